Background: an optimization exercise with open tools, aiming at small area, a short achievable clock period and few clock cycles per item. Do not read the settings as production practice.
At most, simulation tests tie the RTL to the original design; equivalence was not proved.
The runs stand in the order in which they began. Some may have run side by side, so a run need not build on the results above it, and the first need not be the original design.
Not every run is shown, and edits may drop behaviour that the tests do not exercise.
Only the layout flow was run in runs 2 to 7, 9, 12 to 14, 21 and 22; the RTL was not checked for function there.

==> flow/design.v <==
module DCSformer(
	clk,
	rst_n,
	i_valid,
	w_valid,
	i_data,
	w_data,
	w_ready,
	o_valid,
	o_data
);
input               clk, rst_n, i_valid, w_valid;
input         [7:0] i_data, w_data;
output logic        w_ready, o_valid;
output logic [31:0] o_data;
parameter IDLE = 3'b000,
		  INPUT = 3'b001,
		  MM = 3'b010,
		  RAT = 3'b011,
		  WEIGHT_IN = 3'b100,
		  OUTPUT = 3'b101;
logic [2:0] current_state, next_state;
logic [6:0] counter;
always_ff @( posedge clk or negedge rst_n ) begin 
	if(!rst_n)begin
		current_state <= IDLE;
	end
	else begin
		current_state <= next_state;
	end
end
always_ff @( posedge clk or negedge rst_n ) begin 
	if(!rst_n)begin
		counter <= 7'b0;
	end
	else begin
		if((current_state==IDLE&&!i_valid) || (current_state==INPUT&& counter==127) || (current_state==MM && counter==63) || (current_state==RAT&& counter==7) || (current_state==WEIGHT_IN && (counter==7 || !w_valid)) || (current_state==OUTPUT && counter==7))begin
			counter <= 7'b0;
		end
		else begin
			counter <= counter + 1;
		end
	end
end
always_comb begin : fsm
	case (current_state)
		IDLE:begin
			if(i_valid)begin
				next_state = INPUT;
			end
			else begin
				next_state = IDLE;
			end
		end 
		INPUT:begin
			if(counter==127)begin
				next_state = MM;
			end
			else begin
				next_state = INPUT;
			end
		end
		MM:begin
			if(counter==63)begin
				next_state = RAT;
			end
			else begin
				next_state = MM;
			end
		end
		RAT:begin
			if(counter==7)begin
				next_state = WEIGHT_IN;
			end
			else begin
				next_state = RAT;
			end
		end
		WEIGHT_IN:begin
			if(counter==7)begin
				next_state = OUTPUT;
			end
			else begin
				next_state = WEIGHT_IN;
			end
		end
		OUTPUT:begin
			if(counter==7)begin
				next_state = IDLE;
			end
			else begin
				next_state = OUTPUT;
			end
		end
		default:
			next_state = IDLE; 
	endcase
end
logic  [7:0][15:0][7:0] i_data_reg;
logic  [7:0][7:0][19:0] mm_out_reg;
logic [22:0] RAT_value;
logic [7:0][19:0] sel_row;
assign sel_row = mm_out_reg[counter[2:0]];
logic [19:0] mm_dot;
logic [15:0][15:0] mm_prod;
logic [15:0][7:0] mm_row_a, mm_row_b;
assign mm_row_a = i_data_reg[counter[5:3]];
assign mm_row_b = i_data_reg[counter[2:0]];
always_comb begin
	mm_dot = 20'b0;
	for(int k=0;k<16;k=k+1)begin
		mm_prod[k] = mm_row_a[k]*mm_row_b[k];
		mm_dot = mm_dot + {4'b0,mm_prod[k]};
	end
end
genvar i,j;
generate
	for(i=0;i<8;i=i+1)begin
		for(j=0;j<16;j=j+1)begin
			always_ff @(posedge clk or negedge rst_n)begin
				if(~rst_n)begin
					i_data_reg[i][j] <= 8'b0;
				end
				else begin
					if(i_valid)begin
						if(i==counter[6:4] && j==counter[3:0])begin
							i_data_reg[i][j] <= i_data;
						end
					end
				end
			end
		end
	end
endgenerate
generate
	for(i=0;i<8;i=i+1)begin
		for(j=0;j<8;j=j+1)begin
			always_ff @(posedge clk or negedge rst_n)begin
				if(~rst_n)begin
					mm_out_reg[i][j] <= 8'b0;
				end
				else begin
					if(current_state==MM)begin
						if(i==counter[5:3] && j==counter[2:0])begin
							mm_out_reg[i][j] <= mm_dot;
						end
					end
					if(current_state==RAT)begin
						if(i==counter[2:0])begin
							if(mm_out_reg[i][j]<RAT_value[22:3])begin
								mm_out_reg[i][j] <= 0;
							end
						end
					end
				end
			end
		end
	end
endgenerate
always_comb  begin
	begin
		if(current_state==RAT)begin
			RAT_value = sel_row[0] + sel_row[1] + sel_row[2] + sel_row[3] + sel_row[4] + sel_row[5] + sel_row[6] + sel_row[7];
		end
		else
			RAT_value = 0;
	end
end
logic [7:0][7:0] weight_in_reg;
always_comb  begin
	if(current_state==RAT && counter==7)begin
		w_ready = 1'b1;
	end
	else
		w_ready = 1'b0;
end
generate
	for(i=0;i<8;i=i+1)begin
		always_ff @(posedge clk or negedge rst_n)begin
			if(~rst_n)begin
				weight_in_reg[i] <= 4'b0;
			end
			else begin
				if(current_state==WEIGHT_IN)begin
					if(i==counter[2:0])begin
						weight_in_reg[i] <= w_data;
					end
				end
			end
		end
	end
endgenerate
always_ff @(posedge clk or negedge rst_n)begin
	if(!rst_n)begin
		o_data <= 31'b0;
	end
	else
	begin
		if(current_state==OUTPUT)begin
			o_data <= sel_row[0]*weight_in_reg[0] + sel_row[1]*weight_in_reg[1] + sel_row[2]*weight_in_reg[2] + sel_row[3]*weight_in_reg[3] + sel_row[4]*weight_in_reg[4] + sel_row[5]*weight_in_reg[5] + sel_row[6]*weight_in_reg[6] + sel_row[7]*weight_in_reg[7];
		end
		else
			o_data <= 0;
	end
end
always_ff @(posedge clk or negedge rst_n)begin
	if(!rst_n)begin
		o_valid <= 1'b0;
	end
	else
	if(current_state==OUTPUT)begin
		o_valid <= 1'b1;
	end
	else
		o_valid <= 1'b0;
end
endmodule
==> flow/run.sh <==
#!/bin/bash
# synth_recipe.tcl (not shown) runs the flow's synth.tcl, then flattens the netlist and writes it again
# the make line also repeats each setting of config.mk as NAME=value (left out here)
make -C /OpenROAD-flow-scripts/flow DESIGN_CONFIG=/design/flow/config.mk WORK_HOME=/design/flow/orfs CLKGATE_MAP_FILE= SYNTH_SCRIPT=/design/flow/synth_recipe.tcl finish
==> flow/config.mk <==
export PLATFORM = sky130hd
export DESIGN_NAME = DCSformer
export DESIGN_NICKNAME = DCSformer
export VERILOG_FILES = /design/flow/design.v
export SDC_FILE = /design/flow/constraint.sdc
export NUM_CORES = 4
export LEC_CHECK = 0
export CAP_MARGIN = 20
export CORE_MARGIN = 2
export CORE_UTILIZATION = 30
export PLACE_DENSITY = 0.5
export SLEW_MARGIN = 20
==> flow/constraint.sdc <==
create_clock -name core_clock -period 12.0 [get_ports {clk}]
set_input_delay 2.4000 -clock core_clock [delete_from_list [all_inputs] [get_ports {clk}]]
set_output_delay 2.4000 -clock core_clock [all_outputs]
set_load 0.01 [all_outputs]
==> impl_metrics.tcl, run 1 <==
set metrics [dict create \
    portBuffers 53 \
    grt_max_degree 180 \
    root_buffer "clkbuf_16" \
    grt_pass1_vias 169183 \
    ys_ff_latch 2411 \
    cpMostUsedCell "fa_1" \
    routedWlPerCell_um 26.4 \
    antenna_found_initial 42 \
    slew_viol_final 0 \
    syn-instance-count 21253 \
    worst_path_largest_cell_delay_ns 0.87 \
    cts_buffers 308 \
    tns_ns 0 \
    wirelength_um 828000 \
    syn_to_final_growth_pct 11.7 \
    chipHeight_um 863 \
    final_common_cell "nand2_1" \
    clock_path_buffers 4 \
    async_reset_ff_share_pct 100 \
    min_period_over_period_pct 96.7 \
    post-place-ws_ns 0.472 \
    tightest_slew_ns 1.23 \
    gp_congestion 0.938 \
    largest_reg_flops 1280 \
    layout.nets 25552 \
    fp.dieArea_um2 745000 \
    grt_util_all_layers_pct 21.9 \
    post-route-util_pct 33.6 \
    cp_slowest_cell "dfrtp_4" \
    synth_nets 25532 \
    grt_overflow_total 0 \
    rows 315 \
    crit_fanout 34 \
    final_antenna_net_count 0 \
    min_period_ns 11.61 \
    h-tree-depth 5 \
    synth_sequential_area_ratio_pct 27.3 \
    cts_setup_buffers 0 \
    worstPathRequired_ns 12.88 \
    hold_violations 0 \
    syn_area_per_cell_um2 10.4 \
    status "complete, no violations" \
    final_cell_mix "3462 x nand2_1, 2498 x inv_1, 2405 x dfrtp_1" \
    netlist_area_um2 221000 \
    critPathArrivalTime_ns 12.49 \
    die_x_um 863 \
    wirelength_met1_um 361000 \
    grt_pass1_wl_um 1210000 \
    post_route_cells_drive_above_1_share_pct 16.4 \
    final_area_um2 247000 \
    top_layer_used "met5" \
    ys_types 88 \
    n_fill_cell 74355 \
    clk-insertion-delay-late_ns 1.05 \
    start_util_pct 30.1 \
    clock_sinks 2411 \
    rsz0062_at_grt "no" \
    core_um2 735000 \
    finClkSkew_ns 0.110 \
    met2_wirelength_um 366000 \
    path_class "reg2reg" \
    setup_violations 0 \
    max-cap-violations 0 \
    synth_edf_count 0 \
    path_clk_slew_ns 0.06 \
    max_freq_mhz 86.1 \
    worstSetupEndpointType "flip-flop" \
    vias_per_cell 5.27 \
    synth_ff_type "dfrtp_1" \
    met3WireLength_um 66500 \
    dr_total_vias 165162 \
    cp-start-kind "flip-flop" \
    drtIter0Drc 15943 \
    drc 0 \
    dr.pass1.iters 8 \
    slew_headroom_pct 17.4 \
    min_path_type "reg2reg" \
    yosys_warnings 1 \
    cts_tree "yes" \
    dp_hpwl_um 619000 \
    io_pins 54 \
    placedInstanceArea_um2 237000 \
    layout_setup_ws_ns 0.392 \
]
## per-stage QoR
step / hold slack [ns] / instances
5_1_grt: 0.533 / 31353
6_report: 0.520 / 31368
4_1_cts: 0.521 / 31344
3_3_place_gp: 0.500 / 30785
2_1_floorplan: 0.491 / 21253
3_5_place_dp: 0.508 / 30785
## cell type report
type / instances / area, µm² / area share [%]
inverters: 2499 / 9390 / 3.80
multi-input cells: 15330 / 148000 / 59.7
diodes: 19 / 47.5 / 0.0192
well taps: 9827 / 12300 / 4.97
clock buffers: 445 / 9030 / 3.65
flip-flops and latches: 2411 / 60400 / 24.4
clock inverters: 114 / 1530 / 0.617
repair buffers: 723 / 6960 / 2.81
## timing repair
action	in CTS	in global routing
setup endpoints to repair	0	1
hold buffers	0	0
gates resized for setup	0	1
## worst paths after layout
kind	startpoint	endpoint	slack, ns	cells past startpoint
max	counter[0]	mm_out_reg[1134]	0.39	28
min	i_data_reg[833]	i_data_reg[833]	0.52	1
max reg2reg	counter[0]	mm_out_reg[1134]	0.39	28
min reg2reg	i_data_reg[833]	i_data_reg[833]	0.52	1
max in group asynchronous	rst_n	i_data_reg[223]	7.91	4
min in group asynchronous	rst_n	mm_out_reg[140]	1.30	1
## synth_stat cells (38+ instances only)
library cell  instances  area [µm²]
nand3_1             102         510
inv_1              2499        9380
o21ai_0             199         996
mux4_2              832       18700
a2111oi_0            38         333
nor3_1               62         310
fa_1               2330       46600
o22ai_1             122         763
nor2_1             1440        5410
buf_2               322        1610
o211ai_1             62         465
dfrtp_1            2411       60300
a21o_1              272        2040
nand2_1            3480       13100
clkbuf_1            591        2220
buf_1                51         191
nand2b_1             94         588
and2_1              328        2050
a211oi_1            324        2430
ha_1               1929       24100
or2_2               145         907
mux2i_1             210        2100
nor2b_1             198        1240
nand4_1             181        1130
mux2_2             1118       12600
nor2_2              136         851
a21oi_1            1363        6820
## worst max-delay path: cells and delay by family, from the launching register on
| kind | cells | cell delay, ns |
|---|---|---|
| flops | 1 | 0.87 |
| buf+inv | 6 | 0.90 |
| compound gates | 5 | 1.04 |
| xor+xnor | 1 | 0.74 |
| fa+ha+maj | 12 | 6.26 |
| simple gates | 2 | 0.25 |
| mux | 2 | 1.30 |
## per-layer routing
layer	vias up	global-route usage [%]
li1	71013	-
met1	86614	30.6
met2	6233	33.7
met3	1294	4.51
met4	8	7.68
met5	-	0
## kinds of logic (layout without fill, tap and decap cells)
family	count (synthesis)	in the layout	synth area share, %
AOI/OAI and AO/OA	2602	2602	7.08
xor gates and xnor gates	43	43	0.180
adders and majority gates	4259	4259	32.0
buffers and inverters	3512	3781	6.25
DFF	2411	2411	27.3
muxes	2160	2160	15.1
other	0	19	0
and+or+nand+nor	6266	6266	12.1
Testbench counts, summed over its fixed seeds: cycles 14,083, items 64.
Power of run 1 is not shown: the default activity estimate is doubtful for this run.
==> run 2, diff against run 1 <==
==> flow/design.v (replaced) <==
module DCSformer(
	clk,
	rst_n,
	i_valid,
	w_valid,
	i_data,
	w_data,
	w_ready,
	o_valid,
	o_data
);
input               clk, rst_n, i_valid, w_valid;
input         [7:0] i_data, w_data;
output logic        w_ready, o_valid;
output logic [31:0] o_data;
localparam [2:0] S_IDLE = 3'd0, S_P1 = 3'd1, S_WAIT = 3'd2, S_P2 = 3'd3,
                 S_FIN = 3'd4, S_OUT = 3'd5;
logic       iv_r, wv_r;
logic [7:0] id_r, wd_r;
always_ff @(posedge clk or negedge rst_n) begin
	if (!rst_n) begin
		iv_r <= 1'b0;
		wv_r <= 1'b0;
	end else begin
		iv_r <= i_valid;
		wv_r <= w_valid;
	end
end
always_ff @(posedge clk) begin
	id_r <= i_data;
	wd_r <= w_data;
end
logic [6:0] cnt;
always_ff @(posedge clk or negedge rst_n) begin
	if (!rst_n) cnt <= 7'd0;
	else if (iv_r) cnt <= cnt + 7'd1;
end
logic [111:0][7:0] xd;
always_ff @(posedge clk) xd <= {xd[110:0], id_r};
logic [2:0] st;
logic [2:0] s;      
logic       h;      
logic [2:0] oc;     
logic [3:0] wcnt;   
logic s2_acc, s2_clr, s2_sh, s2_rot, s2_end;
logic       wr;       
logic [2:0] row_1, row_2, wr_row;
always_ff @(posedge clk or negedge rst_n) begin
	if (!rst_n) begin
		s2_acc <= 1'b0;
		s2_clr <= 1'b0;
		s2_sh  <= 1'b0;
		s2_rot <= 1'b0;
		s2_end <= 1'b0;
		wr     <= 1'b0;
	end else begin
		s2_acc <= iv_r | (st == S_P2);
		s2_clr <= iv_r ? (cnt[3:0] == 4'd0) : (st == S_P2 && s == 3'd0 && !h);
		s2_sh  <= (st == S_P2) & h;
		s2_rot <= (st == S_P2) & h;
		s2_end <= iv_r & (cnt[3:0] == 4'd15);
		wr     <= s2_end;
	end
end
always_ff @(posedge clk) begin
	row_2  <= cnt[6:4];
	wr_row <= row_2;
end
logic p1, p1_last, p2_adv;
assign p1      = (st == S_P1);
assign p1_last = p1 && (s == 3'd7);
assign p2_adv  = (st == S_P2) && h;
always_ff @(posedge clk or negedge rst_n) begin
	if (!rst_n) begin
		st <= S_IDLE;
		s  <= 3'd0;
		h  <= 1'b0;
		oc <= 3'd0;
	end else begin
		case (st)
			S_IDLE: begin
				s <= 3'd0;
				h <= 1'b0;
				if (wr && wr_row == 3'd7) st <= S_P1;
			end
			S_P1: begin
				s <= s + 3'd1;
				if (s == 3'd7) st <= (wcnt != 4'd0) ? S_P2 : S_WAIT;
			end
			S_WAIT: begin
				s <= 3'd0;
				h <= 1'b0;
				if (wcnt != 4'd0) st <= S_P2;
			end
			S_P2: begin
				h <= ~h;
				if (h) begin
					s <= s + 3'd1;
					if (s == 3'd7) st <= S_FIN;
				end
			end
			S_FIN: begin
				st <= S_OUT;
				oc <= 3'd0;
			end
			S_OUT: begin
				oc <= oc + 3'd1;
				if (oc == 3'd7) st <= S_IDLE;
			end
			default: st <= S_IDLE;
		endcase
	end
end
always_ff @(posedge clk or negedge rst_n) begin
	if (!rst_n) begin
		w_ready <= 1'b0;
		o_valid <= 1'b0;
	end else begin
		w_ready <= iv_r && (cnt == 7'd125);
		o_valid <= (st == S_FIN) || (st == S_OUT && oc != 3'd7);
	end
end
logic [7:0][7:0] wbuf;
logic [7:0]      wcur;
always_ff @(posedge clk or negedge rst_n) begin
	if (!rst_n) wcnt <= 4'd0;
	else if (st == S_OUT) wcnt <= 4'd0;
	else if (wv_r) wcnt <= wcnt + 4'd1;
end
always_ff @(posedge clk) begin
	if (wv_r) wbuf[wcnt[2:0]] <= wd_r;
	if ((p1_last || st == S_WAIT) && wcnt != 4'd0) wcur <= wbuf[0];
	else if (p2_adv) wcur <= wbuf[s + 3'd1];
end
logic ring_rot;
assign ring_rot = p1 | p2_adv;
logic [7:0][19:0] acc20;    
logic [7:0][19:0] C0, C1, C2, C3;
logic [3:0][19:0] C4;
logic wrA0, wrA1, wrA2, wrA3, wrA4, wrB1, wrB2, wrB3;
assign wrA0 = wr;
assign wrA1 = wr && wr_row >= 3'd1;
assign wrA2 = wr && wr_row >= 3'd2;
assign wrA3 = wr && wr_row >= 3'd3;
assign wrA4 = wr && wr_row >= 3'd4;
assign wrB3 = wr && wr_row >= 3'd5;
assign wrB2 = wr && wr_row >= 3'd6;
assign wrB1 = wr && wr_row == 3'd7;
always_ff @(posedge clk) begin
	if (ring_rot || wrA0) C0 <= {(ring_rot ? C0[0] : acc20[0]), C0[7:1]};
	if (ring_rot || wrA1) C1[6:0] <= {(ring_rot ? C1[7] : acc20[1]), C1[6:1]};
	if (ring_rot || wrB1) C1[7]   <= ring_rot ? C1[0] : acc20[7];
	if (ring_rot || wrA2) C2[5:0] <= {(ring_rot ? C2[6] : acc20[2]), C2[5:1]};
	if (ring_rot || wrB2) C2[7:6] <= {(ring_rot ? C2[0] : acc20[6]), C2[7]};
	if (ring_rot || wrA3) C3[4:0] <= {(ring_rot ? C3[5] : acc20[3]), C3[4:1]};
	if (ring_rot || wrB3) C3[7:5] <= {(ring_rot ? C3[0] : acc20[5]), C3[7:6]};
	if (ring_rot || wrA4) C4 <= {(ring_rot ? C4[0] : acc20[4]), C4[3:1]};
end
logic [7:0][19:0] tap, tapn;
assign tap[0] = C0[0]; assign tapn[0] = C0[1];
assign tap[1] = C1[7]; assign tapn[1] = C1[0];
assign tap[2] = C2[6]; assign tapn[2] = C2[7];
assign tap[3] = C3[5]; assign tapn[3] = C3[6];
assign tap[4] = C4[0]; assign tapn[4] = C4[1];
assign tap[5] = C3[0]; assign tapn[5] = C3[1];
assign tap[6] = C2[0]; assign tapn[6] = C2[1];
assign tap[7] = C1[0]; assign tapn[7] = C1[1];
logic [7:0][30:0] acc, sum;
logic [7:0][19:0] tr;       
logic [7:0]       mask;
logic [7:0][17:0] prod;
logic a_rot;
assign a_rot = s2_rot | (p1 && s != 3'd7) | (st == S_OUT);
genvar m;
generate
	for (m = 0; m < 8; m = m + 1) begin : lane
		logic [9:0]  a;
		logic [7:0]  b;
		logic [7:0]  xtap;
		logic [30:0] A, T;
		if (m == 0) begin : g0
			assign xtap = id_r;
		end else begin : gm
			assign xtap = xd[16*m-1];
		end
		assign a = (st == S_P2) ? (h ? tap[m][19:10] : tap[m][9:0]) : {2'b00, id_r};
		assign b = (st == S_P2) ? (mask[m] ? wcur : 8'd0) : xtap;
		always_ff @(posedge clk) prod[m] <= a * b;
		assign A = (s2_clr || (p1 && s == 3'd0)) ? 31'd0 : acc[m];
		assign T = p1 ? {11'd0, tap[m]} :
		           (s2_acc ? (s2_sh ? {3'd0, prod[m], 10'd0} : {13'd0, prod[m]}) : 31'd0);
		assign sum[m] = A + T;
		always_ff @(posedge clk) begin
			acc[m] <= a_rot ? sum[(m+7)%8] : sum[m];
			if (p1_last) begin
				tr[m]   <= sum[(m+7)%8][22:3];
				mask[m] <= tapn[m] >= sum[(m+7)%8][22:3];
			end else if (p2_adv) begin
				tr[m]   <= tr[(m+7)%8];
				mask[m] <= tapn[m] >= tr[(m+7)%8];
			end
		end
		assign acc20[m] = acc[m][19:0];
	end
endgenerate
assign o_data = {1'b0, acc[0]};
endmodule
==> run 2 against run 1 <==
  * Hold slack worse by 0.23 ns
  * Synthesized area is 51% lower
  * Design area fell by 50%
  * Wire length fell by 56%
  * Global-route usage fell by 2.6 points
  * Critical path depth shrank 6
  * Clock skew shrank 0.029 ns
  * Critical path type unchanged
  * Core utilization rose by 0.79 points
  * Clock-buffer cell count fell by 136
  * Largest cell class is now sequential cells
==> impl_metrics.tcl, run 2 <==
set metrics [dict create \
    setup_violations 0 \
    synth_edf_count 960 \
    die_x_um 608 \
    portBuffers 52 \
    grt_max_degree 200 \
    cts_tree "yes" \
    rows 221 \
    max_freq_mhz 123 \
    status "complete, no violations" \
    cts_resized 0 \
    fp.dieArea_um2 370000 \
    syn_area_per_cell_um2 11.0 \
    dp_hpwl_um 277000 \
    reg2reg_depth 22 \
    synth_sequential_area_ratio_pct 50.9 \
    wirelength_met1_um 167000 \
    hold_start "xd[731]" \
    ys_types 90 \
    synth_ff_type "dfxtp_1" \
    netlist_area_um2 110000 \
    rsz0062_at_grt "no" \
    start_util_pct 30.2 \
    drc 0 \
    final_common_cell "dfxtp_1" \
    multi_input_area_um2 49400 \
    finClkSkew_ns 0.0805 \
    antenna_found_initial 46 \
    post_route_cells_drive_above_1_share_pct 8.60 \
    gp_congestion 0.922 \
    n_fill_cell 36333 \
    grt_pass1_wl_um 522000 \
    hold_violations 0 \
    final_cell_mix "1307 x dfxtp_1, 1138 x nand2_1, 960 x edfxtp_1" \
    grt_overflow_total 0 \
    path_class "reg2reg" \
    synthTopCellsByCount "1310 x dfxtp_1, 1142 x nand2_1, 960 x edfxtp_1" \
    critPathArrivalTime_ns 8.83 \
    layout.nets 11371 \
    worstSetupEndpointType "flip-flop" \
    root_buffer "clkbuf_16" \
    hold_buffers 0 \
    dr.pass1.iters 9 \
    synthMostInstantiatedCell "dfxtp_1" \
    wirelength_um 364000 \
    seqCellArea_um2 55800 \
    worst_path_largest_cell_delay_ns 0.74 \
    io_pins 54 \
    cp_slowest_cell "xor2_1" \
    tightest_slew_ns 1.28 \
    worstPathRequired_ns 12.67 \
    cts_setup_buffers 0 \
    met2_wirelength_um 162000 \
    post-route-util_pct 34.4 \
    path_clk_slew_ns 0.06 \
    synth_top_area_share_pct 26.3 \
    chipHeight_um 608 \
    yosys_warnings 1 \
    worstSetupEndpoint "mask[0]" \
    drtIter0Drc 6649 \
    r2r-end "mask[0]" \
    syn-instance-count 9936 \
    dr_total_vias 73977 \
    grt_util_all_layers_pct 19.3 \
    yosysTopAreaCell "edfxtp_1" \
    yosys-top-cells-area "edfxtp_1 26%, dfxtp_1 24%, ha_1 9.8%" \
    synth_nets 11209 \
    tns_ns 0 \
    clock_sinks 2300 \
    grt_pass1_vias 73536 \
    h-tree-depth 4 \
    slew_viol_final 0 \
    cp-start-kind "flip-flop" \
    syn_to_final_growth_pct 14.0 \
    largest_reg_flops 896 \
    clock_path_buffers 4 \
    min_period_over_period_pct 68.0 \
    max-cap-violations 0 \
    clk-insertion-delay-late_ns 0.97 \
    top_layer_used "met5" \
    startpoint "st[0]" \
    core_um2 363000 \
    critical_path.cell_chain "inv_1, nor3_2, buf_12, buf_4, buf_4, o21ai_0, ha_1, o211ai_1, a21oi_1, nor4_1, o31a_1, o21ai_0, a21oi_1, xor2_1, ha_1, a21o_1, a21o_1, a21oi_1, o21ai_0, o2111ai_1, a21boi_0, o32a_1" \
    routedWlPerCell_um 24.1 \
    r2r_slack_ns 3.84 \
    min_path_type "reg2reg" \
    crit_fanout 156 \
    r2r_start "st[0]" \
    min_period_ns 8.16 \
    vias_per_cell 4.89 \
    async_reset_ff_share_pct 1.30 \
    met3WireLength_um 24100 \
    slew_headroom_pct 13.6 \
    ys_ff_latch 2300 \
    final_antenna_net_count 0 \
    cts_buffers 240 \
]
==> run 2: cell count changes after synthesis, moves of 960 or more <==
cell and delta:
dfrtp_1 -2381, nand2_1 -2338, fa_1 -1938, inv_1 -1646, dfxtp_1 +1310, ha_1 -1068, a21oi_1 -979, edfxtp_1 +960
==> run 2: per-layer routing <==
metal	up-vias	global-route usage, %
li1	34419	-
met1	36735	27.2
met2	2338	30.2
met3	477	2.91
met4	8	5.92
met5	-	0
==> run 2: worst min path at each step <==
stage	to	depth (start not counted)	slack, ns
4_1_cts	xd[379]	0	0.29
2_1_floorplan	wr_row[0]	0	0.31
3_3_place_gp	xd[668]	0	0.31
3_5_place_dp	xd[269]	0	0.31
6_report	xd[739]	0	0.29
5_1_grt	xd[730]	0	0.30
==> run 2: metrics by stage <==
step           hold WS, ns  worst slack (ns)  instance area (µm²)  cells
6_report             0.287              3.84               125000  15114
2_1_floorplan        0.310              3.28               110000   9936
3_3_place_gp         0.310              4.10               116000  14648
3_5_place_dp         0.312              4.09               116000  14648
4_1_cts              0.293              4.01               125000  15101
5_1_grt              0.299              3.61               125000  15104
==> run 2: critical path: cells and delay by family (launching register included) <==
kind / cells / cell delay, ns
AOI/OAI and AO/OA: 13 / 2.75
buffers and inverters: 4 / 1.86
and+or+nand+nor: 2 / 0.92
adders and majority gates: 2 / 0.85
xor gates and xnor gates: 1 / 0.74
DFF: 1 / 0.48
==> run 2: layout make-up <==
type | instances | share of cell area, %
Antenna cell | 11 | 0.0220
Clock buffer | 309 | 5.30
Clock inverter | 144 | 1.46
Inverter | 853 | 2.56
Multi-Input combinational cell | 6462 | 39.5
Sequential cell | 2300 | 44.7
Tap cell | 4794 | 4.80
Timing Repair Buffer | 241 | 1.61
==> run 2: cell families after synthesis <==
| kind of cell | count (synthesis) | synth area share (%) |
|---|---|---|
| DFF | 2300 | 50.9 |
| adders and majority gates | 1253 | 17.0 |
| other | 1 | 0.00342 |
| xor gates and xnor gates | 309 | 2.47 |
| muxes | 422 | 4.19 |
| buffers and inverters | 1174 | 4.14 |
| and+or+nand+nor | 2653 | 11.0 |
| AOI/OAI and AO/OA | 1824 | 10.3 |
Power of run 2 is not shown: the default activity estimate is doubtful for this run.
==> run 3, diff against run 2 <==
==> flow/design.v (replaced) <==
module DCSformer(
	clk,
	rst_n,
	i_valid,
	w_valid,
	i_data,
	w_data,
	w_ready,
	o_valid,
	o_data
);
input               clk, rst_n, i_valid, w_valid;
input         [7:0] i_data, w_data;
output logic        w_ready, o_valid;
output logic [31:0] o_data;
localparam [2:0] S_IDLE = 3'd0, S_P1 = 3'd1, S_PRE = 3'd2, S_WAIT = 3'd3,
                 S_P2 = 3'd4, S_FIN = 3'd5, S_OUT = 3'd6;
function automatic [35:0] csa;
	input [17:0] x, y, z;
	begin
		csa = {((x & y) | (x & z) | (y & z)) << 1, x ^ y ^ z};
	end
endfunction
logic       iv_r, wv_r;
logic [7:0] id_r, wd_r;
always_ff @(posedge clk or negedge rst_n) begin
	if (!rst_n) begin
		iv_r <= 1'b0;
		wv_r <= 1'b0;
	end else begin
		iv_r <= i_valid;
		wv_r <= w_valid;
	end
end
always_ff @(posedge clk) begin
	id_r <= i_data;
	wd_r <= w_data;
end
logic [6:0] cnt;
always_ff @(posedge clk or negedge rst_n) begin
	if (!rst_n) cnt <= 7'd0;
	else if (iv_r) cnt <= cnt + 7'd1;
end
logic [111:0][7:0] xd;
always_ff @(posedge clk) xd <= {xd[110:0], id_r};
logic [2:0] st, st_n;
logic [2:0] s, s_n;      
logic       h, h_n;      
logic [2:0] oc;          
logic [3:0] wcnt;        
logic       wr;          
logic       s2_end;
logic [2:0] row_2, wr_row;
always_comb begin
	st_n = st;
	s_n  = s;
	h_n  = h;
	case (st)
		S_IDLE: begin
			s_n = 3'd0;
			h_n = 1'b0;
			if (wr && wr_row == 3'd7) st_n = S_P1;
		end
		S_P1: begin
			s_n = s + 3'd1;
			if (s == 3'd7) st_n = S_PRE;
		end
		S_PRE: begin
			s_n = 3'd0;
			h_n = 1'b0;
			st_n = (wcnt != 4'd0) ? S_P2 : S_WAIT;
		end
		S_WAIT: begin
			if (wcnt != 4'd0) st_n = S_P2;
		end
		S_P2: begin
			h_n = ~h;
			if (h) begin
				s_n = s + 3'd1;
				if (s == 3'd7) st_n = S_FIN;
			end
		end
		S_FIN: st_n = S_OUT;
		S_OUT: if (oc == 3'd7) st_n = S_IDLE;
		default: st_n = S_IDLE;
	endcase
end
logic q_p2, q_rrot, q_tadv, q_p1, q_p1clr, q_tload, q_arot, q_wcur;
logic s2_acc, s2_clr, s2_sh;
logic sel_tap, sel_lo, sel_hi, clrA;
always_ff @(posedge clk or negedge rst_n) begin
	if (!rst_n) begin
		st <= S_IDLE;
		s  <= 3'd0;
		h  <= 1'b0;
		oc <= 3'd0;
		q_p2 <= 1'b0; q_rrot <= 1'b0; q_tadv <= 1'b0; q_p1 <= 1'b0;
		q_p1clr <= 1'b0; q_tload <= 1'b0; q_arot <= 1'b0; q_wcur <= 1'b0;
		s2_acc <= 1'b0; s2_clr <= 1'b0; s2_sh <= 1'b0;
		sel_tap <= 1'b0; sel_lo <= 1'b0; sel_hi <= 1'b0; clrA <= 1'b0;
		s2_end <= 1'b0;
		wr     <= 1'b0;
		w_ready <= 1'b0;
		o_valid <= 1'b0;
	end else begin
		st <= st_n;
		s  <= s_n;
		h  <= h_n;
		oc <= (st == S_OUT) ? oc + 3'd1 : 3'd0;
		q_p2    <= (st_n == S_P2);
		q_rrot  <= (st_n == S_P1 && s_n != 3'd7) || (st_n == S_PRE) || (st_n == S_P2 && h_n);
		q_tadv  <= (st_n == S_PRE) || (st_n == S_P2 && h_n);
		q_wcur  <= (st_n == S_P2 && (st != S_P2 || h));
		q_p1    <= (st_n == S_P1);
		q_p1clr <= (st_n == S_P1 && s_n == 3'd0);
		q_tload <= (st_n == S_P1 && s_n == 3'd7);
		q_arot  <= (st_n == S_P1 && s_n != 3'd7) || (st == S_P2 && h) || (st_n == S_OUT);
		s2_acc  <= iv_r | (st == S_P2);
		s2_clr  <= iv_r ? (cnt[3:0] == 4'd0) : (st == S_P2 && s == 3'd0 && !h);
		s2_sh   <= (st == S_P2) & h;
		sel_tap <= (st_n == S_P1);
		sel_lo  <= iv_r | (st == S_P2 && !h);
		sel_hi  <= (st == S_P2 && h);
		clrA    <= (iv_r && cnt[3:0] == 4'd0) || (st == S_P2 && s == 3'd0 && !h) ||
		           (st_n == S_P1 && s_n == 3'd0);
		s2_end  <= iv_r & (cnt[3:0] == 4'd15);
		wr      <= s2_end;
		w_ready <= iv_r && (cnt == 7'd125);
		o_valid <= (st_n == S_OUT);
	end
end
always_ff @(posedge clk) begin
	row_2  <= cnt[6:4];
	wr_row <= row_2;
end
logic [7:0][7:0] wbuf;
logic [7:0]      wcur;
always_ff @(posedge clk or negedge rst_n) begin
	if (!rst_n) wcnt <= 4'd0;
	else if (st == S_OUT) wcnt <= 4'd0;
	else if (wv_r) wcnt <= wcnt + 4'd1;
end
always_ff @(posedge clk) begin
	if (wv_r) wbuf[wcnt[2:0]] <= wd_r;
	if (st_n == S_P2 && (st != S_P2 || h)) wcur <= wbuf[s_n];
end
logic [7:0][19:0] acc20;    
logic [7:0][19:0] C0, C1, C2, C3;
logic [3:0][19:0] C4;
logic wrA0, wrA1, wrA2, wrA3, wrA4, wrB1, wrB2, wrB3;
assign wrA0 = wr;
assign wrA1 = wr && wr_row >= 3'd1;
assign wrA2 = wr && wr_row >= 3'd2;
assign wrA3 = wr && wr_row >= 3'd3;
assign wrA4 = wr && wr_row >= 3'd4;
assign wrB3 = wr && wr_row >= 3'd5;
assign wrB2 = wr && wr_row >= 3'd6;
assign wrB1 = wr && wr_row == 3'd7;
always_ff @(posedge clk) begin
	if (q_rrot || wrA0) C0 <= {(q_rrot ? C0[0] : acc20[0]), C0[7:1]};
	if (q_rrot || wrA1) C1[6:0] <= {(q_rrot ? C1[7] : acc20[1]), C1[6:1]};
	if (q_rrot || wrB1) C1[7]   <= q_rrot ? C1[0] : acc20[7];
	if (q_rrot || wrA2) C2[5:0] <= {(q_rrot ? C2[6] : acc20[2]), C2[5:1]};
	if (q_rrot || wrB2) C2[7:6] <= {(q_rrot ? C2[0] : acc20[6]), C2[7]};
	if (q_rrot || wrA3) C3[4:0] <= {(q_rrot ? C3[5] : acc20[3]), C3[4:1]};
	if (q_rrot || wrB3) C3[7:5] <= {(q_rrot ? C3[0] : acc20[5]), C3[7:6]};
	if (q_rrot || wrA4) C4 <= {(q_rrot ? C4[0] : acc20[4]), C4[3:1]};
end
logic [7:0][19:0] tap, tapn;
assign tap[0] = C0[0]; assign tapn[0] = C0[1];
assign tap[1] = C1[7]; assign tapn[1] = C1[0];
assign tap[2] = C2[6]; assign tapn[2] = C2[7];
assign tap[3] = C3[5]; assign tapn[3] = C3[6];
assign tap[4] = C4[0]; assign tapn[4] = C4[1];
assign tap[5] = C3[0]; assign tapn[5] = C3[1];
assign tap[6] = C2[0]; assign tapn[6] = C2[1];
assign tap[7] = C1[0]; assign tapn[7] = C1[1];
logic [7:0][30:0] acc, sum;
logic [7:0][19:0] tr;       
logic [7:0]       mask;
genvar m;
generate
	for (m = 0; m < 8; m = m + 1) begin : lane
		logic [9:0]  a;
		logic [7:0]  b;
		logic [7:0]  xtap;
		logic [35:0] l1a, l1b, l2a, l2b, l3, l4;
		logic [17:0] ps, pc;
		logic [30:0] A, T1, T2;
		if (m == 0) begin : g0
			assign xtap = id_r;
		end else begin : gm
			assign xtap = xd[16*m-1];
		end
		assign a = q_p2 ? (h ? tap[m][19:10] : tap[m][9:0]) : {2'b00, id_r};
		assign b = q_p2 ? (mask[m] ? wcur : 8'd0) : xtap;
		wire [17:0] pp0 = {8'd0, (a & {10{b[0]}})};
		wire [17:0] pp1 = {7'd0, (a & {10{b[1]}}), 1'd0};
		wire [17:0] pp2 = {6'd0, (a & {10{b[2]}}), 2'd0};
		wire [17:0] pp3 = {5'd0, (a & {10{b[3]}}), 3'd0};
		wire [17:0] pp4 = {4'd0, (a & {10{b[4]}}), 4'd0};
		wire [17:0] pp5 = {3'd0, (a & {10{b[5]}}), 5'd0};
		wire [17:0] pp6 = {2'd0, (a & {10{b[6]}}), 6'd0};
		wire [17:0] pp7 = {1'd0, (a & {10{b[7]}}), 7'd0};
		assign l1a = csa(pp0, pp1, pp2);
		assign l1b = csa(pp3, pp4, pp5);
		assign l2a = csa(l1a[17:0], l1a[35:18], l1b[17:0]);
		assign l2b = csa(l1b[35:18], pp6, pp7);
		assign l3  = csa(l2a[17:0], l2a[35:18], l2b[17:0]);
		assign l4  = csa(l3[17:0], l3[35:18], l2b[35:18]);
		always_ff @(posedge clk) begin
			ps <= l4[17:0];
			pc <= l4[35:18];
		end
		assign A  = clrA ? 31'd0 : acc[m];
		assign T1 = ({31{sel_tap}} & {11'd0, tap[m]}) |
		            ({31{sel_lo}}  & {13'd0, ps}) |
		            ({31{sel_hi}}  & {3'd0, ps, 10'd0});
		assign T2 = ({31{sel_lo}}  & {13'd0, pc}) |
		            ({31{sel_hi}}  & {3'd0, pc, 10'd0});
		assign sum[m] = A + T1 + T2;
		always_ff @(posedge clk) begin
			acc[m] <= q_arot ? sum[(m+7)%8] : sum[m];
			if (q_tload) begin
				tr[m] <= sum[m][22:3];
			end else if (q_tadv) begin
				tr[m] <= tr[(m+7)%8];
			end
			if (q_tadv) mask[m] <= tapn[m] >= tr[(m+7)%8];
		end
		assign acc20[m] = acc[m][19:0];
	end
endgenerate
assign o_data = {1'b0, acc[0]};
endmodule
==> run 3 against run 2 <==
  * Clock-buffer cell count grew 43
  * Die area is 2.2% lower
  * Critical path depth fell by 6
  * Design area fell by 2.1%
  * Flip-flop and latch count is 102 higher
  * Non-clock buffer count shrank 114
  * Register-to-register slack better by 1.6 ns
  * Still clean on timing, DRC and antenna
  * Hold slack improved by 0.012 ns
  * Clock skew is 0.031 ns lower
==> impl_metrics.tcl, run 3 <==
set metrics [dict create \
    slew_viol_final 0 \
    grt_pass1_vias 68843 \
    cts_buffers 267 \
    post_route_cells_drive_above_1_share_pct 9.30 \
    grt_util_met3_pct 2.97 \
    dr_total_vias 68091 \
    yosys-top-cells-area "edfxtp_1 27%, dfxtp_1 26%, fa_1 11%" \
    syn_to_final_growth_pct 14.1 \
    worstSetupEndpointType "flip-flop" \
    finClkSkew_ns 0.0496 \
    gp_congestion 0.933 \
    final_cells 14117 \
    grt_max_degree 138 \
    tns_ns 0 \
    grt_pass1_wl_um 491000 \
    final_common_cell "dfxtp_1" \
    dp_cells 13613 \
    ys_ff_latch 2402 \
    grt_most_used_layer "met2" \
    die_x_um 601 \
    yosysTopAreaCell "edfxtp_1" \
    fp.dieArea_um2 362000 \
    antenna_found_initial 24 \
    rows 219 \
    max-cap-violations 0 \
    io_pins 54 \
    synth_top_area_share_pct 26.9 \
    synthMostInstantiatedCell "dfxtp_1" \
    routedWlPerCell_um 24.3 \
    synth_edf_count 960 \
    max_freq_mhz 151 \
    tightest_slew_ns 1.25 \
    min_path_type "reg2reg" \
    grt_overflow_total 0 \
    met1_usage_pct 25.3 \
    crit_fanout 51 \
    cp-start-kind "flip-flop" \
    whs_ns 0.299 \
    slew_headroom_pct 16.1 \
    yosys_warnings 1 \
    dp_hpwl_um 257000 \
    clock_path_buffers 4 \
    min_period_ns 6.60 \
    netlist_area_um2 107000 \
    final_antenna_net_count 0 \
    vias_per_cell 4.82 \
    h-tree-depth 5 \
    worstPathRequired_ns 12.74 \
    setup_violations 0 \
    core_um2 356000 \
    grt_util_all_layers_pct 18.6 \
    root_buffer "clkbuf_16" \
    dr.pass1.iters 9 \
    layout.nets 10300 \
    hold_violations 0 \
    wirelength_um 343000 \
    syn-instance-count 9067 \
    status "complete, no violations" \
    path_class "reg2reg" \
    drc 0 \
    clk-insertion-delay-late_ns 0.90 \
    grt_use_met2_pct 29.6 \
    chipHeight_um 601 \
    async_reset_ff_share_pct 1.50 \
    min_period_over_period_pct 55.0 \
    largest_reg_flops 896 \
    synthTopCellsByCount "1406 x dfxtp_1, 1295 x nand2_1, 960 x edfxtp_1" \
    synth_sequential_area_ratio_pct 54.1 \
    path_clk_slew_ns 0.06 \
    hold_buffers 0 \
    clock_sinks 2402 \
    synth_ff_type "dfxtp_1" \
    cts_setup_buffers 0 \
    syn_area_per_cell_um2 11.8 \
    ys_types 95 \
    rsz0062_at_grt "no" \
    cts_resized 0 \
    portBuffers 52 \
    drtIter0Drc 6759 \
    final_cell_mix "1406 x dfxtp_1, 1292 x nand2_1, 960 x edfxtp_1" \
    cts_tree "yes" \
    synth_nets 10236 \
    critPathArrivalTime_ns 7.35 \
    start_util_pct 30.1 \
]
==> run 3: changes by cell type after synthesis, moves of 153 or more <==
cell	before	now
fa_1	392	584
ha_1	861	565
o21ai_0	686	317
nor2_1	618	349
nand2_1	1142	1295
and2_1	336	122
==> run 3: final cells by class <==
| class | count | area (µm²) |
|---|---|---|
| diodes | 21 | 52.6 |
| clock buffers | 352 | 7580 |
| clock inverters | 131 | 1580 |
| fillers | 35368 | 233000 |
| inverters | 895 | 3370 |
| multi-input cells | 5438 | 44600 |
| flip-flops and latches | 2402 | 57900 |
| well taps | 4751 | 5940 |
| repair buffers | 127 | 1150 |
==> run 3: per-layer routing <==
| layer | share of wire [%] | vias to the layer above |
|---|---|---|
| li1 | - | 30925 |
| met1 | 44 | 34246 |
| met2 | 45 | 2406 |
| met3 | 6.7 | 504 |
| met4 | 3.9 | 10 |
| met5 | 0.10 | - |
==> run 3: worst max-delay path, stage by stage, from the launching register on <==
cell and delay [ns]:
dfrtp_4 0.67, inv_6 0.36, buf_4 0.63, buf_4 0.67
nand2_1 0.16, fa_1 0.52, inv_1 0.04, ha_1 0.43
nand3_1 0.15, or3_1 0.41, a211oi_1 0.34, o22ai_1 0.27
o31ai_1 0.38, a21o_1 0.24, nand3_1 0.16, xor2_1 0.68
o21ai_0 0.16
==> run 3: cells by family after synthesis <==
family | count (synthesis) | share of synthesized area (%)
fa+ha+maj | 1149 | 17.5
simple gates | 2194 | 8.92
flops | 2402 | 54.1
other cells | 1 | 0.00350
mux | 398 | 4.07
buf+inv | 1227 | 4.42
xor+xnor | 217 | 1.78
compound gates | 1479 | 9.23
==> run 3: worst paths after layout <==
path | startpoint | endpoint | slack [ns] | cells past startpoint
min | xd[530] | xd[538] | 0.30 | 0
max in group asynchronous | rst_n | clrA | 9.93 | 2
min in group asynchronous | rst_n | w_ready | 1.58 | 2
max | clrA | acc[185] | 5.40 | 16
min reg2reg | xd[530] | xd[538] | 0.30 | 0
max reg2reg | clrA | acc[185] | 5.40 | 16
==> run 3: through the flow <==
stage,utilization (%),worst slack (ns),area [µm²]
global placement,31.7,5.57,113000
global route,34.3,5.34,122000
floorplan,-,7.44,107000
finish,34.4,5.40,122000
detailed placement,31.8,5.59,113000
CTS,34.3,5.55,122000
Power of run 3 is not shown: the default activity estimate is doubtful for this run.
==> run 4, diff against run 3 <==
--- a/flow/design.v
+++ b/flow/design.v
@@ -15,4 +15,4 @@
 output logic [31:0] o_data;
-localparam [2:0] S_IDLE = 3'd0, S_P1 = 3'd1, S_PRE = 3'd2, S_WAIT = 3'd3,
-                 S_P2 = 3'd4, S_FIN = 3'd5, S_OUT = 3'd6;
+localparam [2:0] S_IDLE = 3'd0, S_P1 = 3'd1, S_TW = 3'd2, S_PRE = 3'd3,
+                 S_WAIT = 3'd4, S_P2 = 3'd5, S_DRAIN = 3'd6;
 function automatic [35:0] csa;
@@ -48,3 +48,2 @@
 logic       h, h_n;      
-logic [2:0] oc;          
 logic [3:0] wcnt;        
@@ -65,4 +64,5 @@
 			s_n = s + 3'd1;
-			if (s == 3'd7) st_n = S_PRE;
-		end
+			if (s == 3'd7) st_n = S_TW;
+		end
+		S_TW: st_n = S_PRE;
 		S_PRE: begin
@@ -70,6 +70,6 @@
 			h_n = 1'b0;
-			st_n = (wcnt != 4'd0) ? S_P2 : S_WAIT;
+			st_n = (wcnt == 4'd8) ? S_P2 : S_WAIT;
 		end
 		S_WAIT: begin
-			if (wcnt != 4'd0) st_n = S_P2;
+			if (wcnt == 4'd8) st_n = S_P2;
 		end
@@ -79,7 +79,9 @@
 				s_n = s + 3'd1;
-				if (s == 3'd7) st_n = S_FIN;
+				if (s == 3'd7) st_n = S_DRAIN;
 			end
 		end
-		S_FIN: st_n = S_OUT;
-		S_OUT: if (oc == 3'd7) st_n = S_IDLE;
+		S_DRAIN: begin
+			s_n = s + 3'd1;
+			if (s == 3'd1) st_n = S_IDLE;
+		end
 		default: st_n = S_IDLE;
@@ -87,5 +89,5 @@
 end
-logic q_p2, q_rrot, q_tadv, q_p1, q_p1clr, q_tload, q_arot, q_wcur;
-logic s2_acc, s2_clr, s2_sh;
-logic sel_tap, sel_lo, sel_hi, clrA;
+logic q_p2, q_rrot, q_tadv, q_wrot;
+logic clrA, sel_tap, sel_lo, sel_hi;
+logic s3_t, s3_o;
 always_ff @(posedge clk or negedge rst_n) begin
@@ -95,7 +97,5 @@
 		h  <= 1'b0;
-		oc <= 3'd0;
-		q_p2 <= 1'b0; q_rrot <= 1'b0; q_tadv <= 1'b0; q_p1 <= 1'b0;
-		q_p1clr <= 1'b0; q_tload <= 1'b0; q_arot <= 1'b0; q_wcur <= 1'b0;
-		s2_acc <= 1'b0; s2_clr <= 1'b0; s2_sh <= 1'b0;
-		sel_tap <= 1'b0; sel_lo <= 1'b0; sel_hi <= 1'b0; clrA <= 1'b0;
+		q_p2 <= 1'b0; q_rrot <= 1'b0; q_tadv <= 1'b0; q_wrot <= 1'b0;
+		clrA <= 1'b0; sel_tap <= 1'b0; sel_lo <= 1'b0; sel_hi <= 1'b0;
+		s3_t <= 1'b0; s3_o <= 1'b0;
 		s2_end <= 1'b0;
@@ -108,3 +108,2 @@
 		h  <= h_n;
-		oc <= (st == S_OUT) ? oc + 3'd1 : 3'd0;
 		q_p2    <= (st_n == S_P2);
@@ -112,10 +111,4 @@
 		q_tadv  <= (st_n == S_PRE) || (st_n == S_P2 && h_n);
-		q_wcur  <= (st_n == S_P2 && (st != S_P2 || h));
-		q_p1    <= (st_n == S_P1);
-		q_p1clr <= (st_n == S_P1 && s_n == 3'd0);
-		q_tload <= (st_n == S_P1 && s_n == 3'd7);
-		q_arot  <= (st_n == S_P1 && s_n != 3'd7) || (st == S_P2 && h) || (st_n == S_OUT);
-		s2_acc  <= iv_r | (st == S_P2);
-		s2_clr  <= iv_r ? (cnt[3:0] == 4'd0) : (st == S_P2 && s == 3'd0 && !h);
-		s2_sh   <= (st == S_P2) & h;
+		q_wrot  <= (st_n == S_P2 && h_n);
+		clrA    <= (iv_r && cnt[3:0] == 4'd0) || (st == S_P2 && !h) || (st_n == S_P1);
 		sel_tap <= (st_n == S_P1);
@@ -123,4 +116,4 @@
 		sel_hi  <= (st == S_P2 && h);
-		clrA    <= (iv_r && cnt[3:0] == 4'd0) || (st == S_P2 && s == 3'd0 && !h) ||
-		           (st_n == S_P1 && s_n == 3'd0);
+		s3_t    <= sel_tap;
+		s3_o    <= sel_hi;
 		s2_end  <= iv_r & (cnt[3:0] == 4'd15);
@@ -128,3 +121,3 @@
 		w_ready <= iv_r && (cnt == 7'd125);
-		o_valid <= (st_n == S_OUT);
+		o_valid <= s3_o;
 	end
@@ -135,7 +128,6 @@
 end
-logic [7:0][7:0] wbuf;
-logic [7:0]      wcur;
+logic [7:0][7:0] wsr;
 always_ff @(posedge clk or negedge rst_n) begin
 	if (!rst_n) wcnt <= 4'd0;
-	else if (st == S_OUT) wcnt <= 4'd0;
+	else if (st == S_P2) wcnt <= 4'd0;
 	else if (wv_r) wcnt <= wcnt + 4'd1;
@@ -143,4 +135,3 @@
 always_ff @(posedge clk) begin
-	if (wv_r) wbuf[wcnt[2:0]] <= wd_r;
-	if (st_n == S_P2 && (st != S_P2 || h)) wcur <= wbuf[s_n];
+	if (wv_r || q_wrot) wsr <= {(q_wrot ? wsr[0] : wd_r), wsr[7:1]};
 end
@@ -177,5 +168,5 @@
 assign tap[7] = C1[0]; assign tapn[7] = C1[1];
-logic [7:0][30:0] acc, sum;
-logic [7:0][19:0] tr;       
+logic [7:0][27:0] acc;
 logic [7:0]       mask;
+logic [7:0][19:0] tq;       
 genvar m;
@@ -188,3 +179,3 @@
 		logic [17:0] ps, pc;
-		logic [30:0] A, T1, T2;
+		logic [27:0] A, T1, T2;
 		if (m == 0) begin : g0
@@ -195,3 +186,3 @@
 		assign a = q_p2 ? (h ? tap[m][19:10] : tap[m][9:0]) : {2'b00, id_r};
-		assign b = q_p2 ? (mask[m] ? wcur : 8'd0) : xtap;
+		assign b = q_p2 ? (mask[m] ? wsr[(8-m)%8] : 8'd0) : xtap;
 		wire [17:0] pp0 = {8'd0, (a & {10{b[0]}})};
@@ -214,17 +205,11 @@
 		end
-		assign A  = clrA ? 31'd0 : acc[m];
-		assign T1 = ({31{sel_tap}} & {11'd0, tap[m]}) |
-		            ({31{sel_lo}}  & {13'd0, ps}) |
-		            ({31{sel_hi}}  & {3'd0, ps, 10'd0});
-		assign T2 = ({31{sel_lo}}  & {13'd0, pc}) |
-		            ({31{sel_hi}}  & {3'd0, pc, 10'd0});
-		assign sum[m] = A + T1 + T2;
+		assign A  = clrA ? 28'd0 : acc[m];
+		assign T1 = ({28{sel_tap}} & {8'd0, tap[m]}) |
+		            ({28{sel_lo}}  & {10'd0, ps}) |
+		            ({28{sel_hi}}  & {ps, 10'd0});
+		assign T2 = ({28{sel_lo}}  & {10'd0, pc}) |
+		            ({28{sel_hi}}  & {pc, 10'd0});
 		always_ff @(posedge clk) begin
-			acc[m] <= q_arot ? sum[(m+7)%8] : sum[m];
-			if (q_tload) begin
-				tr[m] <= sum[m][22:3];
-			end else if (q_tadv) begin
-				tr[m] <= tr[(m+7)%8];
-			end
-			if (q_tadv) mask[m] <= tapn[m] >= tr[(m+7)%8];
+			acc[m] <= A + T1 + T2;
+			if (q_tadv) mask[m] <= tapn[m] >= tq[0];
 		end
@@ -233,3 +218,8 @@
 endgenerate
-assign o_data = {1'b0, acc[0]};
+logic [30:0] tsum;
+assign tsum = acc[0] + acc[1] + acc[2] + acc[3] + acc[4] + acc[5] + acc[6] + acc[7];
+always_ff @(posedge clk) begin
+	if (s3_t || q_tadv) tq <= {(s3_t ? tsum[22:3] : tq[0]), tq[7:1]};
+	if (s3_o) o_data <= {1'b0, tsum};
+end
 endmodule
==> run 4 against run 3 <==
  * Still clean on timing, DRC and antenna
  * Cell count decreased by 5.5%
  * Fmax grew 16%
  * Synthesized cell count shrank 8.2%
  * Via count fell by 7.9%
  * Critical path depth fell by 5
  * Worst setup slack better by 0.91 ns
  * Design area down 1.7%
  * Critical path type unchanged
==> impl_metrics.tcl, run 4 <==
set metrics [dict create \
    status "complete, no violations" \
    slew_headroom_pct 15.8 \
    dp_cells 12842 \
    syn_area_per_cell_um2 12.6 \
    final_cells 13335 \
    setup_violations 0 \
    ys_types 86 \
    gp_congestion 0.908 \
    top_layer_used "met5" \
    clk-insertion-delay-late_ns 0.91 \
    n_fill_cell 33961 \
    cts_tree "yes" \
    antenna_found_initial 43 \
    finClkSkew_ns 0.0479 \
    yosys_warnings 1 \
    synth_ff_type "dfxtp_1" \
    multi_input_area_um2 42200 \
    cts_setup_buffers 0 \
    worstPathRequired_ns 12.75 \
    chipHeight_um 595 \
    core_um2 347000 \
    netlist_area_um2 105000 \
    min_period_over_period_pct 47.5 \
    wirelength_um 314000 \
    routedWlPerCell_um 23.6 \
    clock_path_buffers 4 \
    hold_violations 0 \
    cp-start-kind "flip-flop" \
    max-cap-violations 0 \
    final_common_cell "dfxtp_1" \
    worstSetupEndpointType "flip-flop" \
    grt_overflow_total 0 \
    path_class "reg2reg" \
    met2_wirelength_um 134000 \
    yosys-top-cells-area "edfxtp_1 28%, dfxtp_1 26%, fa_1 14%" \
    synthMostInstantiatedCell "dfxtp_1" \
    drtIter0Drc 6556 \
    drc 0 \
    path_clk_slew_ns 0.06 \
    layout.nets 9874 \
    hold_buffers 0 \
    grt_pass1_vias 62873 \
    synth_top_area_share_pct 28.2 \
    die_x_um 595 \
    met3WireLength_um 24900 \
    synthTopCellsByCount "1382 x dfxtp_1, 1052 x inv_1, 983 x edfxtp_1" \
    rows 216 \
    post_route_cells_drive_above_1_share_pct 8.58 \
    cts_resized 0 \
    slew_viol_final 0 \
    max_freq_mhz 176 \
    async_reset_ff_share_pct 1.42 \
    wirelength_met1_um 146000 \
    start_util_pct 30.2 \
    yosysTopAreaCell "edfxtp_1" \
    ys_ff_latch 2399 \
    portBuffers 52 \
    largest_reg_flops 896 \
    tns_ns 0 \
    dr.pass1.iters 9 \
    syn-instance-count 8328 \
    min_path_type "reg2reg" \
    synth_sequential_area_ratio_pct 55.4 \
    clock_sinks 2399 \
    rsz0062_at_grt "no" \
    dp_hpwl_um 240000 \
    fp.dieArea_um2 354000 \
    io_pins 54 \
    min_period_ns 5.69 \
    post-route-util_pct 34.6 \
    root_buffer "clkbuf_16" \
    synth_edf_count 983 \
    grt_util_all_layers_pct 17.5 \
    final_antenna_net_count 0 \
    seqCellArea_um2 58100 \
    vias_per_cell 4.70 \
    tightest_slew_ns 1.25 \
    grt_max_degree 181 \
    syn_to_final_growth_pct 14.7 \
    grt_pass1_wl_um 448000 \
    critPathArrivalTime_ns 6.45 \
    synth_nets 9666 \
    cts_buffers 267 \
    final_cell_mix "1382 x dfxtp_1, 1052 x inv_1, 983 x edfxtp_1" \
    crit_fanout 69 \
    h-tree-depth 5 \
    dr_total_vias 62741 \
]
==> run 4: stage by stage <==
| step | worst slack [ns] | instance area [µm²] | hold WS, ns |
|---|---|---|---|
| 3_5_place_dp | 6.33 | 111000 | 0.312 |
| 2_1_floorplan | 3.42 | 105000 | 0.310 |
| 4_1_cts | 6.31 | 120000 | 0.313 |
| 6_report | 6.31 | 120000 | 0.312 |
| 3_3_place_gp | 6.43 | 111000 | 0.310 |
| 5_1_grt | 6.06 | 120000 | 0.320 |
==> run 4: final timing paths <==
| path | depth (start not counted) | start | slack (ns) | endpoint |
|---|---|---|---|---|
| min in group asynchronous | 2 | rst_n | 1.59 | w_ready |
| worst max-delay path | 11 | q_p2 | 6.31 | lane[6].ps[9] |
| worst max register to register | 11 | q_p2 | 6.31 | lane[6].ps[9] |
| worst min-delay path | 0 | xd[623] | 0.31 | xd[631] |
| worst min register to register | 0 | xd[623] | 0.31 | xd[631] |
| max in group asynchronous | 2 | rst_n | 9.93 | q_rrot |
==> run 4: logic make-up (layout without fill, tap and decap cells) <==
family	Yosys count	in the layout	synth area share, %
AO/OA/AOI/OAI	1181	1181	7.63
XOR/XNOR	234	234	1.96
buffers and inverters	1237	1654	4.44
adder cells (fa/ha/maj)	1318	1318	21.1
flip-flops	2399	2399	55.4
AND/OR/NAND/NOR	1816	1816	7.99
multiplexers	142	142	1.45
other	1	13	0.00358
==> run 4: worst max-delay path, stage by stage (launching register included) <==
cell     delay [ns]
dfrtp_4        0.88
buf_4          0.58
buf_4          0.78
nor2b_1        0.12
a21oi_1        0.86
nor2_1         0.18
fa_1           0.57
inv_1          0.06
fa_1           0.51
fa_1           0.49
inv_1          0.05
fa_1           0.43
==> run 4: final cells by class <==
class	count	share of cell area, %
Timing Repair Buffer	124	0.927
Tap cell	4578	4.77
Antenna cell	12	0.0250
Sequential cell	2399	48.4
Multi-Input combinational cell	4692	35.1
Clock inverter	120	1.27
Inverter	1052	3.29
Clock buffer	358	6.26
==> run 4: routing by layer <==
metal	up-vias	GRT usage [%]
met5	-	0
met4	6	5.25
met3	424	3.89
met2	2188	26.0
met1	31932	25.3
li1	28191	-
Power of run 4 is not shown: the default activity estimate is doubtful for this run.
==> run 5, diff against run 4 <==
--- a/flow/config.mk
+++ b/flow/config.mk
@@ -7,3 +7,4 @@
 export LEC_CHECK = 0
-export CAP_MARGIN = 20
+export ABC_CLOCK_PERIOD_IN_PS = 4000
+export CAP_MARGIN = 80
 export CORE_MARGIN = 2
@@ -11,2 +12,2 @@
 export PLACE_DENSITY = 0.5
-export SLEW_MARGIN = 20
+export SLEW_MARGIN = 80
==> run 5 against run 4 <==
  * Sequential share of layout area fell by 2.4 points
  * Critical path depth rose by 6
  * Wire length rose by 0.72%
  * Synthesized cell count did not move
  * Critical endpoint is now o_data[30]
  * Fmax rose by 2.6%
  * Global-route usage rose by 0.14 points
  * Die area did not move
  * Register-to-register slack improved by 0.15 ns
  * Design area rose by 5.3%
==> impl_metrics.tcl, run 5 <==
set metrics [dict create \
    finClkSkew_ns 0.0471 \
    chipHeight_um 595 \
    dr_total_vias 64706 \
    synth_ff_type "dfxtp_1" \
    syn_to_final_growth_pct 20.8 \
    routedWlPerCell_um 23.0 \
    path_class "reg2reg" \
    r2r_start "acc[86]" \
    root_buffer "clkbuf_16" \
    min_period_ns 5.55 \
    yosys_warnings 1 \
    dp_cells 13251 \
    critPathArrivalTime_ns 6.19 \
    synth_edf_count 983 \
    io_pins 54 \
    r2r_slack_ns 6.45 \
    ys_types 86 \
    async_reset_ff_share_pct 1.42 \
    core_um2 347000 \
    tns_ns 0 \
    vias_per_cell 4.70 \
    max_freq_mhz 180 \
    cts_tree "yes" \
    worstSetupEndpointType "flip-flop" \
    hold_buffers 0 \
    n_fill_cell 33469 \
    final_cell_mix "1316 x dfxtp_1, 1009 x inv_1, 983 x edfxtp_1" \
    start_util_pct 30.2 \
    layout.nets 10310 \
    post-route-util_pct 36.5 \
    cts_setup_buffers 0 \
    setup_violations 0 \
    syn_area_per_cell_um2 12.6 \
    max-cap-violations 0 \
    path_clk_slew_ns 0.06 \
    synth_sequential_area_ratio_pct 55.4 \
    min_path_cells 0 \
    rows 216 \
    die_x_um 595 \
    grt_util_all_layers_pct 17.6 \
    synth_top_area_share_pct 28.2 \
    crit_fanout 3 \
    status "complete, no violations" \
    post_route_cells_drive_above_1_share_pct 16.7 \
    cp-start-kind "flip-flop" \
    cts_buffers 267 \
    syn-instance-count 8328 \
    yosys-top-cells-area "edfxtp_1 28%, dfxtp_1 26%, fa_1 14%" \
    grt_pass1_wl_um 455000 \
    hold_start "xd[451]" \
    final_cells 13771 \
    multi_input_area_um2 44400 \
    h-tree-depth 5 \
    min_period_over_period_pct 46.2 \
    drtIter0Drc 6448 \
    netlist_area_um2 105000 \
    r2r-end "o_data[30]" \
    antenna_found_initial 31 \
    synthTopCellsByCount "1382 x dfxtp_1, 1052 x inv_1, 983 x edfxtp_1" \
    grt_pass1_vias 65066 \
    largest_reg_flops 896 \
    reg2reg_depth 17 \
    dp_hpwl_um 252000 \
    hold_violations 0 \
    grt_max_degree 46 \
    fp.dieArea_um2 354000 \
    dr.pass1.iters 7 \
    cts_resized 0 \
    final_common_cell "dfxtp_1" \
    clock_sinks 2399 \
    slew_viol_final 0 \
    wirelength_um 317000 \
    grt_overflow_total 0 \
    drc 0 \
    seqCellArea_um2 58200 \
    worstPathRequired_ns 12.65 \
    yosysTopAreaCell "edfxtp_1" \
    portBuffers 52 \
    holdPathEnd "xd[459]" \
    ys_ff_latch 2399 \
    clock_path_buffers 4 \
    final_antenna_net_count 0 \
    gp_congestion 0.908 \
    min_path_type "reg2reg" \
    synthMostInstantiatedCell "dfxtp_1" \
    clk-insertion-delay-late_ns 0.89 \
    rsz0062_at_grt "no" \
    synth_nets 9666 \
]
-- run 5: cell counts after synthesis --
Identical to the previous run, type by type.
-- run 5: worst max-delay path, stage by stage (launching register included) --
cell,delay (ns)
dfxtp_1,0.35
fa_1,0.56
inv_1,0.09
fa_1,0.56
fa_1,0.43
fa_1,0.49
inv_1,0.04
ha_1,0.23
fa_1,0.54
a21o_1,0.21
a21oi_2,0.24
o21a_1,0.23
o21ai_1,0.14
a21oi_2,0.24
o31ai_4,0.11
and3_2,0.29
a21o_1,0.23
a221o_1,0.31
-- run 5: final cells by class --
cell class	instances	area share [%]
diodes	6	0.0119
inverters	1052	3.14
well taps	4578	4.53
clock buffers	360	5.91
clock inverters	124	1.01
repair buffers	560	4.35
multi-input cells	4692	35.1
flip-flops and latches	2399	46.0
-- run 5: how the worst max path moves through the flow --
stage,startpoint,to,slack [ns]
detailed placement,acc[86],o_data[30],6.47
CTS,acc[86],tq[159],6.46
finish,acc[86],o_data[30],6.45
floorplan,q_rrot,C1[0],3.42
global route,acc[86],tq[159],6.28
global placement,q_p2,lane[6].ps[8],6.43
-- run 5: metal layers --
metal | vias up | global-route usage (%) | share of wire [%]
met5 | - | 0 | 0.0041
met2 | 2301 | 26.0 | 43
met1 | 32860 | 26.1 | 47
met4 | 2 | 5.78 | 3.4
met3 | 426 | 2.93 | 7.3
li1 | 29117 | - | -
-- run 5: stage by stage --
step	area, µm²	worst slack (ns)	hold WS (ns)
floorplan	105000	3.42	0.310
global placement	111000	6.43	0.310
detailed placement	117000	6.47	0.312
CTS	126000	6.46	0.305
global route	126000	6.28	0.313
finish	127000	6.45	0.308
-- run 5: cells by family (layout without fill, tap and decap cells) --
group                    after synthesis  after routing  share of synthesized area, %
other                                  1              7                       0.00358
XOR/XNOR                             234            234                          1.96
flip-flops                          2399           2399                          55.4
AND/OR/NAND/NOR                     1816           1816                          7.99
AO/OA/AOI/OAI                       1181           1181                          7.63
adder cells (fa/ha/maj)             1318           1318                          21.1
buffers and inverters               1237           2096                          4.44
multiplexers                         142            142                          1.45
Power of run 5 is not shown: the default activity estimate is doubtful for this run.
==> run 6, diff against run 5 <==
--- a/flow/config.mk
+++ b/flow/config.mk
@@ -10,4 +10,4 @@
 export CORE_MARGIN = 2
-export CORE_UTILIZATION = 30
-export PLACE_DENSITY = 0.5
+export CORE_UTILIZATION = 55
+export PLACE_DENSITY = 0.65
 export SLEW_MARGIN = 80
==> run 6 against run 5 <==
  * First-iteration DRC count rose by 3.5%
  * Synthesized cell count unchanged
  * Die area fell by 45%
  * Design area decreased by 2.9%
  * Sequential share of layout area increased by 1.3 points
  * Non-clock buffer count fell by 66
  * Clock skew up 0.057 ns
  * Wire length fell by 6.6%
  * Hold slack improved by 0.0013 ns
  * Highest routed layer unchanged
==> impl_metrics.tcl, run 6 <==
set metrics [dict create \
    synth_top_family_by_area "adder cells" \
    ys_ff_latch 2399 \
    final_common_cell "dfxtp_1" \
    min_path_cells 0 \
    crit_fanout 30 \
    async_reset_ff_share_pct 1.42 \
    vias_per_cell 5.56 \
    cts_resized 0 \
    synthAdderAreaFrac_pct 21.1 \
    synth_ff_type "dfxtp_1" \
    gp_congestion 1.00 \
    final_cell_mix "1337 x dfxtp_1, 1004 x inv_1, 983 x edfxtp_1" \
    cp-start-kind "flip-flop" \
    final_area_um2 123000 \
    grt_pass1_vias 63852 \
    worstPathRequired_ns 12.72 \
    dr.pass1.iters 7 \
    dp_cells 11120 \
    syn_to_final_growth_pct 17.3 \
    drc 0 \
    ys_types 86 \
    drtIter0Drc 6676 \
    rsz0062_at_grt "no" \
    tns_ns 0 \
    final_antenna_net_count 0 \
    critPathArrivalTime_ns 6.28 \
    finClkSkew_ns 0.104 \
    min_path_type "reg2reg" \
    start_util_pct 55.2 \
    clk-insertion-delay-late_ns 0.91 \
    synth_top_area_share_pct 28.2 \
    largest_reg_flops 896 \
    synth_nets 9666 \
    routedWlPerCell_um 25.5 \
    dr_total_vias 64500 \
    portBuffers 52 \
    cts_setup_buffers 0 \
    cts_tree "yes" \
    synth_sequential_area_ratio_pct 55.4 \
    yosys_warnings 1 \
    cts_buffers 233 \
    synthMuxAreaShare_pct 1.45 \
    syn_area_per_cell_um2 12.6 \
    layout.nets 10210 \
    hold_start "xd[333]" \
    root_buffer "clkbuf_16" \
    io_pins 54 \
    synth-compound-area-share_pct 7.63 \
    clock_path_buffers 3 \
    wirelength_um 296000 \
    max_freq_mhz 180 \
    hold_violations 0 \
    die_x_um 440 \
    synthSimpleGateAreaFrac_pct 7.99 \
    post_route_cells_drive_above_1_share_pct 15.9 \
    min_period_over_period_pct 46.3 \
    fp.dieArea_um2 194000 \
    reg2reg_depth 21 \
    worstSetupEndpointType "flip-flop" \
    clock_sinks 2399 \
    syn-instance-count 8328 \
    grt_util_all_layers_pct 30.7 \
    holdPathEnd "xd[341]" \
    placedInstanceArea_um2 114000 \
    synth_xor_area_share_pct 1.96 \
    r2r-end "acc[166]" \
    min_period_ns 5.56 \
    chipHeight_um 440 \
    status "complete, no violations" \
    rows 160 \
    dp_hpwl_um 233000 \
    netlist_area_um2 105000 \
    final_cells 11600 \
    yosysTopAreaCell "edfxtp_1" \
    h-tree-depth 4 \
    antenna_found_initial 17 \
    slew_viol_final 0 \
    grt_pass1_wl_um 428000 \
    r2r_start "sel_lo" \
    path_clk_slew_ns 0.06 \
    path_class "reg2reg" \
    grt_overflow_total 0 \
    synth_edf_count 983 \
    r2r_slack_ns 6.44 \
    synthTopCellsByCount "1382 x dfxtp_1, 1052 x inv_1, 983 x edfxtp_1" \
    post-route-util_pct 64.7 \
    core_um2 190000 \
    synthMostInstantiatedCell "dfxtp_1" \
    grt_max_degree 46 \
    yosys-top-cells-area "edfxtp_1 28%, dfxtp_1 26%, fa_1 14%" \
    max-cap-violations 0 \
    setup_violations 0 \
    hold_buffers 0 \
]
==> run 6: layout make-up <==
type,instances,area [µm²]
diodes,7,17.5
clock buffers,303,6430
clock inverters,142,1760
fillers,14175,66900
inverters,1052,3970
multi-input cells,4692,44200
flip-flops and latches,2399,58100
well taps,2511,3140
repair buffers,494,5260
==> run 6: how the worst max path moves through the flow <==
stage | start | to | slack, ns | cells after the start
2_1_floorplan | q_rrot | C1[0] | 3.42 | 4
3_3_place_gp | sel_lo | acc[166] | 6.39 | 15
3_5_place_dp | sel_lo | acc[166] | 6.61 | 21
4_1_cts | sel_lo | acc[166] | 6.52 | 21
5_1_grt | sel_lo | acc[166] | 6.23 | 21
6_report | sel_lo | acc[166] | 6.44 | 21
==> run 6: critical path, stage by stage (launching register included) <==
cell,delay (ns)
dfrtp_4,0.54
buf_8,0.19
buf_16,0.18
buf_16,0.18
buf_8,0.18
buf_16,0.16
buf_16,0.17
a222oi_1,0.33
clkdlybuf4s50_1,0.57
fa_1,0.41
inv_1,0.07
ha_1,0.29
a21o_1,0.22
a21o_1,0.17
a21oi_1,0.16
nand3_1,0.24
o31ai_4,0.24
buf_2,0.20
o31ai_4,0.08
a41o_1,0.27
o41a_1,0.32
xor2_1,0.15
==> run 6: kinds of logic after synthesis <==
logic type,after synthesis
xor gates and xnor gates,234
DFF,2399
and+or+nand+nor,1816
other,1
buffers and inverters,1237
AOI/OAI and AO/OA,1181
muxes,142
adders and majority gates,1318
==> run 6: stage by stage <==
step / setup WS, ns / hold slack [ns]
floorplan: 3.42 / 0.310
global placement: 6.39 / 0.310
detailed placement: 6.61 / 0.312
CTS: 6.52 / 0.291
global route: 6.23 / 0.307
finish: 6.44 / 0.309
==> run 6: layer usage <==
| metal | share of wire [%] | global-route usage (%) | vias to the layer above |
|---|---|---|---|
| li1 | - | - | 28891 |
| met1 | 44 | 45.4 | 32391 |
| met5 | 0.0044 | 0 | - |
| met4 | 3.9 | 11.3 | 2 |
| met3 | 9.7 | 7.72 | 504 |
| met2 | 42 | 43.6 | 2712 |
Power of run 6 is not shown: the default activity estimate is doubtful for this run.
==> run 7, diff against run 6 <==
--- a/flow/design.v
+++ b/flow/design.v
@@ -89,5 +89,4 @@
 end
-logic q_p2, q_rrot, q_tadv, q_wrot;
-logic clrA, sel_tap, sel_lo, sel_hi;
-logic s3_t, s3_o;
+logic q_rrot, q_tadv, q_wrot;
+logic s3_t, s3_o, s3_hi;
 always_ff @(posedge clk or negedge rst_n) begin
@@ -97,5 +96,5 @@
 		h  <= 1'b0;
-		q_p2 <= 1'b0; q_rrot <= 1'b0; q_tadv <= 1'b0; q_wrot <= 1'b0;
-		clrA <= 1'b0; sel_tap <= 1'b0; sel_lo <= 1'b0; sel_hi <= 1'b0;
-		s3_t <= 1'b0; s3_o <= 1'b0;
+		q_rrot <= 1'b0; q_tadv <= 1'b0; q_wrot <= 1'b0;
+		stap <= 1'b0;
+		s3_t <= 1'b0; s3_o <= 1'b0; s3_hi <= 1'b0;
 		s2_end <= 1'b0;
@@ -108,3 +107,2 @@
 		h  <= h_n;
-		q_p2    <= (st_n == S_P2);
 		q_rrot  <= (st_n == S_P1 && s_n != 3'd7) || (st_n == S_PRE) || (st_n == S_P2 && h_n);
@@ -112,8 +110,6 @@
 		q_wrot  <= (st_n == S_P2 && h_n);
-		clrA    <= (iv_r && cnt[3:0] == 4'd0) || (st == S_P2 && !h) || (st_n == S_P1);
-		sel_tap <= (st_n == S_P1);
-		sel_lo  <= iv_r | (st == S_P2 && !h);
-		sel_hi  <= (st == S_P2 && h);
-		s3_t    <= sel_tap;
-		s3_o    <= sel_hi;
+		stap    <= (st_n == S_P1);
+		s3_hi   <= (st == S_P2 && h);
+		s3_t    <= stap;
+		s3_o    <= s3_hi;
 		s2_end  <= iv_r & (cnt[3:0] == 4'd15);
@@ -171,2 +167,10 @@
 logic [7:0][19:0] tq;       
+logic [6:0] nidx;           
+assign nidx = iv_r ? cnt + 7'd1 : cnt;
+logic [7:0] mask_n;         
+logic [7:0] sin, slo, shi, sw, clr, tlo, thi;
+logic       stap;
+logic       p2h0_n, p2h1_n;
+assign p2h0_n = (st_n == S_P2) && !h_n;
+assign p2h1_n = (st_n == S_P2) && h_n;
 genvar m;
@@ -185,4 +189,20 @@
 		end
-		assign a = q_p2 ? (h ? tap[m][19:10] : tap[m][9:0]) : {2'b00, id_r};
-		assign b = q_p2 ? (mask[m] ? wsr[(8-m)%8] : 8'd0) : xtap;
+		always_ff @(posedge clk or negedge rst_n) begin
+			if (!rst_n) begin
+				sin[m] <= 1'b0; slo[m] <= 1'b0; shi[m] <= 1'b0; sw[m] <= 1'b0;
+				clr[m] <= 1'b0; tlo[m] <= 1'b0; thi[m] <= 1'b0;
+			end else begin
+				sin[m] <= i_valid && (nidx[6:4] >= m);
+				slo[m] <= p2h0_n && mask_n[m];
+				shi[m] <= p2h1_n && mask_n[m];
+				sw[m]  <= (st_n == S_P2) && mask_n[m];
+				clr[m] <= (sin[m] && cnt[3:0] == 4'd0) || (st == S_P2 && !h) || (st_n == S_P1);
+				tlo[m] <= sin[m] || slo[m];
+				thi[m] <= shi[m];
+			end
+		end
+		assign mask_n[m] = q_tadv ? (tapn[m] >= tq[0]) : mask[m];
+		assign a = ({10{shi[m]}} & tap[m][19:10]) | ({10{slo[m]}} & tap[m][9:0]) |
+		           ({10{sin[m]}} & {2'b00, id_r});
+		assign b = ({8{sw[m]}} & wsr[(8-m)%8]) | ({8{sin[m]}} & xtap);
 		wire [17:0] pp0 = {8'd0, (a & {10{b[0]}})};
@@ -205,11 +225,11 @@
 		end
-		assign A  = clrA ? 28'd0 : acc[m];
-		assign T1 = ({28{sel_tap}} & {8'd0, tap[m]}) |
-		            ({28{sel_lo}}  & {10'd0, ps}) |
-		            ({28{sel_hi}}  & {ps, 10'd0});
-		assign T2 = ({28{sel_lo}}  & {10'd0, pc}) |
-		            ({28{sel_hi}}  & {pc, 10'd0});
+		assign A  = clr[m] ? 28'd0 : acc[m];
+		assign T1 = ({28{stap}}   & {8'd0, tap[m]}) |
+		            ({28{tlo[m]}} & {10'd0, ps}) |
+		            ({28{thi[m]}} & {ps, 10'd0});
+		assign T2 = ({28{tlo[m]}} & {10'd0, pc}) |
+		            ({28{thi[m]}} & {pc, 10'd0});
 		always_ff @(posedge clk) begin
 			acc[m] <= A + T1 + T2;
-			if (q_tadv) mask[m] <= tapn[m] >= tq[0];
+			mask[m] <= mask_n[m];
 		end
==> flow/config.mk (replaced) <==
export PLATFORM = sky130hd
export DESIGN_NAME = DCSformer
export DESIGN_NICKNAME = DCSformer
export VERILOG_FILES = /design/flow/design.v
export SDC_FILE = /design/flow/constraint.sdc
export NUM_CORES = 4
export LEC_CHECK = 0
export CAP_MARGIN = 20
export CORE_MARGIN = 2
export CORE_UTILIZATION = 30
export PLACE_DENSITY = 0.5
export SLEW_MARGIN = 20
==> run 7 against run 6 <==
  * Critical path depth decreased by 1
  * Cell count increased by 16%
  * Non-clock buffer count decreased by 266
  * Critical endpoint is now tq[159]
  * Synthesized area increased by 0.72%
  * First-iteration DRC count increased by 8.8%
  * Die area increased by 84%
  * Via count increased by 0.24%
  * Clock-buffer cell count increased by 54
  * Core utilization decreased by 30 points
  * Sequential share of layout area increased by 1.5 points
  * Fmax decreased by 3.1%
==> impl_metrics.tcl, run 7 <==
set metrics [dict create \
    h-tree-depth 5 \
    setup_violations 0 \
    holdPathEnd "xd[166]" \
    worst_path_largest_cell_delay_ns 0.72 \
    wirelength_um 335000 \
    final_cells 13495 \
    synth_top_area_share_pct 27.8 \
    slew_viol_final 0 \
    drtIter0Drc 7265 \
    dp_hpwl_um 256000 \
    core_um2 350000 \
    rows 217 \
    clock_sinks 2451 \
    hold_violations 0 \
    grt_overflow_total 0 \
    max-cap-violations 0 \
    cp_slowest_cell "o31ai_1" \
    rsz0062_at_grt "no" \
    die_x_um 597 \
    grt_pass1_vias 65110 \
    min_path_cells 0 \
    grt_util_all_layers_pct 18.6 \
    critical_path.cell_chain "inv_1, fa_1, inv_1, fa_1, fa_1, inv_1, fa_1, inv_1, ha_1, inv_1, fa_1, nor2b_1, o31a_1, nor3_1, o31ai_1, a31o_2, a211o_1, a21oi_1, xnor2_1, mux2_2" \
    synth_sequential_area_ratio_pct 56.2 \
    synth_ff_type "dfxtp_1" \
    r2r_slack_ns 6.26 \
    syn_area_per_cell_um2 12.6 \
    crit_fanout 5 \
    slew_headroom_pct 18.3 \
    dp_cells 12973 \
    synth_nets 9706 \
    gp_congestion 0.940 \
    max_freq_mhz 174 \
    hold_buffers 0 \
    drc 0 \
    wirelength_met1_um 148000 \
    dr_total_vias 64652 \
    finClkSkew_ns 0.0646 \
    async_reset_ff_share_pct 3.51 \
    worstPathRequired_ns 12.62 \
    path_clk_slew_ns 0.06 \
    layout.nets 9997 \
    vias_per_cell 4.79 \
    ys_ff_latch 2451 \
    post_route_cells_drive_above_1_share_pct 9.00 \
    top_layer_used "met5" \
    yosys_warnings 1 \
    clock_path_buffers 4 \
    hold_start "xd[158]" \
    antenna_found_initial 40 \
    final_antenna_net_count 0 \
    reg2reg_depth 20 \
    r2r_start "acc[86]" \
    grt_pass1_wl_um 476000 \
    worstSetupEndpointType "flip-flop" \
    cp-start-kind "flip-flop" \
    cts_resized 0 \
    root_buffer "clkbuf_16" \
    portBuffers 52 \
    clk-insertion-delay-late_ns 0.91 \
    synthTopCellsByCount "1390 x dfxtp_1, 1080 x inv_1, 975 x edfxtp_1" \
    cts_tree "yes" \
    final_cell_mix "1385 x dfxtp_1, 1079 x inv_1, 975 x edfxtp_1" \
    grt_max_degree 92 \
    tns_ns 0 \
    fp.dieArea_um2 356000 \
    ys_types 76 \
    r2r-end "tq[159]" \
    status "complete, no violations" \
    yosys-top-cells-area "edfxtp_1 28%, dfxtp_1 26%, fa_1 14%" \
    largest_reg_flops 896 \
    chipHeight_um 597 \
    met3WireLength_um 22300 \
    synthMostInstantiatedCell "dfxtp_1" \
    path_class "reg2reg" \
    post-route-util_pct 34.8 \
    synth_edf_count 975 \
    routedWlPerCell_um 24.8 \
    cts_setup_buffers 0 \
    whs_ns 0.304 \
    dr.pass1.iters 13 \
    start_util_pct 30.2 \
    netlist_area_um2 105000 \
    min_period_ns 5.74 \
    io_pins 54 \
    yosysTopAreaCell "edfxtp_1" \
    cts_buffers 270 \
    critPathArrivalTime_ns 6.35 \
    final_common_cell "dfxtp_1" \
    met2_wirelength_um 153000 \
    min_path_type "reg2reg" \
    syn-instance-count 8368 \
    min_period_over_period_pct 47.8 \
    tightest_slew_ns 1.22 \
    syn_to_final_growth_pct 15.2 \
]
## run 7: changes by cell type after synthesis, sizes merged, moves of 13 or more
| cell | delta |
|---|---|
| a211oi | +13 |
| a21o | -46 |
| a21oi | -24 |
| a222oi | +64 |
| a22oi | +83 |
| clkbuf | +36 |
| dfrtp | +52 |
| inv | +28 |
| mux2 | -28 |
| mux2i | -65 |
| nor2 | +19 |
| nor2b | -88 |
| o21ai | +21 |
## run 7: cells by family after synthesis
logic type      synth area share (%)
compound gates                  8.39
xor+xnor                        1.94
flops                           56.2
other cells                  0.00355
buf+inv                         4.59
simple gates                    7.40
mux                            0.521
fa+ha+maj                       21.0
## run 7: final cells by class
type,instances,area [µm²]
flip-flops and latches,2451,59300
multi-input cells,4627,41400
clock inverters,134,1520
repair buffers,228,1820
clock buffers,357,7610
well taps,4599,5750
diodes,18,45.0
fillers,34198,228000
inverters,1081,4060
## run 7: worst max path at each step
stage | start | endpoint
after global placement | acc[86] | tq[157]
after CTS | acc[86] | tq[159]
after floorplan | wr | C1[0]
after detailed placement | acc[86] | tq[159]
final | acc[86] | tq[159]
after global routing | acc[87] | tq[156]
## run 7: per-layer routing
metal	GRT usage, %	vias up
li1	-	28753
met1	25.9	33014
met2	29.5	2410
met3	2.80	469
met4	6.50	6
met5	0	-
## run 7: critical path: cells and delay by family (launching register included)
kind,cells,cell delay [ns]
AOI/OAI and AO/OA,5,1.47
xor gates and xnor gates,1,0.17
adders and majority gates,6,2.63
buffers and inverters,5,0.38
DFF,1,0.30
muxes,1,0.28
and+or+nand+nor,2,0.23
## run 7: stage by stage
step           setup slack [ns]  instance area, µm²
6_report                   6.26              122000
5_1_grt                    5.92              121000
4_1_cts                    6.28              121000
3_5_place_dp               6.30              112000
3_3_place_gp               6.29              112000
2_1_floorplan              3.37              106000
Power of run 7 is not shown: the default activity estimate is doubtful for this run.
==> run 8, diff against run 7 <==
--- a/flow/design.v
+++ b/flow/design.v
@@ -16,3 +16,3 @@
 localparam [2:0] S_IDLE = 3'd0, S_P1 = 3'd1, S_TW = 3'd2, S_PRE = 3'd3,
-                 S_WAIT = 3'd4, S_P2 = 3'd5, S_DRAIN = 3'd6;
+                 S_WAIT = 3'd4, S_P2 = 3'd5;
 function automatic [35:0] csa;
@@ -21,2 +21,8 @@
 		csa = {((x & y) | (x & z) | (y & z)) << 1, x ^ y ^ z};
+	end
+endfunction
+function automatic [61:0] csa31;
+	input [30:0] x, y, z;
+	begin
+		csa31 = {((x & y) | (x & z) | (y & z)) << 1, x ^ y ^ z};
 	end
@@ -66,3 +72,6 @@
 		end
-		S_TW: st_n = S_PRE;
+		S_TW: begin
+			s_n = s + 3'd1;
+			if (s == 3'd1) st_n = S_PRE;
+		end
 		S_PRE: begin
@@ -79,8 +88,4 @@
 				s_n = s + 3'd1;
-				if (s == 3'd7) st_n = S_DRAIN;
+				if (s == 3'd7) st_n = S_IDLE;
 			end
-		end
-		S_DRAIN: begin
-			s_n = s + 3'd1;
-			if (s == 3'd1) st_n = S_IDLE;
 		end
@@ -90,3 +95,3 @@
 logic q_rrot, q_tadv, q_wrot;
-logic s3_t, s3_o, s3_hi;
+logic s3_t, s3_o, s3_hi, s4_t, s4_o;
 always_ff @(posedge clk or negedge rst_n) begin
@@ -98,3 +103,3 @@
 		stap <= 1'b0;
-		s3_t <= 1'b0; s3_o <= 1'b0; s3_hi <= 1'b0;
+		s3_t <= 1'b0; s3_o <= 1'b0; s3_hi <= 1'b0; s4_t <= 1'b0; s4_o <= 1'b0;
 		s2_end <= 1'b0;
@@ -114,2 +119,4 @@
 		s3_o    <= s3_hi;
+		s4_t    <= s3_t;
+		s4_o    <= s3_o;
 		s2_end  <= iv_r & (cnt[3:0] == 4'd15);
@@ -117,3 +124,3 @@
 		w_ready <= iv_r && (cnt == 7'd125);
-		o_valid <= s3_o;
+		o_valid <= s4_o;
 	end
@@ -238,7 +245,18 @@
 endgenerate
-logic [30:0] tsum;
-assign tsum = acc[0] + acc[1] + acc[2] + acc[3] + acc[4] + acc[5] + acc[6] + acc[7];
-always_ff @(posedge clk) begin
-	if (s3_t || q_tadv) tq <= {(s3_t ? tsum[22:3] : tq[0]), tq[7:1]};
-	if (s3_o) o_data <= {1'b0, tsum};
+logic [61:0] t1a, t1b, t2a, t2b, t3, t4;
+logic [30:0] ts, tc, tsum;
+assign t1a = csa31({3'd0, acc[0]}, {3'd0, acc[1]}, {3'd0, acc[2]});
+assign t1b = csa31({3'd0, acc[3]}, {3'd0, acc[4]}, {3'd0, acc[5]});
+assign t2a = csa31(t1a[30:0], t1a[61:31], t1b[30:0]);
+assign t2b = csa31(t1b[61:31], {3'd0, acc[6]}, {3'd0, acc[7]});
+assign t3  = csa31(t2a[30:0], t2a[61:31], t2b[30:0]);
+assign t4  = csa31(t3[30:0], t3[61:31], t2b[61:31]);
+always_ff @(posedge clk) begin
+	ts <= t4[30:0];
+	tc <= t4[61:31];
+end
+assign tsum = ts + tc;
+always_ff @(posedge clk) begin
+	if (s4_t || q_tadv) tq <= {(s4_t ? tsum[22:3] : tq[0]), tq[7:1]};
+	if (s4_o) o_data <= {1'b0, tsum};
 end
==> flow/flow/run.sh (new file) <==
#!/bin/bash
set -uo pipefail
cd "$(dirname "$0")/.."
bash standard.sh SETUP_SLACK_MARGIN=8 SKIP_GATE_CLONING=1 \
  "BUFFER_PORTS_ARGS=-buffer_cell sky130_fd_sc_hd__buf_4" finish > flow_standard.log 2>&1
==> flow/standard.sh (new file) <==
#!/bin/bash
# synth_recipe.tcl (not shown) runs the flow's synth.tcl, then flattens the netlist and writes it again
# the make line also repeats each setting of config.mk as NAME=value (left out here)
make -C /OpenROAD-flow-scripts/flow DESIGN_CONFIG=/design/flow/config.mk WORK_HOME=/design/flow/orfs CLKGATE_MAP_FILE= SYNTH_SCRIPT=/design/flow/synth_recipe.tcl "${@:-finish}"
removed: flow/run.sh
==> run 8 against run 7 <==
  * Still clean on timing, DRC and antenna
  * Non-clock buffer count is 24 lower
  * First-iteration DRC count is 15% lower
  * Via count is 0.39% lower
  * Design area is 2.6% higher
  * Die area is 1.2% higher
  * Register-to-register slack better by 1.6 ns
==> impl_metrics.tcl, run 8 <==
set metrics [dict create \
    status "complete, no violations" \
    synthTopCellsByCount "1448 x dfxtp_1, 975 x edfxtp_1, 930 x inv_1" \
    synth_sequential_area_ratio_pct 56.6 \
    min_period_ns 4.13 \
    slew_headroom_pct 30.4 \
    critical_path.cell_chain "buf_16, buf_12, buf_16, a22o_1, fa_1, ha_4, a21oi_2, o211ai_1, o31ai_2, o21ai_2, a311oi_2, o21ai_1, a21o_1, a21o_1, a21oi_2, xnor2_1" \
    syn-instance-count 8308 \
    critPathArrivalTime_ns 4.97 \
    rows 219 \
    yosys-top-cells-area "edfxtp_1 27%, dfxtp_1 27%, fa_1 14%" \
    grt_pass1_wl_um 472000 \
    cts_tree "yes" \
    dr_total_vias 64399 \
    final_cell_mix "1442 x dfxtp_1, 975 x edfxtp_1, 917 x inv_1, 917 x nand2_1, 744 x fa_1" \
    grt_overflow_total 0 \
    clock_path_buffers 4 \
    max-cap-violations 0 \
    worst_path_largest_cell_delay_ns 0.60 \
    finClkSkew_ns 0.101 \
    dp_hpwl_um 249000 \
    portBuffers 52 \
    largest_reg_flops 896 \
    cts_buffers 281 \
    hold_start "xd[146]" \
    grt_util_all_layers_pct 18.1 \
    fp.dieArea_um2 361000 \
    path_class "reg2reg" \
    final_antenna_net_count 0 \
    hold_violations 0 \
    min_path_type "reg2reg" \
    vias_per_cell 4.73 \
    gp_congestion 0.944 \
    setup_violations 0 \
    post_route_cells_drive_above_1_share_pct 11.7 \
    worstPathRequired_ns 12.84 \
    routedWlPerCell_um 24.5 \
    start_util_pct 30.1 \
    clock_sinks 2511 \
    hold_buffers 0 \
    layout.nets 9944 \
    drc 0 \
    tightest_slew_ns 1.04 \
    synth_top_area_share_pct 27.4 \
    min_period_over_period_pct 34.4 \
    die_x_um 601 \
    slew_viol_final 0 \
    worstSetupEndpointType "flip-flop" \
    drtIter0Drc 6146 \
    grt_max_degree 141 \
    rsz0062_at_grt "yes" \
    netlist_area_um2 107000 \
    max_freq_mhz 242 \
    syn_to_final_growth_pct 16.8 \
    core_um2 355000 \
    clk-insertion-delay-late_ns 0.93 \
    dr.pass1.iters 6 \
    io_pins 54 \
    cp_num_buf_inv 3 \
    r2r_start "stap" \
    ys_types 77 \
    synth_ff_type "dfxtp_1" \
    ys_ff_latch 2511 \
    h-tree-depth 5 \
    chipHeight_um 601 \
    yosys_warnings 1 \
    synth_edf_count 975 \
    synth_nets 9646 \
    syn_area_per_cell_um2 12.9 \
    synthMostInstantiatedCell "dfxtp_1" \
    cp_slowest_cell "fa_1" \
    r2r_slack_ns 7.87 \
    startpoint "stap" \
    cp-start-kind "flip-flop" \
    crit_fanout 17 \
    tns_ns 0 \
    wirelength_um 334000 \
    yosysTopAreaCell "edfxtp_1" \
    root_buffer "clkbuf_16" \
    final_common_cell "dfxtp_1" \
    cpLargestDelayFamily "compound AO/OA/AOI/OAI gates" \
    path_clk_slew_ns 0.06 \
    grt_pass1_vias 65603 \
    async_reset_ff_share_pct 3.50 \
    antenna_found_initial 40 \
]
run 8: cell count changes after synthesis, sizes merged, moves of 58 or more:
cell / previous run / this run
nand2: 470 / 924
nor2: 730 / 306
inv: 1080 / 930
or2: 129 / 18
o21ai: 274 / 185
mux2: 47 / 133
a22oi: 141 / 200
dfxtp: 1390 / 1448
run 8: final timing paths:
check,depth (start not counted),endpoint
setup reg to reg,16,acc[136]
max in group asynchronous,3,q_rrot
setup / recovery,16,acc[136]
hold / removal,0,xd[154]
hold reg to reg,0,xd[154]
min in group asynchronous,1,w_ready
run 8: per-stage QoR:
stage                     std cells  hold slack, ns  area [µm²]  setup WS (ns)  util [%]
after floorplan                8308           0.310      107000           8.01         -
after global placement        12989           0.310      113000           6.16      31.8
after detailed placement      12989           0.312      113000           6.08      31.8
after CTS                     13543           0.241      123000           7.83      34.7
after global routing          13607           0.261      125000           7.73      35.1
final                         13623           0.253      125000           7.87      35.1
run 8: metal layers:
layer	GRT usage, %	vias to the layer above	share of wire [%]
met1	24.2	32883	43
met3	3.19	522	6.9
li1	-	28743	-
met5	0	-	0.017
met2	28.8	2243	46
met4	7.89	8	4.8
run 8: cell families after synthesis:
family	share of synthesized area, %
muxes	1.42
xor gates and xnor gates	1.94
other	0.00351
AOI/OAI and AO/OA	7.95
buffers and inverters	3.94
and+or+nand+nor	7.40
adders and majority gates	20.7
DFF	56.6
run 8: final cells by class:
cell class / instances / area, µm²
Tap cell: 4751 / 5940
Inverter: 930 / 3490
Clock inverter: 130 / 1390
Fill cell: 34804 / 230000
Antenna cell: 33 / 82.6
Multi-Input combinational cell: 4678 / 43500
Clock buffer: 386 / 7880
Sequential cell: 2511 / 60500
Timing Repair Buffer: 204 / 1860
run 8: repair_timing:
| action | 4_1_cts | 5_1_grt |
|---|---|---|
| pin swaps | 59 | 157 |
| gates resized for setup | 144 | 183 |
| endpoints found under the setup margin | 171 | 90 |
| endpoints found under the hold margin | 0 | 0 |
| buffers inserted | 38 | 46 |
Testbench counts for the RTL of run 8, summed over its fixed seeds: cycles 10,384, items 64.
Power of run 8 is not shown: the default activity estimate is doubtful for this run.
==> run 9, diff against run 8 <==
--- a/flow/design.v
+++ b/flow/design.v
@@ -72,6 +72,3 @@
 		end
-		S_TW: begin
-			s_n = s + 3'd1;
-			if (s == 3'd1) st_n = S_PRE;
-		end
+		S_TW: st_n = S_PRE;
 		S_PRE: begin
@@ -95,3 +92,3 @@
 logic q_rrot, q_tadv, q_wrot;
-logic s3_t, s3_o, s3_hi, s4_t, s4_o;
+logic s3_o, s3_hi, s4_t, s4_o;
 always_ff @(posedge clk or negedge rst_n) begin
@@ -102,4 +99,4 @@
 		q_rrot <= 1'b0; q_tadv <= 1'b0; q_wrot <= 1'b0;
-		stap <= 1'b0;
-		s3_t <= 1'b0; s3_o <= 1'b0; s3_hi <= 1'b0; s4_t <= 1'b0; s4_o <= 1'b0;
+		p1t <= 1'b0;
+		s3_o <= 1'b0; s3_hi <= 1'b0; s4_t <= 1'b0; s4_o <= 1'b0;
 		s2_end <= 1'b0;
@@ -115,7 +112,6 @@
 		q_wrot  <= (st_n == S_P2 && h_n);
-		stap    <= (st_n == S_P1);
+		p1t     <= (st_n == S_P1);
 		s3_hi   <= (st == S_P2 && h);
-		s3_t    <= stap;
 		s3_o    <= s3_hi;
-		s4_t    <= s3_t;
+		s4_t    <= p1t;
 		s4_o    <= s3_o;
@@ -177,4 +173,4 @@
 logic [7:0] mask_n;         
-logic [7:0] sin, slo, shi, sw, clr, tlo, thi;
-logic       stap;
+logic [7:0] sin, slo, shi, sw, clr, thi;
+logic       p1t;            
 logic       p2h0_n, p2h1_n;
@@ -199,3 +195,3 @@
 				sin[m] <= 1'b0; slo[m] <= 1'b0; shi[m] <= 1'b0; sw[m] <= 1'b0;
-				clr[m] <= 1'b0; tlo[m] <= 1'b0; thi[m] <= 1'b0;
+				clr[m] <= 1'b0; thi[m] <= 1'b0;
 			end else begin
@@ -205,4 +201,4 @@
 				sw[m]  <= (st_n == S_P2) && mask_n[m];
-				clr[m] <= (sin[m] && cnt[3:0] == 4'd0) || (st == S_P2 && !h) || (st_n == S_P1);
-				tlo[m] <= sin[m] || slo[m];
+				clr[m] <= (sin[m] && cnt[3:0] == 4'd0) || (s2_end && row_2 == 3'd7) ||
+				          (st == S_P2 && !h);
 				thi[m] <= shi[m];
@@ -233,7 +229,4 @@
 		assign A  = clr[m] ? 28'd0 : acc[m];
-		assign T1 = ({28{stap}}   & {8'd0, tap[m]}) |
-		            ({28{tlo[m]}} & {10'd0, ps}) |
-		            ({28{thi[m]}} & {ps, 10'd0});
-		assign T2 = ({28{tlo[m]}} & {10'd0, pc}) |
-		            ({28{thi[m]}} & {pc, 10'd0});
+		assign T1 = thi[m] ? {ps, 10'd0} : {10'd0, ps};
+		assign T2 = thi[m] ? {pc, 10'd0} : {10'd0, pc};
 		always_ff @(posedge clk) begin
@@ -247,6 +240,10 @@
 logic [30:0] ts, tc, tsum;
-assign t1a = csa31({3'd0, acc[0]}, {3'd0, acc[1]}, {3'd0, acc[2]});
-assign t1b = csa31({3'd0, acc[3]}, {3'd0, acc[4]}, {3'd0, acc[5]});
+logic [7:0][27:0] tin;
+for (genvar k = 0; k < 8; k = k + 1) begin : g_tin
+	assign tin[k] = acc[k] | ({8'd0, tap[k]} & {28{p1t}});
+end
+assign t1a = csa31({3'd0, tin[0]}, {3'd0, tin[1]}, {3'd0, tin[2]});
+assign t1b = csa31({3'd0, tin[3]}, {3'd0, tin[4]}, {3'd0, tin[5]});
 assign t2a = csa31(t1a[30:0], t1a[61:31], t1b[30:0]);
-assign t2b = csa31(t1b[61:31], {3'd0, acc[6]}, {3'd0, acc[7]});
+assign t2b = csa31(t1b[61:31], {3'd0, tin[6]}, {3'd0, tin[7]});
 assign t3  = csa31(t2a[30:0], t2a[61:31], t2b[30:0]);
@@ -260,3 +257,3 @@
 	if (s4_t || q_tadv) tq <= {(s4_t ? tsum[22:3] : tq[0]), tq[7:1]};
-	if (s4_o) o_data <= {1'b0, tsum};
+	o_data <= {1'b0, tsum};
 end
==> flow/flow/run.sh (replaced) <==
#!/bin/bash
set -uo pipefail
cd "$(dirname "$0")/.."
bash standard.sh SETUP_SLACK_MARGIN=8.5 SKIP_GATE_CLONING=1 \
  "BUFFER_PORTS_ARGS=-buffer_cell sky130_fd_sc_hd__buf_4" finish > flow_standard.log 2>&1
==> run 9 against run 8 <==
  * Still clean on timing, DRC and antenna
  * Cell count increased by 0.76%
  * Synthesized cell count grew 0.43%
  * First-iteration DRC count down 2.3%
  * Core utilization up 0.85 points
  * Global-route usage is 0.45 points lower
  * Critical path depth down 15
  * Worst setup slack improved by 0.22 ns
  * Hold slack improved by 0.047 ns
  * Via count is 0.22% lower
  * Non-clock buffer count rose by 100
  * Critical path type is now reg2out
  * Critical endpoint is now o_valid
==> impl_metrics.tcl, run 9 <==
set metrics [dict create \
    r2r-end "acc[111]" \
    worstSetupEndpointType "output port" \
    r2r_slack_ns 8.42 \
    min_path_cells 0 \
    crit_fanout 1 \
    die_x_um 602 \
    worstPathRequired_ns 9.60 \
    status "complete, no violations" \
    io_pins 54 \
    slew_headroom_pct 29.1 \
    yosys-top-cells-area "dfxtp_1 28%, edfxtp_1 26%, fa_1 14%" \
    drtIter0Drc 6004 \
    cts_buffers 281 \
    synthTopCellsByCount "1479 x dfxtp_1, 944 x edfxtp_1, 877 x nand2_1" \
    setup_violations 0 \
    critical_path.cell_chain "buf_6" \
    grt_overflow_total 0 \
    layout.nets 10069 \
    post_route_cells_drive_above_1_share_pct 16.2 \
    ys_ff_latch 2502 \
    final_cells 13726 \
    path_class "reg2out" \
    clock_sinks 2502 \
    synth_sequential_area_ratio_pct 55.9 \
    rows 219 \
    max-cap-violations 0 \
    yosys_warnings 1 \
    ys_types 84 \
    netlist_area_um2 107000 \
    reg2reg_depth 15 \
    hold_start "xd[331]" \
    dp_cells 12998 \
    hold_violations 0 \
    drc 0 \
    met1_usage_pct 24.9 \
    synth_top_area_share_pct 27.6 \
    critPathArrivalTime_ns 1.51 \
    synth_ff_type "dfxtp_1" \
    cpLargestDelayFamily "flip-flops" \
    synth_edf_count 944 \
    routedWlPerCell_um 24.0 \
    clk-insertion-delay-late_ns 0.91 \
    largest_reg_flops 896 \
    core_um2 356000 \
    start_util_pct 30.1 \
    max_freq_mhz 256 \
    dr_total_vias 64255 \
    grt_most_used_layer "met2" \
    synthMostInstantiatedCell "dfxtp_1" \
    rsz0062_at_grt "yes" \
    cts_tree "yes" \
    syn_to_final_growth_pct 19.3 \
    dr.pass1.iters 17 \
    async_reset_ff_share_pct 3.16 \
    min_period_ns 3.91 \
    slew_viol_final 0 \
    dp_hpwl_um 243000 \
    synth_nets 9681 \
    fp.dieArea_um2 362000 \
    grt_max_degree 87 \
    tightest_slew_ns 1.06 \
    cp-start-kind "flip-flop" \
    holdPathEnd "xd[339]" \
    final_common_cell "dfxtp_1" \
    grt_use_met2_pct 27.2 \
    r2r_start "thi[3]" \
    cp_slowest_cell "dfrtp_2" \
    wirelength_um 329000 \
    root_buffer "clkbuf_16" \
    clock_path_buffers 4 \
    syn_area_per_cell_um2 12.8 \
    portBuffers 52 \
    finClkSkew_ns 0.0539 \
    min_path_type "reg2reg" \
    tns_ns 0 \
    h-tree-depth 5 \
    final_cell_mix "1431 x dfxtp_1, 944 x edfxtp_1, 839 x inv_1" \
    gp_congestion 0.944 \
    final_antenna_net_count 0 \
    worst_path_largest_cell_delay_ns 0.47 \
    grt_pass1_wl_um 465000 \
    cp_num_buf_inv 1 \
    hold_buffers 0 \
    min_period_over_period_pct 32.6 \
    yosysTopAreaCell "dfxtp_1" \
    syn-instance-count 8344 \
    path_clk_slew_ns 0.06 \
    antenna_found_initial 33 \
    chipHeight_um 602 \
    vias_per_cell 4.68 \
    grt_util_all_layers_pct 17.7 \
    grt_pass1_vias 65345 \
    grt_util_met3_pct 2.91 \
]
## run 9: how the worst max path moves through the flow
stage,start,cells after the start,to,slack [ns]
global route,o_valid,1,o_valid,8.05
detailed placement,p1t,9,ts[1],7.38
global placement,p1t,9,ts[1],7.40
floorplan,q_rrot,4,C1[0],6.45
CTS,o_valid,1,o_valid,8.01
finish,o_valid,1,o_valid,8.09
## run 9: worst reg2reg max path, delay by kind of cell (launching register included)
family                     cells  cell delay [ns]
adders and majority gates      2             0.71
xor gates and xnor gates       1             0.12
AOI/OAI and AO/OA              7             1.23
DFF                            1             0.41
buffers and inverters          3             0.45
and+or+nand+nor                2             0.61
## run 9: layout make-up
type,count,area (µm²)
sequential,2502,60100
antenna,14,35.0
multi-input combinational,4798,45900
timing repair buffer,304,3230
clock inverter,123,1570
fill,34574,228000
clock buffer,389,8020
tap,4751,5940
inverter,845,3180
## run 9: kinds of logic after synthesis
kind of cell	count (synthesis)	synth area share, %
adder cells (fa/ha/maj)	1317	20.6
AND/OR/NAND/NOR	1851	8.17
multiplexers	255	2.58
buffers and inverters	1044	3.68
AO/OA/AOI/OAI	1134	7.04
XOR/XNOR	240	1.96
flip-flops	2502	55.9
other	1	0.00350
## run 9: what timing repair did
action / CTS / global route
gates cloned: 0 / 0
hold endpoints to repair: 0 / 0
gates resized for setup: 378 / 346
pin swaps: 57 / 140
endpoints found under the setup margin: 589 / 274
buffers inserted: 107 / 94
## run 9: stage by stage
step                cell area [µm²]  setup WS [ns]  utilization (%)  hold slack [ns]
floorplan                    107000           6.45                -            0.310
CTS                          125000           8.01             35.3            0.289
detailed placement           113000           7.38             31.8            0.312
global placement             113000           7.40             31.8            0.310
global route                 128000           8.05             36.0            0.295
finish                       128000           8.09             36.0            0.301
## run 9: per-layer routing
layer  part of all wire (%)  wire length, µm
met4                    4.3            14100
met1                     45           148000
met5                  0.017               57
met2                     44           144000
met3                    7.1            23300
Power of run 9 is not shown: the default activity estimate is doubtful for this run.
==> run 10, diff against run 9 <==
--- a/flow/design.v
+++ b/flow/design.v
@@ -15,3 +15,3 @@
 output logic [31:0] o_data;
-localparam [2:0] S_IDLE = 3'd0, S_P1 = 3'd1, S_TW = 3'd2, S_PRE = 3'd3,
+localparam [2:0] S_IDLE = 3'd0, S_P1 = 3'd1, S_PRE = 3'd3,
                  S_WAIT = 3'd4, S_P2 = 3'd5;
@@ -29,17 +29,9 @@
 endfunction
-logic       iv_r, wv_r;
-logic [7:0] id_r, wd_r;
-always_ff @(posedge clk or negedge rst_n) begin
-	if (!rst_n) begin
-		iv_r <= 1'b0;
-		wv_r <= 1'b0;
-	end else begin
-		iv_r <= i_valid;
-		wv_r <= w_valid;
-	end
-end
-always_ff @(posedge clk) begin
-	id_r <= i_data;
-	wd_r <= w_data;
-end
+logic       iv_r;
+logic [7:0] id_r;
+always_ff @(posedge clk or negedge rst_n) begin
+	if (!rst_n) iv_r <= 1'b0;
+	else iv_r <= i_valid;
+end
+always_ff @(posedge clk) id_r <= i_data;
 logic [6:0] cnt;
@@ -66,3 +58,3 @@
 			h_n = 1'b0;
-			if (wr && wr_row == 3'd7) st_n = S_P1;
+			if (s2_end && row_2 == 3'd7) st_n = S_P1;
 		end
@@ -70,5 +62,4 @@
 			s_n = s + 3'd1;
-			if (s == 3'd7) st_n = S_TW;
-		end
-		S_TW: st_n = S_PRE;
+			if (s == 3'd7) st_n = S_PRE;
+		end
 		S_PRE: begin
@@ -109,9 +100,9 @@
 		h  <= h_n;
-		q_rrot  <= (st_n == S_P1 && s_n != 3'd7) || (st_n == S_PRE) || (st_n == S_P2 && h_n);
+		q_rrot  <= (st_n == S_P1 && s_n != 3'd0) || (st_n == S_PRE) || (st_n == S_P2 && h_n);
 		q_tadv  <= (st_n == S_PRE) || (st_n == S_P2 && h_n);
 		q_wrot  <= (st_n == S_P2 && h_n);
-		p1t     <= (st_n == S_P1);
+		p1t     <= (st_n == S_P1 && s_n != 3'd0);
 		s3_hi   <= (st == S_P2 && h);
 		s3_o    <= s3_hi;
-		s4_t    <= p1t;
+		s4_t    <= (st == S_P1);
 		s4_o    <= s3_o;
@@ -131,6 +122,6 @@
 	else if (st == S_P2) wcnt <= 4'd0;
-	else if (wv_r) wcnt <= wcnt + 4'd1;
-end
-always_ff @(posedge clk) begin
-	if (wv_r || q_wrot) wsr <= {(q_wrot ? wsr[0] : wd_r), wsr[7:1]};
+	else if (w_valid) wcnt <= wcnt + 4'd1;
+end
+always_ff @(posedge clk) begin
+	if (w_valid || q_wrot) wsr <= {(q_wrot ? wsr[0] : w_data), wsr[7:1]};
 end
@@ -206,3 +197,3 @@
 		end
-		assign mask_n[m] = q_tadv ? (tapn[m] >= tq[0]) : mask[m];
+		assign mask_n[m] = q_tadv ? (tapn[m] >= tq[2]) : mask[m];
 		assign a = ({10{shi[m]}} & tap[m][19:10]) | ({10{slo[m]}} & tap[m][9:0]) |
--- a/flow/config.mk
+++ b/flow/config.mk
@@ -10,2 +10,4 @@
 export CORE_UTILIZATION = 30
+export CTS_CLUSTER_DIAMETER = 100
+export CTS_CLUSTER_SIZE = 30
 export PLACE_DENSITY = 0.5
==> run 10 against run 9 <==
  * Flip-flop and latch count fell by 9
  * Critical path type unchanged
  * First-iteration DRC count increased by 8.0%
  * Critical path depth did not move
  * Highest routed layer is now met4
  * Clock-buffer cell count shrank 232
  * Still clean
  * Critical endpoint is now o_data[27]
  * Sequential share of layout area grew 2.3 points
  * Cell count fell by 1.9%
  * Hold slack improved by 0.014 ns
==> impl_metrics.tcl, run 10 <==
set metrics [dict create \
    status "complete, no violations" \
    cts_buffers 115 \
    seqCellArea_um2 59900 \
    whs_ns 0.315 \
    portBuffers 52 \
    setup_violations 0 \
    start_util_pct 30.2 \
    slew_headroom_pct 25.9 \
    min_period_over_period_pct 31.8 \
    placedInstanceArea_um2 114000 \
    drc 0 \
    max-cap-violations 0 \
    antenna_found_initial 32 \
    path_class "reg2out" \
    yosys-top-cells-area "dfxtp_1 27%, edfxtp_1 26%, fa_1 14%" \
    dr_total_vias 63844 \
    min_path_type "reg2reg" \
    grt_pass1_vias 63822 \
    tns_ns 0 \
    clk-insertion-delay-late_ns 0.96 \
    clock_sinks 2493 \
    critPathArrivalTime_ns 1.42 \
    min_period_ns 3.82 \
    synth_edf_count 944 \
    hold_violations 0 \
    rows 219 \
    cpLargestDelayFamily "flip-flops" \
    async_reset_ff_share_pct 3.13 \
    tightest_slew_ns 1.11 \
    gp_congestion 0.932 \
    slew_viol_final 0 \
    grt_pass1_wl_um 465000 \
    netlist_area_um2 108000 \
    final_cell_mix "1427 x dfxtp_1, 944 x edfxtp_1, 828 x inv_1" \
    ys_types 89 \
    largest_reg_flops 896 \
    syn_to_final_growth_pct 13.0 \
    root_buffer "clkbuf_16" \
    ys_ff_latch 2493 \
    clock_path_buffers 4 \
    grt_max_degree 94 \
    final_antenna_net_count 0 \
    cp_slowest_cell "dfxtp_4" \
    cp_num_buf_inv 1 \
    cts_tree "yes" \
    vias_per_cell 4.74 \
    h-tree-depth 3 \
    synth_nets 9756 \
    yosysTopAreaCell "dfxtp_1" \
    multi_input_area_um2 45900 \
    yosys_warnings 1 \
    dr.pass1.iters 7 \
    dp_hpwl_um 251000 \
    die_x_um 603 \
    layout.nets 9949 \
    cp-start-kind "flip-flop" \
    worstSetupEndpointType "output port" \
    fp.dieArea_um2 363000 \
    crit_fanout 1 \
    routedWlPerCell_um 24.6 \
    finClkSkew_ns 0.0862 \
    synth_ff_type "dfxtp_1" \
    drtIter0Drc 6482 \
    final_area_um2 122000 \
    synthMostInstantiatedCell "dfxtp_1" \
    worstPathRequired_ns 9.60 \
    synth_sequential_area_ratio_pct 55.5 \
    io_pins 54 \
    final_common_cell "dfxtp_1" \
    r2r_slack_ns 8.38 \
    rsz0062_at_grt "yes" \
    post_route_cells_drive_above_1_share_pct 12.4 \
    grt_util_all_layers_pct 17.8 \
    synthTopCellsByCount "1471 x dfxtp_1, 944 x edfxtp_1, 870 x nand2_1" \
    syn-instance-count 8419 \
    max_freq_mhz 262 \
    chipHeight_um 603 \
    wirelength_um 332000 \
    grt_overflow_total 0 \
    critical_path.cell_chain "buf_6" \
    n_fill_cell 34814 \
    synth_top_area_share_pct 27.4 \
    syn_area_per_cell_um2 12.8 \
    worst_path_largest_cell_delay_ns 0.37 \
    path_clk_slew_ns 0.10 \
    core_um2 356000 \
]
==> run 10: cell count changes in the layout (fill, tap and decap cells not counted), sizes merged, moves of 13 or more <==
cell	change
a31oi	-18
clkbuf	-234
o21ai	+19
bufinv	-20
a41oi	+15
xnor2	-13
a21oi	+21
nor3	+19
clkinv	-51
buf	-23
clkinvlp	-13
==> run 10: final cells by class <==
type / count / share of cell area [%]
Sequential cell: 2493 / 49.3
Multi-Input combinational cell: 4884 / 37.7
Tap cell: 4751 / 4.89
Inverter: 839 / 2.60
Clock buffer: 157 / 2.55
Timing Repair Buffer: 279 / 2.37
Clock inverter: 47 / 0.614
Antenna cell: 14 / 0.0288
==> run 10: what timing repair did <==
action | 4_1_cts | 5_1_grt
pin swaps | 22 | 119
resized for setup | 262 | 336
endpoints found under the hold margin | 0 | 0
setup buffers | 80 | 90
hold buffers | 0 | 0
setup endpoints to repair | 343 | 192
==> run 10: worst reg2reg max path, cell delays in order, from the launching register on <==
cell and delay, ns:
dfrtp_1 0.42, buf_12 0.15, buf_12 0.14, buf_6 0.14, buf_4 0.16, nor2b_4 0.12, fa_2 0.48, ha_4 0.28
nand2_2 0.08, o21ai_4 0.08, a2111o_1 0.37, a2111o_1 0.48, a311o_1 0.39, a21oi_2 0.14, xnor2_1 0.12
==> run 10: metal layers <==
| layer | share of wire (%) | wire [µm] | track usage (%) | vias up |
|---|---|---|---|---|
| li1 | - | - | - | 28569 |
| met1 | 45 | 150000 | 25.3 | 32856 |
| met2 | 45 | 150000 | 28.2 | 2055 |
| met3 | 6.4 | 21400 | 2.40 | 364 |
| met4 | 3.1 | 10200 | 4.94 | 0 |
| met5 | 0 | 0 | 0 | - |
==> run 10: logic make-up after synthesis <==
| family | Yosys count | synth area share (%) |
|---|---|---|
| adder cells (fa/ha/maj) | 1317 | 20.6 |
| flip-flops | 2493 | 55.5 |
| XOR/XNOR | 222 | 1.81 |
| buffers and inverters | 1042 | 3.64 |
| AND/OR/NAND/NOR | 1877 | 8.27 |
| AO/OA/AOI/OAI | 1195 | 7.43 |
| multiplexers | 272 | 2.75 |
| other | 1 | 0.00349 |
==> run 10: through the flow <==
stage          worst slack (ns)  cells  utilization (%)
2_1_floorplan              8.51   8419                -
3_3_place_gp               7.84  13074             31.9
3_5_place_dp               7.82  13075             31.9
4_1_cts                    8.08  13359             33.5
5_1_grt                    8.09  13454             34.1
6_report                   8.18  13464             34.1
==> run 10: final timing paths <==
check                            from    endpoint  cells after the start
min in group asynchronous       rst_n       sw[7]                      1
hold reg to reg               xd[597]     xd[605]                      0
max in group asynchronous       rst_n      clr[3]                      2
setup / recovery           o_data[27]  o_data[27]                      1
hold / removal                xd[597]     xd[605]                      0
setup reg to reg               thi[5]    acc[167]                     14
Testbench counts for the RTL of run 10, summed over its fixed seeds: cycles 10,260, items 64.
Power of run 10 is not shown: the default activity estimate is doubtful for this run.
==> run 11, diff against run 10 <==
--- a/flow/config.mk
+++ b/flow/config.mk
@@ -10,4 +10,2 @@
 export CORE_UTILIZATION = 30
-export CTS_CLUSTER_DIAMETER = 100
-export CTS_CLUSTER_SIZE = 30
 export PLACE_DENSITY = 0.5
==> run 11 against run 10 <==
  * Worst setup slack improved by 0.050 ns
  * Flip-flop and latch count did not move
  * Design area rose by 4.5%
  * Wire length rose by 1.4%
  * Clock-buffer cell count rose by 213
  * Critical path type unchanged
  * Highest routed layer unchanged
==> impl_metrics.tcl, run 11 <==
set metrics [dict create \
    status "complete, no violations" \
    slew_headroom_pct 23.0 \
    dr.pass1.iters 8 \
    worst_path_largest_cell_delay_ns 0.35 \
    grt_pass1_vias 65973 \
    grt_max_degree 94 \
    syn-instance-count 8419 \
    grt_util_all_layers_pct 18.0 \
    largest_reg_flops 896 \
    tns_ns 0 \
    h-tree-depth 5 \
    slew_viol_final 0 \
    routedWlPerCell_um 24.4 \
    critPathArrivalTime_ns 1.37 \
    die_x_um 603 \
    crit_fanout 1 \
    clk-insertion-delay-late_ns 0.90 \
    min_period_over_period_pct 31.4 \
    dr_total_vias 65328 \
    cp-start-kind "flip-flop" \
    async_reset_ff_share_pct 3.13 \
    worstPathRequired_ns 9.60 \
    root_buffer "clkbuf_16" \
    layout_setup_ws_ns 8.23 \
    wirelength_um 336000 \
    core_um2 356000 \
    ys_ff_latch 2493 \
    yosys-top-cells-area "dfxtp_1 27%, edfxtp_1 26%, fa_1 14%" \
    cp_slowest_cell "dfxtp_4" \
    path_clk_slew_ns 0.06 \
    synthMostInstantiatedCell "dfxtp_1" \
    grt_pass1_wl_um 472000 \
    cts_buffers 274 \
    netlist_area_um2 108000 \
    yosys_warnings 1 \
    synth_ff_type "dfxtp_1" \
    dp_hpwl_um 251000 \
    vias_per_cell 4.75 \
    start_util_pct 30.2 \
    synth_edf_count 944 \
    hold_start "xd[867]" \
    syn_area_per_cell_um2 12.8 \
    drtIter0Drc 6475 \
    syn_to_final_growth_pct 18.1 \
    min_path_type "reg2reg" \
    layout.nets 10106 \
    setup_violations 0 \
    yosysTopAreaCell "dfxtp_1" \
    synth_sequential_area_ratio_pct 55.5 \
    path_class "reg2out" \
    finClkSkew_ns 0.0606 \
    r2r_start "p1t" \
    synth_top_area_share_pct 27.4 \
    chipHeight_um 603 \
    rsz0062_at_grt "yes" \
    hold_buffers 0 \
    final_cell_mix "1428 x dfxtp_1, 944 x edfxtp_1, 829 x nand2_1" \
    max_freq_mhz 265 \
    post-place-ws_ns 7.82 \
    clock_sinks 2493 \
    post_route_cells_drive_above_1_share_pct 15.3 \
    max-cap-violations 0 \
    final_antenna_net_count 0 \
    synth_nets 9756 \
    io_pins 54 \
    hold_violations 0 \
    worstSetupEndpointType "output port" \
    cp_num_buf_inv 1 \
    final_common_cell "dfxtp_1" \
    gp_congestion 0.932 \
    cts_tree "yes" \
    drc 0 \
    startpoint "o_data[27]" \
    fp.dieArea_um2 363000 \
    antenna_found_initial 31 \
    critical_path.cell_chain "buf_6" \
    synthTopCellsByCount "1471 x dfxtp_1, 944 x edfxtp_1, 870 x nand2_1" \
    ys_types 89 \
    rows 219 \
    whs_ns 0.303 \
    tightest_slew_ns 1.16 \
    portBuffers 52 \
    grt_overflow_total 0 \
    clock_path_buffers 4 \
    min_period_ns 3.77 \
    cpLargestDelayFamily "flip-flops" \
]
-- run 11: cell counts after synthesis --
Identical to the previous run, type by type.
-- run 11: worst register-to-register path, delay by kind of cell (launching register included) --
kind            cells  cell delay (ns)
compound gates      1             0.36
fa+ha+maj           4             1.98
buf+inv             4             0.60
flops               1             0.50
-- run 11: timing repair --
item	in CTS	in global routing
pin swaps	28	118
endpoints found under the hold margin	0	0
endpoints found under the setup margin	345	211
resized for setup	253	373
buffers inserted	83	86
-- run 11: metrics by stage --
step                      utilization [%]  instances  area [µm²]
after floorplan                         -       8419      108000
after global placement               31.9      13074      114000
after detailed placement             31.9      13075      114000
after CTS                            34.9      13656      125000
after global routing                 35.6      13744      127000
final                                35.6      13760      127000
-- run 11: layout make-up --
type	count	area, µm²
antenna	18	45.0
clock buffer	370	7760
clock inverter	128	1320
fill	34489	229000
inverter	839	3160
multi-input combinational	4884	45900
sequential	2493	59900
tap	4751	5940
timing repair buffer	277	3010
-- run 11: metal layers --
metal  vias to the layer above  share of wire [%]  track usage [%]  wire [µm]
met4                         0                3.7             5.92      12400
met1                     33357                 45             25.3     151000
met3                       524                6.8             3.02      22800
li1                      29072                  -                -          -
met2                      2375                 45             28.2     150000
met5                         -                  0                0          0
-- run 11: cells by family (layout without fill, tap and decap cells) --
family          Yosys count  after routing  synth area share (%)
simple gates           1877           1877                  8.27
buf+inv                1042           1614                  3.64
other cells               1             19               0.00349
mux                     272            272                  2.75
flops                  2493           2493                  55.5
fa+ha+maj              1317           1317                  20.6
compound gates         1195           1195                  7.43
xor+xnor                222            222                  1.81
-- run 11: worst paths after layout --
kind	to	slack, ns	cells past startpoint
max in group asynchronous	sin[3]	8.96	2
setup reg to reg	ts[5]	8.43	9
hold / removal	xd[875]	0.30	0
min in group asynchronous	thi[1]	1.58	1
hold reg to reg	xd[875]	0.30	0
setup / recovery	o_data[27]	8.23	1
Power of run 11 is not shown: the default activity estimate is doubtful for this run.
==> run 12, diff against run 11 <==
--- a/flow/design.v
+++ b/flow/design.v
@@ -50,2 +50,4 @@
 logic [2:0] row_2, wr_row;
+logic w_all;
+assign w_all = (wcnt == 4'd8) || (wcnt == 4'd7 && w_valid);
 always_comb begin
@@ -67,6 +69,6 @@
 			h_n = 1'b0;
-			st_n = (wcnt == 4'd8) ? S_P2 : S_WAIT;
+			st_n = w_all ? S_P2 : S_WAIT;
 		end
 		S_WAIT: begin
-			if (wcnt == 4'd8) st_n = S_P2;
+			if (w_all) st_n = S_P2;
 		end
--- a/flow/config.mk
+++ b/flow/config.mk
@@ -10,2 +10,4 @@
 export CORE_UTILIZATION = 30
+export CTS_CLUSTER_DIAMETER = 100
+export CTS_CLUSTER_SIZE = 22
 export PLACE_DENSITY = 0.5
==> run 12 against run 11 <==
  * Largest cell class unchanged
  * Highest routed layer is now met5
  * Register-to-register slack worse by 0.25 ns
  * Clock skew down 0.0096 ns
  * Cell count down 2.2%
  * Synthesized cell count down 1.8%
  * Sequential share of layout area up 1.2 points
  * Synthesized area down 0.81%
  * Worst setup slack worse by 0.12 ns
==> impl_metrics.tcl, run 12 <==
set metrics [dict create \
    final_cell_mix "1424 x dfxtp_1, 944 x edfxtp_1, 809 x inv_1" \
    io_pins 54 \
    fp.dieArea_um2 360000 \
    met1_usage_pct 25.0 \
    routedWlPerCell_um 24.8 \
    grt_util_met3_pct 2.66 \
    syn_area_per_cell_um2 12.9 \
    hold_violations 0 \
    slew_viol_final 0 \
    yosysTopAreaCell "dfxtp_1" \
    status "complete, no violations" \
    grt_util_all_layers_pct 18.0 \
    dr.pass1.iters 6 \
    path_clk_slew_ns 0.09 \
    dr_total_vias 63613 \
    critPathArrivalTime_ns 1.50 \
    reg2reg_depth 16 \
    placedInstanceArea_um2 113000 \
    synth_edf_count 944 \
    rows 219 \
    slew_headroom_pct 30.5 \
    clock_sinks 2493 \
    worst_path_largest_cell_delay_ns 0.48 \
    yosys_warnings 1 \
    path_class "reg2out" \
    synth_nets 9606 \
    yosys-top-cells-area "dfxtp_1 28%, edfxtp_1 27%, fa_1 14%" \
    antenna_found_initial 32 \
    grt_pass1_wl_um 467000 \
    worstSetupEndpointType "output port" \
    min_path_type "reg2reg" \
    post-place-ws_ns 7.45 \
    post_route_cells_drive_above_1_share_pct 16.1 \
    min_period_over_period_pct 32.5 \
    max_freq_mhz 257 \
    cpLargestDelayFamily "flip-flops" \
    rsz0062_at_grt "yes" \
    syn_to_final_growth_pct 16.1 \
    ys_ff_latch 2493 \
    tns_ns 0 \
    drc 0 \
    grt_most_used_layer "met2" \
    final_area_um2 124000 \
    multi_input_area_um2 46300 \
    synth_sequential_area_ratio_pct 56.0 \
    synthMostInstantiatedCell "dfxtp_1" \
    dp_hpwl_um 248000 \
    drtIter0Drc 6162 \
    cts_buffers 149 \
    crit_fanout 1 \
    cts_tree "yes" \
    layout.nets 9944 \
    final_antenna_net_count 0 \
    synthTopCellsByCount "1471 x dfxtp_1, 944 x edfxtp_1, 855 x nand2_1" \
    r2r_start "thi[0]" \
    async_reset_ff_share_pct 3.13 \
    layout_setup_ws_ns 8.10 \
    start_util_pct 30.1 \
    cp-start-kind "flip-flop" \
    grt_use_met2_pct 28.4 \
    critical_path.cell_chain "buf_6" \
    clock_path_buffers 4 \
    chipHeight_um 600 \
    ys_types 76 \
    n_fill_cell 34491 \
    grt_pass1_vias 63822 \
    finClkSkew_ns 0.0510 \
    largest_reg_flops 896 \
    die_x_um 600 \
    cp_slowest_cell "dfrtp_2" \
    worstPathRequired_ns 9.60 \
    r2r-end "acc[26]" \
    synth_ff_type "dfxtp_1" \
    setup_violations 0 \
    grt_max_degree 100 \
    core_um2 355000 \
    synth_top_area_share_pct 27.6 \
    netlist_area_um2 107000 \
    r2r_slack_ns 8.18 \
    holdPathEnd "xd[846]" \
    clk-insertion-delay-late_ns 0.87 \
    vias_per_cell 4.73 \
    seqCellArea_um2 59900 \
    syn-instance-count 8269 \
    gp_congestion 0.953 \
    hold_start "xd[838]" \
    h-tree-depth 4 \
    max-cap-violations 0 \
    tightest_slew_ns 1.04 \
    root_buffer "clkbuf_16" \
    wirelength_um 333000 \
    min_period_ns 3.90 \
    portBuffers 52 \
    cp_num_buf_inv 1 \
    whs_ns 0.273 \
    min_path_cells 0 \
    final_common_cell "dfxtp_1" \
    grt_overflow_total 0 \
]
run 12: cell types whose count changed after synthesis, sizes merged, moves of 13 or more:
| cell | previous run | this run |
|---|---|---|
| o21a | 29 | 42 |
| a41oi | 15 | 2 |
| nand4 | 46 | 31 |
| a21o | 248 | 220 |
| a21oi | 380 | 342 |
| nand2 | 870 | 855 |
| nor3 | 62 | 38 |
run 12: kinds of logic after synthesis:
| group | count (synthesis) | synth area share, % |
|---|---|---|
| multiplexers | 269 | 2.74 |
| buffers and inverters | 1033 | 3.64 |
| AO/OA/AOI/OAI | 1101 | 6.89 |
| flip-flops | 2493 | 56.0 |
| adder cells (fa/ha/maj) | 1317 | 20.7 |
| AND/OR/NAND/NOR | 1820 | 8.08 |
| XOR/XNOR | 235 | 1.93 |
| other | 1 | 0.00351 |
run 12: layer usage:
layer | up-vias | share of wire, %
met5 | - | 0.0075
met1 | 32843 | 44
li1 | 28304 | -
met2 | 2031 | 45
met4 | 4 | 4.0
met3 | 431 | 6.7
run 12: per-stage QoR:
stage	cells	utilization, %
floorplan	8269	-
global placement	12941	31.9
detailed placement	12941	31.9
CTS	13345	34.2
global route	13454	34.9
finish	13462	34.9
run 12: final cells by class:
type	count	area share (%)
inverters	842	2.56
clock inverters	40	0.412
clock buffers	205	3.28
flip-flops and latches	2493	48.3
well taps	4751	4.80
multi-input cells	4743	37.3
diodes	10	0.0202
repair buffers	378	3.24
run 12: timing repair:
action	4_1_cts	5_1_grt
buffers inserted	159	105
resized for setup	465	387
hold endpoints to repair	0	0
hold buffers	0	0
setup endpoints to repair	769	533
pin swaps	105	190
run 12: worst max path at each step:
stage / start / to / slack (ns) / cells after the start
after floorplan: clr[7] / acc[222] / 8.39 / 17
after global placement: p1t / ts[1] / 7.49 / 9
after detailed placement: p1t / ts[1] / 7.45 / 9
after CTS: w_ready / w_ready / 7.98 / 1
after global routing: w_ready / w_ready / 8.02 / 1
final: w_ready / w_ready / 8.10 / 1
Power of run 12 is not shown: the default activity estimate is doubtful for this run.
==> run 13, diff against run 12 <==
==> flow/flow/run.sh (replaced) <==
#!/bin/bash
set -uo pipefail
cd "$(dirname "$0")/.."
sed 's/yosys synth -nofsm -noshare /yosys synth -nofsm -noshare -noabc /' synth_recipe.tcl > synth_noabc.tcl
grep -q -- '-nofsm -noshare -noabc' synth_noabc.tcl || { echo "could not derive synth_noabc.tcl" > flow_standard.log; exit 1; }
bash standard.sh SYNTH_SCRIPT="$PWD/synth_noabc.tcl" SETUP_SLACK_MARGIN=8.5 SKIP_GATE_CLONING=1 \
  "BUFFER_PORTS_ARGS=-buffer_cell sky130_fd_sc_hd__buf_4" finish > flow_standard.log 2>&1
==> run 13 against run 12 <==
  * Largest cell class unchanged
  * Clock skew up 0.0061 ns
  * Wire length down 4.1%
  * Flip-flop and latch count unchanged
  * Synthesized cell count down 9.4%
  * Clock-buffer cell count up 1
  * First-iteration DRC count up 2.5%
  * Fmax up 3.1%
  * Core utilization up 0.33 points
  * Highest routed layer is now met4
==> impl_metrics.tcl, run 13 <==
set metrics [dict create \
    met3WireLength_um 19900 \
    netlist_area_um2 104000 \
    worstSetupEndpointType "flip-flop" \
    tightest_slew_ns 1.11 \
    cts_buffers 149 \
    clock_path_buffers 4 \
    multi_input_area_um2 46200 \
    min_period_over_period_pct 31.5 \
    n_fill_cell 33204 \
    synthTopCellsByCount "1471 x dfxtp_1, 944 x edfxtp_1, 801 x nor2_1" \
    final_cell_mix "1430 x dfxtp_1, 944 x edfxtp_1, 752 x nor2_1" \
    cts_tree "yes" \
    async_reset_ff_share_pct 3.13 \
    max-cap-violations 0 \
    grt_max_degree 87 \
    syn-instance-count 7488 \
    layout_setup_ws_ns 8.22 \
    grt_pass1_vias 61849 \
    core_um2 346000 \
    min_path_type "reg2reg" \
    post-place-ws_ns 7.48 \
    slew_headroom_pct 25.9 \
    yosys-top-cells-area "dfxtp_1 28%, edfxtp_1 27%, fa_1 14%" \
    synthMostInstantiatedCell "dfxtp_1" \
    io_pins 54 \
    synth_sequential_area_ratio_pct 57.2 \
    gp_congestion 0.966 \
    routedWlPerCell_um 25.3 \
    start_util_pct 30.2 \
    clk-insertion-delay-late_ns 0.90 \
    yosys_warnings 1 \
    largest_reg_flops 896 \
    synth_nets 8827 \
    grt_util_all_layers_pct 17.6 \
    syn_to_final_growth_pct 16.9 \
    top_layer_used "met4" \
    path_class "reg2reg" \
    hold_buffers 0 \
    critPathArrivalTime_ns 4.52 \
    synth_top_area_share_pct 28.2 \
    slew_viol_final 0 \
    status "complete, no violations" \
    fp.dieArea_um2 353000 \
    rows 216 \
    clock_sinks 2493 \
    layout.nets 9281 \
    final_antenna_net_count 0 \
    crit_fanout 11 \
    worstPathRequired_ns 12.74 \
    drtIter0Drc 6317 \
    chipHeight_um 594 \
    dr.pass1.iters 11 \
    die_x_um 594 \
    syn_area_per_cell_um2 13.9 \
    portBuffers 52 \
    hold_violations 0 \
    min_period_ns 3.78 \
    final_common_cell "dfxtp_1" \
    wirelength_met1_um 141000 \
    vias_per_cell 4.84 \
    synth_edf_count 944 \
    setup_violations 0 \
    cp-start-kind "flip-flop" \
    finClkSkew_ns 0.0571 \
    tns_ns 0 \
    wirelength_um 320000 \
    synth_ff_type "dfxtp_1" \
    rsz0062_at_grt "yes" \
    drc 0 \
    yosysTopAreaCell "dfxtp_1" \
    dp_hpwl_um 240000 \
    ys_ff_latch 2493 \
    path_clk_slew_ns 0.09 \
    dr_total_vias 61159 \
    post_route_cells_drive_above_1_share_pct 19.9 \
    antenna_found_initial 23 \
    grt_overflow_total 0 \
    root_buffer "clkbuf_16" \
    max_freq_mhz 265 \
    met2_wirelength_um 143000 \
    h-tree-depth 4 \
    grt_pass1_wl_um 449000 \
    seqCellArea_um2 59800 \
    ys_types 83 \
]
-- run 13: cell count changes after synthesis, sizes merged, moves of 120 or more --
cell and delta:
nand2b -288, nor2 +569, inv -740, nor2b +257, and2 +120, nand2 -743
-- run 13: area by class of cell --
class	instances	share of cell area, %
sequential	2493	49.0
multi-input combinational	4662	37.9
tap	4578	4.69
timing repair buffer	534	4.24
clock buffer	206	3.31
clock inverter	42	0.519
inverter	102	0.320
antenna	11	0.0226
-- run 13: repair_timing --
| action | 4_1_cts | 5_1_grt |
|---|---|---|
| cloned | 0 | 0 |
| resized for setup | 403 | 453 |
| buffers inserted | 185 | 152 |
| pin swaps | 215 | 336 |
| endpoints found under the setup margin | 497 | 276 |
-- run 13: through the flow --
step | util [%] | instance area, µm² | hold slack [ns] | instances
after floorplan | - | 104000 | 0.310 | 7488
after global placement | 32.0 | 111000 | 0.310 | 12019
after detailed placement | 32.0 | 111000 | 0.312 | 12029
after CTS | 34.3 | 119000 | 0.301 | 12462
after global routing | 35.2 | 122000 | 0.303 | 12619
final | 35.2 | 122000 | 0.300 | 12628
-- run 13: worst max-delay path, cell delays in order (launching register included) --
cell and delay (ns):
dfrtp_2 0.53, a222oi_1 0.69, buf_4 0.28, buf_12 0.13
nor2_2 0.04, fa_2 0.53, fa_2 0.44, fa_2 0.55
fa_2 0.43
-- run 13: path summary, 6_finish.rpt --
| check | start | endpoint | slack, ns | cells after the start |
|---|---|---|---|---|
| max in group asynchronous | rst_n | shi[5] | 9.02 | 2 |
| min in group asynchronous | rst_n | s4_o | 1.62 | 1 |
| max | shi[0] | lane[0].ps[7] | 8.22 | 8 |
| min reg2reg | xd[213] | xd[221] | 0.30 | 0 |
| min | xd[213] | xd[221] | 0.30 | 0 |
| max reg2reg | shi[0] | lane[0].ps[7] | 8.22 | 8 |
-- run 13: layer usage --
| layer | GRT usage (%) | vias to the layer above |
|---|---|---|
| li1 | - | 27010 |
| met1 | 24.3 | 31640 |
| met2 | 27.5 | 2058 |
| met3 | 2.65 | 451 |
| met4 | 7.49 | 0 |
| met5 | 0 | - |
-- run 13: kinds of logic after synthesis --
family / count (synthesis) / synth area share [%]
flops: 2493 / 57.2
simple gates: 1756 / 8.27
fa+ha+maj: 1319 / 21.2
compound gates: 1093 / 7.31
buf+inv: 333 / 1.20
mux: 269 / 2.90
xor+xnor: 224 / 1.88
other cells: 1 / 0.00359
Power of run 13 is not shown: the default activity estimate is doubtful for this run.
==> run 14, diff against run 13 <==
==> flow/flow/run.sh (replaced) <==
#!/bin/bash
set -uo pipefail
cd "$(dirname "$0")/.."
bash standard.sh SETUP_SLACK_MARGIN=8.5 SKIP_GATE_CLONING=1 \
  "BUFFER_PORTS_ARGS=-buffer_cell sky130_fd_sc_hd__buf_4" finish > flow_standard.log 2>&1
--- a/flow/config.mk
+++ b/flow/config.mk
@@ -7,2 +7,3 @@
 export LEC_CHECK = 0
+export ABC_AREA = 1
 export CAP_MARGIN = 20
==> run 14 against run 13 <==
  * Still clean
  * Flip-flop and latch count is the same
  * Clock-buffer cell count down 3
  * Synthesized area up 6.5%
  * Core utilization fell by 1.5 points
  * Fmax decreased by 2.9%
  * Critical path depth fell by 7
  * Register-to-register slack better by 0.14 ns
  * Highest routed layer is now met5
==> impl_metrics.tcl, run 14 <==
set metrics [dict create \
    status "complete, no violations" \
    yosys_warnings 1 \
    slew_viol_final 0 \
    root_buffer "clkbuf_16" \
    wirelength_um 350000 \
    h-tree-depth 4 \
    met2_wirelength_um 148000 \
    die_x_um 613 \
    netlist_area_um2 111000 \
    portBuffers 52 \
    synthMostInstantiatedCell "nand2_1" \
    cp_slowest_cell "dfrtp_2" \
    ys_types 53 \
    final_common_cell "nand2_1" \
    antenna_found_initial 38 \
    critPathArrivalTime_ns 1.49 \
    tns_ns 0 \
    async_reset_ff_share_pct 3.13 \
    synth_ff_type "dfxtp_1" \
    io_pins 54 \
    min_path_type "reg2reg" \
    max-cap-violations 0 \
    grt_pass1_wl_um 497000 \
    setup_violations 0 \
    syn_area_per_cell_um2 10.4 \
    clk-insertion-delay-late_ns 0.89 \
    dr_total_vias 72417 \
    min_period_ns 3.89 \
    cts_buffers 151 \
    finClkSkew_ns 0.0693 \
    worstSetupEndpointType "output port" \
    rows 223 \
    yosys-top-cells-area "dfxtp_1 26%, edfxtp_1 25%, fa_1 14%" \
    max_freq_mhz 257 \
    wirelength_met1_um 157000 \
    met3WireLength_um 25300 \
    slew_headroom_pct 18.6 \
    hold_buffers 0 \
    syn_to_final_growth_pct 12.0 \
    synth_nets 12003 \
    worstPathRequired_ns 9.60 \
    grt_max_degree 90 \
    grt_overflow_total 0 \
    synth_edf_count 944 \
    synthTopCellsByCount "2817 x nand2_1, 1689 x inv_1, 1471 x dfxtp_1" \
    fp.dieArea_um2 376000 \
    routedWlPerCell_um 22.1 \
    final_cell_mix "2810 x nand2_1, 1659 x inv_1, 1440 x dfxtp_1" \
    rsz0062_at_grt "yes" \
    critical_path.cell_chain "buf_6" \
    worst_path_largest_cell_delay_ns 0.48 \
    final_antenna_net_count 0 \
    crit_fanout 1 \
    yosysTopAreaCell "dfxtp_1" \
    ys_ff_latch 2493 \
    drtIter0Drc 7297 \
    cp_num_buf_inv 1 \
    dr.pass1.iters 6 \
    clock_path_buffers 4 \
    hold_violations 0 \
    cpLargestDelayFamily "flip-flops" \
    cp-start-kind "flip-flop" \
    path_class "reg2out" \
    drc 0 \
    post-route-util_pct 33.8 \
    min_period_over_period_pct 32.4 \
    post_route_cells_drive_above_1_share_pct 6.46 \
    gp_congestion 1.01 \
    grt_pass1_vias 70463 \
    clock_sinks 2493 \
    dp_hpwl_um 274000 \
    synth_sequential_area_ratio_pct 53.7 \
    grt_util_all_layers_pct 18.4 \
    tightest_slew_ns 1.22 \
    vias_per_cell 4.58 \
    syn-instance-count 10666 \
    top_layer_used "met5" \
    path_clk_slew_ns 0.08 \
    start_util_pct 30.1 \
    core_um2 369000 \
    chipHeight_um 613 \
    synth_top_area_share_pct 26.5 \
    layout.nets 12116 \
    largest_reg_flops 896 \
    cts_tree "yes" \
]
-- run 14: changes by cell type in the layout (fill, tap and decap cells not counted), sizes merged, moves of 76 or more --
cell   delta
nand4    +76
inv    +1589
xnor2   -132
a22oi    -83
a21o    -315
a21oi   +178
nand2  +2705
and2    -150
mux2    -268
nor2    -340
o21ai   +253
buf     -355
nor2b   -410
nand3   +229
-- run 14: worst paths after layout --
check                      slack (ns)      end    start  cells past startpoint
max                              8.11  w_ready  w_ready                      1
min reg2reg                      0.30  xd[840]  xd[832]                      0
max in group asynchronous        9.14   sin[1]    rst_n                      2
min                              0.30  xd[840]  xd[832]                      0
min in group asynchronous        1.54   sin[4]    rst_n                      1
max reg2reg                      8.36    ts[2]      p1t                      9
-- run 14: cell type report --
class                      instances  area [µm²]
fill                           37657      244000
sequential                      2493       59800
multi-input combinational       6251       45600
inverter                        1702        6470
tap                             4950        6190
clock buffer                     203        4060
timing repair buffer             180        1910
clock inverter                    41         502
antenna                            8        20.0
-- run 14: timing repair --
action | 4_1_cts | 5_1_grt
gates resized for setup | 290 | 189
cloned | 0 | 0
buffers inserted | 33 | 41
pin swaps | 23 | 56
endpoints found under the setup margin | 442 | 241
-- run 14: cells by family (layout without fill, tap and decap cells) --
family / count (synthesis) / in the layout / share of synthesized area, %
mux: 24 / 24 / 0.216
other cells: 1 / 9 / 0.00337
simple gates: 3799 / 3799 / 13.7
xor+xnor: 149 / 149 / 1.17
flops: 2493 / 2493 / 53.7
compound gates: 961 / 961 / 4.78
fa+ha+maj: 1317 / 1317 / 19.9
buf+inv: 1922 / 2126 / 6.52
-- run 14: through the flow --
stage	area (µm²)	cells	hold WS [ns]	worst slack, ns
6_report	125000	15828	0.305	8.11
4_1_cts	124000	15779	0.302	8.05
2_1_floorplan	111000	10666	0.310	7.37
5_1_grt	125000	15822	0.315	8.08
3_5_place_dp	117000	15502	0.312	7.55
3_3_place_gp	117000	15501	0.310	7.54
-- run 14: routing by layer --
metal  vias to the layer above  global-route usage [%]
met5                         -                       0
met4                         6                    8.84
met1                     35497                    25.9
met2                      2526                    27.4
li1                      33860                       -
met3                       528                    2.95
Power of run 14 is not shown: the default activity estimate is doubtful for this run.
==> run 15, diff against run 14 <==
--- a/flow/design.v
+++ b/flow/design.v
@@ -166,3 +166,3 @@
 logic [7:0] mask_n;         
-logic [7:0] sin, slo, shi, sw, clr, thi;
+logic [7:0] sin, slo, shi, sw, clr, ash;
 logic       p1t;            
@@ -179,3 +179,3 @@
 		logic [17:0] ps, pc;
-		logic [27:0] A, T1, T2;
+		logic [27:0] A;
 		if (m == 0) begin : g0
@@ -188,7 +188,7 @@
 				sin[m] <= 1'b0; slo[m] <= 1'b0; shi[m] <= 1'b0; sw[m] <= 1'b0;
-				clr[m] <= 1'b0; thi[m] <= 1'b0;
+				clr[m] <= 1'b0; ash[m] <= 1'b0;
 			end else begin
 				sin[m] <= i_valid && (nidx[6:4] >= m);
-				slo[m] <= p2h0_n && mask_n[m];
-				shi[m] <= p2h1_n && mask_n[m];
+				shi[m] <= p2h0_n && mask_n[m];
+				slo[m] <= p2h1_n && mask_n[m];
 				sw[m]  <= (st_n == S_P2) && mask_n[m];
@@ -196,3 +196,3 @@
 				          (st == S_P2 && !h);
-				thi[m] <= shi[m];
+				ash[m] <= slo[m];
 			end
@@ -221,7 +221,5 @@
 		end
-		assign A  = clr[m] ? 28'd0 : acc[m];
-		assign T1 = thi[m] ? {ps, 10'd0} : {10'd0, ps};
-		assign T2 = thi[m] ? {pc, 10'd0} : {10'd0, pc};
+		assign A  = clr[m] ? 28'd0 : (ash[m] ? {acc[m][17:0], 10'd0} : acc[m]);
 		always_ff @(posedge clk) begin
-			acc[m] <= A + T1 + T2;
+			acc[m] <= A + {10'd0, ps} + {10'd0, pc};
 			mask[m] <= mask_n[m];
==> flow/flow/run.sh (replaced) <==
#!/bin/bash
set -uo pipefail
cd "$(dirname "$0")/.."
sed 's/yosys synth -nofsm -noshare /yosys synth -nofsm -noshare -noabc /' synth_recipe.tcl > synth_noabc.tcl
grep -q -- '-nofsm -noshare -noabc' synth_noabc.tcl || { echo "could not derive synth_noabc.tcl" > flow_standard.log; exit 1; }
bash standard.sh SYNTH_SCRIPT="$PWD/synth_noabc.tcl" SETUP_SLACK_MARGIN=8.5 SKIP_GATE_CLONING=1 \
  "BUFFER_PORTS_ARGS=-buffer_cell sky130_fd_sc_hd__buf_4" finish > flow_standard.log 2>&1
--- a/flow/config.mk
+++ b/flow/config.mk
@@ -7,3 +7,2 @@
 export LEC_CHECK = 0
-export ABC_AREA = 1
 export CAP_MARGIN = 20
==> run 15 against run 14 <==
  * Sequential share of layout area rose by 3.7 points
  * Flip-flop and latch count unchanged
  * Clock skew decreased by 0.0093 ns
  * Synthesized cell count is 35% lower
  * First-iteration DRC count fell by 18%
  * Non-clock buffer count is 415 higher
  * Highest routed layer unchanged
  * Register-to-register slack got worse by 0.26 ns
  * Hold slack got worse by 0.0088 ns
  * Design area shrank 7.0%
==> impl_metrics.tcl, run 15 <==
set metrics [dict create \
    status "complete, no violations" \
    async_reset_ff_share_pct 3.13 \
    synth_nets 8085 \
    h-tree-depth 4 \
    dr_total_vias 57706 \
    grt_util_all_layers_pct 17.5 \
    post_route_cells_drive_above_1_share_pct 20.3 \
    start_util_pct 30.2 \
    largest_reg_flops 896 \
    slew_headroom_pct 22.7 \
    synthMostInstantiatedCell "dfxtp_1" \
    ys_ff_latch 2493 \
    yosys-top-cells-area "dfxtp_1 30%, edfxtp_1 29%, fa_1 14%" \
    path_clk_slew_ns 0.09 \
    dp_hpwl_um 217000 \
    seqCellArea_um2 59900 \
    drc 0 \
    ys_types 76 \
    setup_violations 0 \
    r2r_slack_ns 8.10 \
    core_um2 328000 \
    chipHeight_um 578 \
    tightest_slew_ns 1.15 \
    n_fill_cell 31202 \
    min_path_type "reg2reg" \
    fp.dieArea_um2 334000 \
    hold_buffers 0 \
    synth_ff_type "dfxtp_1" \
    grt_max_degree 83 \
    crit_fanout 5 \
    cts_tree "yes" \
    layout.nets 8623 \
    multi_input_area_um2 40300 \
    grt_overflow_total 0 \
    slew_viol_final 0 \
    rows 210 \
    final_cell_mix "1424 x dfxtp_1, 944 x edfxtp_1, 852 x nor2_1" \
    min_period_ns 3.90 \
    max_freq_mhz 256 \
    path_class "reg2reg" \
    gp_congestion 0.963 \
    syn_to_final_growth_pct 17.1 \
    clock_path_buffers 4 \
    synth_top_area_share_pct 29.8 \
    yosys_warnings 1 \
    worstSetupEndpointType "flip-flop" \
    synth_edf_count 944 \
    io_pins 54 \
    finClkSkew_ns 0.0600 \
    clk-insertion-delay-late_ns 0.87 \
    grt_pass1_wl_um 419000 \
    root_buffer "clkbuf_16" \
    final_common_cell "dfxtp_1" \
    clock_sinks 2493 \
    critPathArrivalTime_ns 4.62 \
    tns_ns 0 \
    rsz0062_at_grt "yes" \
    cts_buffers 143 \
    antenna_found_initial 36 \
    syn_area_per_cell_um2 14.4 \
    wirelength_um 299000 \
    synth_sequential_area_ratio_pct 60.4 \
    vias_per_cell 4.86 \
    min_period_over_period_pct 32.5 \
    max-cap-violations 0 \
    hold_violations 0 \
    cp-start-kind "flip-flop" \
    routedWlPerCell_um 25.2 \
    dr.pass1.iters 8 \
    worstPathRequired_ns 12.72 \
    final_antenna_net_count 0 \
    drtIter0Drc 5996 \
    yosysTopAreaCell "dfxtp_1" \
    netlist_area_um2 98900 \
    syn-instance-count 6882 \
    die_x_um 578 \
    grt_pass1_vias 57284 \
    synthTopCellsByCount "1471 x dfxtp_1, 944 x edfxtp_1, 920 x nor2_1" \
    portBuffers 52 \
]
run 15: final cells by class:
cell class	instances	area share (%)
diodes	15	0.0324
well taps	4346	4.69
clock inverters	37	0.411
flip-flops and latches	2493	51.7
repair buffers	595	4.76
inverters	90	0.295
clock buffers	205	3.33
multi-input cells	4097	34.8
run 15: path summary, 6_finish.rpt:
path | startpoint | end | cells past startpoint
worst max-delay path | C3[5] | lane[5].ps[10] | 8
worst min-delay path | xd[863] | xd[871] | 0
worst max register to register | C3[5] | lane[5].ps[10] | 8
worst min register to register | xd[863] | xd[871] | 0
max in group asynchronous | rst_n | clr[6] | 2
min in group asynchronous | rst_n | s4_o | 1
run 15: routing by layer:
| metal | track usage (%) | share of wire [%] |
|---|---|---|
| met1 | 24.4 | 44 |
| met2 | 26.5 | 43 |
| met3 | 3.55 | 8.2 |
| met4 | 6.96 | 4.7 |
| met5 | 0 | 0.014 |
run 15: worst max-delay path, cell delays in order, from the launching register on:
cell      delay [ns]
edfxtp_1        0.50
a222oi_1        0.85
buf_4           0.31
buf_6           0.12
nor2_2          0.04
fa_2            0.52
fa_1            0.44
fa_2            0.56
fa_2            0.43
run 15: per-stage QoR:
| step | std cells | utilization, % | worst slack [ns] | hold WS [ns] | instance area [µm²] |
|---|---|---|---|---|---|
| 3_5_place_dp | 11241 | 32.2 | 7.56 | 0.312 | 105000 |
| 5_1_grt | 11865 | 35.4 | 8.02 | 0.309 | 116000 |
| 3_3_place_gp | 11201 | 32.1 | 7.33 | 0.310 | 105000 |
| 4_1_cts | 11724 | 34.6 | 7.97 | 0.302 | 113000 |
| 2_1_floorplan | 6882 | - | 8.39 | 0.310 | 99300 |
| 6_report | 11878 | 35.4 | 8.10 | 0.296 | 116000 |
run 15: logic make-up after synthesis:
| group | after synthesis | synth area share [%] |
|---|---|---|
| AO/OA/AOI/OAI | 961 | 6.75 |
| XOR/XNOR | 209 | 1.85 |
| adder cells (fa/ha/maj) | 1183 | 20.1 |
| buffers and inverters | 292 | 1.11 |
| flip-flops | 2493 | 60.4 |
| multiplexers | 326 | 3.54 |
| other | 1 | 0.00379 |
| AND/OR/NAND/NOR | 1417 | 6.29 |
run 15: what timing repair did:
action                     CTS  global route
setup buffers              241           138
pin swaps                  253           317
resized for setup          441           352
setup endpoints to repair  486           469
Testbench counts for the RTL of run 15, summed over its fixed seeds: cycles 10,222, items 64.
Power of run 15 is not shown: the default activity estimate is doubtful for this run.
==> run 16, diff against run 15 <==
==> flow/flow/run.sh (replaced) <==
#!/bin/bash
set -uo pipefail
cd "$(dirname "$0")/.."
sed 's/yosys synth -nofsm -noshare /yosys synth -nofsm -noshare -noabc /' synth_recipe.tcl > synth_noabc.tcl
grep -q -- '-nofsm -noshare -noabc' synth_noabc.tcl || { echo "could not derive synth_noabc.tcl" > flow_standard.log; exit 1; }
bash standard.sh SYNTH_SCRIPT="$PWD/synth_noabc.tcl" SETUP_SLACK_MARGIN=8.1 SKIP_GATE_CLONING=1 \
  "BUFFER_PORTS_ARGS=-buffer_cell sky130_fd_sc_hd__buf_4" finish > flow_standard.log 2>&1
--- a/flow/config.mk
+++ b/flow/config.mk
@@ -9,6 +9,6 @@
 export CORE_MARGIN = 2
-export CORE_UTILIZATION = 30
+export CORE_UTILIZATION = 50
 export CTS_CLUSTER_DIAMETER = 100
 export CTS_CLUSTER_SIZE = 22
-export PLACE_DENSITY = 0.5
+export PLACE_DENSITY = 0.6
 export SLEW_MARGIN = 20
==> run 16 against run 15 <==
  * Still clean on timing, DRC and antenna
  * Non-clock buffer count fell by 358
  * Clock skew decreased by 0.012 ns
  * Clock-buffer cell count down 13
  * Critical endpoint is now lane[1].ps[7]
  * Highest routed layer unchanged
==> impl_metrics.tcl, run 16 <==
set metrics [dict create \
    tns_ns 0 \
    ys_types 76 \
    dr.pass1.iters 13 \
    final_common_cell "dfxtp_1" \
    finClkSkew_ns 0.0483 \
    synth_sequential_area_ratio_pct 60.4 \
    h-tree-depth 4 \
    final_cell_mix "1464 x dfxtp_1, 944 x edfxtp_1, 912 x nor2_1" \
    largest_reg_flops 896 \
    wirelength_um 274000 \
    layout.nets 8258 \
    status "complete, no violations" \
    drtIter0Drc 6696 \
    worst_path_largest_cell_delay_ns 0.96 \
    cts_buffers 136 \
    hold_violations 0 \
    cp_slowest_cell "a222oi_1" \
    max-cap-violations 0 \
    worstPathRequired_ns 12.73 \
    yosysTopAreaCell "dfxtp_1" \
    synth_nets 8085 \
    start_util_pct 50.2 \
    yosys-top-cells-area "dfxtp_1 30%, edfxtp_1 29%, fa_1 14%" \
    ys_ff_latch 2493 \
    async_reset_ff_share_pct 3.13 \
    crit_fanout 10 \
    grt_overflow_total 0 \
    final_antenna_net_count 0 \
    syn_to_final_growth_pct 9.13 \
    die_x_um 449 \
    rsz0062_at_grt "yes" \
    clk-insertion-delay-late_ns 0.85 \
    critPathArrivalTime_ns 4.61 \
    cts_tree "yes" \
    n_fill_cell 16244 \
    io_pins 54 \
    synthTopCellsByCount "1471 x dfxtp_1, 944 x edfxtp_1, 920 x nor2_1" \
    grt_pass1_vias 54900 \
    path_class "reg2reg" \
    hold_buffers 0 \
    syn_area_per_cell_um2 14.4 \
    max_freq_mhz 257 \
    antenna_found_initial 29 \
    rows 163 \
    routedWlPerCell_um 28.0 \
    dp_hpwl_um 207000 \
    slew_viol_final 0 \
    grt_max_degree 86 \
    synth_ff_type "dfxtp_1" \
    path_clk_slew_ns 0.10 \
    min_path_type "reg2reg" \
    yosys_warnings 1 \
    grt_util_all_layers_pct 27.1 \
    cpMostUsedCell "fa_1" \
    core_um2 197000 \
    worstSetupEndpointType "flip-flop" \
    tightest_slew_ns 1.13 \
    clock_path_buffers 3 \
    dr_total_vias 55911 \
    grt_pass1_wl_um 392000 \
    portBuffers 52 \
    min_period_ns 3.88 \
    gp_congestion 1.02 \
    setup_violations 0 \
    clock_sinks 2493 \
    chipHeight_um 449 \
    netlist_area_um2 98900 \
    critical_path.cell_chain "a222oi_1, buf_4, buf_4, nor2_1, fa_1, fa_1, fa_1, fa_1" \
    cp-start-kind "flip-flop" \
    vias_per_cell 5.70 \
    synth_top_area_share_pct 29.8 \
    synth_edf_count 944 \
    fp.dieArea_um2 201000 \
    min_period_over_period_pct 32.4 \
    drc 0 \
    syn-instance-count 6882 \
    whs_ns 0.311 \
    post_route_cells_drive_above_1_share_pct 9.96 \
    slew_headroom_pct 24.1 \
    synthMostInstantiatedCell "dfxtp_1" \
    root_buffer "clkbuf_16" \
]
run 16: what timing repair did:
action | in CTS | in global routing
resized for setup | 53 | 63
hold endpoints to repair | 0 | 0
endpoints found under the setup margin | 171 | 122
pin swaps | 13 | 9
buffers inserted | 30 | 16
cloned | 0 | 0
run 16: cells by family after synthesis:
logic type	count (synthesis)	share of synthesized area [%]
flip-flops	2493	60.4
buffers and inverters	292	1.11
AND/OR/NAND/NOR	1417	6.29
AO/OA/AOI/OAI	961	6.75
XOR/XNOR	209	1.85
adder cells (fa/ha/maj)	1183	20.1
other	1	0.00379
multiplexers	326	3.54
run 16: through the flow:
stage	setup WS, ns	cell area [µm²]	std cells	util (%)
final	8.12	108000	9801	54.8
after floorplan	8.11	99000	6882	-
after global routing	8.09	108000	9791	54.8
after detailed placement	7.59	103000	9506	52.2
after global placement	7.09	103000	9487	52.2
after CTS	8.10	108000	9755	54.6
run 16: critical path, delay by kind of cell (launching register included):
kind | cells | cell delay, ns
adders and majority gates | 4 | 1.78
AOI/OAI and AO/OA | 1 | 0.96
DFF | 1 | 0.58
buffers and inverters | 2 | 0.39
and+or+nand+nor | 1 | 0.05
run 16: metal layers:
layer	vias to the layer above	part of all wire, %	global-route usage [%]
met3	506	8.1	4.66
li1	24461	-	-
met5	-	0.023	0
met4	8	5.0	11.6
met1	28534	43	39.1
met2	2402	44	40.6
run 16: final timing paths:
| kind | from | endpoint | slack [ns] | cells past startpoint |
|---|---|---|---|---|
| worst min-delay path | xd[83] | xd[91] | 0.31 | 0 |
| min in group asynchronous | rst_n | ash[4] | 1.62 | 1 |
| worst max register to register | shi[1] | lane[1].ps[7] | 8.12 | 8 |
| worst min register to register | xd[83] | xd[91] | 0.31 | 0 |
| max in group asynchronous | rst_n | q_rrot | 9.00 | 2 |
| worst max-delay path | shi[1] | lane[1].ps[7] | 8.12 | 8 |
run 16: area by class of cell:
type	instances	area [µm²]	share of cell area (%)
Clock buffer	192	3650	3.39
Sequential cell	2493	59800	55.4
Antenna cell	25	62.6	0.0580
Timing Repair Buffer	237	1810	1.67
Inverter	90	338	0.313
Multi-Input combinational cell	4097	38500	35.6
Tap cell	2640	3300	3.06
Clock inverter	27	513	0.475
Power of run 16 is not shown: the default activity estimate is doubtful for this run.
==> run 17, diff against run 16 <==
==> flow/flow/run.sh (replaced) <==
#!/bin/bash
set -uo pipefail
cd "$(dirname "$0")/.."
sed 's/yosys synth -nofsm -noshare /yosys synth -nofsm -noshare -noabc /' synth_recipe.tcl > synth_noabc.tcl
grep -q -- '-nofsm -noshare -noabc' synth_noabc.tcl || { echo "could not derive synth_noabc.tcl" > flow_standard.log; exit 1; }
bash standard.sh SYNTH_SCRIPT="$PWD/synth_noabc.tcl" SETUP_SLACK_MARGIN=8.4 SKIP_GATE_CLONING=1 \
  "BUFFER_PORTS_ARGS=-buffer_cell sky130_fd_sc_hd__buf_4" finish > flow_standard.log 2>&1
--- a/flow/config.mk
+++ b/flow/config.mk
@@ -9,6 +9,6 @@
 export CORE_MARGIN = 2
-export CORE_UTILIZATION = 50
+export CORE_UTILIZATION = 60
 export CTS_CLUSTER_DIAMETER = 100
 export CTS_CLUSTER_SIZE = 22
-export PLACE_DENSITY = 0.6
+export PLACE_DENSITY = 0.7
 export SLEW_MARGIN = 20
==> run 17 against run 16 <==
  * Still clean
  * Synthesized cell count did not move
  * Die area down 17%
  * Worst setup slack better by 0.065 ns
  * First-iteration DRC count increased by 4.1%
  * Wire length down 1.6%
  * Hold slack worse by 0.019 ns
  * Cell count down 3.2%
  * Core utilization up 12 points
  * Critical endpoint is now w_ready
  * Highest routed layer unchanged
==> impl_metrics.tcl, run 17 <==
set metrics [dict create \
    layout.nets 8417 \
    synth_edf_count 944 \
    synthTopCellsByCount "1471 x dfxtp_1, 944 x edfxtp_1, 920 x nor2_1" \
    ys_ff_latch 2493 \
    hold_buffers 0 \
    ys_types 76 \
    slew_viol_final 0 \
    chipHeight_um 410 \
    h-tree-depth 4 \
    netlist_area_um2 98900 \
    clk-insertion-delay-late_ns 0.86 \
    final_cell_mix "1436 x dfxtp_1, 944 x edfxtp_1, 899 x nor2_1" \
    final_common_cell "dfxtp_1" \
    antenna_found_initial 17 \
    tns_ns 0 \
    cts_tree "yes" \
    grt_overflow_total 0 \
    dr_total_vias 57336 \
    min_period_ns 3.82 \
    routedWlPerCell_um 28.4 \
    yosys_warnings 1 \
    r2r_slack_ns 8.27 \
    worstPathRequired_ns 9.60 \
    cp_slowest_cell "dfrtp_1" \
    clock_path_buffers 3 \
    tightest_slew_ns 1.23 \
    final_antenna_net_count 0 \
    grt_max_degree 141 \
    synthMostInstantiatedCell "dfxtp_1" \
    syn_to_final_growth_pct 10.7 \
    path_class "reg2out" \
    dr.pass1.iters 9 \
    cp_num_buf_inv 1 \
    max-cap-violations 0 \
    dp_hpwl_um 199000 \
    clock_sinks 2493 \
    synth_ff_type "dfxtp_1" \
    synth_top_area_share_pct 29.8 \
    die_x_um 410 \
    post-place-ws_ns 7.70 \
    worstSetupEndpointType "output port" \
    synth_nets 8085 \
    synth_sequential_area_ratio_pct 60.4 \
    grt_util_all_layers_pct 32.0 \
    io_pins 54 \
    rsz0062_at_grt "yes" \
    cp-start-kind "flip-flop" \
    syn-instance-count 6882 \
    yosysTopAreaCell "dfxtp_1" \
    async_reset_ff_share_pct 3.13 \
    cts_buffers 131 \
    gp_congestion 1.01 \
    finClkSkew_ns 0.0674 \
    drc 0 \
    vias_per_cell 6.04 \
    portBuffers 52 \
    grt_pass1_vias 56459 \
    wirelength_um 270000 \
    largest_reg_flops 896 \
    root_buffer "clkbuf_16" \
    yosys-top-cells-area "dfxtp_1 30%, edfxtp_1 29%, fa_1 14%" \
    core_um2 164000 \
    setup_violations 0 \
    worst_path_largest_cell_delay_ns 0.43 \
    min_path_type "reg2reg" \
    critPathArrivalTime_ns 1.42 \
    syn_area_per_cell_um2 14.4 \
    status "complete, no violations" \
    grt_pass1_wl_um 384000 \
    crit_fanout 1 \
    layout_setup_ws_ns 8.18 \
    hold_violations 0 \
    critical_path.cell_chain "buf_6" \
    fp.dieArea_um2 168000 \
    rows 149 \
    drtIter0Drc 6970 \
    max_freq_mhz 262 \
    min_period_over_period_pct 31.8 \
    start_util_pct 60.2 \
    path_clk_slew_ns 0.09 \
    cpLargestDelayFamily "flip-flops" \
    slew_headroom_pct 18.3 \
    post_route_cells_drive_above_1_share_pct 13.9 \
]
==> run 17: layout make-up <==
type,instances,area (µm²)
Multi-Input combinational cell,4097,39200
Fill cell,11698,54900
Tap cell,2189,2740
Sequential cell,2493,59900
Clock inverter,16,332
Clock buffer,194,3570
Antenna cell,11,27.5
Timing Repair Buffer,401,3430
Inverter,90,338
==> run 17: through the flow <==
| step | hold slack, ns | cell area, µm² | instances | utilization [%] |
|---|---|---|---|---|
| final | 0.291 | 110000 | 9491 | 66.6 |
| after global routing | 0.318 | 109000 | 9480 | 66.6 |
| after CTS | 0.303 | 108000 | 9339 | 65.4 |
| after detailed placement | 0.312 | 102000 | 9059 | 62.3 |
| after global placement | 0.309 | 102000 | 9024 | 62.2 |
| after floorplan | 0.310 | 99200 | 6882 | - |
==> run 17: layer usage <==
layer / track usage [%] / up-vias / routed length, µm
li1: - / 24771 / -
met1: 45.5 / 29165 / 111000
met2: 47.1 / 2834 / 117000
met5: 0 / - / 13
met4: 16.2 / 2 / 15900
met3: 6.46 / 564 / 25300
==> run 17: path summary, 6_finish.rpt <==
kind,startpoint,end,cells after the start
min reg2reg,xd[871],xd[879],0
max,w_ready,w_ready,1
min in group asynchronous,rst_n,sw[3],1
max in group asynchronous,rst_n,clr[6],2
max reg2reg,slo[1],lane[1].ps[9],10
min,xd[871],xd[879],0
==> run 17: what timing repair did <==
item	4_1_cts	5_1_grt
setup buffers	70	140
gates resized for setup	193	201
gates cloned	0	0
endpoints found under the setup margin	561	325
pin swaps	37	149
==> run 17: logic make-up (layout without fill, tap and decap cells) <==
group	Yosys count	in the layout	share of synthesized area, %
adder cells (fa/ha/maj)	1183	1183	20.1
other	1	12	0.00379
AND/OR/NAND/NOR	1417	1417	6.29
flip-flops	2493	2493	60.4
multiplexers	326	326	3.54
AO/OA/AOI/OAI	961	961	6.75
XOR/XNOR	209	209	1.85
buffers and inverters	292	701	1.11
Power of run 17 is not shown: the default activity estimate is doubtful for this run.
==> run 18, diff against run 17 <==
--- a/flow/config.mk
+++ b/flow/config.mk
@@ -9,6 +9,6 @@
 export CORE_MARGIN = 2
-export CORE_UTILIZATION = 60
+export CORE_UTILIZATION = 50
 export CTS_CLUSTER_DIAMETER = 100
 export CTS_CLUSTER_SIZE = 22
-export PLACE_DENSITY = 0.7
+export PLACE_DENSITY = 0.6
 export SLEW_MARGIN = 20
==> run 18 against run 17 <==
  * Still clean
  * Register-to-register slack lost 0.23 ns
  * Flip-flop and latch count is the same
  * Wire length grew 4.5%
  * Synthesized area is the same
  * First-iteration DRC count down 3.4%
  * Die area increased by 20%
  * Sequential share of layout area down 0.93 points
==> impl_metrics.tcl, run 18 <==
set metrics [dict create \
    io_pins 54 \
    grt_overflow_total 0 \
    synth_top_area_share_pct 29.8 \
    root_buffer "clkbuf_16" \
    die_x_um 449 \
    n_fill_cell 15962 \
    multi_input_area_um2 39400 \
    async_reset_ff_share_pct 3.13 \
    grt_util_all_layers_pct 27.6 \
    wirelength_met1_um 121000 \
    tightest_slew_ns 1.24 \
    path_clk_slew_ns 0.09 \
    critPathArrivalTime_ns 4.74 \
    cp-start-kind "flip-flop" \
    met2_wirelength_um 121000 \
    syn_to_final_growth_pct 12.6 \
    dp_hpwl_um 208000 \
    dr_total_vias 57195 \
    slew_viol_final 0 \
    setup_violations 0 \
    chipHeight_um 449 \
    path_class "reg2reg" \
    grt_pass1_vias 55657 \
    max-cap-violations 0 \
    drc 0 \
    grt_pass1_wl_um 398000 \
    whs_ns 0.302 \
    synth_sequential_area_ratio_pct 60.4 \
    dr.pass1.iters 10 \
    synth_edf_count 944 \
    fp.dieArea_um2 201000 \
    antenna_found_initial 28 \
    rsz0062_at_grt "yes" \
    final_antenna_net_count 0 \
    yosysTopAreaCell "dfxtp_1" \
    finClkSkew_ns 0.0398 \
    gp_congestion 0.999 \
    drtIter0Drc 6731 \
    synth_ff_type "dfxtp_1" \
    yosys_warnings 1 \
    routedWlPerCell_um 28.1 \
    ys_ff_latch 2493 \
    post_route_cells_drive_above_1_share_pct 15.5 \
    vias_per_cell 5.71 \
    final_cells 10012 \
    synthTopCellsByCount "1471 x dfxtp_1, 944 x edfxtp_1, 920 x nor2_1" \
    status "complete, no violations" \
    worstSetupEndpointType "flip-flop" \
    min_path_type "reg2reg" \
    final_cell_mix "1437 x dfxtp_1, 944 x edfxtp_1, 892 x nor2_1" \
    min_period_ns 3.96 \
    crit_fanout 11 \
    clk-insertion-delay-late_ns 0.85 \
    synth_nets 8085 \
    tns_ns 0 \
    seqCellArea_um2 59900 \
    cts_buffers 135 \
    worstPathRequired_ns 12.78 \
    clock_path_buffers 3 \
    largest_reg_flops 896 \
    final_common_cell "dfxtp_1" \
    hold_buffers 0 \
    grt_max_degree 141 \
    wirelength_um 282000 \
    rows 163 \
    top_layer_used "met5" \
    dp_cells 9515 \
    start_util_pct 50.2 \
    max_freq_mhz 252 \
    yosys-top-cells-area "dfxtp_1 30%, edfxtp_1 29%, fa_1 14%" \
    min_period_over_period_pct 33.0 \
    cts_tree "yes" \
    netlist_area_um2 98900 \
    hold_violations 0 \
    met3WireLength_um 23600 \
    ys_types 76 \
    portBuffers 52 \
    clock_sinks 2493 \
    h-tree-depth 4 \
    slew_headroom_pct 17.5 \
    synthMostInstantiatedCell "dfxtp_1" \
    syn-instance-count 6882 \
    layout.nets 8484 \
    core_um2 197000 \
    syn_area_per_cell_um2 14.4 \
]
run 18: cell counts after synthesis:
No cell type changed its count.
run 18: final timing paths:
path | start | to | slack [ns] | cells past startpoint
hold / removal | xd[717] | xd[725] | 0.30 | 0
setup reg to reg | id_r[3] | lane[4].ps[7] | 8.04 | 9
hold reg to reg | xd[717] | xd[725] | 0.30 | 0
max in group asynchronous | rst_n | clr[7] | 8.98 | 2
setup / recovery | id_r[3] | lane[4].ps[7] | 8.04 | 9
min in group asynchronous | rst_n | clr[4] | 1.66 | 1
run 18: layer usage:
metal	up-vias	track usage [%]
met5	-	0
met4	2	14.0
met3	520	4.62
met2	2526	40.2
met1	29199	40.1
li1	24948	-
run 18: stage by stage:
step | instance area, µm² | setup WS (ns) | util, %
detailed placement | 103000 | 7.65 | 52.3
floorplan | 99200 | 8.39 | -
finish | 111000 | 8.04 | 56.5
global placement | 103000 | 7.20 | 52.2
global route | 111000 | 8.08 | 56.5
CTS | 109000 | 8.09 | 55.4
run 18: what timing repair did:
action / CTS / global route
setup endpoints to repair: 595 / 499
setup buffers: 113 / 151
gates resized for setup: 269 / 185
pin swaps: 101 / 154
run 18: kinds of logic (layout without fill, tap and decap cells):
logic type / count (synthesis) / after routing / synth area share [%]
multiplexers: 326 / 326 / 3.54
buffers and inverters: 292 / 774 / 1.11
AND/OR/NAND/NOR: 1417 / 1417 / 6.29
XOR/XNOR: 209 / 209 / 1.85
adder cells (fa/ha/maj): 1183 / 1183 / 20.1
AO/OA/AOI/OAI: 961 / 961 / 6.75
flip-flops: 2493 / 2493 / 60.4
other: 1 / 9 / 0.00379
run 18: cell type report:
| class | instances | share of cell area (%) |
|---|---|---|
| clock buffer | 193 | 3.35 |
| multi-input combinational | 4097 | 35.4 |
| sequential | 2493 | 53.8 |
| antenna | 8 | 0.0180 |
| clock inverter | 27 | 0.404 |
| inverter | 90 | 0.310 |
| timing repair buffer | 464 | 3.80 |
| tap | 2640 | 2.97 |
run 18: worst max-delay path: stages, from the launching register on:
cell      delay [ns]
dfxtp_1         0.33
buf_12          0.16
a222oi_1        0.77
buf_4           0.32
buf_12          0.12
nor2_4          0.03
fa_1            0.50
fa_2            0.60
fa_2            0.44
fa_2            0.53
Power of run 18 is not shown: the default activity estimate is doubtful for this run.
==> run 19, diff against run 18 <==
--- a/flow/design.v
+++ b/flow/design.v
@@ -23,6 +23,6 @@
 endfunction
-function automatic [61:0] csa31;
-	input [30:0] x, y, z;
+function automatic [45:0] csa23;
+	input [22:0] x, y, z;
 	begin
-		csa31 = {((x & y) | (x & z) | (y & z)) << 1, x ^ y ^ z};
+		csa23 = {((x & y) | (x & z) | (y & z)) << 1, x ^ y ^ z};
 	end
@@ -91,4 +91,2 @@
 		h  <= 1'b0;
-		q_rrot <= 1'b0; q_tadv <= 1'b0; q_wrot <= 1'b0;
-		p1t <= 1'b0;
 		s3_o <= 1'b0; s3_hi <= 1'b0; s4_t <= 1'b0; s4_o <= 1'b0;
@@ -102,6 +100,2 @@
 		h  <= h_n;
-		q_rrot  <= (st_n == S_P1 && s_n != 3'd0) || (st_n == S_PRE) || (st_n == S_P2 && h_n);
-		q_tadv  <= (st_n == S_PRE) || (st_n == S_P2 && h_n);
-		q_wrot  <= (st_n == S_P2 && h_n);
-		p1t     <= (st_n == S_P1 && s_n != 3'd0);
 		s3_hi   <= (st == S_P2 && h);
@@ -119,2 +113,6 @@
 	wr_row <= row_2;
+	q_rrot <= (st_n == S_P1 && s_n != 3'd0) || (st_n == S_PRE) || (st_n == S_P2 && h_n);
+	q_tadv <= (st_n == S_PRE) || (st_n == S_P2 && h_n);
+	q_wrot <= (st_n == S_P2 && h_n);
+	p1t    <= (st_n == S_P1 && s_n != 3'd0);
 end
@@ -160,3 +158,3 @@
 assign tap[7] = C1[0]; assign tapn[7] = C1[1];
-logic [7:0][27:0] acc;
+logic [7:0][19:0] acc;
 logic [7:0]       mask;
@@ -166,3 +164,3 @@
 logic [7:0] mask_n;         
-logic [7:0] sin, slo, shi, sw, clr, ash;
+logic [7:0] sin, slo, shi, sw, clr;
 logic       p1t;            
@@ -179,3 +177,3 @@
 		logic [17:0] ps, pc;
-		logic [27:0] A;
+		logic [19:0] A;
 		if (m == 0) begin : g0
@@ -185,15 +183,9 @@
 		end
-		always_ff @(posedge clk or negedge rst_n) begin
-			if (!rst_n) begin
-				sin[m] <= 1'b0; slo[m] <= 1'b0; shi[m] <= 1'b0; sw[m] <= 1'b0;
-				clr[m] <= 1'b0; ash[m] <= 1'b0;
-			end else begin
-				sin[m] <= i_valid && (nidx[6:4] >= m);
-				shi[m] <= p2h0_n && mask_n[m];
-				slo[m] <= p2h1_n && mask_n[m];
-				sw[m]  <= (st_n == S_P2) && mask_n[m];
-				clr[m] <= (sin[m] && cnt[3:0] == 4'd0) || (s2_end && row_2 == 3'd7) ||
-				          (st == S_P2 && !h);
-				ash[m] <= slo[m];
-			end
+		always_ff @(posedge clk) begin
+			sin[m] <= i_valid && (nidx[6:4] >= m);
+			shi[m] <= p2h0_n && mask_n[m];
+			slo[m] <= p2h1_n && mask_n[m];
+			sw[m]  <= (st_n == S_P2) && mask_n[m];
+			clr[m] <= (sin[m] && cnt[3:0] == 4'd0) || (s2_end && row_2 == 3'd7) ||
+			          (st == S_P2);
 		end
@@ -221,27 +213,28 @@
 		end
-		assign A  = clr[m] ? 28'd0 : (ash[m] ? {acc[m][17:0], 10'd0} : acc[m]);
+		assign A  = clr[m] ? 20'd0 : acc[m];
 		always_ff @(posedge clk) begin
-			acc[m] <= A + {10'd0, ps} + {10'd0, pc};
+			acc[m] <= A + {2'd0, ps} + {2'd0, pc};
 			mask[m] <= mask_n[m];
 		end
-		assign acc20[m] = acc[m][19:0];
+		assign acc20[m] = acc[m];
 	end
 endgenerate
-logic [61:0] t1a, t1b, t2a, t2b, t3, t4;
-logic [30:0] ts, tc, tsum;
-logic [7:0][27:0] tin;
+logic [45:0] t1a, t1b, t2a, t2b, t3, t4;
+logic [22:0] ts, tc;
+logic [30:0] tsum;
+logic [7:0][19:0] tin;
 for (genvar k = 0; k < 8; k = k + 1) begin : g_tin
-	assign tin[k] = acc[k] | ({8'd0, tap[k]} & {28{p1t}});
-end
-assign t1a = csa31({3'd0, tin[0]}, {3'd0, tin[1]}, {3'd0, tin[2]});
-assign t1b = csa31({3'd0, tin[3]}, {3'd0, tin[4]}, {3'd0, tin[5]});
-assign t2a = csa31(t1a[30:0], t1a[61:31], t1b[30:0]);
-assign t2b = csa31(t1b[61:31], {3'd0, tin[6]}, {3'd0, tin[7]});
-assign t3  = csa31(t2a[30:0], t2a[61:31], t2b[30:0]);
-assign t4  = csa31(t3[30:0], t3[61:31], t2b[61:31]);
-always_ff @(posedge clk) begin
-	ts <= t4[30:0];
-	tc <= t4[61:31];
-end
-assign tsum = ts + tc;
+	assign tin[k] = acc[k] | (tap[k] & {20{p1t}});
+end
+assign t1a = csa23({3'd0, tin[0]}, {3'd0, tin[1]}, {3'd0, tin[2]});
+assign t1b = csa23({3'd0, tin[3]}, {3'd0, tin[4]}, {3'd0, tin[5]});
+assign t2a = csa23(t1a[22:0], t1a[45:23], t1b[22:0]);
+assign t2b = csa23(t1b[45:23], {3'd0, tin[6]}, {3'd0, tin[7]});
+assign t3  = csa23(t2a[22:0], t2a[45:23], t2b[22:0]);
+assign t4  = csa23(t3[22:0], t3[45:23], t2b[45:23]);
+always_ff @(posedge clk) begin
+	ts <= t4[22:0];
+	tc <= t4[45:23];
+end
+assign tsum = {8'd0, ts} + {8'd0, tc} + ({o_data[20:0], 10'd0} & {31{s4_o}});
 always_ff @(posedge clk) begin
--- a/flow/config.mk
+++ b/flow/config.mk
@@ -9,6 +9,6 @@
 export CORE_MARGIN = 2
-export CORE_UTILIZATION = 50
+export CORE_UTILIZATION = 60
 export CTS_CLUSTER_DIAMETER = 100
-export CTS_CLUSTER_SIZE = 22
-export PLACE_DENSITY = 0.6
+export CTS_CLUSTER_SIZE = 28
+export PLACE_DENSITY = 0.7
 export SLEW_MARGIN = 20
==> run 19 against run 18 <==
  * Still clean on timing, DRC and antenna
  * Via count is 9.8% lower
  * Global-route usage up 2.4 points
  * Synthesized area down 5.7%
  * Register-to-register slack got worse by 0.07 ns
  * Cell count shrank 14%
  * Worst setup slack got worse by 0.069 ns
  * Hold slack better by 0.0073 ns
  * First-iteration DRC count shrank 9.4%
  * Critical endpoint is now lane[7].ps[11]
==> impl_metrics.tcl, run 19 <==
set metrics [dict create \
    crit_fanout 3 \
    startpoint "C1[17]" \
    setup_violations 0 \
    ys_ff_latch 2406 \
    grt_overflow_total 0 \
    worstPathRequired_ns 12.65 \
    final_cell_mix "1376 x dfxtp_1, 944 x edfxtp_1, 771 x nor2_1" \
    drc 0 \
    tightest_slew_ns 1.27 \
    cpMostUsedCell "fa_1" \
    final_common_cell "dfxtp_1" \
    synthTopCellsByCount "1435 x dfxtp_1, 944 x edfxtp_1, 780 x nor2_1" \
    synthMostInstantiatedCell "dfxtp_1" \
    path_class "reg2reg" \
    max_freq_mhz 248 \
    routedWlPerCell_um 27.2 \
    synth_top_area_share_pct 30.8 \
    slew_viol_final 0 \
    clock_path_buffers 3 \
    r2r-end "lane[7].ps[11]" \
    io_pins 54 \
    largest_reg_flops 896 \
    r2r_start "C1[17]" \
    dp_cells 8345 \
    post-place-ws_ns 7.56 \
    r2r_slack_ns 7.97 \
    antenna_found_initial 21 \
    worstSetupEndpointType "flip-flop" \
    clk-insertion-delay-late_ns 0.80 \
    yosys_warnings 1 \
    cp_slowest_cell "a222oi_1" \
    synth_nets 7474 \
    worstSetupEndpoint "lane[7].ps[11]" \
    layout.nets 7698 \
    post-route-util_pct 65.6 \
    tns_ns 0 \
    final_cells 8647 \
    path_clk_slew_ns 0.12 \
    rows 144 \
    worst_path_largest_cell_delay_ns 0.86 \
    dr_total_vias 51584 \
    h-tree-depth 3 \
    core_um2 154000 \
    min_period_ns 4.03 \
    dr.pass1.iters 8 \
    min_path_type "reg2reg" \
    post_route_cells_drive_above_1_share_pct 11.8 \
    portBuffers 52 \
    vias_per_cell 5.97 \
    netlist_area_um2 93300 \
    min_period_over_period_pct 33.6 \
    chipHeight_um 398 \
    grt_pass1_vias 51194 \
    layout_setup_ws_ns 7.97 \
    status "complete, no violations" \
    cts_buffers 96 \
    hold_violations 0 \
    start_util_pct 60.5 \
    cp-start-kind "flip-flop" \
    max-cap-violations 0 \
    dp_hpwl_um 174000 \
    synth_sequential_area_ratio_pct 61.9 \
    yosys-top-cells-area "dfxtp_1 31%, edfxtp_1 30%, fa_1 14%" \
    n_fill_cell 11108 \
    critical_path.cell_chain "a222oi_1, buf_4, buf_4, buf_6, nor2_2, fa_2, fa_1, fa_1, fa_1" \
    syn-instance-count 6307 \
    finClkSkew_ns 0.0616 \
    reg2reg_depth 9 \
    grt_pass1_wl_um 341000 \
    yosysTopAreaCell "dfxtp_1" \
    wirelength_um 235000 \
    drtIter0Drc 6095 \
    grt_max_degree 89 \
    synth_ff_type "dfxtp_1" \
    grt_util_all_layers_pct 30.0 \
    root_buffer "clkbuf_16" \
    final_antenna_net_count 0 \
    syn_area_per_cell_um2 14.8 \
    rsz0062_at_grt "yes" \
    fp.dieArea_um2 159000 \
    gp_congestion 1.02 \
    clock_sinks 2406 \
    cts_tree "yes" \
    critPathArrivalTime_ns 4.68 \
    die_x_um 398 \
    syn_to_final_growth_pct 8.49 \
    ys_types 77 \
    slew_headroom_pct 15.1 \
    synth_edf_count 944 \
    async_reset_ff_share_pct 1.12 \
]
run 19: changes by cell type after synthesis, sizes merged, moves of 42 or more:
cell	before	now
nor2b	43	185
o21ai	121	79
and2	93	18
nor2	920	780
mux2i	137	6
dfrtp	78	27
run 19: area by class of cell:
cell class              count  area (µm²)  area share [%]
flip-flops and latches   2406       57900            57.2
multi-input cells        3635       34900            34.5
repair buffers            308        2650            2.62
clock buffers             149        2640            2.61
well taps                2044        2560            2.53
inverters                  84         327           0.323
clock inverters            11         178           0.176
diodes                     10        25.0          0.0247
run 19: through the flow:
| stage | hold WS, ns | area (µm²) |
|---|---|---|
| 2_1_floorplan | 0.310 | 93300 |
| 3_3_place_gp | 0.309 | 96300 |
| 3_5_place_dp | 0.312 | 96500 |
| 4_1_cts | 0.308 | 101000 |
| 5_1_grt | 0.313 | 101000 |
| 6_report | 0.309 | 101000 |
run 19: what timing repair did:
action,CTS,global route
hold buffers,0,0
buffers inserted,96,34
setup endpoints to repair,313,232
pin swaps,71,64
gates resized for setup,166,84
run 19: kinds of logic (layout without fill, tap and decap cells):
logic type	Yosys count	in the layout	synth area share, %
compound gates	873	873	6.62
simple gates	1274	1274	6.17
flops	2406	2406	61.9
other cells	1	11	0.00402
fa+ha+maj	1147	1147	20.5
mux	192	192	2.31
xor+xnor	148	148	1.39
buf+inv	266	552	1.08
run 19: layer usage:
metal	vias up	wire [µm]	global-route usage, %
li1	22551	-	-
met1	26101	92200	40.2
met2	2358	106000	46.0
met3	568	22800	7.15
met4	6	14000	15.4
met5	-	42	0
run 19: worst min-delay path by stage:
stage               cells after the start  slack (ns)    start         to
floorplan                               0        0.31    ts[0]  o_data[0]
finish                                  0        0.31  xd[366]    xd[374]
global placement                        0        0.31  xd[311]    xd[319]
detailed placement                      0        0.31   xd[47]     xd[55]
global route                            0        0.31  xd[346]    xd[354]
CTS                                     0        0.31  xd[346]    xd[354]
run 19: worst max-delay path, delay by kind of cell (launching register included):
kind | cells | cell delay [ns]
fa+ha+maj | 4 | 1.92
compound gates | 1 | 0.86
flops | 1 | 0.56
buf+inv | 3 | 0.50
simple gates | 1 | 0.04
Testbench counts for the RTL of run 19, summed over its fixed seeds: cycles 10,222, items 64.
Power of run 19 is not shown: the default activity estimate is doubtful for this run.
==> run 20, diff against run 19 <==
--- a/flow/config.mk
+++ b/flow/config.mk
@@ -11,3 +11,3 @@
 export CTS_CLUSTER_DIAMETER = 100
-export CTS_CLUSTER_SIZE = 28
+export CTS_CLUSTER_SIZE = 22
 export PLACE_DENSITY = 0.7
==> run 20 against run 19 <==
  * Synthesized area did not move
  * Fmax rose by 7.3%
  * Critical path type unchanged
  * Core utilization up 0.31 points
  * Highest routed layer unchanged
  * Cell count rose by 0.23%
==> impl_metrics.tcl, run 20 <==
set metrics [dict create \
    worstSetupEndpointType "flip-flop" \
    synthTopCellsByCount "1435 x dfxtp_1, 944 x edfxtp_1, 780 x nor2_1" \
    yosys_warnings 1 \
    hold_violations 0 \
    tightest_slew_ns 1.24 \
    fp.dieArea_um2 159000 \
    rows 144 \
    synthMostInstantiatedCell "dfxtp_1" \
    async_reset_ff_share_pct 1.12 \
    vias_per_cell 5.96 \
    grt_pass1_wl_um 342000 \
    dr_total_vias 51651 \
    tns_ns 0 \
    synth_nets 7474 \
    start_util_pct 60.5 \
    routedWlPerCell_um 27.2 \
    yosys-top-cells-area "dfxtp_1 31%, edfxtp_1 30%, fa_1 14%" \
    core_um2 154000 \
    cp-start-kind "flip-flop" \
    cp_slowest_cell "a222oi_1" \
    rsz0062_at_grt "yes" \
    max_freq_mhz 266 \
    synth_top_area_share_pct 30.8 \
    h-tree-depth 3 \
    drc 0 \
    dp_hpwl_um 174000 \
    wirelength_um 236000 \
    critPathArrivalTime_ns 4.44 \
    r2r_slack_ns 8.24 \
    crit_fanout 4 \
    min_period_over_period_pct 31.3 \
    ys_types 77 \
    min_period_ns 3.76 \
    final_cell_mix "1378 x dfxtp_1, 944 x edfxtp_1, 764 x nor2_1" \
    worstPathRequired_ns 12.68 \
    final_area_um2 102000 \
    root_buffer "clkbuf_16" \
    post-place-ws_ns 7.56 \
    layout.nets 7702 \
    post_route_cells_drive_above_1_share_pct 12.0 \
    netlist_area_um2 93300 \
    slew_viol_final 0 \
    yosysTopAreaCell "dfxtp_1" \
    min_path_type "reg2reg" \
    path_clk_slew_ns 0.10 \
    grt_overflow_total 0 \
    die_x_um 398 \
    io_pins 54 \
    chipHeight_um 398 \
    synth_ff_type "dfxtp_1" \
    cpMostUsedCell "fa_2" \
    syn_area_per_cell_um2 14.8 \
    clock_sinks 2406 \
    path_class "reg2reg" \
    syn-instance-count 6307 \
    post-route-util_pct 65.9 \
    critical_path.cell_chain "a222oi_1, buf_4, buf_6, nor2_4, fa_2, fa_2, fa_2, fa_1" \
    cts_tree "yes" \
    layout_setup_ws_ns 8.24 \
    ys_ff_latch 2406 \
    portBuffers 52 \
    drtIter0Drc 5938 \
    synth_sequential_area_ratio_pct 61.9 \
    hold_buffers 0 \
    status "complete, no violations" \
    placedInstanceArea_um2 96500 \
    clk-insertion-delay-late_ns 0.82 \
    final_common_cell "dfxtp_1" \
    grt_util_all_layers_pct 30.0 \
    dr.pass1.iters 9 \
    synth_edf_count 944 \
    final_antenna_net_count 0 \
    slew_headroom_pct 16.8 \
    grt_pass1_vias 51562 \
    max-cap-violations 0 \
    clock_path_buffers 3 \
    gp_congestion 1.02 \
    worst_path_largest_cell_delay_ns 0.68 \
    grt_max_degree 89 \
    cts_buffers 119 \
    largest_reg_flops 896 \
    antenna_found_initial 22 \
    finClkSkew_ns 0.0710 \
    syn_to_final_growth_pct 9.00 \
    setup_violations 0 \
]
[run 20: cell counts after synthesis]
Identical to the previous run, type by type.
[run 20: cells by family after synthesis]
logic type	after synthesis	share of synthesized area (%)
AND/OR/NAND/NOR	1274	6.17
adder cells (fa/ha/maj)	1147	20.5
AO/OA/AOI/OAI	873	6.62
flip-flops	2406	61.9
other	1	0.00402
XOR/XNOR	148	1.39
multiplexers	192	2.31
buffers and inverters	266	1.08
[run 20: worst max-delay path, delay by kind of cell (launching register included)]
kind	cells	cell delay [ns]
fa+ha+maj	4	2.00
compound gates	1	0.68
flops	1	0.51
buf+inv	2	0.40
simple gates	1	0.03
[run 20: timing repair]
item,CTS,global route
setup endpoints to repair,316,242
setup buffers,87,24
pin swaps,80,111
resized for setup,173,83
[run 20: through the flow]
stage,hold WS (ns),instances
2_1_floorplan,0.310,6307
3_3_place_gp,0.309,8317
3_5_place_dp,0.312,8345
4_1_cts,0.307,8628
5_1_grt,0.315,8654
6_report,0.315,8667
[run 20: worst paths after layout]
| path | start | cells after the start | to |
|---|---|---|---|
| max in group asynchronous | rst_n | 1 | s4_o |
| worst max-delay path | C1[17] | 8 | lane[7].ps[11] |
| worst min-delay path | xd[656] | 0 | xd[664] |
| worst max register to register | C1[17] | 8 | lane[7].ps[11] |
| min in group asynchronous | rst_n | 1 | w_ready |
| worst min register to register | xd[656] | 0 | xd[664] |
[run 20: cell type report]
cell class / count / area, µm²
multi-input combinational: 3635 / 34900
timing repair buffer: 289 / 2460
tap: 2044 / 2560
fill: 11061 / 52600
inverter: 84 / 319
clock inverter: 9 / 188
sequential: 2406 / 57900
antenna: 13 / 32.5
clock buffer: 187 / 3250
[run 20: layer usage]
layer / GRT usage, % / share of wire, %
met5: 0 / 0.020
met4: 16.1 / 6.2
met3: 6.59 / 9.6
met2: 46.3 / 45
met1: 40.2 / 39
Power of run 20 is not shown: the default activity estimate is doubtful for this run.
==> run 21, diff against run 20 <==
--- a/flow/design.v
+++ b/flow/design.v
@@ -17,6 +17,6 @@
                  S_WAIT = 3'd4, S_P2 = 3'd5;
-function automatic [35:0] csa;
-	input [17:0] x, y, z;
+function automatic [39:0] csa20;
+	input [19:0] x, y, z;
 	begin
-		csa = {((x & y) | (x & z) | (y & z)) << 1, x ^ y ^ z};
+		csa20 = {((x & y) | (x & z) | (y & z)) << 1, x ^ y ^ z};
 	end
@@ -175,4 +175,5 @@
 		logic [7:0]  xtap;
-		logic [35:0] l1a, l1b, l2a, l2b, l3, l4;
-		logic [17:0] ps, pc;
+		logic [39:0] l1a, l1b, l1c, l2a, l2b, l3, l4;
+		logic [9:0]  ar, arn;
+		logic [7:0]  br, brn;
 		logic [19:0] A;
@@ -195,23 +196,26 @@
 		assign b = ({8{sw[m]}} & wsr[(8-m)%8]) | ({8{sin[m]}} & xtap);
-		wire [17:0] pp0 = {8'd0, (a & {10{b[0]}})};
-		wire [17:0] pp1 = {7'd0, (a & {10{b[1]}}), 1'd0};
-		wire [17:0] pp2 = {6'd0, (a & {10{b[2]}}), 2'd0};
-		wire [17:0] pp3 = {5'd0, (a & {10{b[3]}}), 3'd0};
-		wire [17:0] pp4 = {4'd0, (a & {10{b[4]}}), 4'd0};
-		wire [17:0] pp5 = {3'd0, (a & {10{b[5]}}), 5'd0};
-		wire [17:0] pp6 = {2'd0, (a & {10{b[6]}}), 6'd0};
-		wire [17:0] pp7 = {1'd0, (a & {10{b[7]}}), 7'd0};
-		assign l1a = csa(pp0, pp1, pp2);
-		assign l1b = csa(pp3, pp4, pp5);
-		assign l2a = csa(l1a[17:0], l1a[35:18], l1b[17:0]);
-		assign l2b = csa(l1b[35:18], pp6, pp7);
-		assign l3  = csa(l2a[17:0], l2a[35:18], l2b[17:0]);
-		assign l4  = csa(l3[17:0], l3[35:18], l2b[35:18]);
 		always_ff @(posedge clk) begin
-			ps <= l4[17:0];
-			pc <= l4[35:18];
-		end
+			arn <= ~a;
+			brn <= ~b;
+		end
+		assign ar = ~arn;
+		assign br = ~brn;
 		assign A  = clr[m] ? 20'd0 : acc[m];
+		wire [19:0] pp0 = {10'd0, (ar & {10{br[0]}})};
+		wire [19:0] pp1 = {9'd0, (ar & {10{br[1]}}), 1'd0};
+		wire [19:0] pp2 = {8'd0, (ar & {10{br[2]}}), 2'd0};
+		wire [19:0] pp3 = {7'd0, (ar & {10{br[3]}}), 3'd0};
+		wire [19:0] pp4 = {6'd0, (ar & {10{br[4]}}), 4'd0};
+		wire [19:0] pp5 = {5'd0, (ar & {10{br[5]}}), 5'd0};
+		wire [19:0] pp6 = {4'd0, (ar & {10{br[6]}}), 6'd0};
+		wire [19:0] pp7 = {3'd0, (ar & {10{br[7]}}), 7'd0};
+		assign l1a = csa20(pp0, pp1, pp2);
+		assign l1b = csa20(pp3, pp4, pp5);
+		assign l1c = csa20(pp6, pp7, A);
+		assign l2a = csa20(l1a[19:0], l1a[39:20], l1b[19:0]);
+		assign l2b = csa20(l1b[39:20], l1c[19:0], l1c[39:20]);
+		assign l3  = csa20(l2a[19:0], l2a[39:20], l2b[19:0]);
+		assign l4  = csa20(l3[19:0], l3[39:20], l2b[39:20]);
 		always_ff @(posedge clk) begin
-			acc[m] <= A + {2'd0, ps} + {2'd0, pc};
+			acc[m] <= l4[19:0] + l4[39:20];
 			mask[m] <= mask_n[m];
==> run 21 against run 20 <==
  * Still clean
  * Hold slack lost 0.034 ns
  * Synthesized area shrank 2.0%
  * Via count shrank 3.4%
  * Critical path depth grew 6
  * Non-clock buffer count grew 74
==> impl_metrics.tcl, run 21 <==
set metrics [dict create \
    reg2reg_depth 14 \
    grt_pass1_wl_um 332000 \
    die_x_um 394 \
    clock_path_buffers 3 \
    grt_max_degree 88 \
    final_common_cell "dfxtp_1" \
    rsz0062_at_grt "yes" \
    slew_headroom_pct 16.6 \
    grt_overflow_total 0 \
    syn-instance-count 6193 \
    grt_util_all_layers_pct 29.4 \
    syn_area_per_cell_um2 14.8 \
    dr.pass1.iters 9 \
    min_path_type "reg2reg" \
    syn_to_final_growth_pct 13.2 \
    antenna_found_initial 20 \
    final_antenna_net_count 0 \
    post-route-util_pct 68.2 \
    portBuffers 52 \
    yosys_warnings 1 \
    status "complete, no violations" \
    start_util_pct 60.3 \
    cp-start-kind "flip-flop" \
    cts_tree "yes" \
    worstSetupEndpointType "flip-flop" \
    final_area_um2 103000 \
    synthMuxAreaShare_pct 2.35 \
    async_reset_ff_share_pct 1.17 \
    wirelength_um 228000 \
    clock_sinks 2310 \
    yosys-top-cells-area "edfxtp_1 31%, dfxtp_1 29%, fa_1 14%" \
    clk-insertion-delay-late_ns 0.82 \
    synthSimpleGateAreaFrac_pct 6.01 \
    ys_types 78 \
    synth_edf_count 944 \
    max_freq_mhz 226 \
    synthAdderAreaFrac_pct 21.3 \
    placedInstanceArea_um2 95100 \
    synth_xor_area_share_pct 1.48 \
    dp_hpwl_um 162000 \
    tns_ns 0 \
    h-tree-depth 3 \
    post_route_cells_drive_above_1_share_pct 22.4 \
    path_class "reg2reg" \
    n_fill_cell 10291 \
    tightest_slew_ns 1.25 \
    synth_sequential_area_ratio_pct 61.1 \
    gp_congestion 0.951 \
    dp_cells 8046 \
    fp.dieArea_um2 155000 \
    synth-compound-area-share_pct 6.43 \
    chipHeight_um 394 \
    yosysTopAreaCell "edfxtp_1" \
    synth_top_family_by_area "adder cells" \
    rows 143 \
    largest_reg_flops 896 \
    synth_top_area_share_pct 31.0 \
    grt_pass1_vias 50051 \
    netlist_area_um2 91400 \
    worstPathRequired_ns 12.66 \
    vias_per_cell 5.85 \
    crit_fanout 8 \
    final_cell_mix "1136 x dfxtp_1, 944 x edfxtp_1, 584 x fa_1" \
    drtIter0Drc 5298 \
    root_buffer "clkbuf_16" \
    min_period_ns 4.43 \
    synth_nets 7384 \
    setup_violations 0 \
    dr_total_vias 49880 \
    ys_ff_latch 2310 \
    core_um2 152000 \
    hold_violations 0 \
    synthMostInstantiatedCell "dfxtp_1" \
    path_clk_slew_ns 0.09 \
    max-cap-violations 0 \
    min_period_over_period_pct 36.9 \
    slew_viol_final 0 \
    drc 0 \
    io_pins 54 \
    finClkSkew_ns 0.0875 \
    critPathArrivalTime_ns 5.09 \
    min_path_cells 0 \
    synthTopCellsByCount "1339 x dfxtp_1, 944 x edfxtp_1, 766 x nor2_1" \
    cts_buffers 115 \
    final_cells 8522 \
    synth_ff_type "dfxtp_1" \
    layout.nets 7603 \
    routedWlPerCell_um 26.8 \
]
run 21: layout make-up:
type | instances | area, µm² | area share (%)
Antenna cell | 3 | 7.51 | 0.00726
Clock buffer | 184 | 3160 | 3.05
Clock inverter | 10 | 249 | 0.241
Inverter | 68 | 262 | 0.253
Multi-Input combinational cell | 3554 | 37400 | 36.2
Sequential cell | 2310 | 56400 | 54.6
Tap cell | 2030 | 2540 | 2.46
Timing Repair Buffer | 363 | 3320 | 3.21
run 21: timing repair:
item | 4_1_cts | 5_1_grt
buffers inserted | 187 | 91
gates cloned | 0 | 0
pin swaps | 156 | 185
resized for setup | 549 | 228
hold buffers | 0 | 0
endpoints found under the setup margin | 280 | 147
run 21: logic make-up after synthesis:
group	Yosys count
AO/OA/AOI/OAI	818
other	1
AND/OR/NAND/NOR	1219
multiplexers	191
flip-flops	2310
adder cells (fa/ha/maj)	1171
buffers and inverters	329
XOR/XNOR	154
run 21: worst paths after layout:
kind                                start       to  slack (ns)
setup / recovery           lane[4].arn[6]  acc[99]        7.57
hold / removal                    xd[413]  xd[421]        0.28
setup reg to reg           lane[4].arn[6]  acc[99]        7.57
hold reg to reg                   xd[413]  xd[421]        0.28
max in group asynchronous           rst_n     s4_t       10.14
min in group asynchronous           rst_n  w_ready        1.50
run 21: per-stage QoR:
| stage | worst slack (ns) | hold WS (ns) |
|---|---|---|
| after floorplan | 7.81 | 0.310 |
| final | 7.57 | 0.282 |
| after global placement | 7.11 | 0.310 |
| after CTS | 7.63 | 0.275 |
| after global routing | 7.45 | 0.287 |
| after detailed placement | 7.01 | 0.312 |
run 21: critical path, stage by stage, from the launching register on:
cell     delay, ns
dfxtp_2       0.46
nor2_1        0.10
fa_1          0.53
fa_1          0.44
fa_1          0.57
fa_1          0.45
ha_4          0.25
a21o_1        0.19
a21oi_2       0.16
nor2_1        0.08
a21oi_1       0.23
o31ai_4       0.15
or4_1         0.41
a31oi_1       0.19
xnor2_1       0.09
run 21: routing by layer:
metal	up-vias	global-route usage [%]	wire [µm]	share of wire (%)
li1	22009	-	-	-
met4	16	11.7	10000	4.4
met5	-	0	111	0.049
met2	2019	44.2	102000	45
met1	25446	41.9	94000	41
met3	390	6.44	21900	9.6
Power of run 21 is not shown: the default activity estimate is doubtful for this run.
==> run 22, diff against run 21 <==
--- a/flow/design.v
+++ b/flow/design.v
@@ -17,6 +17,79 @@
                  S_WAIT = 3'd4, S_P2 = 3'd5;
-function automatic [39:0] csa20;
-	input [19:0] x, y, z;
+function automatic [39:0] dadda_mac;
+	input [9:0] a;
+	input [7:0] b;
+	input [19:0] c;
+	reg t1, t2, t3, t4, t5, t6, t7, t8, t9, t10, t11, t12, t13, t14, t15, t16, t17, t18, t19, t20, t21, t22, t23, t24, t25, t26, t27, t28, t29, t30, t31, t32, t33, t34, t35, t36, t37, t38, t39, t40, t41, t42, t43, t44, t45, t46, t47, t48, t49, t50, t51, t52, t53, t54, t55, t56, t57, t58, t59, t60, t61, t62, t63, t64, t65, t66, t67, t68, t69, t70, t71, t72, t73, t74, t75, t76, t77, t78, t79, t80, t81, t82, t83, t84, t85, t86, t87, t88, t89, t90, t91, t92, t93, t94, t95, t96, t97, t98, t99, t100, t101, t102, t103, t104, t105, t106, t107, t108, t109, t110, t111, t112, t113, t114, t115, t116, t117, t118, t119, t120, t121, t122, t123, t124, t125, t126, t127, t128, t129, t130, t131, t132, t133, t134, t135, t136, t137, t138, t139, t140;
 	begin
-		csa20 = {((x & y) | (x & z) | (y & z)) << 1, x ^ y ^ z};
+		t1 = (a[0] & b[5]) ^ (a[1] & b[4]); t2 = (a[0] & b[5]) & (a[1] & b[4]);
+		t3 = (a[0] & b[6]) ^ (a[1] & b[5]) ^ (a[2] & b[4]); t4 = ((a[0] & b[6]) & (a[1] & b[5])) | ((a[0] & b[6]) & (a[2] & b[4])) | ((a[1] & b[5]) & (a[2] & b[4]));
+		t5 = (a[3] & b[3]) ^ (a[4] & b[2]); t6 = (a[3] & b[3]) & (a[4] & b[2]);
+		t7 = (a[0] & b[7]) ^ (a[1] & b[6]) ^ (a[2] & b[5]); t8 = ((a[0] & b[7]) & (a[1] & b[6])) | ((a[0] & b[7]) & (a[2] & b[5])) | ((a[1] & b[6]) & (a[2] & b[5]));
+		t9 = (a[3] & b[4]) ^ (a[4] & b[3]) ^ (a[5] & b[2]); t10 = ((a[3] & b[4]) & (a[4] & b[3])) | ((a[3] & b[4]) & (a[5] & b[2])) | ((a[4] & b[3]) & (a[5] & b[2]));
+		t11 = (a[6] & b[1]) ^ (a[7] & b[0]); t12 = (a[6] & b[1]) & (a[7] & b[0]);
+		t13 = (a[1] & b[7]) ^ (a[2] & b[6]) ^ (a[3] & b[5]); t14 = ((a[1] & b[7]) & (a[2] & b[6])) | ((a[1] & b[7]) & (a[3] & b[5])) | ((a[2] & b[6]) & (a[3] & b[5]));
+		t15 = (a[4] & b[4]) ^ (a[5] & b[3]) ^ (a[6] & b[2]); t16 = ((a[4] & b[4]) & (a[5] & b[3])) | ((a[4] & b[4]) & (a[6] & b[2])) | ((a[5] & b[3]) & (a[6] & b[2]));
+		t17 = (a[7] & b[1]) ^ (a[8] & b[0]) ^ c[8]; t18 = ((a[7] & b[1]) & (a[8] & b[0])) | ((a[7] & b[1]) & c[8]) | ((a[8] & b[0]) & c[8]);
+		t19 = (a[2] & b[7]) ^ (a[3] & b[6]) ^ (a[4] & b[5]); t20 = ((a[2] & b[7]) & (a[3] & b[6])) | ((a[2] & b[7]) & (a[4] & b[5])) | ((a[3] & b[6]) & (a[4] & b[5]));
+		t21 = (a[5] & b[4]) ^ (a[6] & b[3]) ^ (a[7] & b[2]); t22 = ((a[5] & b[4]) & (a[6] & b[3])) | ((a[5] & b[4]) & (a[7] & b[2])) | ((a[6] & b[3]) & (a[7] & b[2]));
+		t23 = (a[8] & b[1]) ^ (a[9] & b[0]) ^ c[9]; t24 = ((a[8] & b[1]) & (a[9] & b[0])) | ((a[8] & b[1]) & c[9]) | ((a[9] & b[0]) & c[9]);
+		t25 = (a[3] & b[7]) ^ (a[4] & b[6]) ^ (a[5] & b[5]); t26 = ((a[3] & b[7]) & (a[4] & b[6])) | ((a[3] & b[7]) & (a[5] & b[5])) | ((a[4] & b[6]) & (a[5] & b[5]));
+		t27 = (a[6] & b[4]) ^ (a[7] & b[3]) ^ (a[8] & b[2]); t28 = ((a[6] & b[4]) & (a[7] & b[3])) | ((a[6] & b[4]) & (a[8] & b[2])) | ((a[7] & b[3]) & (a[8] & b[2]));
+		t29 = (a[9] & b[1]) ^ c[10]; t30 = (a[9] & b[1]) & c[10];
+		t31 = (a[4] & b[7]) ^ (a[5] & b[6]) ^ (a[6] & b[5]); t32 = ((a[4] & b[7]) & (a[5] & b[6])) | ((a[4] & b[7]) & (a[6] & b[5])) | ((a[5] & b[6]) & (a[6] & b[5]));
+		t33 = (a[7] & b[4]) ^ (a[8] & b[3]) ^ (a[9] & b[2]); t34 = ((a[7] & b[4]) & (a[8] & b[3])) | ((a[7] & b[4]) & (a[9] & b[2])) | ((a[8] & b[3]) & (a[9] & b[2]));
+		t35 = (a[5] & b[7]) ^ (a[6] & b[6]) ^ (a[7] & b[5]); t36 = ((a[5] & b[7]) & (a[6] & b[6])) | ((a[5] & b[7]) & (a[7] & b[5])) | ((a[6] & b[6]) & (a[7] & b[5]));
+		t37 = (a[0] & b[3]) ^ (a[1] & b[2]); t38 = (a[0] & b[3]) & (a[1] & b[2]);
+		t39 = (a[0] & b[4]) ^ (a[1] & b[3]) ^ (a[2] & b[2]); t40 = ((a[0] & b[4]) & (a[1] & b[3])) | ((a[0] & b[4]) & (a[2] & b[2])) | ((a[1] & b[3]) & (a[2] & b[2]));
+		t41 = (a[3] & b[1]) ^ (a[4] & b[0]); t42 = (a[3] & b[1]) & (a[4] & b[0]);
+		t43 = t1 ^ (a[2] & b[3]) ^ (a[3] & b[2]); t44 = (t1 & (a[2] & b[3])) | (t1 & (a[3] & b[2])) | ((a[2] & b[3]) & (a[3] & b[2]));
+		t45 = (a[4] & b[1]) ^ (a[5] & b[0]) ^ c[5]; t46 = ((a[4] & b[1]) & (a[5] & b[0])) | ((a[4] & b[1]) & c[5]) | ((a[5] & b[0]) & c[5]);
+		t47 = t3 ^ t5 ^ (a[5] & b[1]); t48 = (t3 & t5) | (t3 & (a[5] & b[1])) | (t5 & (a[5] & b[1]));
+		t49 = (a[6] & b[0]) ^ c[6] ^ t2; t50 = ((a[6] & b[0]) & c[6]) | ((a[6] & b[0]) & t2) | (c[6] & t2);
+		t51 = t7 ^ t9 ^ t11; t52 = (t7 & t9) | (t7 & t11) | (t9 & t11);
+		t53 = c[7] ^ t4 ^ t6; t54 = (c[7] & t4) | (c[7] & t6) | (t4 & t6);
+		t55 = t13 ^ t15 ^ t17; t56 = (t13 & t15) | (t13 & t17) | (t15 & t17);
+		t57 = t8 ^ t10 ^ t12; t58 = (t8 & t10) | (t8 & t12) | (t10 & t12);
+		t59 = t19 ^ t21 ^ t23; t60 = (t19 & t21) | (t19 & t23) | (t21 & t23);
+		t61 = t14 ^ t16 ^ t18; t62 = (t14 & t16) | (t14 & t18) | (t16 & t18);
+		t63 = t25 ^ t27 ^ t29; t64 = (t25 & t27) | (t25 & t29) | (t27 & t29);
+		t65 = t20 ^ t22 ^ t24; t66 = (t20 & t22) | (t20 & t24) | (t22 & t24);
+		t67 = t31 ^ t33 ^ c[11]; t68 = (t31 & t33) | (t31 & c[11]) | (t33 & c[11]);
+		t69 = t26 ^ t28 ^ t30; t70 = (t26 & t28) | (t26 & t30) | (t28 & t30);
+		t71 = t35 ^ (a[8] & b[4]) ^ (a[9] & b[3]); t72 = (t35 & (a[8] & b[4])) | (t35 & (a[9] & b[3])) | ((a[8] & b[4]) & (a[9] & b[3]));
+		t73 = c[12] ^ t32 ^ t34; t74 = (c[12] & t32) | (c[12] & t34) | (t32 & t34);
+		t75 = (a[6] & b[7]) ^ (a[7] & b[6]) ^ (a[8] & b[5]); t76 = ((a[6] & b[7]) & (a[7] & b[6])) | ((a[6] & b[7]) & (a[8] & b[5])) | ((a[7] & b[6]) & (a[8] & b[5]));
+		t77 = (a[9] & b[4]) ^ c[13] ^ t36; t78 = ((a[9] & b[4]) & c[13]) | ((a[9] & b[4]) & t36) | (c[13] & t36);
+		t79 = (a[7] & b[7]) ^ (a[8] & b[6]) ^ (a[9] & b[5]); t80 = ((a[7] & b[7]) & (a[8] & b[6])) | ((a[7] & b[7]) & (a[9] & b[5])) | ((a[8] & b[6]) & (a[9] & b[5]));
+		t81 = (a[0] & b[2]) ^ (a[1] & b[1]); t82 = (a[0] & b[2]) & (a[1] & b[1]);
+		t83 = t37 ^ (a[2] & b[1]) ^ (a[3] & b[0]); t84 = (t37 & (a[2] & b[1])) | (t37 & (a[3] & b[0])) | ((a[2] & b[1]) & (a[3] & b[0]));
+		t85 = t39 ^ t41 ^ c[4]; t86 = (t39 & t41) | (t39 & c[4]) | (t41 & c[4]);
+		t87 = t43 ^ t45 ^ t40; t88 = (t43 & t45) | (t43 & t40) | (t45 & t40);
+		t89 = t47 ^ t49 ^ t44; t90 = (t47 & t49) | (t47 & t44) | (t49 & t44);
+		t91 = t51 ^ t53 ^ t48; t92 = (t51 & t53) | (t51 & t48) | (t53 & t48);
+		t93 = t55 ^ t57 ^ t52; t94 = (t55 & t57) | (t55 & t52) | (t57 & t52);
+		t95 = t59 ^ t61 ^ t56; t96 = (t59 & t61) | (t59 & t56) | (t61 & t56);
+		t97 = t63 ^ t65 ^ t60; t98 = (t63 & t65) | (t63 & t60) | (t65 & t60);
+		t99 = t67 ^ t69 ^ t64; t100 = (t67 & t69) | (t67 & t64) | (t69 & t64);
+		t101 = t71 ^ t73 ^ t68; t102 = (t71 & t73) | (t71 & t68) | (t73 & t68);
+		t103 = t75 ^ t77 ^ t72; t104 = (t75 & t77) | (t75 & t72) | (t77 & t72);
+		t105 = t79 ^ c[14] ^ t76; t106 = (t79 & c[14]) | (t79 & t76) | (c[14] & t76);
+		t107 = (a[8] & b[7]) ^ (a[9] & b[6]) ^ c[15]; t108 = ((a[8] & b[7]) & (a[9] & b[6])) | ((a[8] & b[7]) & c[15]) | ((a[9] & b[6]) & c[15]);
+		t109 = (a[0] & b[1]) ^ (a[1] & b[0]); t110 = (a[0] & b[1]) & (a[1] & b[0]);
+		t111 = t81 ^ (a[2] & b[0]) ^ c[2]; t112 = (t81 & (a[2] & b[0])) | (t81 & c[2]) | ((a[2] & b[0]) & c[2]);
+		t113 = t83 ^ c[3] ^ t82; t114 = (t83 & c[3]) | (t83 & t82) | (c[3] & t82);
+		t115 = t85 ^ t38 ^ t84; t116 = (t85 & t38) | (t85 & t84) | (t38 & t84);
+		t117 = t87 ^ t42 ^ t86; t118 = (t87 & t42) | (t87 & t86) | (t42 & t86);
+		t119 = t89 ^ t46 ^ t88; t120 = (t89 & t46) | (t89 & t88) | (t46 & t88);
+		t121 = t91 ^ t50 ^ t90; t122 = (t91 & t50) | (t91 & t90) | (t50 & t90);
+		t123 = t93 ^ t54 ^ t92; t124 = (t93 & t54) | (t93 & t92) | (t54 & t92);
+		t125 = t95 ^ t58 ^ t94; t126 = (t95 & t58) | (t95 & t94) | (t58 & t94);
+		t127 = t97 ^ t62 ^ t96; t128 = (t97 & t62) | (t97 & t96) | (t62 & t96);
+		t129 = t99 ^ t66 ^ t98; t130 = (t99 & t66) | (t99 & t98) | (t66 & t98);
+		t131 = t101 ^ t70 ^ t100; t132 = (t101 & t70) | (t101 & t100) | (t70 & t100);
+		t133 = t103 ^ t74 ^ t102; t134 = (t103 & t74) | (t103 & t102) | (t74 & t102);
+		t135 = t105 ^ t78 ^ t104; t136 = (t105 & t78) | (t105 & t104) | (t78 & t104);
+		t137 = t107 ^ t80 ^ t106; t138 = (t107 & t80) | (t107 & t106) | (t80 & t106);
+		t139 = (a[9] & b[7]) ^ c[16] ^ t108; t140 = ((a[9] & b[7]) & c[16]) | ((a[9] & b[7]) & t108) | (c[16] & t108);
+		dadda_mac = {1'b0, 1'b0, t140, t138, t136, t134, t132, t130, t128, t126, t124, t122, t120, t118, t116, t114, t112, t110, c[1], c[0], c[19], c[18], c[17], t139, t137, t135, t133, t131, t129, t127, t125, t123, t121, t119, t117, t115, t113, t111, t109, (a[0] & b[0])};
 	end
@@ -175,3 +248,3 @@
 		logic [7:0]  xtap;
-		logic [39:0] l1a, l1b, l1c, l2a, l2b, l3, l4;
+		logic [39:0] l4;
 		logic [9:0]  ar, arn;
@@ -203,17 +276,3 @@
 		assign A  = clr[m] ? 20'd0 : acc[m];
-		wire [19:0] pp0 = {10'd0, (ar & {10{br[0]}})};
-		wire [19:0] pp1 = {9'd0, (ar & {10{br[1]}}), 1'd0};
-		wire [19:0] pp2 = {8'd0, (ar & {10{br[2]}}), 2'd0};
-		wire [19:0] pp3 = {7'd0, (ar & {10{br[3]}}), 3'd0};
-		wire [19:0] pp4 = {6'd0, (ar & {10{br[4]}}), 4'd0};
-		wire [19:0] pp5 = {5'd0, (ar & {10{br[5]}}), 5'd0};
-		wire [19:0] pp6 = {4'd0, (ar & {10{br[6]}}), 6'd0};
-		wire [19:0] pp7 = {3'd0, (ar & {10{br[7]}}), 7'd0};
-		assign l1a = csa20(pp0, pp1, pp2);
-		assign l1b = csa20(pp3, pp4, pp5);
-		assign l1c = csa20(pp6, pp7, A);
-		assign l2a = csa20(l1a[19:0], l1a[39:20], l1b[19:0]);
-		assign l2b = csa20(l1b[39:20], l1c[19:0], l1c[39:20]);
-		assign l3  = csa20(l2a[19:0], l2a[39:20], l2b[19:0]);
-		assign l4  = csa20(l3[19:0], l3[39:20], l2b[39:20]);
+		assign l4 = dadda_mac(ar, br, A);
 		always_ff @(posedge clk) begin
==> run 22 against run 21 <==
  * Largest cell class unchanged
  * Synthesized cell count is essentially flat
  * Via count is 1.5% higher
  * Non-clock buffer count is 4 higher
==> impl_metrics.tcl, run 22 <==
set metrics [dict create \
    ys_ff_latch 2310 \
    path_class "reg2reg" \
    synthMostInstantiatedCell "dfxtp_1" \
    rsz0062_at_grt "yes" \
    finClkSkew_ns 0.0745 \
    reg2reg_depth 14 \
    yosysTopAreaCell "edfxtp_1" \
    routedWlPerCell_um 27.5 \
    min_period_over_period_pct 36.6 \
    dr.pass1.iters 8 \
    clock_sinks 2310 \
    wirelength_um 234000 \
    r2r_slack_ns 7.61 \
    worst_path_largest_cell_delay_ns 0.55 \
    rows 142 \
    drc 0 \
    io_pins 54 \
    syn-instance-count 6199 \
    clk-insertion-delay-late_ns 0.83 \
    grt_pass1_wl_um 335000 \
    final_cell_mix "1135 x dfxtp_1, 944 x edfxtp_1, 585 x fa_1" \
    grt_util_all_layers_pct 30.5 \
    hold_violations 0 \
    synth_nets 7262 \
    max_freq_mhz 228 \
    dp_hpwl_um 168000 \
    portBuffers 52 \
    start_util_pct 60.4 \
    min_period_ns 4.39 \
    final_cells 8518 \
    path_clk_slew_ns 0.09 \
    r2r-end "acc[77]" \
    gp_congestion 0.962 \
    largest_reg_flops 896 \
    critPathArrivalTime_ns 5.05 \
    chipHeight_um 392 \
    worstPathRequired_ns 12.65 \
    cp-start-kind "flip-flop" \
    critical_path.cell_chain "nor2_4, fa_1, fa_1, fa_1, fa_1, ha_2, or3_4, a2111o_1, a32oi_2, o21ba_4, nand2_2, a21o_1, a21o_1, xor2_1" \
    tns_ns 0 \
    slew_headroom_pct 21.1 \
    root_buffer "clkbuf_16" \
    syn_to_final_growth_pct 13.6 \
    dp_cells 8030 \
    synth_sequential_area_ratio_pct 61.7 \
    syn_area_per_cell_um2 14.6 \
    core_um2 150000 \
    die_x_um 392 \
    synthTopCellsByCount "1339 x dfxtp_1, 944 x edfxtp_1, 777 x nor2_1" \
    grt_pass1_vias 49417 \
    synth_edf_count 944 \
    hold_buffers 0 \
    min_path_type "reg2reg" \
    cpLargestDelayFamily "adder cells" \
    r2r_start "lane[3].brn[4]" \
    tightest_slew_ns 1.18 \
    synth_ff_type "dfxtp_1" \
    grt_overflow_total 0 \
    n_fill_cell 10196 \
    dr_total_vias 50636 \
    cts_buffers 116 \
    grt_max_degree 141 \
    setup_violations 0 \
    slew_viol_final 0 \
    ys_types 76 \
    fp.dieArea_um2 154000 \
    cp_slowest_cell "fa_1" \
    final_antenna_net_count 0 \
    async_reset_ff_share_pct 1.17 \
    startpoint "lane[3].brn[4]" \
    antenna_found_initial 12 \
    cts_tree "yes" \
    synth_top_area_share_pct 31.3 \
    yosys_warnings 1 \
    worstSetupEndpoint "acc[77]" \
    yosys-top-cells-area "edfxtp_1 31%, dfxtp_1 30%, fa_1 14%" \
    max-cap-violations 0 \
    post_route_cells_drive_above_1_share_pct 22.1 \
    h-tree-depth 3 \
    cpMostUsedCell "fa_1" \
    crit_fanout 7 \
    status "complete, no violations" \
    vias_per_cell 5.94 \
    drtIter0Drc 6113 \
    layout.nets 7482 \
    final_common_cell "dfxtp_1" \
    netlist_area_um2 90400 \
    cp.depth 14 \
    worstSetupEndpointType "flip-flop" \
    cp_num_buf_inv 0 \
    clock_path_buffers 3 \
]
run 22: changes by cell type after synthesis, moves of 11 or more:
cell / delta
nor2_1: +11
a31oi_1: +15
nor3_1: +12
nand4_1: +12
nand2_1: +16
nand2b_1: -14
o21ai_0: +23
ha_1: -128
a21oi_1: +12
nand3_1: +14
o21ai_1: -14
run 22: timing repair:
action | 4_1_cts | 5_1_grt
pin swaps | 230 | 208
cloned | 0 | 0
gates resized for setup | 567 | 241
buffers inserted | 188 | 99
setup endpoints to repair | 192 | 157
run 22: final cells by class:
type | count | area (µm²) | area share [%]
clock buffer | 184 | 3160 | 3.07
antenna | 4 | 10.0 | 0.00975
tap | 2016 | 2520 | 2.46
timing repair buffer | 367 | 3400 | 3.31
clock inverter | 13 | 264 | 0.257
inverter | 76 | 289 | 0.281
multi-input combinational | 3548 | 36600 | 35.6
sequential | 2310 | 56500 | 55.0
run 22: worst min path at each step:
stage | start | endpoint | slack, ns | depth (start not counted)
after floorplan | ts[0] | o_data[0] | 0.31 | 0
after global placement | xd[497] | xd[505] | 0.31 | 0
after detailed placement | xd[2] | xd[10] | 0.31 | 0
after CTS | xd[481] | xd[489] | 0.27 | 0
after global routing | xd[481] | xd[489] | 0.28 | 0
final | xd[481] | xd[489] | 0.27 | 0
run 22: logic make-up (layout without fill, tap and decap cells):
group	Yosys count	after routing	share of synthesized area, %
compound gates	869	869	6.81
flops	2310	2310	61.7
xor+xnor	162	162	1.57
other cells	1	5	0.00415
mux	192	192	2.38
buf+inv	341	640	1.42
simple gates	1281	1281	6.38
fa+ha+maj	1043	1043	19.7
run 22: metrics by stage:
stage	hold WS [ns]	setup slack, ns	cell area, µm²	utilization [%]
floorplan	0.310	7.70	93000	-
global route	0.278	7.46	103000	68.6
global placement	0.310	7.10	94200	62.9
detailed placement	0.312	7.12	94300	62.9
finish	0.269	7.61	103000	68.6
CTS	0.266	7.59	101000	67.4
run 22: layer usage:
layer | wire, µm | track usage (%) | vias up | part of all wire [%]
met5 | 0 | 0 | - | 0
met4 | 12200 | 12.6 | 0 | 5.2
met3 | 22900 | 6.21 | 452 | 9.8
met2 | 102000 | 45.0 | 2370 | 44
met1 | 96400 | 44.6 | 25790 | 41
li1 | - | - | 22024 | -
Power of run 22 is not shown: the default activity estimate is doubtful for this run.
==> run 23, diff against run 22 <==
==> flow/design.v (replaced) <==
module DCSformer(
	clk,
	rst_n,
	i_valid,
	w_valid,
	i_data,
	w_data,
	w_ready,
	o_valid,
	o_data
);
input               clk, rst_n, i_valid, w_valid;
input         [7:0] i_data, w_data;
output logic        w_ready, o_valid;
output logic [31:0] o_data;
localparam [2:0] S_IDLE = 3'd0, S_P1 = 3'd1, S_PRE = 3'd3,
                 S_WAIT = 3'd4, S_P2 = 3'd5;
function automatic [35:0] dadda_mul;
	input [9:0] a;
	input [7:0] b;
	reg t1, t2, t3, t4, t5, t6, t7, t8, t9, t10, t11, t12, t13, t14, t15, t16, t17, t18, t19, t20, t21, t22, t23, t24, t25, t26, t27, t28, t29, t30, t31, t32, t33, t34, t35, t36, t37, t38, t39, t40, t41, t42, t43, t44, t45, t46, t47, t48, t49, t50, t51, t52, t53, t54, t55, t56, t57, t58, t59, t60, t61, t62, t63, t64, t65, t66, t67, t68, t69, t70, t71, t72, t73, t74, t75, t76, t77, t78, t79, t80, t81, t82, t83, t84, t85, t86, t87, t88, t89, t90, t91, t92, t93, t94, t95, t96, t97, t98, t99, t100, t101, t102, t103, t104, t105, t106, t107, t108;
	begin
		t1 = (a[0] & b[6]) ^ (a[1] & b[5]); t2 = (a[0] & b[6]) & (a[1] & b[5]);
		t3 = (a[0] & b[7]) ^ (a[1] & b[6]) ^ (a[2] & b[5]); t4 = ((a[0] & b[7]) & (a[1] & b[6])) | ((a[0] & b[7]) & (a[2] & b[5])) | ((a[1] & b[6]) & (a[2] & b[5]));
		t5 = (a[3] & b[4]) ^ (a[4] & b[3]); t6 = (a[3] & b[4]) & (a[4] & b[3]);
		t7 = (a[1] & b[7]) ^ (a[2] & b[6]) ^ (a[3] & b[5]); t8 = ((a[1] & b[7]) & (a[2] & b[6])) | ((a[1] & b[7]) & (a[3] & b[5])) | ((a[2] & b[6]) & (a[3] & b[5]));
		t9 = (a[4] & b[4]) ^ (a[5] & b[3]) ^ (a[6] & b[2]); t10 = ((a[4] & b[4]) & (a[5] & b[3])) | ((a[4] & b[4]) & (a[6] & b[2])) | ((a[5] & b[3]) & (a[6] & b[2]));
		t11 = (a[2] & b[7]) ^ (a[3] & b[6]) ^ (a[4] & b[5]); t12 = ((a[2] & b[7]) & (a[3] & b[6])) | ((a[2] & b[7]) & (a[4] & b[5])) | ((a[3] & b[6]) & (a[4] & b[5]));
		t13 = (a[5] & b[4]) ^ (a[6] & b[3]) ^ (a[7] & b[2]); t14 = ((a[5] & b[4]) & (a[6] & b[3])) | ((a[5] & b[4]) & (a[7] & b[2])) | ((a[6] & b[3]) & (a[7] & b[2]));
		t15 = (a[3] & b[7]) ^ (a[4] & b[6]) ^ (a[5] & b[5]); t16 = ((a[3] & b[7]) & (a[4] & b[6])) | ((a[3] & b[7]) & (a[5] & b[5])) | ((a[4] & b[6]) & (a[5] & b[5]));
		t17 = (a[6] & b[4]) ^ (a[7] & b[3]); t18 = (a[6] & b[4]) & (a[7] & b[3]);
		t19 = (a[4] & b[7]) ^ (a[5] & b[6]) ^ (a[6] & b[5]); t20 = ((a[4] & b[7]) & (a[5] & b[6])) | ((a[4] & b[7]) & (a[6] & b[5])) | ((a[5] & b[6]) & (a[6] & b[5]));
		t21 = (a[0] & b[4]) ^ (a[1] & b[3]); t22 = (a[0] & b[4]) & (a[1] & b[3]);
		t23 = (a[0] & b[5]) ^ (a[1] & b[4]) ^ (a[2] & b[3]); t24 = ((a[0] & b[5]) & (a[1] & b[4])) | ((a[0] & b[5]) & (a[2] & b[3])) | ((a[1] & b[4]) & (a[2] & b[3]));
		t25 = (a[3] & b[2]) ^ (a[4] & b[1]); t26 = (a[3] & b[2]) & (a[4] & b[1]);
		t27 = t1 ^ (a[2] & b[4]) ^ (a[3] & b[3]); t28 = (t1 & (a[2] & b[4])) | (t1 & (a[3] & b[3])) | ((a[2] & b[4]) & (a[3] & b[3]));
		t29 = (a[4] & b[2]) ^ (a[5] & b[1]) ^ (a[6] & b[0]); t30 = ((a[4] & b[2]) & (a[5] & b[1])) | ((a[4] & b[2]) & (a[6] & b[0])) | ((a[5] & b[1]) & (a[6] & b[0]));
		t31 = t3 ^ t5 ^ (a[5] & b[2]); t32 = (t3 & t5) | (t3 & (a[5] & b[2])) | (t5 & (a[5] & b[2]));
		t33 = (a[6] & b[1]) ^ (a[7] & b[0]) ^ t2; t34 = ((a[6] & b[1]) & (a[7] & b[0])) | ((a[6] & b[1]) & t2) | ((a[7] & b[0]) & t2);
		t35 = t7 ^ t9 ^ (a[7] & b[1]); t36 = (t7 & t9) | (t7 & (a[7] & b[1])) | (t9 & (a[7] & b[1]));
		t37 = (a[8] & b[0]) ^ t4 ^ t6; t38 = ((a[8] & b[0]) & t4) | ((a[8] & b[0]) & t6) | (t4 & t6);
		t39 = t11 ^ t13 ^ (a[8] & b[1]); t40 = (t11 & t13) | (t11 & (a[8] & b[1])) | (t13 & (a[8] & b[1]));
		t41 = (a[9] & b[0]) ^ t8 ^ t10; t42 = ((a[9] & b[0]) & t8) | ((a[9] & b[0]) & t10) | (t8 & t10);
		t43 = t15 ^ t17 ^ (a[8] & b[2]); t44 = (t15 & t17) | (t15 & (a[8] & b[2])) | (t17 & (a[8] & b[2]));
		t45 = (a[9] & b[1]) ^ t12 ^ t14; t46 = ((a[9] & b[1]) & t12) | ((a[9] & b[1]) & t14) | (t12 & t14);
		t47 = t19 ^ (a[7] & b[4]) ^ (a[8] & b[3]); t48 = (t19 & (a[7] & b[4])) | (t19 & (a[8] & b[3])) | ((a[7] & b[4]) & (a[8] & b[3]));
		t49 = (a[9] & b[2]) ^ t16 ^ t18; t50 = ((a[9] & b[2]) & t16) | ((a[9] & b[2]) & t18) | (t16 & t18);
		t51 = (a[5] & b[7]) ^ (a[6] & b[6]) ^ (a[7] & b[5]); t52 = ((a[5] & b[7]) & (a[6] & b[6])) | ((a[5] & b[7]) & (a[7] & b[5])) | ((a[6] & b[6]) & (a[7] & b[5]));
		t53 = (a[8] & b[4]) ^ (a[9] & b[3]) ^ t20; t54 = ((a[8] & b[4]) & (a[9] & b[3])) | ((a[8] & b[4]) & t20) | ((a[9] & b[3]) & t20);
		t55 = (a[6] & b[7]) ^ (a[7] & b[6]) ^ (a[8] & b[5]); t56 = ((a[6] & b[7]) & (a[7] & b[6])) | ((a[6] & b[7]) & (a[8] & b[5])) | ((a[7] & b[6]) & (a[8] & b[5]));
		t57 = (a[0] & b[3]) ^ (a[1] & b[2]); t58 = (a[0] & b[3]) & (a[1] & b[2]);
		t59 = t21 ^ (a[2] & b[2]) ^ (a[3] & b[1]); t60 = (t21 & (a[2] & b[2])) | (t21 & (a[3] & b[1])) | ((a[2] & b[2]) & (a[3] & b[1]));
		t61 = t23 ^ t25 ^ (a[5] & b[0]); t62 = (t23 & t25) | (t23 & (a[5] & b[0])) | (t25 & (a[5] & b[0]));
		t63 = t27 ^ t29 ^ t24; t64 = (t27 & t29) | (t27 & t24) | (t29 & t24);
		t65 = t31 ^ t33 ^ t28; t66 = (t31 & t33) | (t31 & t28) | (t33 & t28);
		t67 = t35 ^ t37 ^ t32; t68 = (t35 & t37) | (t35 & t32) | (t37 & t32);
		t69 = t39 ^ t41 ^ t36; t70 = (t39 & t41) | (t39 & t36) | (t41 & t36);
		t71 = t43 ^ t45 ^ t40; t72 = (t43 & t45) | (t43 & t40) | (t45 & t40);
		t73 = t47 ^ t49 ^ t44; t74 = (t47 & t49) | (t47 & t44) | (t49 & t44);
		t75 = t51 ^ t53 ^ t48; t76 = (t51 & t53) | (t51 & t48) | (t53 & t48);
		t77 = t55 ^ (a[9] & b[4]) ^ t52; t78 = (t55 & (a[9] & b[4])) | (t55 & t52) | ((a[9] & b[4]) & t52);
		t79 = (a[7] & b[7]) ^ (a[8] & b[6]) ^ (a[9] & b[5]); t80 = ((a[7] & b[7]) & (a[8] & b[6])) | ((a[7] & b[7]) & (a[9] & b[5])) | ((a[8] & b[6]) & (a[9] & b[5]));
		t81 = (a[0] & b[2]) ^ (a[1] & b[1]); t82 = (a[0] & b[2]) & (a[1] & b[1]);
		t83 = t57 ^ (a[2] & b[1]) ^ (a[3] & b[0]); t84 = (t57 & (a[2] & b[1])) | (t57 & (a[3] & b[0])) | ((a[2] & b[1]) & (a[3] & b[0]));
		t85 = t59 ^ (a[4] & b[0]) ^ t58; t86 = (t59 & (a[4] & b[0])) | (t59 & t58) | ((a[4] & b[0]) & t58);
		t87 = t61 ^ t22 ^ t60; t88 = (t61 & t22) | (t61 & t60) | (t22 & t60);
		t89 = t63 ^ t26 ^ t62; t90 = (t63 & t26) | (t63 & t62) | (t26 & t62);
		t91 = t65 ^ t30 ^ t64; t92 = (t65 & t30) | (t65 & t64) | (t30 & t64);
		t93 = t67 ^ t34 ^ t66; t94 = (t67 & t34) | (t67 & t66) | (t34 & t66);
		t95 = t69 ^ t38 ^ t68; t96 = (t69 & t38) | (t69 & t68) | (t38 & t68);
		t97 = t71 ^ t42 ^ t70; t98 = (t71 & t42) | (t71 & t70) | (t42 & t70);
		t99 = t73 ^ t46 ^ t72; t100 = (t73 & t46) | (t73 & t72) | (t46 & t72);
		t101 = t75 ^ t50 ^ t74; t102 = (t75 & t50) | (t75 & t74) | (t50 & t74);
		t103 = t77 ^ t54 ^ t76; t104 = (t77 & t54) | (t77 & t76) | (t54 & t76);
		t105 = t79 ^ t56 ^ t78; t106 = (t79 & t56) | (t79 & t78) | (t56 & t78);
		t107 = (a[8] & b[7]) ^ (a[9] & b[6]) ^ t80; t108 = ((a[8] & b[7]) & (a[9] & b[6])) | ((a[8] & b[7]) & t80) | ((a[9] & b[6]) & t80);
		dadda_mul = {1'b0, t108, t106, t104, t102, t100, t98, t96, t94, t92, t90, t88, t86, t84, t82, (a[2] & b[0]), (a[1] & b[0]), 1'b0, 1'b0, (a[9] & b[7]), t107, t105, t103, t101, t99, t97, t95, t93, t91, t89, t87, t85, t83, t81, (a[0] & b[1]), (a[0] & b[0])};
	end
endfunction
function automatic [45:0] csa23;
	input [22:0] x, y, z;
	begin
		csa23 = {((x & y) | (x & z) | (y & z)) << 1, x ^ y ^ z};
	end
endfunction
logic       iv_r;
logic [7:0] id_r;
always_ff @(posedge clk or negedge rst_n) begin
	if (!rst_n) iv_r <= 1'b0;
	else iv_r <= i_valid;
end
always_ff @(posedge clk) id_r <= i_data;
logic [6:0] cnt;
always_ff @(posedge clk or negedge rst_n) begin
	if (!rst_n) cnt <= 7'd0;
	else if (iv_r) cnt <= cnt + 7'd1;
end
logic [111:0][7:0] xd;
always_ff @(posedge clk) xd <= {xd[110:0], id_r};
logic [2:0] st, st_n;
logic [2:0] s, s_n;      
logic       h, h_n;      
logic [3:0] wcnt;        
logic       wr;          
logic       s2_end;
logic [2:0] row_2, wr_row;
logic w_all;
assign w_all = (wcnt == 4'd8) || (wcnt == 4'd7 && w_valid);
always_comb begin
	st_n = st;
	s_n  = s;
	h_n  = h;
	case (st)
		S_IDLE: begin
			s_n = 3'd0;
			h_n = 1'b0;
			if (s2_end && row_2 == 3'd7) st_n = S_P1;
		end
		S_P1: begin
			s_n = s + 3'd1;
			if (s == 3'd7) st_n = S_PRE;
		end
		S_PRE: begin
			s_n = 3'd0;
			h_n = 1'b0;
			st_n = w_all ? S_P2 : S_WAIT;
		end
		S_WAIT: begin
			if (w_all) st_n = S_P2;
		end
		S_P2: begin
			h_n = ~h;
			if (h) begin
				s_n = s + 3'd1;
				if (s == 3'd7) st_n = S_IDLE;
			end
		end
		default: st_n = S_IDLE;
	endcase
end
logic q_rrot, q_tadv, q_wrot;
logic s3_o, s3_hi, s4_t, s4_o;
always_ff @(posedge clk or negedge rst_n) begin
	if (!rst_n) begin
		st <= S_IDLE;
		s  <= 3'd0;
		h  <= 1'b0;
		s3_o <= 1'b0; s3_hi <= 1'b0; s4_t <= 1'b0; s4_o <= 1'b0;
		s2_end <= 1'b0;
		wr     <= 1'b0;
		w_ready <= 1'b0;
		o_valid <= 1'b0;
	end else begin
		st <= st_n;
		s  <= s_n;
		h  <= h_n;
		s3_hi   <= (st == S_P2 && h);
		s3_o    <= s3_hi;
		s4_t    <= (st == S_P1);
		s4_o    <= s3_o;
		s2_end  <= iv_r & (cnt[3:0] == 4'd15);
		wr      <= s2_end;
		w_ready <= iv_r && (cnt == 7'd125);
		o_valid <= s4_o;
	end
end
always_ff @(posedge clk) begin
	row_2  <= cnt[6:4];
	wr_row <= row_2;
	q_rrot <= (st_n == S_P1 && s_n != 3'd0) || (st_n == S_PRE) || (st_n == S_P2 && h_n);
	q_tadv <= (st_n == S_PRE) || (st_n == S_P2 && h_n);
	q_wrot <= (st_n == S_P2 && h_n);
	p1t    <= (st_n == S_P1 && s_n != 3'd0);
end
logic [7:0][7:0] wsr;
always_ff @(posedge clk or negedge rst_n) begin
	if (!rst_n) wcnt <= 4'd0;
	else if (st == S_P2) wcnt <= 4'd0;
	else if (w_valid) wcnt <= wcnt + 4'd1;
end
always_ff @(posedge clk) begin
	if (w_valid || q_wrot) wsr <= {(q_wrot ? wsr[0] : w_data), wsr[7:1]};
end
logic [7:0][19:0] acc20;    
logic [7:0][19:0] C0, C1, C2, C3;
logic [3:0][19:0] C4;
logic wrA0, wrA1, wrA2, wrA3, wrA4, wrB1, wrB2, wrB3;
assign wrA0 = wr;
assign wrA1 = wr && wr_row >= 3'd1;
assign wrA2 = wr && wr_row >= 3'd2;
assign wrA3 = wr && wr_row >= 3'd3;
assign wrA4 = wr && wr_row >= 3'd4;
assign wrB3 = wr && wr_row >= 3'd5;
assign wrB2 = wr && wr_row >= 3'd6;
assign wrB1 = wr && wr_row == 3'd7;
always_ff @(posedge clk) begin
	if (q_rrot || wrA0) C0 <= {(q_rrot ? C0[0] : acc20[0]), C0[7:1]};
	if (q_rrot || wrA1) C1[6:0] <= {(q_rrot ? C1[7] : acc20[1]), C1[6:1]};
	if (q_rrot || wrB1) C1[7]   <= q_rrot ? C1[0] : acc20[7];
	if (q_rrot || wrA2) C2[5:0] <= {(q_rrot ? C2[6] : acc20[2]), C2[5:1]};
	if (q_rrot || wrB2) C2[7:6] <= {(q_rrot ? C2[0] : acc20[6]), C2[7]};
	if (q_rrot || wrA3) C3[4:0] <= {(q_rrot ? C3[5] : acc20[3]), C3[4:1]};
	if (q_rrot || wrB3) C3[7:5] <= {(q_rrot ? C3[0] : acc20[5]), C3[7:6]};
	if (q_rrot || wrA4) C4 <= {(q_rrot ? C4[0] : acc20[4]), C4[3:1]};
end
logic [7:0][19:0] tap, tapn;
assign tap[0] = C0[0]; assign tapn[0] = C0[1];
assign tap[1] = C1[7]; assign tapn[1] = C1[0];
assign tap[2] = C2[6]; assign tapn[2] = C2[7];
assign tap[3] = C3[5]; assign tapn[3] = C3[6];
assign tap[4] = C4[0]; assign tapn[4] = C4[1];
assign tap[5] = C3[0]; assign tapn[5] = C3[1];
assign tap[6] = C2[0]; assign tapn[6] = C2[1];
assign tap[7] = C1[0]; assign tapn[7] = C1[1];
logic [7:0][19:0] acc;
logic [7:0]       mask;
logic [7:0][19:0] tq;       
logic [6:0] nidx;           
assign nidx = iv_r ? cnt + 7'd1 : cnt;
logic [7:0] mask_n;         
logic [7:0] sin, slo, shi, sw, clr;
logic       p1t;            
logic       p2h0_n, p2h1_n;
assign p2h0_n = (st_n == S_P2) && !h_n;
assign p2h1_n = (st_n == S_P2) && h_n;
genvar m;
generate
	for (m = 0; m < 8; m = m + 1) begin : lane
		logic [9:0]  a;
		logic [7:0]  b;
		logic [7:0]  xtap;
		logic [35:0] l4;
		logic [17:0] ps, pc;
		logic [19:0] A;
		if (m == 0) begin : g0
			assign xtap = id_r;
		end else begin : gm
			assign xtap = xd[16*m-1];
		end
		always_ff @(posedge clk) begin
			sin[m] <= i_valid && (nidx[6:4] >= m);
			shi[m] <= p2h0_n && mask_n[m];
			slo[m] <= p2h1_n && mask_n[m];
			sw[m]  <= (st_n == S_P2) && mask_n[m];
			clr[m] <= (sin[m] && cnt[3:0] == 4'd0) || (s2_end && row_2 == 3'd7) ||
			          (st == S_P2);
		end
		assign mask_n[m] = q_tadv ? (tapn[m] >= tq[2]) : mask[m];
		assign a = ({10{shi[m]}} & tap[m][19:10]) | ({10{slo[m]}} & tap[m][9:0]) |
		           ({10{sin[m]}} & {2'b00, id_r});
		assign b = ({8{sw[m]}} & wsr[(8-m)%8]) | ({8{sin[m]}} & xtap);
		assign l4 = dadda_mul(a, b);
		always_ff @(posedge clk) begin
			ps <= l4[17:0];
			pc <= l4[35:18];
		end
		assign A  = clr[m] ? 20'd0 : acc[m];
		always_ff @(posedge clk) begin
			acc[m] <= A + {2'd0, ps} + {2'd0, pc};
			mask[m] <= mask_n[m];
		end
		assign acc20[m] = acc[m];
	end
endgenerate
logic [45:0] t1a, t1b, t2a, t2b, t3, t4;
logic [22:0] ts, tc;
logic [30:0] tsum;
logic [7:0][19:0] tin;
for (genvar k = 0; k < 8; k = k + 1) begin : g_tin
	assign tin[k] = acc[k] | (tap[k] & {20{p1t}});
end
assign t1a = csa23({3'd0, tin[0]}, {3'd0, tin[1]}, {3'd0, tin[2]});
assign t1b = csa23({3'd0, tin[3]}, {3'd0, tin[4]}, {3'd0, tin[5]});
assign t2a = csa23(t1a[22:0], t1a[45:23], t1b[22:0]);
assign t2b = csa23(t1b[45:23], {3'd0, tin[6]}, {3'd0, tin[7]});
assign t3  = csa23(t2a[22:0], t2a[45:23], t2b[22:0]);
assign t4  = csa23(t3[22:0], t3[45:23], t2b[45:23]);
always_ff @(posedge clk) begin
	ts <= t4[22:0];
	tc <= t4[45:23];
end
assign tsum = {8'd0, ts} + {8'd0, tc} + ({o_data[20:0], 10'd0} & {31{s4_o}});
always_ff @(posedge clk) begin
	if (s4_t || q_tadv) tq <= {(s4_t ? tsum[22:3] : tq[0]), tq[7:1]};
	o_data <= {1'b0, tsum};
end
endmodule
--- a/flow/config.mk
+++ b/flow/config.mk
@@ -10,2 +10,3 @@
 export CORE_UTILIZATION = 60
+export CTS_BUF_LIST = sky130_fd_sc_hd__clkbuf_8 sky130_fd_sc_hd__clkbuf_16
 export CTS_CLUSTER_DIAMETER = 100
==> run 23 against run 22 <==
  * Worst setup slack gained 0.71 ns
  * Critical path depth shrank 13
  * Critical path type is now reg2out
  * Synthesized area grew 1.9%
  * First-iteration DRC count shrank 12%
  * Via count shrank 1.3%
  * Fmax grew 19%
  * Global-route usage shrank 2.0 points
  * Die area grew 1.9%
  * Critical endpoint is now o_data[1]
==> impl_metrics.tcl, run 23 <==
set metrics [dict create \
    largest_reg_flops 896 \
    gp_congestion 0.954 \
    netlist_area_um2 92200 \
    max_freq_mhz 271 \
    synth_nets 7243 \
    synth_sequential_area_ratio_pct 63.2 \
    min_path_type "reg2reg" \
    slew_viol_final 0 \
    grt_util_all_layers_pct 28.5 \
    fp.dieArea_um2 157000 \
    critical_path.cell_chain "buf_6" \
    yosys_warnings 1 \
    path_clk_slew_ns 0.10 \
    final_common_cell "dfxtp_1" \
    slew_headroom_pct 22.8 \
    chipHeight_um 396 \
    core_um2 152000 \
    h-tree-depth 3 \
    clk-insertion-delay-late_ns 0.80 \
    routedWlPerCell_um 26.1 \
    grt_use_met2_pct 43.1 \
    cpLargestDelayFamily "flip-flops" \
    clock_sinks 2430 \
    grt_pass1_vias 49552 \
    synth_ff_type "dfxtp_1" \
    synthMostInstantiatedCell "dfxtp_1" \
    met1_usage_pct 40.2 \
    max-cap-violations 0 \
    vias_per_cell 5.88 \
    cp-start-kind "flip-flop" \
    finClkSkew_ns 0.0414 \
    synth_edf_count 944 \
    path_class "reg2out" \
    wirelength_um 222000 \
    drtIter0Drc 5374 \
    grt_most_used_layer "met2" \
    hold_violations 0 \
    rsz0062_at_grt "yes" \
    syn_to_final_growth_pct 8.45 \
    final_cell_mix "1407 x dfxtp_1, 944 x edfxtp_1, 766 x nor2_1" \
    tightest_slew_ns 1.16 \
    setup_violations 0 \
    drc 0 \
    antenna_found_initial 15 \
    cts_buffers 120 \
    cp_slowest_cell "dfxtp_4" \
    min_period_over_period_pct 30.7 \
    critPathArrivalTime_ns 1.29 \
    grt_pass1_wl_um 324000 \
    worst_path_largest_cell_delay_ns 0.37 \
    grt_max_degree 161 \
    final_antenna_net_count 0 \
    min_period_ns 3.69 \
    syn_area_per_cell_um2 14.9 \
    yosys-top-cells-area "dfxtp_1 32%, edfxtp_1 31%, fa_1 14%" \
    layout.nets 7445 \
    synth_top_area_share_pct 31.7 \
    dp_hpwl_um 164000 \
    yosysTopAreaCell "dfxtp_1" \
    tns_ns 0 \
    syn-instance-count 6180 \
    io_pins 54 \
    crit_fanout 2 \
    root_buffer "clkbuf_16" \
    status "complete, no violations" \
    worstSetupEndpointType "output port" \
    portBuffers 52 \
    cts_tree "yes" \
    die_x_um 396 \
    ys_types 77 \
    start_util_pct 60.5 \
    rows 143 \
    ys_ff_latch 2430 \
    clock_path_buffers 3 \
    post_route_cells_drive_above_1_share_pct 10.2 \
    cp_num_buf_inv 1 \
    grt_util_met3_pct 6.00 \
    worstPathRequired_ns 9.60 \
    hold_buffers 0 \
    dr_total_vias 50003 \
    dr.pass1.iters 7 \
    grt_overflow_total 0 \
    async_reset_ff_share_pct 1.11 \
    synthTopCellsByCount "1459 x dfxtp_1, 944 x edfxtp_1, 766 x nor2_1" \
]
run 23: cell types whose count changed after synthesis, moves of 12 or more:
cell	change
a21o_1	-19
clkbuf_1	-109
xnor2_1	-15
dfxtp_1	+120
nor4_1	+13
a31oi_1	-13
inv_1	+12
nor2b_1	-17
o21ai_1	+17
run 23: what timing repair did:
action                     CTS  global route
resized for setup          117            37
hold endpoints to repair     0             0
setup endpoints to repair  244           206
setup buffers               31            18
pin swaps                   13             9
run 23: layout make-up:
type                       count  area [µm²]
sequential                  2430       58400
fill                       10823       52300
multi-input combinational   3510       33300
clock buffer                 122        3030
tap                         2030        2540
timing repair buffer         232        1970
clock inverter                81         458
inverter                      88         334
antenna                        4        10.0
run 23: final timing paths:
path                            from             to  slack (ns)  cells past startpoint
setup / recovery           o_data[1]      o_data[1]        8.31                      1
hold / removal               xd[865]        xd[873]        0.30                      0
setup reg to reg              slo[4]  lane[4].ps[7]        8.45                      8
hold reg to reg              xd[865]        xd[873]        0.30                      0
max in group asynchronous      rst_n          s3_hi       10.21                      1
min in group asynchronous      rst_n        wcnt[0]        1.50                      1
run 23: per-layer routing:
| layer | part of all wire (%) | routed length (µm) |
|---|---|---|
| met3 | 9.5 | 21000 |
| met4 | 4.9 | 11000 |
| met2 | 44 | 98400 |
| met1 | 41 | 91500 |
| met5 | 0.040 | 88 |
run 23: cells by family (layout without fill, tap and decap cells):
| kind of cell | after synthesis | after routing | synth area share, % |
|---|---|---|---|
| adders and majority gates | 1043 | 1043 | 19.4 |
| AOI/OAI and AO/OA | 868 | 868 | 6.57 |
| muxes | 191 | 191 | 2.33 |
| and+or+nand+nor | 1257 | 1257 | 6.14 |
| xor gates and xnor gates | 150 | 150 | 1.43 |
| other | 1 | 5 | 0.00407 |
| buffers and inverters | 240 | 523 | 0.981 |
| DFF | 2430 | 2430 | 63.2 |
run 23: through the flow:
step	utilization, %	instance area (µm²)	worst slack (ns)	hold WS, ns	std cells
after floorplan	-	92200	8.32	0.310	6180
after global placement	62.7	95500	7.74	0.310	8228
after detailed placement	62.8	95600	7.72	0.312	8240
after CTS	65.5	99700	8.27	0.324	8474
after global routing	65.7	100000	8.27	0.322	8493
final	65.7	100000	8.31	0.300	8497
Testbench counts for the RTL of run 23, summed over its fixed seeds: cycles 10,222, items 64.
Power of run 23 is not shown: the default activity estimate is doubtful for this run.
==> run 24, diff against run 23 <==
==> flow/flow/run.sh (replaced) <==
#!/bin/bash
set -uo pipefail
cd "$(dirname "$0")/.."
sed 's/yosys synth -nofsm -noshare /yosys synth -nofsm -noshare -noabc /' synth_recipe.tcl > synth_noabc.tcl
grep -q -- '-nofsm -noshare -noabc' synth_noabc.tcl || { echo "could not derive synth_noabc.tcl" > flow_standard.log; exit 1; }
bash standard.sh SYNTH_SCRIPT="$PWD/synth_noabc.tcl" SETUP_SLACK_MARGIN=8.5 SKIP_GATE_CLONING=1 \
  "BUFFER_PORTS_ARGS=-buffer_cell sky130_fd_sc_hd__buf_4" finish > flow_standard.log 2>&1
--- a/flow/config.mk
+++ b/flow/config.mk
@@ -10,3 +10,3 @@
 export CORE_UTILIZATION = 60
-export CTS_BUF_LIST = sky130_fd_sc_hd__clkbuf_8 sky130_fd_sc_hd__clkbuf_16
+export CTS_BUF_LIST = sky130_fd_sc_hd__clkbuf_4 sky130_fd_sc_hd__clkbuf_8 sky130_fd_sc_hd__clkbuf_16
 export CTS_CLUSTER_DIAMETER = 100
==> run 24 against run 23 <==
  * First-iteration DRC count is 16% higher
  * Synthesized area unchanged
  * Wire length rose by 6.2%
  * Die area is the same
  * Global-route usage grew 1.7 points
  * Synthesized cell count stayed put
  * Critical path depth is 8 higher
  * Design area is 1.5% higher
  * Sequential share of layout area shrank 0.84 points
  * Critical endpoint is now lane[6].ps[11]
==> impl_metrics.tcl, run 24 <==
set metrics [dict create \
    final_antenna_net_count 0 \
    yosys-top-cells-area "dfxtp_1 32%, edfxtp_1 31%, fa_1 14%" \
    clock_sinks 2430 \
    path_clk_slew_ns 0.09 \
    dp_hpwl_um 174000 \
    routedWlPerCell_um 27.5 \
    synthMostInstantiatedCell "dfxtp_1" \
    path_class "reg2reg" \
    ys_types 77 \
    root_buffer "clkbuf_16" \
    chipHeight_um 396 \
    yosysTopAreaCell "dfxtp_1" \
    min_path_type "reg2reg" \
    worstSetupEndpointType "flip-flop" \
    min_path_cells 0 \
    cts_tree "yes" \
    tns_ns 0 \
    worstPathRequired_ns 12.66 \
    core_um2 152000 \
    drc 0 \
    reg2reg_depth 9 \
    synth_sequential_area_ratio_pct 63.2 \
    max-cap-violations 0 \
    hold_start "xd[556]" \
    die_x_um 396 \
    slew_viol_final 0 \
    slew_headroom_pct 22.4 \
    min_period_over_period_pct 32.0 \
    critPathArrivalTime_ns 4.50 \
    async_reset_ff_share_pct 1.11 \
    synth_nets 7243 \
    rsz0062_at_grt "yes" \
    status "complete, no violations" \
    post_route_cells_drive_above_1_share_pct 13.9 \
    grt_pass1_wl_um 340000 \
    syn_area_per_cell_um2 14.9 \
    grt_overflow_total 0 \
    syn-instance-count 6180 \
    synth_ff_type "dfxtp_1" \
    fp.dieArea_um2 157000 \
    grt_max_degree 93 \
    synth_edf_count 944 \
    io_pins 54 \
    gp_congestion 0.983 \
    final_cell_mix "1393 x dfxtp_1, 944 x edfxtp_1, 753 x nor2_1" \
    holdPathEnd "xd[564]" \
    grt_util_all_layers_pct 30.2 \
    synth_top_area_share_pct 31.7 \
    wirelength_um 236000 \
    vias_per_cell 5.93 \
    layout.nets 7524 \
    rows 143 \
    tightest_slew_ns 1.16 \
    largest_reg_flops 896 \
    start_util_pct 60.5 \
    clock_path_buffers 3 \
    drtIter0Drc 6248 \
    grt_pass1_vias 50183 \
    r2r_start "sin[6]" \
    max_freq_mhz 261 \
    r2r_slack_ns 8.16 \
    antenna_found_initial 24 \
    syn_to_final_growth_pct 10.1 \
    portBuffers 52 \
    h-tree-depth 3 \
    min_period_ns 3.84 \
    hold_violations 0 \
    synthTopCellsByCount "1459 x dfxtp_1, 944 x edfxtp_1, 766 x nor2_1" \
    dr.pass1.iters 10 \
    crit_fanout 4 \
    finClkSkew_ns 0.0408 \
    netlist_area_um2 92200 \
    cp-start-kind "flip-flop" \
    cts_buffers 120 \
    final_common_cell "dfxtp_1" \
    hold_buffers 0 \
    setup_violations 0 \
    r2r-end "lane[6].ps[11]" \
    dr_total_vias 50903 \
    clk-insertion-delay-late_ns 0.79 \
    yosys_warnings 1 \
    ys_ff_latch 2430 \
]
## run 24: cell counts after synthesis
Identical to the previous run, type by type.
## run 24: logic make-up (layout without fill, tap and decap cells)
group           after synthesis  in the layout  share of synthesized area (%)
compound gates              868            868                           6.57
fa+ha+maj                  1043           1043                           19.4
buf+inv                     240            600                          0.981
simple gates               1257           1257                           6.14
mux                         191            191                           2.33
flops                      2430           2430                           63.2
other cells                   1             10                        0.00407
xor+xnor                    150            150                           1.43
## run 24: per-stage QoR
step                worst slack (ns)  cells  instance area [µm²]  hold slack [ns]  utilization (%)
finish                          8.16   8579               101000            0.319             66.7
global route                    8.19   8570               101000            0.319             66.6
CTS                             8.23   8506               101000            0.318             66.1
detailed placement              7.61   8237                95600            0.312             62.8
global placement                7.65   8229                95500            0.310             62.7
floorplan                       8.32   6180                92200            0.310                -
## run 24: metal layers
| layer | wire, µm | global-route usage [%] | up-vias |
|---|---|---|---|
| li1 | - | - | 22145 |
| met1 | 96000 | 43.2 | 25887 |
| met2 | 103000 | 44.8 | 2394 |
| met3 | 23800 | 6.06 | 473 |
| met4 | 13200 | 14.0 | 4 |
| met5 | 20 | 0 | - |
## run 24: layout make-up
type | count | area (µm²)
Antenna cell | 9 | 22.5
Timing Repair Buffer | 311 | 2820
Clock inverter | 7 | 123
Multi-Input combinational cell | 3510 | 33700
Fill cell | 10727 | 50800
Tap cell | 2030 | 2540
Clock buffer | 194 | 3590
Inverter | 88 | 342
Sequential cell | 2430 | 58400
## run 24: worst max-delay path by stage
stage	from	end
finish	sin[6]	lane[6].ps[11]
global route	sin[6]	lane[6].ps[8]
CTS	w_ready	w_ready
detailed placement	p1t	ts[15]
global placement	p1t	ts[14]
floorplan	q_rrot	C3[0]
## run 24: worst max-delay path: stages (launching register included)
cell and delay, ns:
dfxtp_4 0.40, buf_12 0.15, a222oi_1 0.74, buf_4 0.29, buf_6 0.11, nor2_4 0.03
fa_2 0.56, fa_2 0.45, fa_2 0.56, fa_2 0.42
## run 24: repair_timing
item,CTS,global route
pin swaps,72,104
setup endpoints to repair,349,330
resized for setup,213,87
setup buffers,68,63
Power of run 24 is not shown: the default activity estimate is doubtful for this run.
==> run 25, diff against run 24 <==
==> flow/flow/run.sh (replaced) <==
#!/bin/bash
set -uo pipefail
cd "$(dirname "$0")/.."
sed 's/yosys synth -nofsm -noshare /yosys synth -nofsm -noshare -noabc /' synth_recipe.tcl > synth_noabc.tcl
grep -q -- '-nofsm -noshare -noabc' synth_noabc.tcl || { echo "could not derive synth_noabc.tcl" > flow_standard.log; exit 1; }
bash standard.sh SYNTH_SCRIPT="$PWD/synth_noabc.tcl" SETUP_SLACK_MARGIN=8.2 SKIP_GATE_CLONING=1 \
  "BUFFER_PORTS_ARGS=-buffer_cell sky130_fd_sc_hd__buf_4" finish > flow_standard.log 2>&1
--- a/flow/config.mk
+++ b/flow/config.mk
@@ -10,3 +10,3 @@
 export CORE_UTILIZATION = 60
-export CTS_BUF_LIST = sky130_fd_sc_hd__clkbuf_4 sky130_fd_sc_hd__clkbuf_8 sky130_fd_sc_hd__clkbuf_16
+export CTS_BUF_LIST = sky130_fd_sc_hd__clkbuf_8 sky130_fd_sc_hd__clkbuf_16
 export CTS_CLUSTER_DIAMETER = 100
==> run 25 against run 24 <==
  * Still clean
  * Sequential share of layout area grew 1.1 points
  * Synthesized cell count is the same
  * Flip-flop and latch count is the same
  * Critical path depth shrank 2
  * First-iteration DRC count grew 2.0%
  * Design area shrank 2.0%
  * Non-clock buffer count shrank 106
  * Die area is the same
  * Fmax grew 1.4%
  * Clock-buffer cell count shrank 71
  * Critical endpoint is now lane[3].ps[10]
==> impl_metrics.tcl, run 25 <==
set metrics [dict create \
    final_area_um2 99500 \
    dp_hpwl_um 173000 \
    gp_congestion 0.990 \
    die_x_um 396 \
    clock_sinks 2430 \
    n_fill_cell 10806 \
    start_util_pct 60.5 \
    syn-instance-count 6180 \
    drc 0 \
    syn_to_final_growth_pct 7.91 \
    setup_violations 0 \
    cpLargestDelayFamily "adder cells" \
    cpMostUsedCell "fa_1" \
    synth_ff_type "dfxtp_1" \
    final_cell_mix "1434 x dfxtp_1, 944 x edfxtp_1, 766 x nor2_1" \
    max_freq_mhz 264 \
    synth_sequential_area_ratio_pct 63.2 \
    rsz0062_at_grt "no" \
    tightest_slew_ns 1.23 \
    post_route_cells_drive_above_1_share_pct 9.31 \
    layout.nets 7418 \
    synth_nets 7243 \
    synth_edf_count 944 \
    slew_viol_final 0 \
    chipHeight_um 396 \
    synth_top_area_share_pct 31.7 \
    grt_pass1_wl_um 335000 \
    finClkSkew_ns 0.0583 \
    final_common_cell "dfxtp_1" \
    dr_total_vias 50705 \
    cts_tree "yes" \
    cp_slowest_cell "a222oi_1" \
    path_clk_slew_ns 0.10 \
    grt_util_all_layers_pct 29.7 \
    fp.dieArea_um2 157000 \
    min_period_ns 3.78 \
    grt_max_degree 91 \
    synthTopCellsByCount "1459 x dfxtp_1, 944 x edfxtp_1, 766 x nor2_1" \
    worst_path_largest_cell_delay_ns 0.83 \
    netlist_area_um2 92200 \
    antenna_found_initial 14 \
    placedInstanceArea_um2 95600 \
    slew_headroom_pct 18.0 \
    worstSetupEndpointType "flip-flop" \
    tns_ns 0 \
    syn_area_per_cell_um2 14.9 \
    async_reset_ff_share_pct 1.11 \
    wirelength_um 233000 \
    core_um2 152000 \
    worstPathRequired_ns 12.69 \
    hold_violations 0 \
    cp_num_buf_inv 1 \
    largest_reg_flops 896 \
    clock_path_buffers 3 \
    whs_ns 0.292 \
    ys_types 77 \
    status "complete, no violations" \
    grt_pass1_vias 49483 \
    path_class "reg2reg" \
    clk-insertion-delay-late_ns 0.82 \
    h-tree-depth 3 \
    cts_buffers 120 \
    cp-start-kind "flip-flop" \
    critPathArrivalTime_ns 4.48 \
    final_cells 8471 \
    portBuffers 52 \
    max-cap-violations 0 \
    root_buffer "clkbuf_16" \
    drtIter0Drc 6375 \
    min_period_over_period_pct 31.5 \
    critical_path.cell_chain "a222oi_1, buf_4, nor2_1, fa_1, fa_1, fa_1, fa_1" \
    final_antenna_net_count 0 \
    vias_per_cell 5.99 \
    routedWlPerCell_um 27.5 \
    io_pins 54 \
    dp_cells 8241 \
    yosys_warnings 1 \
    min_path_type "reg2reg" \
    synthMostInstantiatedCell "dfxtp_1" \
    grt_overflow_total 0 \
    yosysTopAreaCell "dfxtp_1" \
    crit_fanout 10 \
    rows 143 \
    yosys-top-cells-area "dfxtp_1 32%, edfxtp_1 31%, fa_1 14%" \
    ys_ff_latch 2430 \
    dr.pass1.iters 7 \
]
-- run 25: changes by cell type in the layout (fill, tap and decap cells not counted), sizes merged --
cell / change
diode: -1
clkbuf: -70
buf: -111
clkdlybuf4s18: +4
inv: +72
clkinvlp: -2
-- run 25: path summary, 6_finish.rpt --
| check | start | cells after the start | slack [ns] | end |
|---|---|---|---|---|
| hold / removal | xd[700] | 0 | 0.29 | xd[708] |
| min in group asynchronous | rst_n | 1 | 1.52 | h |
| setup reg to reg | slo[3] | 7 | 8.22 | lane[3].ps[10] |
| max in group asynchronous | rst_n | 1 | 10.16 | iv_r |
| hold reg to reg | xd[700] | 0 | 0.29 | xd[708] |
| setup / recovery | slo[3] | 7 | 8.22 | lane[3].ps[10] |
-- run 25: cell families (layout without fill, tap and decap cells) --
family,count (synthesis),in the layout,synth area share (%)
fa+ha+maj,1043,1043,19.4
simple gates,1257,1257,6.14
buf+inv,240,493,0.981
compound gates,868,868,6.57
mux,191,191,2.33
other cells,1,9,0.00407
flops,2430,2430,63.2
xor+xnor,150,150,1.43
-- run 25: layout make-up --
cell class | count | area, µm² | area share [%]
clock buffers | 123 | 3070 | 3.08
flip-flops and latches | 2430 | 58300 | 58.6
diodes | 8 | 20.0 | 0.0201
well taps | 2030 | 2540 | 2.55
multi-input cells | 3510 | 33200 | 33.4
repair buffers | 205 | 1600 | 1.61
clock inverters | 77 | 394 | 0.396
inverters | 88 | 334 | 0.336
-- run 25: timing repair --
action	4_1_cts	5_1_grt
endpoints found under the setup margin	107	162
setup buffers	5	13
gates resized for setup	35	36
pin swaps	5	11
hold buffers	0	0
-- run 25: worst register-to-register path, cell delays in order, from the launching register on --
cell      delay (ns)
dfxtp_1         0.49
a222oi_1        0.84
buf_4           0.31
nor2_1          0.08
fa_1            0.51
fa_1            0.48
fa_1            0.58
fa_1            0.42
-- run 25: metal layers --
layer  vias to the layer above  global-route usage, %  wire length (µm)
li1                      21932                      -                 -
met1                     25750                   42.7             95900
met2                      2522                   43.5            100000
met3                       501                   7.16             24500
met4                         0                   13.0             12300
met5                         -                      0                 0
-- run 25: metrics by stage --
| stage | utilization, % | worst slack, ns |
|---|---|---|
| 2_1_floorplan | - | 8.32 |
| 3_3_place_gp | 62.7 | 7.69 |
| 3_5_place_dp | 62.8 | 7.58 |
| 4_1_cts | 65.1 | 8.20 |
| 5_1_grt | 65.3 | 8.20 |
| 6_report | 65.3 | 8.22 |
Power of run 25 is not shown: the default activity estimate is doubtful for this run.
==> run 26, diff against run 25 <==
==> flow/flow/run.sh (replaced) <==
#!/bin/bash
set -uo pipefail
cd "$(dirname "$0")/.."
sed 's/yosys synth -nofsm -noshare /yosys synth -nofsm -noshare -noabc /' synth_recipe.tcl > synth_noabc.tcl
grep -q -- '-nofsm -noshare -noabc' synth_noabc.tcl || { echo "could not derive synth_noabc.tcl" > flow_standard.log; exit 1; }
bash standard.sh SYNTH_SCRIPT="$PWD/synth_noabc.tcl" SETUP_SLACK_MARGIN=8.4 SKIP_GATE_CLONING=1 \
  "BUFFER_PORTS_ARGS=-buffer_cell sky130_fd_sc_hd__buf_4" finish > flow_standard.log 2>&1
--- a/flow/config.mk
+++ b/flow/config.mk
@@ -9,3 +9,3 @@
 export CORE_MARGIN = 2
-export CORE_UTILIZATION = 60
+export CORE_UTILIZATION = 70
 export CTS_BUF_LIST = sky130_fd_sc_hd__clkbuf_8 sky130_fd_sc_hd__clkbuf_16
@@ -13,3 +13,3 @@
 export CTS_CLUSTER_SIZE = 22
-export PLACE_DENSITY = 0.7
+export PLACE_DENSITY = 0.8
 export SLEW_MARGIN = 20
==> run 26 against run 25 <==
  * Synthesized area unchanged
  * Fmax rose by 2.1%
  * Via count grew 0.49%
  * Wire length down 1.9%
  * Die area shrank 14%
  * First-iteration DRC count rose by 4.8%
  * Critical path type is now reg2out
==> impl_metrics.tcl, run 26 <==
set metrics [dict create \
    synth_sequential_area_ratio_pct 63.2 \
    die_x_um 367 \
    drc 0 \
    clk-insertion-delay-late_ns 0.83 \
    synth_top_area_share_pct 31.7 \
    min_path_type "reg2reg" \
    gp_congestion 1.02 \
    synth_nets 7243 \
    worstPathRequired_ns 9.60 \
    path_class "reg2out" \
    post_route_cells_drive_above_1_share_pct 10.4 \
    cp_slowest_cell "dfxtp_4" \
    tns_ns 0 \
    max-cap-violations 0 \
    async_reset_ff_share_pct 1.11 \
    start_util_pct 70.3 \
    fp.dieArea_um2 135000 \
    synthTopCellsByCount "1459 x dfxtp_1, 944 x edfxtp_1, 766 x nor2_1" \
    wirelength_um 228000 \
    whs_ns 0.300 \
    cts_buffers 120 \
    netlist_area_um2 92200 \
    cp-start-kind "flip-flop" \
    hold_violations 0 \
    max_freq_mhz 270 \
    ys_ff_latch 2430 \
    cts_tree "yes" \
    ys_types 77 \
    post-route-util_pct 76.0 \
    cp_num_buf_inv 1 \
    final_area_um2 99700 \
    hold_buffers 0 \
    synthMostInstantiatedCell "dfxtp_1" \
    clock_sinks 2430 \
    h-tree-depth 3 \
    final_antenna_net_count 0 \
    synth_edf_count 944 \
    syn-instance-count 6180 \
    path_clk_slew_ns 0.09 \
    portBuffers 52 \
    slew_viol_final 0 \
    drtIter0Drc 6678 \
    syn_area_per_cell_um2 14.9 \
    grt_util_all_layers_pct 34.2 \
    rsz0062_at_grt "yes" \
    min_period_over_period_pct 30.9 \
    placedInstanceArea_um2 95100 \
    tightest_slew_ns 1.22 \
    dr.pass1.iters 12 \
    crit_fanout 2 \
    clock_path_buffers 3 \
    grt_max_degree 98 \
    largest_reg_flops 896 \
    finClkSkew_ns 0.0735 \
    synth_ff_type "dfxtp_1" \
    final_common_cell "dfxtp_1" \
    worst_path_largest_cell_delay_ns 0.42 \
    rows 133 \
    critPathArrivalTime_ns 1.31 \
    setup_violations 0 \
    antenna_found_initial 18 \
    cpLargestDelayFamily "flip-flops" \
    dp_hpwl_um 165000 \
    io_pins 54 \
    dr_total_vias 50954 \
    root_buffer "clkbuf_16" \
    worstSetupEndpointType "output port" \
    final_cell_mix "1399 x dfxtp_1, 944 x edfxtp_1, 766 x nor2_1" \
    routedWlPerCell_um 27.8 \
    core_um2 131000 \
    status "complete, no violations" \
    grt_overflow_total 0 \
    syn_to_final_growth_pct 8.09 \
    chipHeight_um 367 \
    yosys-top-cells-area "dfxtp_1 32%, edfxtp_1 31%, fa_1 14%" \
    vias_per_cell 6.21 \
    grt_pass1_wl_um 332000 \
    slew_headroom_pct 18.6 \
    yosysTopAreaCell "dfxtp_1" \
    critical_path.cell_chain "buf_6" \
    grt_pass1_vias 51294 \
    yosys_warnings 1 \
    layout.nets 7434 \
    min_period_ns 3.71 \
]
-- run 26: cell types whose count changed in the layout (fill, tap and decap cells not counted), sizes merged --
cell / delta
buf: +17
clkbuf: -1
clkdlybuf4s15: +1
clkdlybuf4s18: -4
clkinv: +4
diode: -2
inv: -1
-- run 26: through the flow --
step | setup slack, ns | instances
after floorplan | 8.32 | 6180
after global placement | 7.78 | 7945
after detailed placement | 7.63 | 7952
after CTS | 8.26 | 8181
after global routing | 8.27 | 8204
final | 8.29 | 8210
-- run 26: timing repair --
action / 4_1_cts / 5_1_grt
resized for setup: 143 / 44
pin swaps: 14 / 20
setup endpoints to repair: 222 / 222
buffers inserted: 29 / 18
-- run 26: layout make-up --
cell class | count | area, µm²
multi-input combinational | 3510 | 33400
fill | 7919 | 31500
clock buffer | 120 | 3000
timing repair buffer | 221 | 1870
antenna | 6 | 15.0
tap | 1755 | 2200
clock inverter | 80 | 487
sequential | 2430 | 58400
inverter | 88 | 334
-- run 26: kinds of logic after synthesis --
family / Yosys count / synth area share, %
other cells: 1 / 0.00407
simple gates: 1257 / 6.14
xor+xnor: 150 / 1.43
fa+ha+maj: 1043 / 19.4
flops: 2430 / 63.2
mux: 191 / 2.33
buf+inv: 240 / 0.981
compound gates: 868 / 6.57
-- run 26: path summary, 6_finish.rpt --
check	endpoint	start	slack, ns	cells past startpoint
setup / recovery	o_data[1]	o_data[1]	8.29	1
hold / removal	xd[657]	xd[649]	0.30	0
setup reg to reg	shi[1]	tq[46]	8.32	9
hold reg to reg	xd[657]	xd[649]	0.30	0
max in group asynchronous	s3_hi	rst_n	10.19	1
min in group asynchronous	cnt[6]	rst_n	1.52	1
-- run 26: layer usage --
layer	track usage, %	wire (µm)	vias to the layer above
met5	0	69	-
met4	17.5	13600	10
met3	9.51	29300	583
met2	50.8	100000	2839
met1	46.6	84800	25571
li1	-	-	21951
Power of run 26 is not shown: the default activity estimate is doubtful for this run.
==> run 27, diff against run 26 <==
--- a/flow/config.mk
+++ b/flow/config.mk
@@ -7,5 +7,5 @@
 export LEC_CHECK = 0
-export CAP_MARGIN = 20
+export CAP_MARGIN = 0
 export CORE_MARGIN = 2
-export CORE_UTILIZATION = 70
+export CORE_UTILIZATION = 60
 export CTS_BUF_LIST = sky130_fd_sc_hd__clkbuf_8 sky130_fd_sc_hd__clkbuf_16
@@ -13,3 +13,3 @@
 export CTS_CLUSTER_SIZE = 22
-export PLACE_DENSITY = 0.8
-export SLEW_MARGIN = 20
+export PLACE_DENSITY = 0.7
+export SLEW_MARGIN = 0
==> run 27 against run 26 <==
  * Still clean on timing, DRC and antenna
  * Die area is 16% higher
  * Sequential share of layout area is 0.19 points lower
  * Design area is 0.27% higher
  * Critical path type unchanged
==> impl_metrics.tcl, run 27 <==
set metrics [dict create \
    max-cap-violations 0 \
    post_route_cells_drive_above_1_share_pct 10.1 \
    drc 0 \
    post-place-ws_ns 7.72 \
    gp_congestion 0.954 \
    rows 143 \
    critPathArrivalTime_ns 1.30 \
    grt_overflow_total 0 \
    synthTopCellsByCount "1459 x dfxtp_1, 944 x edfxtp_1, 766 x nor2_1" \
    tightest_slew_ns 1.25 \
    async_reset_ff_share_pct 1.11 \
    clock_path_buffers 3 \
    start_util_pct 60.5 \
    clock_sinks 2430 \
    synth_nets 7243 \
    hold_buffers 0 \
    final_cell_mix "1408 x dfxtp_1, 944 x edfxtp_1, 766 x nor2_1" \
    antenna_found_initial 8 \
    worstPathRequired_ns 9.60 \
    status "complete, no violations" \
    h-tree-depth 3 \
    cts_tree "yes" \
    die_x_um 396 \
    final_area_um2 99900 \
    worstSetupEndpointType "output port" \
    grt_util_all_layers_pct 28.7 \
    largest_reg_flops 896 \
    multi_input_area_um2 33300 \
    path_clk_slew_ns 0.10 \
    root_buffer "clkbuf_16" \
    dr_total_vias 49980 \
    cpLargestDelayFamily "flip-flops" \
    final_antenna_net_count 0 \
    dr.pass1.iters 7 \
    tns_ns 0 \
    netlist_area_um2 92200 \
    cp_num_buf_inv 1 \
    routedWlPerCell_um 26.2 \
    finClkSkew_ns 0.0667 \
    synth_sequential_area_ratio_pct 63.2 \
    grt_max_degree 161 \
    critical_path.cell_chain "buf_6" \
    synth_edf_count 944 \
    max_freq_mhz 270 \
    yosysTopAreaCell "dfxtp_1" \
    chipHeight_um 396 \
    syn_to_final_growth_pct 8.38 \
    cts_buffers 120 \
    drtIter0Drc 5267 \
    setup_violations 0 \
    grt_pass1_vias 49826 \
    cp_slowest_cell "dfxtp_4" \
    synth_ff_type "dfxtp_1" \
    n_fill_cell 10789 \
    yosys_warnings 1 \
    portBuffers 52 \
    wirelength_um 223000 \
    r2r_slack_ns 8.43 \
    final_common_cell "dfxtp_1" \
    min_path_type "reg2reg" \
    yosys-top-cells-area "dfxtp_1 32%, edfxtp_1 31%, fa_1 14%" \
    placedInstanceArea_um2 95500 \
    crit_fanout 2 \
    min_period_ns 3.70 \
    synthMostInstantiatedCell "dfxtp_1" \
    vias_per_cell 5.89 \
    syn_area_per_cell_um2 14.9 \
    worst_path_largest_cell_delay_ns 0.38 \
    hold_violations 0 \
    core_um2 152000 \
    slew_viol_final 0 \
    rsz0062_at_grt "yes" \
    grt_pass1_wl_um 326000 \
    cp-start-kind "flip-flop" \
    fp.dieArea_um2 157000 \
    path_class "reg2out" \
    layout.nets 7433 \
    ys_types 77 \
    ys_ff_latch 2430 \
    seqCellArea_um2 58400 \
    synth_top_area_share_pct 31.7 \
    slew_headroom_pct 17.0 \
    layout_setup_ws_ns 8.30 \
    syn-instance-count 6180 \
    clk-insertion-delay-late_ns 0.82 \
    dp_hpwl_um 164000 \
    io_pins 54 \
    min_period_over_period_pct 30.8 \
]
[run 27: cell counts after synthesis]
No cell type changed its count.
[run 27: kinds of logic (layout without fill, tap and decap cells)]
logic type | Yosys count | in the layout | share of synthesized area, %
XOR/XNOR | 150 | 150 | 1.43
other | 1 | 9 | 0.00407
multiplexers | 191 | 191 | 2.33
AND/OR/NAND/NOR | 1257 | 1257 | 6.14
buffers and inverters | 240 | 512 | 0.981
flip-flops | 2430 | 2430 | 63.2
AO/OA/AOI/OAI | 868 | 868 | 6.57
adder cells (fa/ha/maj) | 1043 | 1043 | 19.4
[run 27: routing by layer]
layer / routed length, µm / GRT usage, %
met1: 92200 / 40.3
met2: 98100 / 42.9
met3: 21000 / 6.23
met4: 11500 / 13.6
met5: 27 / 0
[run 27: path summary, 6_finish.rpt]
check                      startpoint             to  depth (start not counted)
max in group asynchronous       rst_n           s4_t                          1
min                           xd[793]        xd[801]                          0
min reg2reg                   xd[793]        xd[801]                          0
max reg2reg                    slo[4]  lane[4].ps[8]                          7
max                         o_data[1]      o_data[1]                          1
min in group asynchronous       rst_n          st[0]                          1
[run 27: area by class of cell]
class,count,area share [%]
Antenna cell,8,0.0200
Clock buffer,121,3.02
Clock inverter,83,0.480
Inverter,88,0.338
Multi-Input combinational cell,3510,33.3
Sequential cell,2430,58.4
Tap cell,2030,2.54
Timing Repair Buffer,220,1.86
[run 27: repair_timing]
action	4_1_cts	5_1_grt
buffers inserted	34	16
endpoints found under the setup margin	259	208
pin swaps	13	8
gates resized for setup	118	33
[run 27: per-stage QoR]
| step | cells | utilization [%] | hold WS (ns) |
|---|---|---|---|
| global route | 8482 | 65.6 | 0.319 |
| detailed placement | 8228 | 62.7 | 0.312 |
| floorplan | 6180 | - | 0.310 |
| CTS | 8466 | 65.4 | 0.314 |
| global placement | 8228 | 62.7 | 0.310 |
| finish | 8490 | 65.6 | 0.306 |
Power of run 27 is not shown: the default activity estimate is doubtful for this run.

-- port drivers added, routing unchanged --
The flow's constraints put no driver on any port. The routed layouts listed below were extracted and timed again, unchanged, in two steps.
Step 1 (the two cells are an assumption about what drives the block):
set clk [get_ports {clk}]
set_driving_cell -lib_cell sky130_fd_sc_hd__clkbuf_16 $clk
set_driving_cell -lib_cell sky130_fd_sc_hd__buf_2 [delete_from_list [all_inputs] $clk]
Step 2 times the ports against the registers' clock, not the clock port: input delays grow and output delays shrink by t, the midpoint of the rising clock arrivals with the driver on.
a / b / c = ideal / step 1 / step 2; a / b = the first two.
run	t (ns)	setup slack, ns	worst slew at a driven data input, ns
run 1	1.142	0.392 / 0.392 / 0.392	0.14
run 2	1.016	3.841 / 3.841 / 3.841	0.05
run 3	0.988	5.396 / 5.396 / 5.396	0.08
run 4	0.980	6.306 / 6.306 / 6.306	0.04
run 5	0.978	6.451 / 6.451 / 6.451	0.04
run 6	0.946	6.441 / 6.441 / 6.441	0.05
run 7	0.970	6.264 / 6.264 / 6.264	0.10
run 8	0.982	7.868 / 7.868 / 7.868	0.13
run 9	0.984	8.090 / 7.992 / 7.994	0.05
run 10	1.012	8.179 / 8.081 / 8.069	0.04
run 11	0.966	8.229 / 8.138 / 8.058	0.05
run 12	0.950	8.104 / 8.006 / 7.654	0.12
run 13	0.967	8.222 / 8.135 / 7.680	0.07
run 14	0.959	8.111 / 8.012 / 7.746	0.23
run 15	0.943	8.097 / 8.001 / 7.890	0.18
run 16	0.922	8.116 / 8.090 / 7.600	0.08
run 17	0.912	8.181 / 8.096 / 7.803	0.07
run 18	0.923	8.037 / 8.037 / 7.820	0.24
run 19	0.859	7.968 / 7.968 / 7.584	0.14
run 20	0.865	8.242 / 8.198 / 7.569	0.16
run 21	0.859	7.572 / 7.572 / 7.572	0.10
run 22	0.869	7.606 / 7.606 / 7.606	0.05
run 23	0.869	8.313 / 8.223 / 7.726	0.07
run 24	0.865	8.164 / 8.164 / 7.865	0.09
run 25	0.877	8.215 / 8.170 / 7.788	0.04
run 26	0.874	8.295 / 8.208 / 7.836	0.08
run 27	0.866	8.300 / 8.216 / 7.680	0.07
After both steps setup and hold are still met in every run listed. The setup slack of run 20, which loses most, moves by -0.044 ns with the drivers and by -0.673 ns with both steps. The worst setup slack also covers recovery checks on asynchronous resets.
